Source: an optimization exercise on an open RTL-to-GDS flow (aim: small area, a short achievable clock period and few clock cycles per item). Production flows keep margins and buffers that such runs may drop.
Where RTL was checked, it was by simulation tests only, not by an equivalence proof against the original.
Order is by start time. A run may have started before the one above it ended, and the first run may already hold edits.
Not every run is shown, and edits may drop behaviour that the tests do not exercise.
The RTL of runs 2 to 4 and 33 was laid out without a check of its function.
Power and IR drop assume default switching activity.

==> design/flow/design.v <==
`timescale 1ns / 1ps
module task3 (
    input  wire        clk,
    input  wire        rst,         
    input  wire [2:0]  opcode,      
    input  wire [7:0]  in2,         
    input  wire [7:0]  in1,         
    input  wire [7:0]  in0,         
    output reg signed [23:0] result,      
    output reg         done         
);
    reg signed [23:0] comb_result;
    always @(*) begin
        case (opcode)
            3'b000: comb_result = $signed({8'd0,in1}) + $signed({8'd0,in0});
            3'b001: comb_result = $signed({8'd0,in0}) - $signed({8'd0,in1});
            3'b010: comb_result = $signed($signed(in0)) * $signed($signed(in1));
            3'b011: comb_result = $signed($signed(in0)) >>> in1; 
            3'b100: comb_result = $signed($signed(in1)) * $signed($signed(in1));
            3'b101: comb_result = $signed($signed(in0)) * $signed($signed(in0)) * $signed($signed(in0));
            3'b110: comb_result = $signed($signed(in2)) + $signed($signed(in1)) + $signed($signed(in0));
            default: comb_result = 24'sd0;
        endcase
    end
    reg [2:0] opcode_reg;
    reg signed [7:0] a_reg, b_reg, c_reg;
    localparam signed [7:0] A_COEF =  8'sd5;
    localparam signed [7:0] B_COEF =  8'sd8;
    localparam signed [7:0] C_COEF = -8'sd4;
    localparam signed [7:0] D_COEF =  8'sd3;
    localparam signed [7:0] E_COEF =  8'sd6;
    localparam signed [7:0] F_COEF = -8'sd2; 
    localparam signed [15:0] G_COEF = 16'sd13;
    reg [2:0] state;
    reg signed [31:0] acc;
    localparam S_IDLE   = 3'd0;
    localparam S_AX2    = 3'd1;
    localparam S_BX     = 3'd2;
    localparam S_CY2    = 3'd3;
    localparam S_DY     = 3'd4;
    localparam S_EZ2    = 3'd5;
    localparam S_FZ     = 3'd6;
    localparam S_DONE   = 3'd7;
    always @(posedge clk) begin
        if (rst) begin
            state      <= S_IDLE;
            acc        <= 0;
            result     <= 0;
            done       <= 0;
            opcode_reg <= 0;
            a_reg      <= 0;
            b_reg      <= 0;
            c_reg      <= 0;
        end
        else begin
            case (state)
                S_IDLE: begin
                    done <= 0;
                    if (opcode == 3'b111) begin
                        opcode_reg <= opcode;
                        a_reg <= $signed(in2);
                        b_reg <= $signed(in1);
                        c_reg <= $signed(in0);
                        acc <= $signed(G_COEF);
                        state <= S_AX2;
                    end
                    else begin
                        result <= comb_result;
                        done   <= 1'b1;
                        state  <= S_IDLE;
                    end
                end
                S_AX2: begin
                    acc <= acc + $signed(A_COEF) * $signed(a_reg) * $signed(a_reg);
                    state <= S_BX;
                end
                S_BX: begin
                    acc <= acc + $signed(B_COEF) * $signed(a_reg);
                    state <= S_CY2;
                end
                S_CY2: begin
                    acc <= acc + $signed(C_COEF) * $signed(b_reg) * $signed(b_reg);
                    state <= S_DY;
                end
                S_DY: begin
                    acc <= acc + $signed(D_COEF) * $signed(b_reg);
                    state <= S_EZ2;
                end
                S_EZ2: begin
                    acc <= acc + $signed(E_COEF) * $signed(c_reg) * $signed(c_reg);
                    state <= S_FZ;
                end
                S_FZ: begin
                    acc <= acc + $signed(F_COEF) * $signed(c_reg);
                    state <= S_DONE; 
                end
                S_DONE: begin
                    result <= acc[23:0];
                    done <= 1'b1;
                    state <= S_IDLE;
                end
                default: state <= S_IDLE;
            endcase
        end
    end
endmodule
==> design/flow/run.sh <==
#!/bin/bash
# synth_recipe.tcl (not shown) runs the flow's synth.tcl, then flattens the netlist and writes it again
# the make line also repeats each setting of config.mk as NAME=value (left out here)
make -C /OpenROAD-flow-scripts/flow DESIGN_CONFIG=/design/flow/config.mk WORK_HOME=/design/flow/orfs CLKGATE_MAP_FILE= SYNTH_SCRIPT=/design/flow/synth_recipe.tcl finish
==> design/flow/config.mk <==
export PLATFORM = sky130hd
export DESIGN_NAME = task3
export DESIGN_NICKNAME = task3
export VERILOG_FILES = /design/flow/design.v
export SDC_FILE = /design/flow/constraint.sdc
export NUM_CORES = 4
export LEC_CHECK = 0
export CAP_MARGIN = 20
export CORE_MARGIN = 2
export CORE_UTILIZATION = 40
export SLEW_MARGIN = 20
==> design/flow/constraint.sdc <==
create_clock -name core_clock -period 11.0 [get_ports {clk}]
set_input_delay 2.2000 -clock core_clock [delete_from_list [all_inputs] [get_ports {clk}]]
set_output_delay 2.2000 -clock core_clock [all_outputs]
set_load 0.01 [all_outputs]
==> results of run 1 <==
-- timing repair --
item | in CTS | in global routing
endpoints found under the setup margin | 0 | 8
hold endpoints to repair | 0 | 0
resized for setup | 0 | 13
-- worst max-delay path by stage --
stage,endpoint,slack [ps],cells after the start
detailed placement,result[22],-70,34
floorplan,result[23],510,37
finish,result[23],620,34
CTS,result[22],300,36
global route,result[23],5,39
global placement,result[22],-40,34
-- layout by cell type (no fill, tap or decap), types with 9 or more instances in the layout --
master           count
a31oi_1             25
dfxtp_1             76
nand2b_1            75
a22oi_1             14
o211ai_1            10
or3_1                9
and3_1              18
o21bai_1            38
and2_1             202
nor3_1              50
nand3_1             37
a211oi_1            45
clkinv_1             9
buf_4               93
o21ai_0            116
a222oi_1             9
a21oi_1            226
or2_2                9
clkbuf_16            9
xor2_1              61
inv_1              777
nor2b_1             30
a221oi_1            13
a211o_1              9
o221ai_1            11
nand2_1            310
o22ai_1             15
o31ai_1             12
xnor2_1            172
a21o_1              67
ha_1               464
nor2_1             288
mux2i_1             12
o21a_1              24
fa_1               547
clkdlybuf4s50_1     48
-- per-stage QoR --
step                 util  std cells  setup TNS (ps)  hold slack (ps)
floorplan               -       4001               0              492
finish              0.432       5130               0              513
global route        0.432       5130               0              546
detailed placement  0.428       5114            -160              505
global placement    0.428       5114           -43.6              500
CTS                 0.431       5130               0              513
-- cell families after synthesis --
family	after synthesis
adders and majority gates	1011
muxes	17
buffers and inverters	900
and+or+nand+nor	1060
xor gates and xnor gates	236
other	1
DFF	76
AOI/OAI and AO/OA	700
-- per-layer routing --
layer  up-vias  share of wire  track usage
li1      12912              -            -
met1     13525           0.45        0.322
met2       787           0.46        0.378
met3       132          0.059       0.0276
met4         4          0.026       0.0566
met5         -        0.00028            0
-- Yosys cell counts, types with 61 or more instances --
library cell,n,area [µm²]
a21o_1,67,503
a21oi_1,227,1140
and2_1,202,1260
clkbuf_1,102,383
dfxtp_1,76,1520
fa_1,547,11000
ha_1,464,5810
inv_1,777,2920
nand2_1,311,1170
nand2b_1,75,469
nor2_1,291,1090
o21ai_0,116,581
xnor2_1,174,1520
xor2_1,61,534
-- tightest hold or removal path: stages (launching register included) --
cell and delay [ps]:
dfxtp_1 320, nor2_1 100, nor3_1 50
-- cell type report --
class,count,area share
Clock buffer,10,0.00636
Tap cell,1080,0.0375
Inverter,787,0.0821
Multi-Input combinational cell,3025,0.796
Clock inverter,6,0.00139
Timing Repair Buffer,146,0.0343
Sequential cell,76,0.0423
==> notes.md, run 1 <==
* Hold endpoint: result[4]
* Worst slew pin tran at 1050 ps
* Top Registers: acc: 24 flops, result: 24 flops
* Worst slew margin at 0.297
* Diode count at 0
* Fmax at 0.0963 GHz
* Worst R2R Path Depth at 37
* Synth async-reset ratio at 0
* Die Span X at 293 µm
* First-pass detailed-route iteration total at 8
* Critical R2R Capture: acc[23]
* DR DRC count at 0
* CTS sink cnt at 76
* Final period demand of the worst path at 10380 ps
* Fin area at 36000 µm²
* CP Data Arrival Time at 10660 ps
* Critical path's slowest cell: fa_1
* PnR worst setup slack at 615 ps
* Multi-input gate area in the final layout at 28700 µm²
* Clock Tree Buf Depth at 2
* Final antenna-violating net count at 0
* Top_reg_cell synth: dfxtp_1
* Largest stage delay, worst path at 570 ps
* Gpl congestion at 0.940
* Routed length per instance at 18.6 µm
* Final setup fails at 0
* Critical Path End Type: flop
* Final Hold Violating Endpoints at 0
* CP startpoint: in0[5]
* Via Count at 27360
* Mux share of post-synthesis cell area at 0.00527
* First-pass GRT wire length at 156 mm
* RSZ-0062 raised after global routing: false
* Xor/xnor cell area share of the yosys netlist at 0.0621
* CP most frequent cell: fa_1
* Post-CTS setup buffers at 0
* Sequential element share of the synthesized area at 0.0454
* Clk root buf: clkbuf_16
* Post-synthesis cell count at 4001
* Total CTS buffers at 9
* Fin crit share at 0.944
* CP max FO at 6
* Vias per cell at 5.33
* Cell Area, Synth at 33500 µm²
* Max Slew Vio Count at 0
* Outcome: complete, no violations
* Min-Delay Path Depth at 2
* Avg Inst Size Synth at 8.37 µm²
* Clock latency (worst-skew pair) at 380 ps
* Complex-gate fraction of the synthesized area at 0.135
* Core region area at 83300 µm²
* Hold buffers post-CTS at 0
* Overflow after GRT at 0
* CP top delay family: adder cells
* Setup Skew at 13.3 ps
* Area Overhead vs Synth at 7.48%
* Vias in the first global route at 28210
* Max cap viols at 0
* Simple-Gate Fraction of Synth Area at 0.151
* Worst Setup Path Type: in2reg
* Setup WS pre-CTS at -73.8 ps
* CTS tree: yes
* Worst r2r src: c_reg[1]
* Layout cells sized above 1 at 0.0365
* Initial antenna violation count at 3
* Fillers at 8452
* Mapped Nets at 5041
* DP Area at 35600 µm²
* FF+latch area at 1520 µm²
* EDFF count, synth at 0
* Adder-Cell Fraction of Synth Area at 0.500
* Initial core utilization at 0.402
* Gr usage total at 0.230
* HPWL Detailed at 79.1 mm
* Clk pin slew, worst setup/hold paths at 60 ps
* Largest family of logic cells by synthesized area: adder cells
* Final #Nets at 5085
* Synth unique cells at 78
* Worst endpoint required time at 11280 ps
* Rows at 106
* Hold/Removal Path Class: reg2reg
* Top Ports at 54
* DIE HEIGHT at 293 µm
* DRT iter0 DRCs at 1738
* Min-delay src: result[4]
* Worst path buffer plus inverter count at 8
* Pin count of the biggest net entering global routing at 77
* Post-Route WL at 95.7 mm
* Reg-to-reg slack, setup at 1380 ps
* Full die area at 86000 µm²
* I/O Buffers at 53
* Yosys reg bits at 76
* Ys Warns at 1
* H-Tree Level Count at 3
* Kind of start point of the critical path: primary input
Testbench counts, summed over its fixed seeds: cycles 299,258, ops 160,000.
Power of run 1 is left out: the tool's default activity adds up to more than one toggle a clock period on the data nets, which glitch-free logic cannot reach.
==> run 2: changes to the inputs <==
==> design/flow/design.v (replaced) <==
module task3 (
    input  wire        clk,
    input  wire        rst,
    input  wire [2:0]  opcode,
    input  wire [7:0]  in2,
    input  wire [7:0]  in1,
    input  wire [7:0]  in0,
    output wire [23:0] result,
    output wire        done
);
    wire [7:0] a = in2, b = in1, c = in0;
    reg  [23:0] S, C;
    reg  [7:0]  ar, cr;
    reg  [1:0]  ph;       
    wire acc = (ph == 2'd0);
    assign done   = acc;
    wire [23:0] P = S + C;
    assign result = P;
    wire is0 = opcode == 3'd0, is1 = opcode == 3'd1, is2 = opcode == 3'd2, is3 = opcode == 3'd3;
    wire is4 = opcode == 3'd4, is5 = opcode == 3'd5, is6 = opcode == 3'd6, is7 = opcode == 3'd7;
    wire [23:0] bz = {16'd0, b};
    wire [23:0] cz = {16'd0, c};
    wire [23:0] as = {{16{a[7]}}, a};
    wire [23:0] bs = {{16{b[7]}}, b};
    wire [23:0] cs = {{16{c[7]}}, c};
    wire [23:0] shr = $signed(cs) >>> b;
    wire [15:0] xm4b = ~{{6{b[7]}}, b, 2'b00};      
    wire [15:0] ar5  = {{8{ar[7]}}, ar} + {{6{ar[7]}}, ar, 2'b00} + 16'd8;
    wire [15:0] cr6  = {{7{cr[7]}}, cr, 1'b0} + {{6{cr[7]}}, cr, 2'b00} - 16'd2;
    reg [15:0] X;
    reg [7:0]  Y;
    reg [23:0] F1, F2, F3;
    always @(*) begin
        X = 16'd0; Y = 8'd0; F1 = 24'd0; F2 = 24'd0; F3 = 24'd0;
        case (ph)
            2'd0: begin
                if (is2)      begin X = cs[15:0]; Y = b; end
                else if (is4) begin X = bs[15:0]; Y = b; end
                else if (is5) begin X = cs[15:0]; Y = c; end
                else if (is7) begin X = xm4b;     Y = b; end
                if (is0)      begin F1 = bz;  F2 = cz; end
                if (is1)      begin F1 = ~bz; F2 = cz; F3 = 24'd1; end
                if (is3)      F1 = shr;
                if (is6)      begin F1 = as; F2 = bs; F3 = cs; end
                if (is7)      begin F1 = {bs[21:0], 2'b00}; F3 = 24'd13; end
            end
            2'd1: begin X = P[15:0]; Y = cr; end
            2'd2: begin X = ar5;     Y = ar; F1 = S; F2 = C; end
            default: begin X = cr6;  Y = cr; F1 = S; F2 = C; end
        endcase
    end
    wire [23:0] xs = {{8{X[15]}}, X};
    wire [23:0] R0 = Y[0] ? xs       : 24'd0;
    wire [23:0] R1 = Y[1] ? xs << 1  : 24'd0;
    wire [23:0] R2 = Y[2] ? xs << 2  : 24'd0;
    wire [23:0] R3 = Y[3] ? xs << 3  : 24'd0;
    wire [23:0] R4 = Y[4] ? xs << 4  : 24'd0;
    wire [23:0] R5 = Y[5] ? xs << 5  : 24'd0;
    wire [23:0] R6 = Y[6] ? xs << 6  : 24'd0;
    wire [23:0] R7 = {~(Y[7] ? xs[16:0] : 17'd0), 7'd0};
    wire [23:0] K  = 24'd128;
    function [47:0] csa(input [23:0] x, input [23:0] y, input [23:0] z);
        csa = {x ^ y ^ z, ((x & y) | (x & z) | (y & z)) << 1};
    endfunction
    wire [23:0] s1, c1, s2, c2, s3, c3, s4, c4;
    assign {s1, c1} = csa(R0, R1, R2);
    assign {s2, c2} = csa(R3, R4, R5);
    assign {s3, c3} = csa(R6, R7, F1);
    assign {s4, c4} = csa(F2, F3, K);
    wire [23:0] s5, c5, s6, c6;
    assign {s5, c5} = csa(s1, c1, s2);
    assign {s6, c6} = csa(c2, s3, c3);
    wire [23:0] s7, c7, s8, c8;
    assign {s7, c7} = csa(s5, c5, s6);
    assign {s8, c8} = csa(c6, s4, c4);
    wire [23:0] s9, c9;
    assign {s9, c9} = csa(s7, c7, s8);
    wire [23:0] s10, c10;
    assign {s10, c10} = csa(s9, c9, c8);
    always @(posedge clk) begin
        S <= s10;
        C <= c10;
        if (acc) begin ar <= a; cr <= c; end
        if (rst) ph <= 2'd0;
        else case (ph)
            2'd0: ph <= is5 ? 2'd1 : is7 ? 2'd2 : 2'd0;
            2'd2: ph <= 2'd3;
            default: ph <= 2'd0;
        endcase
    end
endmodule
==> run 2 against run 1 <==
Compared with the run above: via count shrank 66%; design area decreased by 66%; critical path depth decreased by 17; largest cell class unchanged; fmax increased by 23%; highest routed layer is now met4; clock-buffer cell count stayed put; global-route usage grew 1.3 points; non-clock buffer count is 80 lower; register-to-register slack better by 3000 ps; clock skew about the same; first-iteration DRC count is 43% lower.
==> notes.md, run 2 <==
* Outcome: complete, no violations
* Setup TNS at 0 ps
* DR DRC count at 0
* Commonest non-fill, non-tap cell in the layout: inv_1
* Most common cell in the netlist: inv_1
* Post-CTS setup buffers at 0
* Max Slew Vio Count at 0
* Inst Count DP at 1657
* DRT iter0 DRCs at 995
* Gr usage total at 0.243
* Pin count of the biggest net entering global routing at 53
* Sequential element share of the synthesized area at 0.129
* CP top delay family: simple AND/OR/NAND/NOR gates
* HPWL Detailed at 27.1 mm
* Die Span X at 171 µm
* Most common library cells after synthesis: inv_1 (230), fa_1 (164), ha_1 (90)
* Worst endpoint required time at 11240 ps
* Top Ports at 54
* Top Registers: S: 24 flops, C: 22 flops
* CP most frequent cell: xnor2_1
* Setup WS pre-CTS at 2400 ps
* Gpl congestion at 0.932
* Setup Skew at 13.3 ps
* Via Count at 9417
* Worst path buffer plus inverter count at 1
* Diode count at 0
* CP max FO at 25
* Clk root buf: clkbuf_16
* Clock Tree Buf Depth at 2
* First-pass detailed-route iteration total at 6
* Most frequent cells in the layout: inv_1 (230), fa_1 (164), ha_1 (90)
* Fin crit share at 0.766
* Max reg flops at 24
* Yosys reg bits at 64
* Initial antenna violation count at 0
* Share of the synthesized area in the top cell type at 0.294
* Routed length per instance at 20.1 µm
* Clock latency (worst-skew pair) at 360 ps
* Core region area at 27600 µm²
* CTS tree: yes
* EDFF count, synth at 16
* Worst slew margin at 0.334
* Max cap viols at 0
* Final setup fails at 0
* DIE HEIGHT at 171 µm
* Critical path's slowest cell: clkdlybuf4s50_1
* Synth area leader: fa_1
* Kind of start point of the critical path: primary input
* Vias per cell at 5.63
* PnR worst setup slack at 2580 ps
* Leak at 5.40 nW
* Mapped Nets at 1549
* Final Hold Violating Endpoints at 0
* RSZ-0062 raised after global routing: false
* First-pass GRT wire length at 53.8 mm
* Vias in the first global route at 9416
* Layout cells sized above 1 at 0.0486
* Ys Warns at 1
* PD cells at 243 nW/µm²
* Post-Route WL at 33.6 mm
* CTS resizes at 0
* Top_reg_cell synth: dfxtp_1
* Synth unique cells at 80
* Post-synthesis cell count at 1266
* Synth area leaders: fa_1 (29%), ha_1 (10%), dfxtp_1 (8.6%)
* Initial core utilization at 0.404
* Total chip power at 2.99 mW
* Full die area at 29200 µm²
* Final antenna-violating net count at 0
* I/O Buffers at 53
* Final #Nets at 1573
* Final period demand of the worst path at 8420 ps
* VDD IR max at 200 µV
* Worst Setup Path Type: in2reg
* CTS sink cnt at 64
* Total CTS buffers at 9
* Synth async-reset ratio at 0
* Fmax at 0.119 GHz
* Avg Inst Size Synth at 8.81 µm²
* Fin cells at 1673
* Cell Area, Synth at 11200 µm²
* Critical Path End Type: flop
* Rows at 61
* Largest reg by FF count: S
* CP Cell Sequence: clkdlybuf4s50_1 > nor2b_1 > a22o_1 > a221oi_1 > nor2_1 > nand2_1 > or2_1 > fa_1 > fa_1 > fa_1 > fa_1 > xor2_1 > xnor2_1 > xnor2_1 > xnor2_1 > xnor2_1 > xnor2_1
* Hold/Removal Path Class: reg2reg
* Clk pin slew, worst setup/hold paths at 60 ps
* Area Overhead vs Synth at 10.5%
* CP Data Arrival Time at 8660 ps
* Hold buffers post-CTS at 0
* H-Tree Level Count at 3
* Largest stage delay, worst path at 910 ps
* Worst slew pin tran at 996 ps
* Overflow after GRT at 0
[run 2: changes by cell type after synthesis, moves of 69 or more]
cell     change
ha_1       -374
nand2_1    -241
a21oi_1    -138
nor2_1     -204
and2_1     -195
o21ai_0     -69
fa_1       -383
inv_1      -547
xnor2_1    -144
[run 2: metal layers]
| metal | share of wire | wire [µm] | track usage |
|---|---|---|---|
| met5 | 0 | 0 | 0 |
| met4 | 0.022 | 740 | 0.0604 |
| met3 | 0.10 | 3500 | 0.0694 |
| met2 | 0.43 | 14300 | 0.353 |
| met1 | 0.45 | 15100 | 0.355 |
[run 2: worst min-delay path, cell delays in order (launching register included)]
cell and delay [ps]:
dfxtp_1 340, nor2_1 90, a221oi_1 90, xnor2_1 130
[run 2: area by class of cell]
| type | count | area (µm²) |
|---|---|---|
| multi-input combinational | 918 | 8620 |
| fill | 2792 | 15300 |
| clock inverter | 6 | 50.0 |
| inverter | 231 | 867 |
| tap | 378 | 473 |
| clock buffer | 10 | 239 |
| sequential | 64 | 1440 |
| timing repair buffer | 66 | 628 |
[run 2: metrics by stage]
stage / hold WS (ps) / utilization / area, µm²
final: 666 / 0.446 / 12300
after CTS: 678 / 0.446 / 12300
after detailed placement: 672 / 0.436 / 12000
after global placement: 660 / 0.436 / 12000
after global routing: 733 / 0.446 / 12300
after floorplan: 612 / - / 11200
[run 2: worst paths after layout]
| check | start | to | slack [ps] | cells after the start |
|---|---|---|---|---|
| worst max-delay path | opcode[1] | S[23] | 2580 | 17 |
| worst min-delay path | C[23] | S[23] | 670 | 3 |
| worst max register to register | ar[3] | S[23] | 4400 | 23 |
| worst min register to register | C[23] | S[23] | 670 | 3 |
[run 2: where the power goes]
part           switching (mW)  total [mW]  internal, mW
clock network           0.132       0.294         0.162
registers              0.0653       0.419         0.354
logic                    1.30        2.28         0.976
[run 2: kinds of logic after synthesis]
kind of cell	count (synthesis)	synth area share
AOI/OAI and AO/OA	305	0.190
xor gates and xnor gates	41	0.0322
adders and majority gates	254	0.395
buffers and inverters	284	0.0981
DFF	64	0.129
muxes	30	0.0313
and+or+nand+nor	288	0.124
==> run 3: changes to the inputs <==
==> design/flow/design.v (replaced) <==
module task3 (
    input  wire        clk,
    input  wire        rst,
    input  wire [2:0]  opcode,
    input  wire [7:0]  in2,
    input  wire [7:0]  in1,
    input  wire [7:0]  in0,
    output wire [23:0] result,
    output wire        done
);
    wire [7:0] a = in2, b = in1, c = in0;
    reg  [23:0] S, C;
    reg  [7:0]  ar, cr;
    reg  [1:0]  ph;       
    wire acc = (ph == 2'd0);
    assign done   = acc;
    wire [23:0] P = S + C;
    assign result = P;
    wire is0 = opcode == 3'd0, is1 = opcode == 3'd1, is2 = opcode == 3'd2, is3 = opcode == 3'd3;
    wire is4 = opcode == 3'd4, is5 = opcode == 3'd5, is6 = opcode == 3'd6, is7 = opcode == 3'd7;
    wire [23:0] bz = {16'd0, b};
    wire [23:0] cz = {16'd0, c};
    wire [23:0] bs = {{16{b[7]}}, b};
    wire [23:0] cs = {{16{c[7]}}, c};
    wire [23:0] shr = $signed(cs) >>> b;
    wire [7:0]  t  = (ph == 2'd2) ? ar : cr;
    wire [15:0] ts = {{8{t[7]}}, t};
    wire [15:0] x7 = (ts << 2) + ((ph == 2'd2) ? ts : (ts << 1)) + ((ph == 2'd2) ? 16'd8 : 16'hfffe);
    reg [15:0] X;
    reg [7:0]  Y;
    reg [23:0] F1, F2;
    reg [23:0] K;
    always @(*) begin
        X = 16'd0; Y = 8'd0; F1 = 24'd0; F2 = 24'd0; K = 24'h808080;
        case (ph)
            2'd0: begin
                if (is2)      begin X = cs[15:0]; Y = b; end
                if (is4)      begin X = bs[15:0]; Y = b; end
                if (is5)      begin X = cs[15:0]; Y = c; end
                if (is6)      begin X = {{8{a[7]}}, a}; Y = 8'd1; end
                if (is7)      begin X = ~{bs[13:0], 2'b00}; Y = b; end
                if (is0)      begin F1 = bz;  F2 = cz; end
                if (is1)      begin F1 = ~bz; F2 = cz; K = 24'h808081; end
                if (is3)      F1 = shr;
                if (is6)      begin F1 = bs; F2 = cs; end
                if (is7)      begin F1 = {bs[21:0], 2'b00}; K = 24'h80808d; end
            end
            2'd1: begin X = P[15:0]; Y = cr; end
            default: begin X = x7; Y = t; F1 = S; F2 = C; end
        endcase
    end
    wire [23:0] R0 = {8'd0, ~(X[15] & Y[0]), X[14:0] & {15{Y[0]}}};
    wire [23:0] R1 = {7'd0, ~(X[15] & Y[1]), X[14:0] & {15{Y[1]}}, 1'd0};
    wire [23:0] R2 = {6'd0, ~(X[15] & Y[2]), X[14:0] & {15{Y[2]}}, 2'd0};
    wire [23:0] R3 = {5'd0, ~(X[15] & Y[3]), X[14:0] & {15{Y[3]}}, 3'd0};
    wire [23:0] R4 = {4'd0, ~(X[15] & Y[4]), X[14:0] & {15{Y[4]}}, 4'd0};
    wire [23:0] R5 = {3'd0, ~(X[15] & Y[5]), X[14:0] & {15{Y[5]}}, 5'd0};
    wire [23:0] R6 = {2'd0, ~(X[15] & Y[6]), X[14:0] & {15{Y[6]}}, 6'd0};
    wire [23:0] R7 = {1'd0, (X[15] & Y[7]), ~(X[14:0] & {15{Y[7]}}), 7'd0};
    function [47:0] csa(input [23:0] x, input [23:0] y, input [23:0] z);
        csa = {x ^ y ^ z, ((x & y) | (x & z) | (y & z)) << 1};
    endfunction
    wire [23:0] s1, c1, s2, c2, s3, c3, s4, c4;
    assign {s1, c1} = csa(R0, R1, R2);
    assign {s2, c2} = csa(R3, R4, R5);
    assign {s3, c3} = csa(R6, R7, K);
    wire [23:0] s5, c5, s6, c6;
    assign {s5, c5} = csa(s1, c1, s2);
    assign {s6, c6} = csa(c2, s3, c3);
    assign {s4, c4} = csa(F1, F2, s6);
    wire [23:0] s7, c7, s8, c8;
    assign {s7, c7} = csa(s5, c5, c6);
    wire [23:0] s9, c9;
    assign {s9, c9} = csa(s7, c7, s4);
    wire [23:0] s10, c10;
    assign {s10, c10} = csa(s9, c9, c4);
    always @(posedge clk) begin
        S <= s10;
        C <= c10;
        if (acc) begin ar <= a; cr <= c; end
        if (rst) ph <= 2'd0;
        else case (ph)
            2'd0: ph <= is5 ? 2'd1 : is7 ? 2'd2 : 2'd0;
            2'd2: ph <= 2'd3;
            default: ph <= 2'd0;
        endcase
    end
endmodule
--- a/design/flow/config.mk
+++ b/design/flow/config.mk
@@ -10,2 +10,4 @@
 export CORE_UTILIZATION = 40
+export SETUP_SLACK_MARGIN = 5
 export SLEW_MARGIN = 20
+export TNS_END_PERCENT = 100
==> run 3 against run 2 <==
Compared with the run above: sequential share of layout area is 0.38 points lower; fmax is 30% higher; clock skew is 3.8 ps lower; register-to-register slack better by 130 ps; area after synthesis shrank 13%; clock power hardly changed; non-clock buffer count rose by 104; first-iteration DRC count down 6.4%; via count is 1.8% lower; worst hold slack better by 11 ps; sequential power about the same; clock-buffer cell count increased by 2; largest cell class unchanged.
==> notes.md, run 3 <==
* Final period demand of the worst path at 6470 ps
* Critical path's slowest cell: fa_1
* Layout cells sized above 1 at 0.273
* DR DRC count at 0
* Initial antenna violation count at 0
* Full die area at 25400 µm²
* Top Registers: S: 24 flops, C: 22 flops
* Gr usage total at 0.270
* CTS tree: yes
* Setup TNS at 0 ps
* Largest stage delay, worst path at 550 ps
* CP Cell Sequence: inv_4 > buf_12 > nor2_4 > inv_8 > and2_4 > a21o_1 > ha_4 > fa_2 > buf_4 > xor2_2 > a21oi_1 > o31ai_4 > a31oi_4 > buf_4 > buf_4 > xnor2_1 > mux2_2 > nand2_1 > fa_1 > fa_1 > fa_1 > fa_1 > inv_1 > fa_2
* Commonest non-fill, non-tap cell in the layout: inv_1
* First-pass detailed-route iteration total at 5
* Final setup fails at 0
* Synth async-reset ratio at 0
* DIE HEIGHT at 159 µm
* CP most frequent cell: fa_1
* Clk pin slew, worst setup/hold paths at 60 ps
* Max reg flops at 24
* DRT iter0 DRCs at 931
* Most common cell in the netlist: inv_1
* Kind of start point of the critical path: flop
* CP Data Arrival Time at 6770 ps
* Top Ports at 54
* Leak at 5.38 nW
* Routed length per instance at 21.8 µm
* Max Slew Vio Count at 0
* Synth area leader: fa_1
* Setup Skew at 9.44 ps
* Number of cells on the critical path at 24
* Outcome: complete, no violations
* Clk root buf: clkbuf_16
* Sequential element share of the synthesized area at 0.149
* Worst Setup Path Type: reg2reg
* H-Tree Level Count at 3
* Final antenna-violating net count at 0
* Core region area at 23600 µm²
* Largest reg by FF count: S
* Die Span X at 159 µm
* Min-Delay Path Depth at 3
* HPWL Detailed at 22.5 mm
* Worst R2R Path Depth at 24
* Vias in the first global route at 9373
* Initial core utilization at 0.409
* Overflow after GRT at 0
* Post-synthesis cell count at 1094
* Post-Route WL at 33.9 mm
* Most common library cells after synthesis: inv_1 (139), fa_1 (132), nand2_1 (96)
* Ys Warns at 1
* I/O Buffers at 53
* Share of the synthesized area in the top cell type at 0.274
* Mapped Nets at 1324
* Via Count at 9246
* Total chip power at 3.28 mW
* DP Area at 10700 µm²
* Worst slew pin tran at 939 ps
* Worst path buffer plus inverter count at 7
* Clock Tree Buf Depth at 2
* RSZ-0062 raised after global routing: true
* Final Hold Violating Endpoints at 0
* Worst slew margin at 0.370
* Clock latency (worst-skew pair) at 350 ps
* Final #Nets at 1458
* CP max FO at 6
* Rows at 56
* PD cells at 257 nW/µm²
* Fmax at 0.155 GHz
* Critical Path End Type: flop
* Avg Inst Size Synth at 8.83 µm²
* Max cap viols at 0
* First-pass GRT wire length at 53.4 mm
* Fin crit share at 0.588
* Gpl congestion at 0.933
* Hold/Removal Path Class: reg2reg
* Total CTS buffers at 9
* VDD IR max at 146 µV
* Synth area leaders: fa_1 (27%), dfxtp_1 (9.9%), ha_1 (8.9%)
* Cell Area, Synth at 9660 µm²
* EDFF count, synth at 16
* Yosys reg bits at 64
* Vias per cell at 5.95
* Synth unique cells at 81
* Most frequent cells in the layout: inv_1 (118), nand2_1 (94), fa_1 (94)
* Top_reg_cell synth: dfxtp_1
* Area Overhead vs Synth at 32.4%
* CTS sink cnt at 64
* CP top delay family: adder cells
* Pin count of the biggest net entering global routing at 29
* Fin area at 12800 µm²
* Worst endpoint required time at 11300 ps
## run 3: cell count changes after synthesis, moves of 11 or more
cell	delta
nand3_1	+12
fa_1	-32
a21oi_1	-34
a22oi_1	-14
nor2_1	-23
nand2_1	+26
ha_1	-21
xnor2_1	-11
inv_1	-91
## run 3: per-stage QoR
step	hold WS, ps	setup slack [ps]	std cells	utilization
floorplan	617	4830	1094	-
CTS	679	4610	1541	0.526
detailed placement	668	3270	1427	0.452
finish	677	4530	1553	0.542
global placement	647	2940	1427	0.452
global route	721	4370	1552	0.542
## run 3: logic make-up (layout without fill, tap and decap cells)
| group | Yosys count | count (layout) | share of synthesized area |
|---|---|---|---|
| multiplexers | 25 | 25 | 0.0298 |
| buffers and inverters | 194 | 331 | 0.0776 |
| adder cells (fa/ha/maj) | 201 | 201 | 0.363 |
| AO/OA/AOI/OAI | 265 | 266 | 0.192 |
| flip-flops | 64 | 64 | 0.149 |
| AND/OR/NAND/NOR | 314 | 315 | 0.158 |
| other | 0 | 1 | 0 |
| XOR/XNOR | 31 | 31 | 0.0295 |
## run 3: final cells by class
cell class	instances	area, µm²
inverters	143	551
clock inverters	4	45.0
repair inverters	2	12.5
diodes	1	2.50
repair buffers	170	1720
flip-flops and latches	64	1450
multi-input cells	838	8370
fillers	2092	10800
well taps	319	399
clock buffers	12	246
## run 3: metal layers
metal	wire length (µm)	vias up	global-route usage
li1	-	4072	-
met1	14100	4558	0.371
met2	15200	504	0.414
met3	3090	112	0.0518
met4	1550	0	0.122
met5	0	-	0
## run 3: what timing repair did
item	CTS	global route
setup buffers	88	11
hold buffers	0	0
resized for setup	169	73
pin swaps	61	32
gates cloned	10	0
endpoints found under the setup margin	47	42
## run 3: worst paths after layout
kind	endpoint	start	slack [ps]
max	S[14]	ph[1]	4530
min	S[23]	S[23]	680
max reg2reg	S[14]	ph[1]	4530
min reg2reg	S[23]	S[23]	680
## run 3: power breakdown
part	switching, mW	leakage (nW)	internal (mW)	total, mW
Combinational	1.40	4.67	1.17	2.57
Sequential	0.0608	0.568	0.360	0.421
Clock	0.113	0.146	0.181	0.294
## run 3: tightest hold or removal path: cells and delay by family (launching register included)
kind,cells,cell delay [ps]
AO/OA/AOI/OAI,1,110
XOR/XNOR,1,70
flip-flops,1,360
AND/OR/NAND/NOR,1,90
==> run 4: changes to the inputs <==
--- a/design/flow/config.mk
+++ b/design/flow/config.mk
@@ -7,2 +7,3 @@
 export LEC_CHECK = 0
+export ABC_CLOCK_PERIOD_IN_PS = 4000
 export CAP_MARGIN = 20
==> run 4 against run 3 <==
Compared with the run above: still clean; core utilization is the same; register-to-register slack is essentially flat; first-iteration DRC count unchanged; flip-flop and latch count stayed put; clock-buffer cell count unchanged; fmax stayed put; final cell count did not move; sequential share of layout area did not move.
==> notes.md, run 4 <==
* Synth unique cells at 81
* PD cells at 257 nW/µm²
* Worst Setup Path Type: reg2reg
* GRT busiest layer: met2
* HPWL Detailed at 22.5 mm
* RSZ-0062 raised after global routing: true
* CP Data Arrival Time at 6770 ps
* Outcome: complete, no violations
* Clk root buf: clkbuf_16
* Area Overhead vs Synth at 32.4%
* Worst slew margin at 0.370
* Kind of start point of the critical path: flop
* First-pass detailed-route iteration total at 5
* Hold/Removal Path Class: reg2reg
* Top Registers: S: 24 flops, C: 22 flops
* CTS sink cnt at 64
* Overflow after GRT at 0
* Leak at 5.38 nW
* Worst endpoint required time at 11300 ps
* Gpl congestion at 0.933
* Share of the synthesized area in the top cell type at 0.274
* Layout cells sized above 1 at 0.273
* Final #Nets at 1458
* Final period demand of the worst path at 6470 ps
* Setup TNS at 0 ps
* Max reg flops at 24
* Synth async-reset ratio at 0
* Most frequent cells in the layout: inv_1 (118), nand2_1 (94), fa_1 (94)
* Pin count of the biggest net entering global routing at 29
* Vias in the first global route at 9373
* Mapped Nets at 1324
* Clk pin slew, worst setup/hold paths at 60 ps
* Clock Tree Buf Depth at 2
* Most common cell in the netlist: inv_1
* Synth area leader: fa_1
* Adder-Cell Fraction of Synth Area at 0.363
* Top Ports at 54
* Clock latency (worst-skew pair) at 350 ps
* Total CTS buffers at 9
* Xor/xnor cell area share of the yosys netlist at 0.0295
* Routing usage on met1 at 0.371
* CTS tree: yes
* Worst slew pin tran at 939 ps
* EDFF count, synth at 16
* Largest reg by FF count: S
* I/O Buffers at 53
* GR met3 Demand/Resource at 0.0518
* Top_reg_cell synth: dfxtp_1
* Commonest non-fill, non-tap cell in the layout: inv_1
* Final antenna-violating net count at 0
* Met2 Usage GRT at 0.414
* Gr usage total at 0.270
* DRT iter0 DRCs at 931
* Final setup fails at 0
* Post-synthesis cell count at 1094
* Critical Path End Type: flop
* Largest family of logic cells by synthesized area: adder cells
* Max cap viols at 0
* Die Span X at 159 µm
* Full die area at 25400 µm²
* Ys Warns at 1
* Simple-Gate Fraction of Synth Area at 0.158
* Cell Area, Synth at 9660 µm²
* Via Count at 9246
* Setup Skew at 9.44 ps
* Final Hold Violating Endpoints at 0
* Initial core utilization at 0.409
* Routed length per instance at 21.8 µm
* Synth area leaders: fa_1 (27%), dfxtp_1 (9.9%), ha_1 (8.9%)
* Yosys reg bits at 64
* Most common library cells after synthesis: inv_1 (139), fa_1 (132), nand2_1 (96)
* Sequential element share of the synthesized area at 0.149
* First-pass GRT wire length at 53.4 mm
* Hold buffers post-CTS at 0
* CP max FO at 6
* Avg Inst Size Synth at 8.83 µm²
* FF+latch area at 1450 µm²
* VDD IR max at 146 µV
* Core region area at 23600 µm²
* Complex-gate fraction of the synthesized area at 0.192
* H-Tree Level Count at 3
* Fmax at 0.155 GHz
* Initial antenna violation count at 0
* Fin crit share at 0.588
* Max Slew Vio Count at 0
* Post-Route WL at 33.9 mm
* Multi-input gate area in the final layout at 8370 µm²
* Worst hold margin at 677 ps
* Fillers at 2092
* DIE HEIGHT at 159 µm
* DR DRC count at 0
* Rows at 56
* Vias per cell at 5.95
* Mux share of post-synthesis cell area at 0.0298
run 4: cell counts after synthesis:
No cell type changed its count.
run 4: final cells by class:
type,instances,share of cell area
clock buffer,12,0.0193
inverter,143,0.0430
antenna,1,0.000196
multi-input combinational,838,0.654
clock inverter,4,0.00352
sequential,64,0.113
tap,319,0.0312
timing repair inverter,2,0.000978
timing repair buffer,170,0.134
run 4: metal layers:
metal | wire (µm) | share of wire
met1 | 14100 | 0.42
met2 | 15200 | 0.45
met3 | 3090 | 0.091
met4 | 1550 | 0.046
met5 | 0 | 0
run 4: what timing repair did:
item                                    CTS  global route
endpoints found under the setup margin   47            42
hold endpoints to repair                  0             0
setup buffers                            88            11
gates cloned                             10             0
gates resized for setup                 169            73
pin swaps                                61            32
run 4: worst paths after layout:
kind | start | to | slack (ps) | depth (start not counted)
worst max-delay path | ph[1] | S[14] | 4530 | 24
worst min-delay path | S[23] | S[23] | 680 | 3
worst max register to register | ph[1] | S[14] | 4530 | 24
worst min register to register | S[23] | S[23] | 680 | 3
run 4: stage by stage:
step	instance area, µm²	std cells	utilization	setup slack [ps]	power, mW
3_5_place_dp	10700	1427	0.452	3270	2.64
3_3_place_gp	10700	1427	0.452	2940	2.60
2_1_floorplan	9950	1094	-	4830	1.90
6_report	12800	1553	0.542	4530	3.28
4_1_cts	12400	1541	0.526	4610	3.18
5_1_grt	12800	1552	0.542	4370	3.59
run 4: critical path, stage by stage (launching register included):
cell and delay, ps:
dfxtp_4 400, inv_4 50, buf_12 130, nor2_4 190, inv_8 40, and2_4 160
a21o_1 190, ha_4 170, fa_2 370, buf_4 150, xor2_2 310, a21oi_1 170
o31ai_4 310, a31oi_4 190, buf_4 170, buf_4 130, xnor2_1 330, mux2_2 310
nand2_1 90, fa_1 440, fa_1 500, fa_1 520, fa_1 550, inv_1 50
fa_2 500
run 4: cells by family (layout without fill, tap and decap cells):
family | Yosys count | after routing
mux | 25 | 25
flops | 64 | 64
buf+inv | 194 | 331
simple gates | 314 | 315
compound gates | 265 | 266
fa+ha+maj | 201 | 201
other cells | 0 | 1
xor+xnor | 31 | 31
run 4: power by group:
| part | total (mW) | switching (mW) | internal, mW |
|---|---|---|---|
| clock | 0.294 | 0.113 | 0.181 |
| sequential | 0.421 | 0.0608 | 0.360 |
| combinational | 2.57 | 1.40 | 1.17 |
| total | 3.28 | 1.58 | 1.71 |
==> run 5: changes to the inputs <==
==> design/flow/design.v (replaced) <==
module task3 (
    input  wire        clk,
    input  wire        rst,
    input  wire [2:0]  opcode,
    input  wire [7:0]  in2,
    input  wire [7:0]  in1,
    input  wire [7:0]  in0,
    output wire [23:0] result,
    output wire        done
);
    wire [7:0] a = in2, b = in1, c = in0;
    reg  [23:0] S, C;         
    reg  [7:0]  ar, yr;       
    reg  [10:0] xr;           
    reg  [1:0]  ph;           
    wire acc = (ph == 2'd0);
    assign done   = acc;
    wire [23:0] P = S + C;
    assign result = P;
    wire is0 = opcode == 3'd0, is1 = opcode == 3'd1, is2 = opcode == 3'd2, is3 = opcode == 3'd3;
    wire is4 = opcode == 3'd4, is5 = opcode == 3'd5, is6 = opcode == 3'd6, is7 = opcode == 3'd7;
    wire [23:0] bz = {16'd0, b};
    wire [23:0] cz = {16'd0, c};
    wire [23:0] bs = {{16{b[7]}}, b};
    wire [23:0] cs = {{16{c[7]}}, c};
    wire [23:0] shr = $signed(cs) >>> b;
    wire [1:0]  s7 = {1'b0, a[7]} + {1'b0, b[7]} + {1'b0, c[7]};
    reg [15:0] X;
    reg [7:0]  Y;
    reg [23:0] F1, F2;
    reg        k1, k13;
    always @(*) begin
        X = 16'd0; Y = 8'd0; F1 = 24'd0; F2 = 24'd0; k1 = 1'b0; k13 = 1'b0;
        case (ph)
            2'd0: begin
                if (is0) begin F1 = bz;  F2 = cz; end
                if (is1) begin F1 = ~bz; F2 = cz; k1 = 1'b1; end
                if (is2) begin X = cs[15:0]; Y = b; F2 = {17'd0, b[7], 6'd0}; end
                if (is3) F1 = shr;
                if (is4) begin X = bs[15:0]; Y = b; F2 = {17'd0, b[7], 6'd0}; end
                if (is5) begin X = cs[15:0]; Y = c; F2 = {17'd0, c[7], 6'd0}; end
                if (is6) begin X = {{8{a[7]}}, a}; Y = 8'd1; F1 = bs; F2 = cs; end
                if (is7) begin X = ~{bs[13:0], 2'b00}; Y = b; F1 = {bs[21:0], 2'b00};
                               F2 = {16'd0, s7, 6'd0}; k13 = 1'b1; end
            end
            2'd1: begin X = P[15:0]; Y = yr; F2 = {17'd0, yr[7], 6'd0}; end
            default: begin X = {{5{xr[10]}}, xr}; Y = yr; F1 = S; F2 = C; end
        endcase
    end
    wire [16:0] xe = {X[15], X};
    wire [8:0]  yb = {Y, 1'b0};
    wire [16:0] v0, v1, v2, v3;
    wire [3:0]  ng;
    genvar j;
    generate for (j = 0; j < 4; j = j + 1) begin : bth
        wire y2 = yb[2*j+2], y1 = yb[2*j+1], y0 = yb[2*j];
        wire one = y1 ^ y0;
        wire two = (y2 & ~y1 & ~y0) | (~y2 & y1 & y0);
        wire [16:0] sel = ({17{one}} & xe) | ({17{two}} & {xe[15:0], 1'b0});
        wire [16:0] v = sel ^ {17{y2}};
        assign ng[j] = y2;
        if (j == 0) assign v0 = v;
        if (j == 1) assign v1 = v;
        if (j == 2) assign v2 = v;
        if (j == 3) assign v3 = v;
    end endgenerate
    wire [23:0] B0 = {5'd0, ~v0[16], v0[16], v0[16], v0[15:0]};
    wire [23:0] B1 = {3'd0, 1'b1, ~v1[16], v1[15:0], 1'b0, ng[0]};
    wire [23:0] B2 = {1'd0, 1'b1, ~v2[16], v2[15:0], 1'b0, ng[1], 1'b0, k1};
    wire [23:0] B3 = {1'b1, ~v3[16], v3[15:0], 1'b0, ng[2], k13, k13, 1'b0, k13};
    function [47:0] csa(input [23:0] x, input [23:0] y, input [23:0] z);
        csa = {x ^ y ^ z, ((x & y) | (x & z) | (y & z)) << 1};
    endfunction
    wire [23:0] s1, c1, s2, c2, s3, c3, s4, c4;
    assign {s1, c1} = csa(B0, B1, B2);
    assign {s2, c2} = csa(B3, F1, F2);
    assign {s3, c3} = csa(s1, c1, s2);
    assign {s4, c4} = csa(s3, c3, c2);
    always @(posedge clk) begin
        S <= s4;
        C <= c4;
        if (acc) begin
            ar <= a;
            yr <= c;
            xr <= {c[7], c[7], c[7], c} * 11'sd6 - 11'sd2;
        end else if (ph == 2'd2) begin
            yr <= ar;
            xr <= {ar[7], ar[7], ar[7], ar} * 11'sd5 + 11'sd8;
        end
        if (rst) ph <= 2'd0;
        else case (ph)
            2'd0: ph <= is5 ? 2'd1 : is7 ? 2'd2 : 2'd0;
            2'd2: ph <= 2'd3;
            default: ph <= 2'd0;
        endcase
    end
endmodule
--- a/design/flow/config.mk
+++ b/design/flow/config.mk
@@ -7,3 +7,2 @@
 export LEC_CHECK = 0
-export ABC_CLOCK_PERIOD_IN_PS = 4000
 export CAP_MARGIN = 20
==> run 5 against run 4 <==
Compared with the run above: total power down 9.1%; area after synthesis up 1.8%; fmax up 9.8%; design area down 9.0%; clock-buffer cell count down 3.
==> notes.md, run 5 <==
* Final setup fails at 0
* PD cells at 257 nW/µm²
* Top_reg_cell synth: dfxtp_1
* Synth async-reset ratio at 0
* Post-Route WL at 34.5 mm
* Pin count of the biggest net entering global routing at 58
* Setup TNS at 0 ps
* Clk pin slew, worst setup/hold paths at 70 ps
* Via Count at 9827
* Sequential share of power at 0.161
* DRT iter0 DRCs at 1075
* Hold buffers post-CTS at 0
* CP most frequent cell: fa_1
* Fin crit share at 0.535
* First-pass detailed-route iteration total at 8
* Worst endpoint required time at 11240 ps
* H-Tree Level Count at 3
* Min-Delay Path Depth at 2
* Clock Tree Buf Depth at 2
* Total CTS buffers at 9
* Max cap viols at 0
* Inst Count DP at 1516
* Rows at 57
* Largest reg by FF count: S
* Layout cells sized above 1 at 0.144
* Int Pwr at 1.56 mW
* Overflow after GRT at 0
* Share of the synthesized area in the top cell type at 0.163
* Commonest non-fill, non-tap cell in the layout: o21ai_0
* Min-delay src: ar[5]
* Final #Nets at 1393
* Critical Path End Type: flop
* EDFF count, synth at 27
* Vias in the first global route at 9381
* CP max FO at 16
* Clk root buf: clkbuf_16
* Gpl congestion at 0.933
* VDD IR max at 148 µV
* Fin area at 11600 µm²
* Hold endpoint: yr[5]
* Avg Inst Size Synth at 8.07 µm²
* Max reg flops at 24
* Mapped Nets at 1376
* Logic pwr share at 0.718
* Initial core utilization at 0.405
* Vias per cell at 6.28
* Area Overhead vs Synth at 18.3%
* Fin cells at 1565
* Clock latency (worst-skew pair) at 360 ps
* Sw Ratio at 0.477
* CP Data Arrival Time at 6130 ps
* Most common cell in the netlist: o21ai_0
* Most common library cells after synthesis: o21ai_0 (131), nand2_1 (115), a21oi_1 (102)
* Sequential element share of the synthesized area at 0.180
* Psw at 1.42 mW
* Worst slew pin tran at 939 ps
* HPWL Detailed at 23.5 mm
* Setup Skew at 8.96 ps
* Most frequent cells in the layout: o21ai_0 (126), nand2_1 (106), a21oi_1 (94)
* Core region area at 24200 µm²
* Fillers at 2403
* Worst Setup Path Type: in2reg
* Full die area at 25800 µm²
* Worst slew margin at 0.374
* Final Hold Violating Endpoints at 0
* I/O Buffers at 53
* CP top delay family: compound AO/OA/AOI/OAI gates
* Total chip power at 2.99 mW
* DP Area at 10500 µm²
* Reg-to-reg slack, setup at 5830 ps
* PnR worst setup slack at 5110 ps
* Worst r2r src: ph[1]
* Initial antenna violation count at 0
* RSZ-0062 raised after global routing: true
* Worst path buffer plus inverter count at 5
* Hold/Removal Path Class: reg2reg
* Final antenna-violating net count at 0
* Synth unique cells at 82
* Worst hold margin at 608 ps
* FF+latch area at 1770 µm²
* Yosys reg bits at 75
* Die Span X at 161 µm
* Synth area leaders: fa_1 (16%), dfxtp_1 (9.8%), edfxtp_1 (8.2%)
* Clock network power share at 0.122
* Routed length per instance at 22.1 µm
* Multi-input gate area in the final layout at 7660 µm²
* Setup WS pre-CTS at 3330 ps
* Critical R2R Capture: S[20]
* CTS sink cnt at 75
* Leak at 4.85 nW
* First-pass GRT wire length at 54.0 mm
* Outcome: complete, no violations
* Largest stage delay, worst path at 680 ps
* Critical path's slowest cell: a21oi_2
* Cell Area, Synth at 9830 µm²
* Post-synthesis cell count at 1218
* DR DRC count at 0
* Gr usage total at 0.267
* DIE HEIGHT at 161 µm
* CTS tree: yes
* Final period demand of the worst path at 5890 ps
* Top Ports at 54
* Kind of start point of the critical path: primary input
* Fmax at 0.170 GHz
* Max Slew Vio Count at 0
* Worst R2R Path Depth at 14
* Ys Warns at 1
* Final core utilization at 0.480
* Synth area leader: fa_1
* Top Registers: S: 24 flops, C: 22 flops, xr: 11 flops
* CP Cell Sequence: dlygate4sd2_1 > buf_12 > xor2_2 > o22ai_4 > a22oi_2 > buf_12 > a21oi_2 > o221ai_1 > a22oi_1 > fa_1 > inv_1 > fa_1 > inv_1 > fa_1
## run 5: changes by cell type after synthesis, sizes merged, moves of 21 or more
cell | previous run | this run
o21ai | 62 | 140
a21oi | 55 | 107
fa | 132 | 80
inv | 141 | 101
o221ai | 3 | 38
o22ai | 9 | 42
buf | 15 | 45
a22oi | 6 | 27
nand2 | 96 | 117
## run 5: routing by layer
metal  GRT usage  wire [µm]
met1       0.360      14500
met2       0.424      15600
met3      0.0455       2820
met4       0.118       1630
met5           0          0
## run 5: worst reg2reg max path: stages (launching register included)
cell and delay (ps):
dfxtp_1 320, inv_2 620, nand2_1 110, buf_4 270, inv_2 320, buf_12 280, o21ai_0 140, a211oi_1 360
o21ai_0 160, nand2_1 590, o21ai_0 310, fa_1 550, fa_1 560, inv_1 50, fa_1 420
## run 5: cell type report
| class | count | share of cell area |
|---|---|---|
| antenna | 1 | 0.000215 |
| clock buffer | 9 | 0.0194 |
| clock inverter | 7 | 0.0106 |
| inverter | 101 | 0.0339 |
| multi-input combinational | 947 | 0.659 |
| sequential | 75 | 0.152 |
| tap | 324 | 0.0348 |
| timing repair buffer | 101 | 0.0900 |
## run 5: power groups by stage
stage	sequential (mW)	combinational, mW	clock, mW
2_1_floorplan	0.458	1.36	0
3_3_place_gp	0.484	1.99	0
3_5_place_dp	0.483	2.03	0
4_1_cts	0.479	2.12	0.367
5_1_grt	0.491	2.41	0.378
6_report	0.480	2.14	0.364
## run 5: what timing repair did
item	CTS	global route
setup buffers	19	5
pin swaps	10	15
endpoints found under the setup margin	48	38
resized for setup	93	55
gates cloned	5	2
## run 5: worst max-delay path by stage
stage	depth (start not counted)	from	slack [ps]	endpoint
2_1_floorplan	17	opcode[2]	5160	S[9]
3_3_place_gp	13	opcode[2]	3290	S[6]
3_5_place_dp	13	opcode[2]	3330	S[10]
4_1_cts	17	in0[7]	5000	S[10]
5_1_grt	15	in1[1]	4970	S[7]
6_report	14	opcode[1]	5110	S[11]
## run 5: cell families (layout without fill, tap and decap cells)
family	count (synthesis)	in the layout	share of synthesized area
other cells	0	1	0
flops	75	75	0.180
xor+xnor	52	52	0.0479
simple gates	258	258	0.117
mux	22	22	0.0227
fa+ha+maj	139	139	0.236
buf+inv	198	218	0.0815
compound gates	474	476	0.315
Testbench counts for the RTL of run 5, summed over its fixed seeds: cycles 219,878, ops 160,000.
==> run 6: changes to the inputs <==
--- a/design/flow/config.mk
+++ b/design/flow/config.mk
@@ -7,5 +7,6 @@
 export LEC_CHECK = 0
+export ABC_AREA = 1
 export CAP_MARGIN = 20
 export CORE_MARGIN = 2
-export CORE_UTILIZATION = 40
+export CORE_UTILIZATION = 60
 export SETUP_SLACK_MARGIN = 5
==> run 6 against run 5 <==
Compared with the run above: setup slack gained 4.9 ps; sequential power grew 3%; area after synthesis shrank 5.5%; critical path depth shrank 1; combinational power is essentially flat; non-clock buffer count shrank 38; core utilization grew 20 points; final cell count shrank 5.5%.
==> notes.md, run 6 <==
* Area Overhead vs Synth at 11.2%
* Final period demand of the worst path at 5890 ps
* CP Cell Sequence: clkdlybuf4s50_1 > clkinvlp_4 > a21oi_1 > nand2_1 > nand2_2 > nor2_2 > clkinvlp_4 > o221ai_1 > fa_1 > inv_1 > fa_1 > inv_1 > fa_1
* Commonest non-fill, non-tap cell in the layout: nand2_1
* Overflow after GRT at 0
* Critical Path End Type: flop
* CTS tree: yes
* Fin cells at 1479
* Sequential element share of the synthesized area at 0.191
* Outcome: complete, no violations
* Avg Inst Size Synth at 7.44 µm²
* Synth async-reset ratio at 0
* Clock Tree Buf Depth at 2
* DRT iter0 DRCs at 616
* Max Slew Vio Count at 0
* Synth area leaders: fa_1 (17%), nand2_1 (11%), dfxtp_1 (10%)
* Diode count at 0
* Total chip power at 2.91 mW
* Clk root buf: clkbuf_16
* Synth area leader: fa_1
* CP top delay family: adder cells
* I/O Buffers at 53
* FF+latch area at 1770 µm²
* Top_reg_cell synth: dfxtp_1
* Yosys reg bits at 75
* Setup Skew at 9.71 ps
* Fmax at 0.170 GHz
* CP Data Arrival Time at 6110 ps
* Initial core utilization at 0.613
* Max reg flops at 24
* Vias in the first global route at 7828
* Rows at 45
* HPWL Detailed at 21.5 mm
* Multi-input gate area in the final layout at 6590 µm²
* Clock latency (worst-skew pair) at 350 ps
* CP most frequent cell: fa_1
* Fin area at 10300 µm²
* Hold buffers post-CTS at 0
* DR DRC count at 0
* Routed length per instance at 18.2 µm
* Worst slew margin at 0.476
* Worst hold margin at 626 ps
* Core region area at 15100 µm²
* Worst endpoint required time at 11230 ps
* Final #Nets at 1444
* Post-Route WL at 26.9 mm
* Largest stage delay, worst path at 720 ps
* Most common cell in the netlist: nand2_1
* Layout cells sized above 1 at 0.0922
* Final Hold Violating Endpoints at 0
* Mapped Nets at 1406
* Total CTS buffers at 9
* Worst Setup Path Type: in2reg
* Most common library cells after synthesis: nand2_1 (280), inv_1 (189), o21ai_0 (102)
* Ys Warns at 1
* Initial antenna violation count at 0
* Gr usage total at 0.338
* Cell Area, Synth at 9290 µm²
* Final antenna-violating net count at 0
* First-pass GRT wire length at 42.4 mm
* RSZ-0062 raised after global routing: false
* Hold/Removal Path Class: reg2reg
* Setup TNS at 0 ps
* Inst Count DP at 1458
* Top Ports at 54
* Final setup fails at 0
* First-pass detailed-route iteration total at 6
* Die Span X at 128 µm
* Leak at 5.03 nW
* Kind of start point of the critical path: primary input
* Max cap viols at 0
* Share of the synthesized area in the top cell type at 0.172
* Fin crit share at 0.535
* CTS sink cnt at 75
* DIE HEIGHT at 128 µm
* PD cells at 282 nW/µm²
* CP max FO at 9
* Full die area at 16500 µm²
* Gpl congestion at 0.956
* Most frequent cells in the layout: nand2_1 (279), inv_1 (186), o21ai_0 (101)
* VDD IR max at 172 µV
* Worst slew pin tran at 785 ps
* Largest reg by FF count: S
* Top Registers: S: 24 flops, C: 22 flops, xr: 11 flops
* Worst path buffer plus inverter count at 5
* Post-synthesis cell count at 1248
* Via Count at 8547
* H-Tree Level Count at 3
* Clk pin slew, worst setup/hold paths at 60 ps
* Vias per cell at 5.78
* Synth unique cells at 54
* Pin count of the biggest net entering global routing at 38
* EDFF count, synth at 27
* Critical path's slowest cell: clkdlybuf4s50_1
* Fillers at 1333
* DP Area at 9890 µm²
run 6: cell count changes in the layout (fill, tap and decap cells not counted), moves of 22 or more:
| cell | before | now |
|---|---|---|
| nand2_1 | 106 | 279 |
| o22ai_1 | 40 | 18 |
| a21oi_1 | 94 | 51 |
| buf_4 | 35 | 10 |
| o21ai_0 | 126 | 101 |
| nand3_1 | 13 | 64 |
| inv_1 | 93 | 186 |
| xor2_1 | 20 | 58 |
run 6: repair_timing:
item	4_1_cts	5_1_grt
resized for setup	20	20
buffers inserted	3	2
pin swaps	1	0
endpoints found under the setup margin	39	38
run 6: power by group:
| part | internal, mW | switching [mW] |
|---|---|---|
| Clock | 0.180 | 0.132 |
| Sequential | 0.423 | 0.0696 |
| Combinational | 0.882 | 1.23 |
| Total | 1.49 | 1.43 |
run 6: through the flow:
stage	setup WS (ps)	util
floorplan	5550	-
global placement	3960	0.653
detailed placement	3810	0.653
CTS	5030	0.679
global route	5010	0.682
finish	5110	0.682
run 6: path summary, 6_finish.rpt:
check,startpoint,slack [ps],endpoint,cells after the start
worst max-delay path,in1[0],5110,S[8],13
worst min-delay path,ar[0],630,xr[0],2
worst max register to register,ph[0],6000,S[11],12
worst min register to register,ar[0],630,xr[0],2
run 6: worst register-to-register path: stages, from the launching register on:
cell,delay (ps)
dfxtp_1,830
inv_1,590
nor2_1,540
inv_1,250
o21ai_1,530
inv_1,170
nand2_1,100
o21ai_1,80
xor2_1,260
fa_1,510
fa_1,540
inv_1,50
fa_1,420
run 6: logic make-up (layout without fill, tap and decap cells):
kind of cell | Yosys count | in the layout | synth area share
adder cells (fa/ha/maj) | 129 | 129 | 0.239
AND/OR/NAND/NOR | 456 | 456 | 0.215
flip-flops | 75 | 75 | 0.191
multiplexers | 1 | 1 | 0.00108
AO/OA/AOI/OAI | 274 | 274 | 0.185
buffers and inverters | 246 | 289 | 0.106
XOR/XNOR | 67 | 67 | 0.0632
run 6: layer usage:
metal / up-vias / part of all wire / track usage
met5: - / 0 / 0
met4: 0 / 0.045 / 0.164
met3: 73 / 0.071 / 0.0640
met2: 342 / 0.46 / 0.539
met1: 3956 / 0.42 / 0.446
li1: 4176 / - / -
run 6: layout make-up:
type | instances | area share
inverter | 210 | 0.0802
clock buffer | 9 | 0.0218
sequential | 75 | 0.172
multi-input combinational | 927 | 0.638
tap | 188 | 0.0228
clock inverter | 7 | 0.00800
timing repair buffer | 63 | 0.0575
==> run 7: changes to the inputs <==
--- a/design/flow/config.mk
+++ b/design/flow/config.mk
@@ -10,3 +10,3 @@
 export CORE_MARGIN = 2
-export CORE_UTILIZATION = 60
+export CORE_UTILIZATION = 40
 export SETUP_SLACK_MARGIN = 5
==> run 7 against run 6 <==
Compared with the run above: sequential share of layout area shrank 0.30 points; worst hold slack better by 22 ps; final cell count grew 6.8%; clock-buffer cell count grew 3; non-clock buffer count rose by 3; combinational power about the same; clock skew is 3.8 ps lower; critical path depth up 1; die area increased by 48%; routed wire length grew 5.3%; global-route usage down 9.5 points; sequential power barely moved; largest cell class unchanged; highest routed layer unchanged.
==> notes.md, run 7 <==
* Outcome: complete, no violations
* Max reg flops at 24
* Largest stage delay, worst path at 610 ps
* I/O Buffers at 53
* CP max FO at 12
* Layout cells sized above 1 at 0.0989
* Post-Route WL at 28.3 mm
* DR DRC count at 0
* Rows at 55
* Initial core utilization at 0.409
* Fmax at 0.172 GHz
* First-pass GRT wire length at 45.7 mm
* Share of the synthesized area in the top cell type at 0.172
* Gr usage total at 0.243
* Vias in the first global route at 8372
* Final #Nets at 1447
* Fillers at 2344
* DRT iter0 DRCs at 802
* Clk pin slew, worst setup/hold paths at 60 ps
* Setup TNS at 0 ps
* Worst endpoint required time at 11230 ps
* Synth async-reset ratio at 0
* Fin crit share at 0.528
* Synth area leaders: fa_1 (17%), nand2_1 (11%), dfxtp_1 (10%)
* Final Hold Violating Endpoints at 0
* Final period demand of the worst path at 5810 ps
* Top Ports at 54
* Synth area leader: fa_1
* EDFF count, synth at 27
* PD cells at 276 nW/µm²
* Avg Inst Size Synth at 7.44 µm²
* Area Overhead vs Synth at 13.2%
* Sequential element share of the synthesized area at 0.191
* Full die area at 24400 µm²
* Clk root buf: clkbuf_16
* Max cap viols at 0
* Critical Path End Type: flop
* FF+latch area at 1770 µm²
* Fin area at 10500 µm²
* Max Slew Vio Count at 0
* Leak at 5.07 nW
* Clock Tree Buf Depth at 2
* H-Tree Level Count at 3
* Kind of start point of the critical path: primary input
* CP most frequent cell: fa_1
* Diode count at 0
* Total chip power at 2.91 mW
* Gpl congestion at 1.01
* RSZ-0062 raised after global routing: false
* Multi-input gate area in the final layout at 6630 µm²
* Worst slew pin tran at 831 ps
* PnR worst setup slack at 5190 ps
* Hold/Removal Path Class: reg2reg
* Overflow after GRT at 0
* Final antenna-violating net count at 0
* Clock latency (worst-skew pair) at 350 ps
* Cell Area, Synth at 9290 µm²
* CP Data Arrival Time at 6040 ps
* Mapped Nets at 1406
* Worst Setup Path Type: in2reg
* Largest reg by FF count: S
* CTS tree: yes
* First-pass detailed-route iteration total at 6
* Initial antenna violation count at 0
* Yosys reg bits at 75
* Setup Skew at 5.90 ps
* Post-synthesis cell count at 1248
* Die Span X at 156 µm
* Top_reg_cell synth: dfxtp_1
* Vias per cell at 5.43
* Worst slew margin at 0.445
* HPWL Detailed at 22.9 mm
* CTS sink cnt at 75
* Core region area at 22700 µm²
* Most common library cells after synthesis: nand2_1 (280), inv_1 (189), o21ai_0 (102)
* Synth unique cells at 54
* Via Count at 8569
* Hold buffers post-CTS at 0
* Routed length per instance at 17.9 µm
* Critical path's slowest cell: clkdlybuf4s50_1
* Final core utilization at 0.463
* VDD IR max at 144 µV
* DIE HEIGHT at 156 µm
* Final setup fails at 0
* DP Area at 10000 µm²
* Top Registers: S: 24 flops, C: 22 flops, xr: 11 flops
* Ys Warns at 1
* Pin count of the biggest net entering global routing at 38
* Most common cell in the netlist: nand2_1
* Setup WS pre-CTS at 3670 ps
* Total CTS buffers at 9
* Commonest non-fill, non-tap cell in the layout: nand2_1
* Most frequent cells in the layout: nand2_1 (277), inv_1 (185), o21ai_0 (100)
* CP Cell Sequence: clkdlybuf4s50_1 > clkinvlp_4 > a21oi_1 > nand2_1 > nand2_2 > nand2_1 > clkinv_1 > a22oi_1 > o21ai_0 > fa_1 > inv_1 > fa_1 > inv_1 > fa_1
-- run 7: worst paths after layout --
path                             start    end  slack (ps)  cells after the start
worst max-delay path            in1[0]   S[7]        5190                     14
worst min-delay path             S[23]  S[23]         650                      3
worst max register to register   ph[0]   S[4]        6290                     10
worst min register to register   S[23]  S[23]         650                      3
-- run 7: where the power goes --
group | leakage [nW] | internal, mW | switching (mW)
registers | 0.687 | 0.423 | 0.0700
logic | 4.24 | 0.877 | 1.23
clock network | 0.146 | 0.183 | 0.122
-- run 7: kinds of logic (layout without fill, tap and decap cells) --
logic type | Yosys count | in the layout | synth area share
adder cells (fa/ha/maj) | 129 | 129 | 0.239
flip-flops | 75 | 75 | 0.191
XOR/XNOR | 67 | 67 | 0.0632
AND/OR/NAND/NOR | 456 | 456 | 0.215
multiplexers | 1 | 1 | 0.00108
AO/OA/AOI/OAI | 274 | 274 | 0.185
buffers and inverters | 246 | 292 | 0.106
-- run 7: critical path: cells and delay by family --
kind / cells / cell delay [ps]
AND/OR/NAND/NOR: 3 / 410
AO/OA/AOI/OAI: 3 / 550
buffers and inverters: 5 / 1320
adder cells (fa/ha/maj): 3 / 1540
-- run 7: through the flow --
step           hold WS [ps]  cells
3_5_place_dp            641   1556
6_report                648   1579
4_1_cts                 657   1576
2_1_floorplan           559   1248
5_1_grt                 696   1579
3_3_place_gp            622   1556
-- run 7: final cells by class --
| class | count | share of cell area |
|---|---|---|
| Multi-Input combinational cell | 927 | 0.631 |
| Clock inverter | 4 | 0.00464 |
| Timing Repair Buffer | 66 | 0.0602 |
| Clock buffer | 12 | 0.0236 |
| Sequential cell | 75 | 0.169 |
| Tap cell | 285 | 0.0339 |
| Inverter | 210 | 0.0780 |
-- run 7: repair_timing --
item                       4_1_cts  5_1_grt
pin swaps                        1        0
setup buffers                    4        3
setup endpoints to repair       40       38
gates resized for setup         27       29
-- run 7: metal layers --
layer | vias up | wire (µm) | track usage
li1 | 4155 | - | -
met1 | 4082 | 13200 | 0.345
met2 | 286 | 12800 | 0.391
met3 | 46 | 1700 | 0.0346
met4 | 0 | 557 | 0.0603
met5 | - | 0 | 0
==> run 8: changes to the inputs <==
==> design/flow/flow/run.sh (new file) <==
#!/bin/bash
# Standard layout with port buffers of a faster cell and the timing repair
# aimed at a tighter setup margin. The make output goes to standard.log;
# each ORFS step's full log stays under orfs/logs.
set -o pipefail
bash standard.sh "BUFFER_PORTS_ARGS=-buffer_cell sky130_fd_sc_hd__buf_4" SETUP_SLACK_MARGIN=5.5 TNS_END_PERCENT=100 finish > standard.log 2>&1
==> design/flow/standard.sh (new file) <==
#!/bin/bash
# synth_recipe.tcl (not shown) runs the flow's synth.tcl, then flattens the netlist and writes it again
# the make line also repeats each setting of config.mk as NAME=value (left out here)
make -C /OpenROAD-flow-scripts/flow DESIGN_CONFIG=/design/flow/config.mk WORK_HOME=/design/flow/orfs CLKGATE_MAP_FILE= SYNTH_SCRIPT=/design/flow/synth_recipe.tcl "${@:-finish}"
removed: design/flow/run.sh
==> run 8 against run 7 <==
Compared with the run above: still clean on timing, DRC and antenna; register-to-register slack is essentially flat; sequential share of layout area shrank 0.71 points; design area rose by 4.4%; clock skew down 1.3 ps; first-iteration DRC count rose by 5.7%; worst hold slack improved by 6.4 ps; critical path type unchanged; synthesized cell count is the same; sequential power about the same; flip-flop and latch count is the same; via count grew 3.1%; clock power is 7.6% higher; critical endpoint is now S[12]; combinational power is essentially flat.
==> notes.md, run 8 <==
* Int Pwr at 1.48 mW
* Max Slew Vio Count at 0
* Critical path's slowest cell: fa_1
* Adder-Cell Fraction of Synth Area at 0.239
* Top Registers: S: 24 flops, C: 22 flops, xr: 11 flops
* Outcome: complete, no violations
* Largest reg by FF count: S
* VDD IR max at 143 µV
* CTS sink cnt at 75
* Worst Setup Path Type: in2reg
* Most common library cells after synthesis: nand2_1 (280), inv_1 (189), o21ai_0 (102)
* Setup Skew at 4.55 ps
* Gr usage total at 0.246
* First-pass GRT wire length at 46.2 mm
* Commonest non-fill, non-tap cell in the layout: nand2_1
* Final Hold Violating Endpoints at 0
* CP Cell Sequence: buf_4 > inv_1 > nand3_4 > buf_12 > nand2_2 > inv_1 > o221ai_1 > o21ai_0 > a21o_2 > or2_0 > nand2_1 > xor2_2 > fa_1 > fa_1 > inv_1 > fa_1
* RSZ-0062 raised after global routing: true
* Core region area at 22700 µm²
* Pin count of the biggest net entering global routing at 38
* Full die area at 24400 µm²
* Total CTS buffers at 9
* Worst endpoint required time at 11230 ps
* Fillers at 2301
* Avg Inst Size Synth at 7.44 µm²
* Cell Area, Synth at 9290 µm²
* Logic pwr share at 0.720
* Sequential share of power at 0.169
* Gpl congestion at 0.978
* Setup TNS at 0 ps
* Synth unique cells at 54
* Most frequent cells in the layout: nand2_1 (268), inv_1 (183), buf_4 (99)
* Fmax at 0.184 GHz
* CTS tree: yes
* Synth area leader: fa_1
* Complex-gate fraction of the synthesized area at 0.185
* Clock latency (worst-skew pair) at 350 ps
* Routed length per instance at 18.1 µm
* Xor/xnor cell area share of the yosys netlist at 0.0632
* Clk pin slew, worst setup/hold paths at 60 ps
* Worst slew margin at 0.350
* Top Ports at 54
* Final core utilization at 0.483
* CP Data Arrival Time at 5680 ps
* Via Count at 8835
* FF+latch area at 1770 µm²
* CP max FO at 8
* Clock Tree Buf Depth at 2
* Simple-Gate Fraction of Synth Area at 0.215
* DIE HEIGHT at 156 µm
* Sw Ratio at 0.497
* Area Overhead vs Synth at 18.2%
* Final period demand of the worst path at 5450 ps
* Ys Warns at 1
* Hold/Removal Path Class: reg2reg
* Vias in the first global route at 8412
* DR DRC count at 0
* Max reg flops at 24
* Diode count at 0
* Fin crit share at 0.495
* Reg-to-reg slack, setup at 6300 ps
* Final antenna-violating net count at 0
* Max cap viols at 0
* Post-Route WL at 29.4 mm
* Synth async-reset ratio at 0
* Final #Nets at 1487
* DRT iter0 DRCs at 848
* HPWL Detailed at 23.0 mm
* Mux share of post-synthesis cell area at 0.00108
* Hold buffers post-CTS at 0
* Largest family of logic cells by synthesized area: adder cells
* Largest stage delay, worst path at 550 ps
* Psw at 1.46 mW
* First-pass detailed-route iteration total at 6
* Overflow after GRT at 0
* EDFF count, synth at 27
* I/O Buffers at 53
* Die Span X at 156 µm
* Post-synthesis cell count at 1248
* Rows at 55
* Kind of start point of the critical path: primary input
* Initial antenna violation count at 0
* H-Tree Level Count at 3
* Top_reg_cell synth: dfxtp_1
* Clock network power share at 0.111
* Critical Path End Type: flop
* Worst slew pin tran at 971 ps
* Synth area leaders: fa_1 (17%), nand2_1 (11%), dfxtp_1 (10%)
* Final setup fails at 0
* Share of the synthesized area in the top cell type at 0.172
* Multi-input gate area in the final layout at 6870 µm²
* Layout cells sized above 1 at 0.187
* Leak at 5.35 nW
* PD cells at 268 nW/µm²
* Sequential element share of the synthesized area at 0.191
* Initial core utilization at 0.409
* Clk root buf: clkbuf_16
* Yosys reg bits at 75
* Most common cell in the netlist: nand2_1
* Mapped Nets at 1406
* Vias per cell at 5.46
==> run 8: worst max-delay path: cells and delay by family <==
family | cells | cell delay (ps)
adder cells (fa/ha/maj) | 3 | 1410
buffers and inverters | 5 | 570
AND/OR/NAND/NOR | 4 | 590
XOR/XNOR | 1 | 210
AO/OA/AOI/OAI | 3 | 690
==> run 8: final cells by class <==
cell class,count,area share
tap,285,0.0325
clock buffer,12,0.0253
clock inverter,4,0.00502
sequential,75,0.161
inverter,210,0.0762
timing repair buffer,103,0.0725
timing repair inverter,1,0.000798
multi-input combinational,929,0.626
==> run 8: logic make-up (layout without fill, tap and decap cells) <==
logic type               after synthesis  after routing
AO/OA/AOI/OAI                        274            275
XOR/XNOR                              67             67
AND/OR/NAND/NOR                      456            457
flip-flops                            75             75
multiplexers                           1              1
adder cells (fa/ha/maj)              129            129
buffers and inverters                246            330
==> run 8: stage by stage <==
step | hold WS [ps] | area (µm²) | std cells | total power [mW] | setup slack, ps
2_1_floorplan | 559 | 9290 | 1248 | 1.89 | 5550
3_3_place_gp | 620 | 9880 | 1555 | 2.49 | 4500
3_5_place_dp | 646 | 9880 | 1555 | 2.53 | 4390
4_1_cts | 663 | 10500 | 1593 | 2.91 | 5530
5_1_grt | 710 | 11000 | 1619 | 3.29 | 5420
6_report | 654 | 11000 | 1619 | 2.94 | 5550
==> run 8: layer usage <==
layer | part of all wire | vias to the layer above | wire length, µm | GRT usage
met5 | 0 | - | 0 | 0
met1 | 0.45 | 4231 | 13400 | 0.344
met3 | 0.070 | 49 | 2050 | 0.0526
met4 | 0.020 | 0 | 602 | 0.0542
met2 | 0.45 | 313 | 13400 | 0.390
li1 | - | 4242 | - | -
==> run 8: worst paths after layout <==
| check | from | cells after the start | to |
|---|---|---|---|
| worst min-delay path | S[23] | 3 | S[23] |
| worst max register to register | ph[0] | 13 | S[18] |
| worst max-delay path | opcode[1] | 16 | S[12] |
| worst min register to register | S[23] | 3 | S[23] |
==> run 8: power groups by stage <==
stage / logic (mW) / clock network [mW] / registers [mW]
2_1_floorplan: 1.43 / 0 / 0.466
3_3_place_gp: 1.99 / 0 / 0.496
3_5_place_dp: 2.03 / 0 / 0.499
4_1_cts: 2.08 / 0.332 / 0.496
5_1_grt: 2.44 / 0.345 / 0.507
6_report: 2.12 / 0.327 / 0.495
==> run 8: timing repair <==
action / 4_1_cts / 5_1_grt
cloned: 2 / 1
buffers inserted: 20 / 25
pin swaps: 11 / 15
endpoints found under the hold margin: 0 / 0
endpoints found under the setup margin: 38 / 39
gates resized for setup: 37 / 59
==> run 9: changes to the inputs <==
==> design/flow/flow/run.sh (replaced) <==
#!/bin/bash
# Standard layout with port buffers of a faster cell and the timing repair
# aimed at a tighter setup margin. The make output goes to standard.log;
# each ORFS step's full log stays under orfs/logs.
set -o pipefail
bash standard.sh "BUFFER_PORTS_ARGS=-buffer_cell sky130_fd_sc_hd__buf_4" SETUP_SLACK_MARGIN=5 TNS_END_PERCENT=100 finish > standard.log 2>&1
==> run 9 against run 8 <==
Compared with the run above: largest power group unchanged; flip-flop and latch count unchanged; largest cell class unchanged; setup slack got worse by 330 ps; first-iteration DRC count decreased by 8.7%; still clean on timing, DRC and antenna.
==> notes.md, run 9 <==
* Initial core utilization at 0.409
* I/O Buffers at 53
* Hold endpoint: S[23]
* Largest reg by FF count: S
* Core region area at 22700 µm²
* First-pass detailed-route iteration total at 5
* Area Overhead vs Synth at 10.5%
* Max Slew Vio Count at 0
* Fin crit share at 0.526
* Avg Inst Size Synth at 7.44 µm²
* Mapped Nets at 1406
* H-Tree Level Count at 3
* Vias per cell at 5.40
* PnR worst setup slack at 5220 ps
* Final core utilization at 0.452
* Final Hold Violating Endpoints at 0
* Int Pwr at 1.43 mW
* Fmax at 0.173 GHz
* DP Area at 9880 µm²
* Top_reg_cell synth: dfxtp_1
* Fin area at 10300 µm²
* Max reg flops at 24
* CTS resizes at 1
* Most common library cells after synthesis: nand2_1 (280), inv_1 (189), o21ai_0 (102)
* Synth area leader: fa_1
* Synth unique cells at 54
* Ys Warns at 1
* EDFF count, synth at 27
* Setup WS pre-CTS at 4390 ps
* Cell Area, Synth at 9290 µm²
* Post-CTS setup buffers at 0
* VDD IR max at 140 µV
* Min-delay src: S[23]
* Final period demand of the worst path at 5780 ps
* Full die area at 24400 µm²
* Critical Path End Type: flop
* Commonest non-fill, non-tap cell in the layout: nand2_1
* Fin cells at 1571
* Pin count of the biggest net entering global routing at 38
* Clock latency (worst-skew pair) at 350 ps
* Diode count at 0
* Sequential element share of the synthesized area at 0.191
* Clock network power share at 0.115
* CTS tree: yes
* Sw Ratio at 0.499
* HPWL Detailed at 23.0 mm
* Overflow after GRT at 0
* CP max FO at 14
* CP Data Arrival Time at 6080 ps
* Final setup fails at 0
* Final antenna-violating net count at 0
* DRT iter0 DRCs at 774
* Worst slew pin tran at 856 ps
* DR DRC count at 0
* Worst r2r src: ph[0]
* Worst hold margin at 654 ps
* Share of the synthesized area in the top cell type at 0.172
* Inst Count DP at 1555
* Critical R2R Capture: S[19]
* Min-Delay Path Depth at 3
* Die Span X at 156 µm
* Synth area leaders: fa_1 (17%), nand2_1 (11%), dfxtp_1 (10%)
* Outcome: complete, no violations
* Max cap viols at 0
* Total CTS buffers at 9
* Synth async-reset ratio at 0
* Vias in the first global route at 8244
* Hold/Removal Path Class: reg2reg
* Setup Skew at 4.99 ps
* Top Ports at 54
* First-pass GRT wire length at 45.4 mm
* Psw at 1.42 mW
* Most frequent cells in the layout: nand2_1 (279), inv_1 (189), o21ai_0 (102)
* Via Count at 8480
* Worst endpoint required time at 11290 ps
* Gpl congestion at 0.978
* Leak at 5.04 nW
* Gr usage total at 0.242
* Setup TNS at 0 ps
* Rows at 55
* RSZ-0062 raised after global routing: true
* Post-Route WL at 28.2 mm
* Final #Nets at 1439
* PD cells at 277 nW/µm²
* Worst R2R Path Depth at 15
* Total chip power at 2.85 mW
* Logic pwr share at 0.711
* Worst Setup Path Type: in2reg
* Top Registers: S: 24 flops, C: 22 flops, xr: 11 flops
* Layout cells sized above 1 at 0.122
* Clk root buf: clkbuf_16
* Most common cell in the netlist: nand2_1
* Sequential share of power at 0.174
* DIE HEIGHT at 156 µm
* CTS sink cnt at 75
* Clk pin slew, worst setup/hold paths at 60 ps
* Clock Tree Buf Depth at 2
* Post-synthesis cell count at 1248
* Yosys reg bits at 75
* Worst slew margin at 0.429
* Kind of start point of the critical path: primary input
* Initial antenna violation count at 0
* Routed length per instance at 18.0 µm
* Hold buffers post-CTS at 0
* Reg-to-reg slack, setup at 5970 ps
==> run 9: power groups by stage <==
stage / combinational, mW / clock [mW] / sequential [mW]
floorplan: 1.43 / 0 / 0.466
global placement: 1.99 / 0 / 0.496
detailed placement: 2.03 / 0 / 0.499
CTS: 2.04 / 0.332 / 0.495
global route: 2.35 / 0.345 / 0.506
finish: 2.03 / 0.327 / 0.495
==> run 9: per-layer routing <==
| metal | vias to the layer above | GRT usage | routed length (µm) |
|---|---|---|---|
| met5 | - | 0 | 0 |
| met4 | 0 | 0.0511 | 444 |
| met3 | 35 | 0.0476 | 1790 |
| li1 | 4149 | - | - |
| met2 | 254 | 0.381 | 12600 |
| met1 | 4042 | 0.344 | 13300 |
==> run 9: final cells by class <==
cell class,instances,area (µm²)
Sequential cell,75,1770
Clock inverter,4,55.1
Tap cell,285,357
Multi-Input combinational cell,927,6560
Clock buffer,12,278
Inverter,210,801
Fill cell,2379,12400
Timing Repair Buffer,58,435
==> run 9: logic make-up after synthesis <==
kind of cell	share of synthesized area
AOI/OAI and AO/OA	0.185
muxes	0.00108
and+or+nand+nor	0.215
adders and majority gates	0.239
buffers and inverters	0.106
xor gates and xnor gates	0.0632
DFF	0.191
==> run 9: worst max-delay path, stage by stage <==
cell      delay [ps]
buf_4            160
inv_1            140
nor2_8           250
inv_2            140
o21ai_1          310
nand2_1          110
nand2_2          210
clkinv_1         340
nand2_2          300
o21ai_0          200
fa_1             560
inv_1             50
fa_1             520
inv_1             50
fa_1             520
==> run 9: worst max-delay path by stage <==
stage | from | to | slack (ps) | depth (start not counted)
after floorplan | opcode[0] | S[9] | 5550 | 19
after global placement | opcode[0] | S[7] | 4500 | 18
after detailed placement | opcode[0] | S[19] | 4390 | 17
after CTS | opcode[0] | S[19] | 5010 | 17
after global routing | opcode[1] | S[19] | 4970 | 18
final | opcode[0] | S[7] | 5220 | 15
==> run 10: changes to the inputs <==
--- a/design/flow/design.v
+++ b/design/flow/design.v
@@ -81,9 +81,9 @@
         C <= c4;
-        if (acc) begin
-            ar <= a;
+        ar <= a;
+        if (ph == 2'd2) begin
+            yr <= ar;
+            xr <= {ar[7], ar[7], ar[7], ar} * 11'sd5 + 11'sd8;
+        end else begin
             yr <= c;
             xr <= {c[7], c[7], c[7], c} * 11'sd6 - 11'sd2;
-        end else if (ph == 2'd2) begin
-            yr <= ar;
-            xr <= {ar[7], ar[7], ar[7], ar} * 11'sd5 + 11'sd8;
         end
==> run 10 against run 9 <==
Compared with the run above: still clean; critical path depth grew 2; clock-buffer cell count is the same; global-route usage shrank 0.48 points; synthesized cell count shrank 1.2%; clock skew grew 4.8 ps; worst hold slack lost 180 ps; register-to-register slack lost 160 ps; routed wire length shrank 4.5%; design area shrank 3.7%; area after synthesis shrank 4.4%; critical path type unchanged; largest power group unchanged.
==> notes.md, run 10 <==
* Outcome: complete, no violations
* DP Area at 9450 µm²
* Via Count at 8373
* Inst Count DP at 1533
* Max reg flops at 24
* Share of the synthesized area in the top cell type at 0.180
* Most common library cells after synthesis: nand2_1 (257), inv_1 (188), o21ai_0 (112)
* Worst slew margin at 0.422
* Commonest non-fill, non-tap cell in the layout: nand2_1
* Core region area at 21800 µm²
* CP Cell Sequence: buf_4 > inv_2 > nand3_2 > nand2_1 > nand2_1 > nand3_1 > a21oi_2 > a21oi_1 > inv_1 > nor2_1 > o21ai_0 > o21ai_0 > fa_1 > inv_1 > fa_1 > inv_1 > fa_1
* RSZ-0062 raised after global routing: false
* Complex-gate fraction of the synthesized area at 0.191
* Total chip power at 2.79 mW
* Adder-Cell Fraction of Synth Area at 0.250
* Clock latency (worst-skew pair) at 350 ps
* DIE HEIGHT at 153 µm
* Clock Tree Buf Depth at 2
* Leak at 4.93 nW
* Largest reg by FF count: S
* Final period demand of the worst path at 5780 ps
* PD cells at 282 nW/µm²
* Int Pwr at 1.41 mW
* Final antenna-violating net count at 0
* Max cap viols at 0
* Worst endpoint required time at 11230 ps
* Most common cell in the netlist: nand2_1
* Largest family of logic cells by synthesized area: adder cells
* Psw at 1.37 mW
* CP max FO at 15
* PnR worst setup slack at 5220 ps
* Top Ports at 54
* Avg Inst Size Synth at 7.20 µm²
* Critical Path End Type: flop
* Initial antenna violation count at 0
* Setup WS pre-CTS at 4540 ps
* Gr usage total at 0.237
* Routed length per instance at 17.3 µm
* Pin count of the biggest net entering global routing at 53
* Clk pin slew, worst setup/hold paths at 60 ps
* Final #Nets at 1432
* DRT iter0 DRCs at 695
* Logic pwr share at 0.718
* Max Slew Vio Count at 0
* Xor/xnor cell area share of the yosys netlist at 0.0730
* Die Span X at 153 µm
* Area Overhead vs Synth at 11.3%
* Sw Ratio at 0.494
* Sequential element share of the synthesized area at 0.169
* Post-Route WL at 26.9 mm
* Clock network power share at 0.117
* Synth area leader: fa_1
* CTS sink cnt at 75
* Fillers at 2256
* Mapped Nets at 1391
* Ys Warns at 1
* Final setup fails at 0
* Yosys reg bits at 75
* Worst hold margin at 478 ps
* First-pass detailed-route iteration total at 5
* Top Registers: S: 24 flops, C: 22 flops, xr: 11 flops
* Vias in the first global route at 8200
* I/O Buffers at 53
* DR DRC count at 0
* Top_reg_cell synth: dfxtp_1
* Vias per cell at 5.37
* Setup TNS at 0 ps
* Post-synthesis cell count at 1233
* Fmax at 0.173 GHz
* Critical path's slowest cell: fa_1
* Most frequent cells in the layout: nand2_1 (255), inv_1 (187), o21ai_0 (112)
* Final core utilization at 0.453
* Synth async-reset ratio at 0
* Fin cells at 1559
* Hold buffers post-CTS at 0
* VDD IR max at 102 µV
* Initial core utilization at 0.407
* Final Hold Violating Endpoints at 0
* Cell Area, Synth at 8870 µm²
* Simple-Gate Fraction of Synth Area at 0.206
* HPWL Detailed at 21.5 mm
* Hold/Removal Path Class: reg2reg
* CP top delay family: adder cells
* Largest stage delay, worst path at 540 ps
* Worst Setup Path Type: in2reg
* CP Data Arrival Time at 6010 ps
* Fin crit share at 0.525
* Worst slew pin tran at 865 ps
* Gpl congestion at 0.999
* CTS tree: yes
* First-pass GRT wire length at 44.1 mm
* EDFF count, synth at 0
* Fin area at 9880 µm²
* Layout cells sized above 1 at 0.115
* Full die area at 23400 µm²
* Synth area leaders: fa_1 (18%), dfxtp_1 (17%), nand2_1 (11%)
* Worst path buffer plus inverter count at 5
* Setup Skew at 9.79 ps
* Diode count at 0
* Total CTS buffers at 9
* Sequential share of power at 0.166
* H-Tree Level Count at 3
* Rows at 54
* Kind of start point of the critical path: primary input
* Overflow after GRT at 0
* Mux share of post-synthesis cell area at 0
* Synth unique cells at 51
* Clk root buf: clkbuf_16
[run 10: cell types whose count changed in the layout (fill, tap and decap cells not counted), sizes merged, moves of 11 or more]
cell    delta
nand3     -11
edfxtp    -27
dfxtp     +27
nand2     -26
o22ai     +14
nor2      +16
[run 10: worst paths after layout]
| kind | slack (ps) | to | start | cells after the start |
|---|---|---|---|---|
| hold reg to reg | 480 | xr[0] | ar[0] | 2 |
| hold / removal | 480 | xr[0] | ar[0] | 2 |
| setup / recovery | 5220 | S[13] | opcode[1] | 17 |
| setup reg to reg | 5810 | S[18] | ph[1] | 17 |
[run 10: logic make-up after synthesis]
logic type,Yosys count
xor+xnor,74
buf+inv,243
flops,75
fa+ha+maj,129
compound gates,283
simple gates,429
[run 10: worst reg2reg max path, cell delays in order (launching register included)]
cell and delay, ps:
dfxtp_1 310, inv_2 620, nand2_2 380, inv_2 440, nand2_2 160, o21ai_0 210
nand2_1 140, o21ai_2 70, buf_4 290, inv_2 130, nand2_1 100, nand2_2 210
o21ai_0 320, xor2_1 210, fa_1 460, fa_1 550, inv_1 50, fa_1 420
[run 10: cell type report]
cell class / instances / area (µm²) / area share
multi-input cells: 915 / 6410 / 0.649
flip-flops and latches: 75 / 1500 / 0.152
inverters: 205 / 782 / 0.0792
repair buffers: 68 / 510 / 0.0517
well taps: 280 / 350 / 0.0355
clock buffers: 12 / 246 / 0.0250
clock inverters: 4 / 73.8 / 0.00747
[run 10: layer usage]
layer | wire (µm) | share of wire | GRT usage
met1 | 12400 | 0.46 | 0.336
met2 | 11900 | 0.44 | 0.371
met3 | 2030 | 0.075 | 0.0428
met4 | 533 | 0.020 | 0.0653
met5 | 0 | 0 | 0
[run 10: power by group through the flow]
| stage | Clock [mW] | Combinational, mW | Sequential, mW |
|---|---|---|---|
| after detailed placement | 0 | 1.99 | 0.466 |
| after global routing | 0.342 | 2.31 | 0.472 |
| after floorplan | 0 | 1.39 | 0.440 |
| final | 0.324 | 2.00 | 0.462 |
| after global placement | 0 | 1.95 | 0.465 |
| after CTS | 0.329 | 2.01 | 0.461 |
[run 10: timing repair]
| item | 4_1_cts | 5_1_grt |
|---|---|---|
| buffers inserted | 2 | 8 |
| pin swaps | 1 | 0 |
| endpoints found under the setup margin | 8 | 24 |
| gates resized for setup | 1 | 7 |
Testbench counts for the RTL of run 10, summed over its fixed seeds: cycles 219,878, ops 160,000.
==> run 11: changes to the inputs <==
--- a/design/flow/config.mk
+++ b/design/flow/config.mk
@@ -11,2 +11,3 @@
 export CORE_UTILIZATION = 40
+export GPL_TIMING_DRIVEN = 1
 export SETUP_SLACK_MARGIN = 5
==> run 11 against run 10 <==
Compared with the run above: still clean on timing, DRC and antenna; combinational power is essentially flat; die area is the same; worst hold slack is the same; clock skew is the same; total power is the same; global-route usage is the same; core utilization is the same; non-clock buffer count is the same; fmax is the same; via count is the same; flip-flop and latch count is the same; highest routed layer unchanged.
==> notes.md, run 11 <==
* Hold/Removal Path Class: reg2reg
* Ys Warns at 1
* Gpl congestion at 0.999
* Top_reg_cell synth: dfxtp_1
* Setup TNS at 0 ps
* Clock latency (worst-skew pair) at 350 ps
* DR DRC count at 0
* Critical Path End Type: flop
* Setup Skew at 9.79 ps
* Hold endpoint: xr[0]
* Sw Ratio at 0.494
* Routed length per instance at 17.3 µm
* Most frequent cells in the layout: nand2_1 (255), inv_1 (187), o21ai_0 (112)
* CP max FO at 15
* EDFF count, synth at 0
* First-pass detailed-route iteration total at 5
* Full die area at 23400 µm²
* Fillers at 2256
* Max reg flops at 24
* Synth area leaders: fa_1 (18%), dfxtp_1 (17%), nand2_1 (11%)
* CTS tree: yes
* Most common cell in the netlist: nand2_1
* Max Slew Vio Count at 0
* Clock Tree Buf Depth at 2
* Worst R2R Path Depth at 17
* Rows at 54
* Final Hold Violating Endpoints at 0
* Sequential element share of the synthesized area at 0.169
* Mapped Nets at 1391
* Psw at 1.37 mW
* Logic pwr share at 0.718
* Top Registers: S: 24 flops, C: 22 flops, xr: 11 flops
* Initial antenna violation count at 0
* Area Overhead vs Synth at 11.3%
* Commonest non-fill, non-tap cell in the layout: nand2_1
* Clk root buf: clkbuf_16
* Fin crit share at 0.525
* Multi-input gate area in the final layout at 6410 µm²
* Final core utilization at 0.453
* CTS sink cnt at 75
* Worst slew pin tran at 865 ps
* Diode count at 0
* HPWL Detailed at 21.5 mm
* Worst slew margin at 0.422
* Outcome: complete, no violations
* Largest reg by FF count: S
* Leak at 4.93 nW
* H-Tree Level Count at 3
* Final setup fails at 0
* DP Area at 9450 µm²
* Min-Delay Path Depth at 2
* DIE HEIGHT at 153 µm
* Die Span X at 153 µm
* Via Count at 8373
* Critical R2R Capture: S[18]
* Post-synthesis cell count at 1233
* Initial core utilization at 0.407
* Clock network power share at 0.117
* RSZ-0062 raised after global routing: false
* First-pass GRT wire length at 44.1 mm
* Post-Route WL at 26.9 mm
* Core region area at 21800 µm²
* Top Ports at 54
* Final period demand of the worst path at 5780 ps
* Fin area at 9880 µm²
* Share of the synthesized area in the top cell type at 0.180
* Avg Inst Size Synth at 7.20 µm²
* PD cells at 282 nW/µm²
* Layout cells sized above 1 at 0.115
* DRT iter0 DRCs at 695
* Final antenna-violating net count at 0
* Min-delay src: ar[0]
* Kind of start point of the critical path: primary input
* Reg-to-reg slack, setup at 5810 ps
* Yosys reg bits at 75
* Clk pin slew, worst setup/hold paths at 60 ps
* Most common library cells after synthesis: nand2_1 (257), inv_1 (188), o21ai_0 (112)
* CP Data Arrival Time at 6010 ps
* Synth async-reset ratio at 0
* Worst r2r src: ph[1]
* Fmax at 0.173 GHz
* Vias per cell at 5.37
* Final #Nets at 1432
* Synth unique cells at 51
* Gr usage total at 0.237
* Vias in the first global route at 8200
* Max cap viols at 0
* FF+latch area at 1500 µm²
* Overflow after GRT at 0
* Worst endpoint required time at 11230 ps
* VDD IR max at 102 µV
* Cell Area, Synth at 8870 µm²
* Total CTS buffers at 9
* I/O Buffers at 53
* Sequential share of power at 0.166
* Worst Setup Path Type: in2reg
* Int Pwr at 1.41 mW
* Synth area leader: fa_1
* Pin count of the biggest net entering global routing at 53
## run 11: cell counts after synthesis
No cell type changed its count.
## run 11: layout make-up
type                       count  share of cell area
sequential                    75               0.152
inverter                     205              0.0792
timing repair buffer          68              0.0517
clock buffer                  12              0.0250
tap                          280              0.0355
clock inverter                 4             0.00747
multi-input combinational    915               0.649
## run 11: metal layers
metal,share of wire,wire (µm),global-route usage
met5,0,0,0
met4,0.020,533,0.0653
met3,0.075,2030,0.0428
met1,0.46,12400,0.336
met2,0.44,11900,0.371
## run 11: through the flow
stage / total power, mW / setup slack (ps) / hold WS (ps) / std cells
6_report: 2.79 / 5220 / 478 / 1559
5_1_grt: 3.12 / 5010 / 515 / 1559
4_1_cts: 2.80 / 5000 / 477 / 1551
3_5_place_dp: 2.46 / 4540 / 468 / 1533
3_3_place_gp: 2.41 / 4510 / 467 / 1533
2_1_floorplan: 1.83 / 5500 / 421 / 1233
## run 11: critical path, cell delays in order
cell,delay [ps]
buf_4,160
inv_2,80
nand3_2,230
nand2_1,170
nand2_1,90
nand3_1,160
a21oi_2,460
a21oi_1,270
inv_1,250
nor2_1,60
o21ai_0,160
o21ai_0,180
fa_1,540
inv_1,50
fa_1,470
inv_1,50
fa_1,420
## run 11: worst max-delay path by stage
stage / end / cells past startpoint / slack (ps) / start
finish: S[13] / 17 / 5220 / opcode[1]
global route: S[13] / 17 / 5010 / opcode[1]
CTS: S[7] / 17 / 5000 / opcode[1]
detailed placement: S[7] / 19 / 4540 / opcode[0]
global placement: S[7] / 19 / 4510 / opcode[0]
floorplan: S[9] / 20 / 5500 / opcode[2]
## run 11: logic make-up after synthesis
family | count (synthesis) | synth area share
simple gates | 429 | 0.206
compound gates | 283 | 0.191
buf+inv | 243 | 0.111
fa+ha+maj | 129 | 0.250
flops | 75 | 0.169
xor+xnor | 74 | 0.0730
## run 11: power by group through the flow
stage                     clock, mW  combinational, mW  sequential, mW
final                         0.324               2.00           0.462
after global routing          0.342               2.31           0.472
after CTS                     0.329               2.01           0.461
after detailed placement          0               1.99           0.466
after global placement            0               1.95           0.465
after floorplan                   0               1.39           0.440
## run 11: timing repair
item / in CTS / in global routing
setup buffers: 2 / 8
endpoints found under the setup margin: 8 / 24
pin swaps: 1 / 0
resized for setup: 1 / 7
hold buffers: 0 / 0
==> run 12: changes to the inputs <==
==> design/flow/flow/run.sh (replaced) <==
#!/bin/bash
# Standard layout with port buffers of a faster cell and the timing repair
# aimed at a tighter setup margin. The make output goes to standard.log;
# each ORFS step's full log stays under orfs/logs.
set -o pipefail
bash standard.sh "BUFFER_PORTS_ARGS=-buffer_cell sky130_fd_sc_hd__buf_4" SETUP_SLACK_MARGIN=4.5 TNS_END_PERCENT=100 finish > standard.log 2>&1
--- a/design/flow/config.mk
+++ b/design/flow/config.mk
@@ -11,3 +11,2 @@
 export CORE_UTILIZATION = 40
-export GPL_TIMING_DRIVEN = 1
 export SETUP_SLACK_MARGIN = 5
==> run 12 against run 11 <==
Compared with the run above: still clean on timing, DRC and antenna; critical path depth grew 1; sequential power is essentially flat; total power shrank 0.46%; area after synthesis is the same; worst hold slack is essentially flat; sequential share of layout area grew 0.17 points; clock power is essentially flat; die area is the same; synthesized cell count is the same; final cell count shrank 0.64%; non-clock buffer count shrank 10.
==> notes.md, run 12 <==
* Clock latency (worst-skew pair) at 350 ps
* Clock Tree Buf Depth at 2
* Top_reg_cell synth: dfxtp_1
* Post-Route WL at 26.8 mm
* First-pass detailed-route iteration total at 5
* Outcome: complete, no violations
* Layout cells sized above 1 at 0.106
* Die Span X at 153 µm
* Mapped Nets at 1391
* Fin cells at 1549
* Post-CTS setup buffers at 0
* Vias per cell at 5.39
* I/O Buffers at 53
* Critical path's slowest cell: a21oi_4
* Clk pin slew, worst setup/hold paths at 60 ps
* Max reg flops at 24
* Largest stage delay, worst path at 630 ps
* Gpl congestion at 0.999
* Synth unique cells at 51
* Setup Skew at 9.55 ps
* CP most frequent cell: nand2_1
* Most frequent cells in the layout: nand2_1 (256), inv_1 (188), o21ai_0 (112)
* CTS sink cnt at 75
* Worst slew margin at 0.421
* Worst endpoint required time at 11230 ps
* Logic pwr share at 0.716
* Diode count at 0
* Share of the synthesized area in the top cell type at 0.180
* Largest reg by FF count: S
* CP top delay family: adder cells
* Worst Setup Path Type: in2reg
* Hold/Removal Path Class: reg2reg
* Most common library cells after synthesis: nand2_1 (257), inv_1 (188), o21ai_0 (112)
* Pin count of the biggest net entering global routing at 53
* Avg Inst Size Synth at 7.20 µm²
* Initial antenna violation count at 0
* Fmax at 0.165 GHz
* Synth area leader: fa_1
* Gr usage total at 0.237
* Worst path buffer plus inverter count at 4
* Critical Path End Type: flop
* Yosys reg bits at 75
* Rows at 54
* Most common cell in the netlist: nand2_1
* Commonest non-fill, non-tap cell in the layout: nand2_1
* DP Area at 9450 µm²
* Max Slew Vio Count at 0
* Routed length per instance at 17.3 µm
* Cell Area, Synth at 8870 µm²
* Final #Nets at 1422
* Synth async-reset ratio at 0
* CP Data Arrival Time at 6300 ps
* Final antenna-violating net count at 0
* H-Tree Level Count at 3
* Max cap viols at 0
* Setup TNS at 0 ps
* First-pass GRT wire length at 44.0 mm
* Sw Ratio at 0.494
* DIE HEIGHT at 153 µm
* VDD IR max at 104 µV
* Inst Count DP at 1533
* Area Overhead vs Synth at 10.1%
* Overflow after GRT at 0
* Psw at 1.37 mW
* CP Cell Sequence: buf_4 > nand3_2 > nor2_1 > nor2_1 > a21oi_4 > inv_4 > nand2_2 > nand2_1 > nand2_2 > inv_1 > nand2_1 > o21ai_0 > nand2_1 > nand2_1 > fa_1 > fa_1 > inv_1 > fa_1
* Synth area leaders: fa_1 (18%), dfxtp_1 (17%), nand2_1 (11%)
* Top Ports at 54
* Fin crit share at 0.552
* DR DRC count at 0
* Final setup fails at 0
* RSZ-0062 raised after global routing: false
* Sequential share of power at 0.167
* Fin area at 9770 µm²
* Kind of start point of the critical path: primary input
* Int Pwr at 1.40 mW
* HPWL Detailed at 21.5 mm
* Clock network power share at 0.117
* Top Registers: S: 24 flops, C: 22 flops, xr: 11 flops
* Initial core utilization at 0.407
* PD cells at 284 nW/µm²
* Full die area at 23400 µm²
* Total CTS buffers at 9
* Ys Warns at 1
* Via Count at 8353
* Sequential element share of the synthesized area at 0.169
* Post-synthesis cell count at 1233
* Vias in the first global route at 8192
* EDFF count, synth at 0
* Final period demand of the worst path at 6070 ps
* DRT iter0 DRCs at 714
* Final Hold Violating Endpoints at 0
* CTS tree: yes
* Leak at 4.88 nW
* Clk root buf: clkbuf_16
* Worst slew pin tran at 867 ps
* Final core utilization at 0.448
* Core region area at 21800 µm²
* CP max FO at 18
run 12: cell counts after synthesis:
No cell type changed its count.
run 12: worst register-to-register path: cells and delay by family, from the launching register on:
family          cells  cell delay [ps]
xor+xnor            1              180
flops               1              310
fa+ha+maj           3             1520
simple gates        5             1270
compound gates      1              140
buf+inv             6             1870
run 12: area by class of cell:
class                           count  area [µm²]
Clock inverter                      4        73.8
Sequential cell                    75        1500
Multi-Input combinational cell    915        6390
Fill cell                        2266       12100
Clock buffer                       12         246
Tap cell                          280         350
Timing Repair Buffer               58         435
Inverter                          205         774
run 12: repair_timing:
item | 4_1_cts | 5_1_grt
gates resized for setup | 0 | 1
setup endpoints to repair | 0 | 2
hold buffers | 0 | 0
run 12: worst paths after layout:
check                               start  endpoint  slack (ps)  depth (start not counted)
worst min-delay path                ar[0]     xr[0]         480                          2
worst min register to register      ar[0]     xr[0]         480                          2
worst max register to register      ph[1]      S[7]        5580                         16
worst max-delay path            opcode[2]     S[19]        4930                         18
run 12: cells by family after synthesis:
family                     Yosys count  synth area share
and+or+nand+nor                    429             0.206
AOI/OAI and AO/OA                  283             0.191
buffers and inverters              243             0.111
adders and majority gates          129             0.250
DFF                                 75             0.169
xor gates and xnor gates            74            0.0730
run 12: through the flow:
stage / setup WS (ps) / hold WS [ps] / total power, mW
6_report: 4930 / 479 / 2.77
3_3_place_gp: 4510 / 467 / 2.41
3_5_place_dp: 4540 / 468 / 2.46
4_1_cts: 4900 / 477 / 2.80
5_1_grt: 4640 / 515 / 3.11
2_1_floorplan: 5500 / 421 / 1.83
run 12: routing by layer:
metal / vias up / global-route usage / routed length [µm]
met4: 0 / 0.0653 / 546
met3: 42 / 0.0428 / 1920
met2: 284 / 0.371 / 11800
met5: - / 0 / 0
li1: 4059 / - / -
met1: 3968 / 0.336 / 12600
run 12: power by group through the flow:
stage	clock (mW)	combinational, mW	sequential, mW
final	0.324	1.99	0.462
after global placement	0	1.95	0.465
after detailed placement	0	1.99	0.466
after CTS	0.329	2.01	0.461
after floorplan	0	1.39	0.440
after global routing	0.342	2.30	0.472
==> run 13: changes to the inputs <==
==> design/flow/flow/run.sh (replaced) <==
#!/bin/bash
# Standard layout, except: synthesis leaves the adder trees to ABC instead
# of extracting full-adder cells (ADDER_MAP_FILE empty), port buffers use a
# faster cell, and the timing repair aims at a tighter setup margin. The make
# output goes to standard.log; each ORFS step's full log stays under orfs/logs.
set -o pipefail
bash standard.sh ADDER_MAP_FILE= "BUFFER_PORTS_ARGS=-buffer_cell sky130_fd_sc_hd__buf_4" SETUP_SLACK_MARGIN=6 TNS_END_PERCENT=100 finish > standard.log 2>&1
==> run 13 against run 12 <==
Compared with the run above: area after synthesis grew 20%; critical path depth shrank 14; sequential share of layout area decreased by 3.2 points; largest power group unchanged.
==> notes.md, run 13 <==
* Initial antenna violation count at 0
* Mapped Nets at 2121
* Clk pin slew, worst setup/hold paths at 70 ps
* Fin area at 12600 µm²
* Via Count at 13383
* Final #Nets at 2187
* Post-Route WL at 41.0 mm
* Core region area at 26100 µm²
* Fmax at 0.202 GHz
* Commonest non-fill, non-tap cell in the layout: nand2_1
* Synth async-reset ratio at 0
* Min-Delay Path Depth at 2
* CTS sink cnt at 75
* Setup TNS at 0 ps
* Vias per cell at 5.36
* Rows at 59
* Adder-Cell Fraction of Synth Area at 0
* Worst slew pin tran at 1050 ps
* Outcome: complete, no violations
* DRT iter0 DRCs at 1319
* Largest reg by FF count: S
* Area Overhead vs Synth at 18.4%
* EDFF count, synth at 0
* Hold buffers post-CTS at 0
* Initial core utilization at 0.408
* Sw Ratio at 0.555
* Kind of start point of the critical path: flop
* DR DRC count at 0
* Top Ports at 54
* Full die area at 28000 µm²
* Inst Count DP at 2442
* Critical R2R Capture: S[6]
* Top_reg_cell synth: dfxtp_1
* Fin crit share at 0.450
* Routed length per instance at 16.4 µm
* H-Tree Level Count at 3
* CTS tree: yes
* Clock network power share at 0.103
* Worst Setup Path Type: reg2out
* Overflow after GRT at 0
* Max reg flops at 24
* Max cap viols at 0
* DP Area at 11300 µm²
* Worst R2R Path Depth at 19
* Final antenna-violating net count at 0
* Layout cells sized above 1 at 0.154
* Pin count of the biggest net entering global routing at 40
* Max Slew Vio Count at 0
* Die Span X at 167 µm
* Logic pwr share at 0.750
* Total CTS buffers at 9
* Gr usage total at 0.285
* First-pass GRT wire length at 63.6 mm
* DIE HEIGHT at 167 µm
* Most common library cells after synthesis: nand2_1 (837), inv_1 (256), nand3_1 (231)
* HPWL Detailed at 31.5 mm
* Leak at 7.19 nW
* Simple-Gate Fraction of Synth Area at 0.531
* Gpl congestion at 0.945
* CP max FO at 21
* Yosys reg bits at 75
* Final core utilization at 0.483
* Final setup fails at 0
* Post-synthesis cell count at 2092
* Clock latency (worst-skew pair) at 360 ps
* VDD IR max at 102 µV
* Fillers at 2835
* Reg-to-reg slack, setup at 6430 ps
* Sequential share of power at 0.148
* Largest family of logic cells by synthesized area: simple AND/OR/NAND/NOR gates
* Synth unique cells at 58
* Min-delay src: ar[7]
* Sequential element share of the synthesized area at 0.141
* Worst r2r src: ph[0]
* Final Hold Violating Endpoints at 0
* Hold endpoint: xr[10]
* Critical Path End Type: output pin
* Clk root buf: clkbuf_16
* First-pass detailed-route iteration total at 17
* Most common cell in the netlist: nand2_1
* Int Pwr at 1.41 mW
* Diode count at 0
* Synth area leaders: nand2_1 (29%), dfxtp_1 (14%), nand3_1 (11%)
* PD cells at 251 nW/µm²
* Setup Skew at 9.39 ps
* Worst endpoint required time at 8800 ps
* Synth area leader: nand2_1
* CP Data Arrival Time at 2750 ps
* Worst slew margin at 0.297
* Top Registers: S: 24 flops, C: 22 flops, xr: 11 flops
* Avg Inst Size Synth at 5.09 µm²
* Psw at 1.76 mW
* Xor/xnor cell area share of the yosys netlist at 0.0432
* Fin cells at 2498
* Hold/Removal Path Class: reg2reg
* I/O Buffers at 53
* Vias in the first global route at 11872
* Most frequent cells in the layout: nand2_1 (789), inv_1 (247), nand3_1 (224)
* Ys Warns at 1
* Final period demand of the worst path at 4950 ps
* RSZ-0062 raised after global routing: true
* Mux share of post-synthesis cell area at 0.00188
* Complex-gate fraction of the synthesized area at 0.157
* Cell Area, Synth at 10700 µm²
* Clock Tree Buf Depth at 2
* Share of the synthesized area in the top cell type at 0.295
==> run 13: through the flow <==
stage / setup WS (ps) / total power [mW] / hold WS (ps)
final: 6050 / 3.17 / 511
after global routing: 5950 / 3.49 / 576
after CTS: 5970 / 2.96 / 514
after detailed placement: 4820 / 2.57 / 509
after global placement: 4900 / 2.53 / 511
after floorplan: 6460 / 1.97 / 451
==> run 13: power groups by stage <==
stage                     logic, mW  registers (mW)  clock network, mW
after floorplan                1.55           0.421                  0
after global placement         2.09           0.447                  0
after detailed placement       2.12           0.448                  0
after CTS                      2.18           0.450              0.328
after global routing           2.66           0.482              0.339
final                          2.38           0.468              0.325
==> run 13: worst max path at each step <==
stage | startpoint | endpoint | slack (ps) | cells past startpoint
after floorplan | opcode[2] | C[16] | 6460 | 23
after global placement | opcode[0] | S[10] | 4900 | 23
after detailed placement | opcode[0] | S[10] | 4820 | 23
after CTS | C[6] | result[23] | 5970 | 16
after global routing | opcode[0] | S[6] | 5950 | 21
final | ph[0] | done | 6050 | 4
==> run 13: cell type report <==
class	instances	area [µm²]	area share
repair buffers	98	815	0.0646
clock inverters	5	62.6	0.00496
clock buffers	11	233	0.0184
inverters	292	1180	0.0935
multi-input cells	1682	8370	0.663
flip-flops and latches	75	1540	0.122
well taps	335	419	0.0332
==> run 13: critical path, stage by stage (launching register included) <==
cell     delay, ps
dfxtp_1        680
inv_1          190
nand2_1        810
inv_2          420
buf_4          280
==> run 13: cells by family after synthesis <==
group,count (synthesis)
flops,75
mux,2
xor+xnor,51
buf+inv,337
compound gates,286
simple gates,1341
==> run 13: repair_timing <==
item | in CTS | in global routing
setup endpoints to repair | 47 | 44
endpoints found under the hold margin | 0 | 0
gates resized for setup | 52 | 157
cloned | 1 | 2
pin swaps | 6 | 38
setup buffers | 8 | 29
==> run 13: per-layer routing <==
metal  vias up  track usage  share of wire
li1       6772            -              -
met1      6025        0.406           0.47
met2       510        0.456           0.44
met3        76       0.0312          0.068
met4         0       0.0813          0.030
met5         -            0              0
==> run 14: changes to the inputs <==
==> design/flow/flow/run.sh (replaced) <==
#!/bin/bash
# Standard layout with port buffers of a faster cell and the timing repair
# aimed at a tighter setup margin. The make output goes to standard.log;
# each ORFS step's full log stays under orfs/logs.
set -o pipefail
bash standard.sh "BUFFER_PORTS_ARGS=-buffer_cell sky130_fd_sc_hd__buf_4" SETUP_SLACK_MARGIN=5 TNS_END_PERCENT=5 finish > standard.log 2>&1
--- a/design/flow/config.mk
+++ b/design/flow/config.mk
@@ -13,2 +13,2 @@
 export SLEW_MARGIN = 20
-export TNS_END_PERCENT = 100
+export TNS_END_PERCENT = 5
==> run 14 against run 13 <==
Compared with the run above: non-clock buffer count fell by 30; flip-flop and latch count did not move; register-to-register slack got worse by 630 ps; via count fell by 38%; worst hold slack got worse by 29 ps; largest cell class unchanged; design area fell by 22%; clock-buffer cell count rose by 1.
==> notes.md, run 14 <==
* CTS tree: yes
* Via Count at 8348
* Multi-input gate area in the final layout at 6400 µm²
* Inst Count DP at 1533
* Total chip power at 2.78 mW
* Cell Area, Synth at 8870 µm²
* Vias in the first global route at 8200
* Mapped Nets at 1391
* Final setup fails at 0
* CP Data Arrival Time at 6050 ps
* Most frequent cells in the layout: nand2_1 (255), inv_1 (187), o21ai_0 (112)
* Clk root buf: clkbuf_16
* Simple-Gate Fraction of Synth Area at 0.206
* Commonest non-fill, non-tap cell in the layout: nand2_1
* Max Slew Vio Count at 0
* VDD IR max at 102 µV
* Fin cells at 1559
* Area Overhead vs Synth at 11.2%
* Clock Tree Buf Depth at 2
* RSZ-0062 raised after global routing: true
* Share of the synthesized area in the top cell type at 0.180
* Final period demand of the worst path at 5820 ps
* FF+latch area at 1500 µm²
* Final #Nets at 1432
* Layout cells sized above 1 at 0.115
* Initial antenna violation count at 0
* Die Span X at 153 µm
* Synth async-reset ratio at 0
* Vias per cell at 5.35
* Avg Inst Size Synth at 7.20 µm²
* Kind of start point of the critical path: primary input
* Worst r2r src: ph[1]
* Outcome: complete, no violations
* Routed length per instance at 17.3 µm
* Synth area leaders: fa_1 (18%), dfxtp_1 (17%), nand2_1 (11%)
* DR DRC count at 0
* Full die area at 23400 µm²
* CTS sink cnt at 75
* Leak at 4.93 nW
* CP max FO at 20
* Yosys reg bits at 75
* Sequential element share of the synthesized area at 0.169
* Post-synthesis cell count at 1233
* Initial core utilization at 0.407
* H-Tree Level Count at 3
* Largest reg by FF count: S
* Final antenna-violating net count at 0
* DIE HEIGHT at 153 µm
* HPWL Detailed at 21.5 mm
* Pin count of the biggest net entering global routing at 53
* Worst Setup Path Type: in2reg
* Total CTS buffers at 9
* PD cells at 282 nW/µm²
* EDFF count, synth at 0
* Xor/xnor cell area share of the yosys netlist at 0.0730
* Hold/Removal Path Class: reg2reg
* Overflow after GRT at 0
* Worst slew margin at 0.416
* Adder-Cell Fraction of Synth Area at 0.250
* Ys Warns at 1
* Fillers at 2257
* Setup TNS at 0 ps
* Diode count at 0
* Worst slew pin tran at 876 ps
* Setup Skew at 9.71 ps
* Max cap viols at 0
* Max reg flops at 24
* First-pass detailed-route iteration total at 5
* Gr usage total at 0.237
* Rows at 54
* Fin area at 9870 µm²
* Gpl congestion at 0.999
* Mux share of post-synthesis cell area at 0
* Core region area at 21800 µm²
* Complex-gate fraction of the synthesized area at 0.191
* Synth area leader: fa_1
* DP Area at 9450 µm²
* Clock latency (worst-skew pair) at 350 ps
* Top_reg_cell synth: dfxtp_1
* Largest family of logic cells by synthesized area: adder cells
* Critical Path End Type: flop
* I/O Buffers at 53
* Most common library cells after synthesis: nand2_1 (257), inv_1 (188), o21ai_0 (112)
* Worst endpoint required time at 11230 ps
* First-pass GRT wire length at 44.1 mm
* DRT iter0 DRCs at 754
* Post-Route WL at 27.0 mm
* Min-delay src: ar[0]
* Fin crit share at 0.529
* Top Registers: S: 24 flops, C: 22 flops, xr: 11 flops
* Fmax at 0.172 GHz
* Top Ports at 54
* Synth unique cells at 51
* Clk pin slew, worst setup/hold paths at 60 ps
* Final Hold Violating Endpoints at 0
* Most common cell in the netlist: nand2_1
* CP startpoint: opcode[0]
[run 14: cell count changes in the layout (fill, tap and decap cells not counted), moves of 20 or more]
cell,change
buf_4,-22
ha_1,+49
xor2_1,+20
inv_1,-60
nand3_1,-171
nand2_1,-534
fa_1,+80
nor2_1,-84
nand2_2,-33
o22ai_1,+23
[run 14: final timing paths]
check | cells past startpoint | slack (ps) | endpoint
worst min-delay path | 2 | 480 | xr[0]
worst max-delay path | 19 | 5180 | S[7]
worst max register to register | 17 | 5800 | S[18]
worst min register to register | 2 | 480 | xr[0]
[run 14: cell families after synthesis]
group                    count (synthesis)
AO/OA/AOI/OAI                          283
XOR/XNOR                                74
adder cells (fa/ha/maj)                129
buffers and inverters                  243
flip-flops                              75
AND/OR/NAND/NOR                        429
[run 14: layer usage]
layer / wire (µm) / vias up / track usage
met3: 1850 / 35 / 0.0428
met5: 0 / - / 0
met2: 11900 / 262 / 0.371
li1: - / 4083 / -
met1: 12700 / 3968 / 0.336
met4: 529 / 0 / 0.0653
[run 14: what timing repair did]
| item | in CTS | in global routing |
|---|---|---|
| hold buffers | 0 | 0 |
| pin swaps | 1 | 0 |
| gates resized for setup | 1 | 5 |
| setup buffers | 2 | 8 |
| setup endpoints to repair | 8 | 24 |
[run 14: layout make-up]
type,instances,area share
tap,280,0.0355
clock inverter,4,0.00748
clock buffer,12,0.0250
sequential,75,0.152
timing repair buffer,68,0.0517
inverter,205,0.0792
multi-input combinational,915,0.649
[run 14: per-stage QoR]
stage | hold WS (ps) | setup WS (ps) | utilization
6_report | 482 | 5180 | 0.452
5_1_grt | 515 | 4950 | 0.452
4_1_cts | 477 | 5000 | 0.448
3_5_place_dp | 468 | 4540 | 0.433
3_3_place_gp | 467 | 4510 | 0.433
2_1_floorplan | 421 | 5500 | -
[run 14: worst max-delay path, cell delays in order]
cell        delay, ps
buf_4             150
inv_2             100
nand2_2           130
nor2_4            230
inv_2             190
nand2_1           130
inv_1              70
o211ai_1          110
nand2_1            90
nand2_2           280
clkinvlp_4        230
buf_4             200
o22ai_1           190
xor2_1            120
fa_1              540
inv_1              50
fa_1              520
inv_1              50
fa_1              450
[run 14: power breakdown]
group	internal (mW)	total [mW]	switching, mW
clock	0.205	0.324	0.119
combinational	0.805	2.00	1.19
sequential	0.399	0.462	0.0622
==> run 15: changes to the inputs <==
==> design/flow/flow/run.sh (replaced) <==
#!/bin/bash
# Standard layout with port buffers of a faster cell and the timing repair
# aimed at a tighter setup margin. The make output goes to standard.log;
# each ORFS step's full log stays under orfs/logs.
set -o pipefail
bash standard.sh "BUFFER_PORTS_ARGS=-buffer_cell sky130_fd_sc_hd__buf_4" SETUP_SLACK_MARGIN=5 TNS_END_PERCENT=30 finish > standard.log 2>&1
--- a/design/flow/config.mk
+++ b/design/flow/config.mk
@@ -13,2 +13,2 @@
 export SLEW_MARGIN = 20
-export TNS_END_PERCENT = 5
+export TNS_END_PERCENT = 30
==> run 15 against run 14 <==
Compared with the run above: clock skew barely moved; flip-flop and latch count is the same; final cell count did not move; sequential power barely moved; core utilization is essentially flat; global-route usage unchanged; clock power is essentially flat; fmax increased by 0.79%; synthesized cell count stayed put; die area stayed put; via count is 0.30% higher; critical path type unchanged; critical endpoint is now S[13]; largest cell class unchanged; largest power group unchanged.
==> notes.md, run 15 <==
* Most common library cells after synthesis: nand2_1 (257), inv_1 (188), o21ai_0 (112)
* CTS tree: yes
* DRT iter0 DRCs at 695
* Max cap viols at 0
* Simple-Gate Fraction of Synth Area at 0.206
* PD cells at 282 nW/µm²
* CP top delay family: adder cells
* Diode count at 0
* Final #Nets at 1432
* RSZ-0062 raised after global routing: false
* VDD IR max at 102 µV
* Worst r2r src: ph[1]
* Clk pin slew, worst setup/hold paths at 60 ps
* Synth area leaders: fa_1 (18%), dfxtp_1 (17%), nand2_1 (11%)
* Hold/Removal Path Class: reg2reg
* Synth async-reset ratio at 0
* First-pass detailed-route iteration total at 5
* Setup Skew at 9.79 ps
* Mapped Nets at 1391
* Top Registers: S: 24 flops, C: 22 flops, xr: 11 flops
* Min-Delay Path Depth at 2
* Post-synthesis cell count at 1233
* Ys Warns at 1
* Adder-Cell Fraction of Synth Area at 0.250
* EDFF count, synth at 0
* Area Overhead vs Synth at 11.3%
* Kind of start point of the critical path: primary input
* CTS sink cnt at 75
* Sequential element share of the synthesized area at 0.169
* Fmax at 0.173 GHz
* Outcome: complete, no violations
* Share of the synthesized area in the top cell type at 0.180
* Worst R2R Path Depth at 17
* Total CTS buffers at 9
* Worst slew pin tran at 865 ps
* PnR worst setup slack at 5220 ps
* Commonest non-fill, non-tap cell in the layout: nand2_1
* CP max FO at 15
* Number of cells on the critical path at 17
* Final setup fails at 0
* Setup TNS at 0 ps
* Complex-gate fraction of the synthesized area at 0.191
* Largest stage delay, worst path at 540 ps
* Vias per cell at 5.37
* CP Cell Sequence: buf_4 > inv_2 > nand3_2 > nand2_1 > nand2_1 > nand3_1 > a21oi_2 > a21oi_1 > inv_1 > nor2_1 > o21ai_0 > o21ai_0 > fa_1 > inv_1 > fa_1 > inv_1 > fa_1
* Top Ports at 54
* Final Hold Violating Endpoints at 0
* Full die area at 23400 µm²
* Layout cells sized above 1 at 0.115
* Synth unique cells at 51
* Crit path capture: S[13]
* Overflow after GRT at 0
* Gpl congestion at 0.999
* Yosys reg bits at 75
* Initial core utilization at 0.407
* DR DRC count at 0
* Worst slew margin at 0.422
* Rows at 54
* Largest family of logic cells by synthesized area: adder cells
* Largest reg by FF count: S
* Critical R2R Capture: S[18]
* Routed length per instance at 17.3 µm
* Post-Route WL at 26.9 mm
* Critical Path End Type: flop
* Mux share of post-synthesis cell area at 0
* Core region area at 21800 µm²
* Avg Inst Size Synth at 7.20 µm²
* Clock Tree Buf Depth at 2
* Top_reg_cell synth: dfxtp_1
* Most frequent cells in the layout: nand2_1 (255), inv_1 (187), o21ai_0 (112)
* Clock latency (worst-skew pair) at 350 ps
* Pin count of the biggest net entering global routing at 53
* Max Slew Vio Count at 0
* Reg-to-reg slack, setup at 5810 ps
* Initial antenna violation count at 0
* Xor/xnor cell area share of the yosys netlist at 0.0730
* Worst path buffer plus inverter count at 5
* Leak at 4.93 nW
* Cell Area, Synth at 8870 µm²
* CP Data Arrival Time at 6010 ps
* Via Count at 8373
* Worst Setup Path Type: in2reg
* Worst endpoint required time at 11230 ps
* Fin crit share at 0.525
* Critical path's slowest cell: fa_1
* CP startpoint: opcode[1]
* Final period demand of the worst path at 5780 ps
* First-pass GRT wire length at 44.1 mm
* Setup WS pre-CTS at 4540 ps
* Final antenna-violating net count at 0
* Synth area leader: fa_1
* H-Tree Level Count at 3
* HPWL Detailed at 21.5 mm
* Gr usage total at 0.237
* Clk root buf: clkbuf_16
* Most common cell in the netlist: nand2_1
* I/O Buffers at 53
* Max reg flops at 24
* Vias in the first global route at 8200
* Die Span X at 153 µm
* DIE HEIGHT at 153 µm
-- run 15: cell types whose count changed in the layout (fill, tap and decap cells not counted) --
cell and delta:
nand2_4 +2, nand2_2 -2
-- run 15: report_power, final --
group,switching (mW),internal (mW),total [mW]
Sequential,0.0622,0.399,0.462
Clock,0.119,0.205,0.324
Combinational,1.19,0.806,2.00
-- run 15: stage by stage --
stage	power (mW)	hold WS, ps	cell area [µm²]	utilization	std cells
after floorplan	1.83	421	8870	-	1233
after global placement	2.41	467	9450	0.433	1533
after detailed placement	2.46	468	9450	0.433	1533
after CTS	2.80	477	9790	0.448	1551
after global routing	3.12	515	9880	0.453	1559
final	2.79	478	9880	0.453	1559
-- run 15: final cells by class --
| cell class | instances | area (µm²) |
|---|---|---|
| Tap cell | 280 | 350 |
| Clock buffer | 12 | 246 |
| Timing Repair Buffer | 68 | 510 |
| Clock inverter | 4 | 73.8 |
| Sequential cell | 75 | 1500 |
| Inverter | 205 | 782 |
| Fill cell | 2256 | 11900 |
| Multi-Input combinational cell | 915 | 6410 |
-- run 15: worst min-delay path by stage --
stage	start	to	slack, ps
after global routing	ar[0]	xr[0]	510
after CTS	ar[0]	xr[0]	480
after global placement	ar[0]	xr[0]	470
final	ar[0]	xr[0]	480
after floorplan	ar[0]	xr[0]	420
after detailed placement	ar[0]	xr[0]	470
-- run 15: what timing repair did --
action	in CTS	in global routing
hold buffers	0	0
resized for setup	1	7
buffers inserted	2	8
pin swaps	1	0
setup endpoints to repair	8	24
-- run 15: cell families (layout without fill, tap and decap cells) --
| family | count (synthesis) | count (layout) |
|---|---|---|
| AO/OA/AOI/OAI | 283 | 283 |
| adder cells (fa/ha/maj) | 129 | 129 |
| XOR/XNOR | 74 | 74 |
| buffers and inverters | 243 | 289 |
| AND/OR/NAND/NOR | 429 | 429 |
| flip-flops | 75 | 75 |
-- run 15: metal layers --
layer	up-vias	global-route usage	wire length (µm)
met4	0	0.0653	533
met2	292	0.371	11900
met1	3962	0.336	12400
met3	39	0.0428	2030
met5	-	0	0
li1	4080	-	-
-- run 15: worst min-delay path, cell delays in order, from the launching register on --
cell     delay (ps)
dfxtp_1         320
inv_1            50
nor2_1           50
==> run 16: changes to the inputs <==
--- a/design/flow/design.v
+++ b/design/flow/design.v
@@ -27,2 +27,3 @@
     wire [1:0]  s7 = {1'b0, a[7]} + {1'b0, b[7]} + {1'b0, c[7]};
+    wire nomul = acc & (is0 | is1 | is3);
     reg [15:0] X;
@@ -35,10 +36,11 @@
             2'd0: begin
+                Y = is5 ? c : is6 ? 8'd1 : b;
                 if (is0) begin F1 = bz;  F2 = cz; end
                 if (is1) begin F1 = ~bz; F2 = cz; k1 = 1'b1; end
-                if (is2) begin X = cs[15:0]; Y = b; F2 = {17'd0, b[7], 6'd0}; end
+                if (is2) begin X = cs[15:0]; F2 = {17'd0, b[7], 6'd0}; end
                 if (is3) F1 = shr;
-                if (is4) begin X = bs[15:0]; Y = b; F2 = {17'd0, b[7], 6'd0}; end
-                if (is5) begin X = cs[15:0]; Y = c; F2 = {17'd0, c[7], 6'd0}; end
-                if (is6) begin X = {{8{a[7]}}, a}; Y = 8'd1; F1 = bs; F2 = cs; end
-                if (is7) begin X = ~{bs[13:0], 2'b00}; Y = b; F1 = {bs[21:0], 2'b00};
+                if (is4) begin X = bs[15:0]; F2 = {17'd0, b[7], 6'd0}; end
+                if (is5) begin X = cs[15:0]; F2 = {17'd0, c[7], 6'd0}; end
+                if (is6) begin X = {{8{a[7]}}, a}; F1 = bs; F2 = cs; end
+                if (is7) begin X = ~{bs[13:0], 2'b00}; F1 = {bs[21:0], 2'b00};
                                F2 = {16'd0, s7, 6'd0}; k13 = 1'b1; end
@@ -59,4 +61,5 @@
         wire [16:0] sel = ({17{one}} & xe) | ({17{two}} & {xe[15:0], 1'b0});
-        wire [16:0] v = sel ^ {17{y2}};
-        assign ng[j] = y2;
+        wire n = (j == 3) ? y2 & ~nomul : y2;
+        wire [16:0] v = sel ^ {17{n}};
+        assign ng[j] = n;
         if (j == 0) assign v0 = v;
==> design/flow/flow/run.sh (replaced) <==
#!/bin/bash
# Standard layout with port buffers of a faster cell and the timing repair
# aimed at a tighter setup margin. The make output goes to standard.log;
# each ORFS step's full log stays under orfs/logs.
set -o pipefail
bash standard.sh "BUFFER_PORTS_ARGS=-buffer_cell sky130_fd_sc_hd__buf_4" SETUP_SLACK_MARGIN=5 TNS_END_PERCENT=100 finish > standard.log 2>&1
--- a/design/flow/config.mk
+++ b/design/flow/config.mk
@@ -13,2 +13,2 @@
 export SLEW_MARGIN = 20
-export TNS_END_PERCENT = 30
+export TNS_END_PERCENT = 100
==> run 16 against run 15 <==
Compared with the run above: combinational power about the same; final cell count up 0.26%; register-to-register slack gained 130 ps; non-clock buffer count fell by 5; fmax shrank 1.0%; area after synthesis up 1.3%; sequential power grew 2%; largest power group unchanged.
==> notes.md, run 16 <==
* H-Tree Level Count at 3
* Clk pin slew, worst setup/hold paths at 60 ps
* Core region area at 22000 µm²
* Complex-gate fraction of the synthesized area at 0.184
* Most common cell in the netlist: nand2_1
* Avg Inst Size Synth at 7.24 µm²
* Post-Route WL at 28.5 mm
* Critical Path End Type: flop
* Cell Area, Synth at 8990 µm²
* Overflow after GRT at 0
* Final setup fails at 0
* Final period demand of the worst path at 5840 ps
* Top Registers: S: 24 flops, C: 22 flops, xr: 11 flops
* Synth area leaders: fa_1 (18%), dfxtp_1 (17%), nand2_1 (11%)
* Initial core utilization at 0.409
* DRT iter0 DRCs at 791
* Min-Delay Path Depth at 2
* Initial antenna violation count at 0
* CP max FO at 22
* Clk root buf: clkbuf_16
* Post-synthesis cell count at 1242
* Clock network power share at 0.120
* Worst slew margin at 0.388
* Max reg flops at 24
* Setup WS pre-CTS at 4710 ps
* Hold/Removal Path Class: reg2reg
* Max cap viols at 0
* Layout cells sized above 1 at 0.111
* Clock Tree Buf Depth at 2
* Synth unique cells at 61
* Simple-Gate Fraction of Synth Area at 0.218
* Outcome: complete, no violations
* VDD IR max at 124 µV
* Mapped Nets at 1400
* Multi-input gate area in the final layout at 6520 µm²
* Final Hold Violating Endpoints at 0
* Full die area at 23700 µm²
* Worst slew pin tran at 919 ps
* Reg-to-reg slack, setup at 5940 ps
* Share of the synthesized area in the top cell type at 0.178
* Worst endpoint required time at 11300 ps
* DIE HEIGHT at 154 µm
* Vias in the first global route at 8173
* Fmax at 0.171 GHz
* DR DRC count at 0
* CTS sink cnt at 75
* Worst R2R Path Depth at 16
* Final antenna-violating net count at 0
* Total CTS buffers at 9
* Synth area leader: fa_1
* Largest family of logic cells by synthesized area: adder cells
* Sequential share of power at 0.167
* Xor/xnor cell area share of the yosys netlist at 0.0741
* Commonest non-fill, non-tap cell in the layout: nand2_1
* Ys Warns at 1
* Most frequent cells in the layout: nand2_1 (262), inv_1 (182), o21ai_0 (124)
* First-pass detailed-route iteration total at 6
* Rows at 54
* Die Span X at 154 µm
* Fin crit share at 0.531
* PD cells at 283 nW/µm²
* I/O Buffers at 53
* Via Count at 8352
* PnR worst setup slack at 5160 ps
* Routed length per instance at 18.2 µm
* Final #Nets at 1438
* HPWL Detailed at 23.0 mm
* Most common library cells after synthesis: nand2_1 (262), inv_1 (182), o21ai_0 (124)
* Sequential element share of the synthesized area at 0.167
* Adder-Cell Fraction of Synth Area at 0.246
* Diode count at 0
* Worst Setup Path Type: in2reg
* CTS tree: yes
* Fillers at 2284
* Setup Skew at 3.24 ps
* Logic pwr share at 0.713
* Int Pwr at 1.42 mW
* Largest reg by FF count: S
* Clock latency (worst-skew pair) at 350 ps
* FF+latch area at 1500 µm²
* Vias per cell at 5.34
* Sw Ratio at 0.496
* Gpl congestion at 1.00
* Setup TNS at 0 ps
* Gr usage total at 0.249
* Synth async-reset ratio at 0
* Mux share of post-synthesis cell area at 0.00111
* Pin count of the biggest net entering global routing at 26
* Area Overhead vs Synth at 10.7%
* Max Slew Vio Count at 0
* Top_reg_cell synth: dfxtp_1
* First-pass GRT wire length at 45.6 mm
* Leak at 4.95 nW
* Kind of start point of the critical path: primary input
* Yosys reg bits at 75
* RSZ-0062 raised after global routing: true
* CP Data Arrival Time at 6130 ps
* EDFF count, synth at 0
* Top Ports at 54
* Psw at 1.39 mW
run 16: changes by cell type after synthesis, sizes merged, moves of 3 or more:
cell,change
nand3,+17
o21ai,+12
o22ai,-8
a31oi,-7
or2,-7
a21oi,-5
nand2,+5
nor3,-3
o21bai,-3
run 16: repair_timing:
item	CTS	global route
endpoints found under the setup margin	0	20
hold endpoints to repair	0	0
gates resized for setup	0	4
hold buffers	0	0
setup buffers	0	5
run 16: area by class of cell:
type                            count  area share
Inverter                          204      0.0777
Tap cell                          280      0.0352
Clock buffer                        9      0.0226
Sequential cell                    75       0.151
Timing Repair Buffer               63      0.0475
Multi-Input combinational cell    927       0.656
Clock inverter                      5      0.0104
run 16: path summary, 6_finish.rpt:
kind | start | endpoint
min reg2reg | ar[0] | xr[0]
min | ar[0] | xr[0]
max reg2reg | ph[1] | S[11]
max | opcode[2] | S[8]
run 16: routing by layer:
metal / track usage / part of all wire / vias up
met3: 0.0496 / 0.076 / 35
met5: 0 / 0 / -
met4: 0.0530 / 0.014 / 0
met2: 0.388 / 0.44 / 251
met1: 0.357 / 0.47 / 3964
li1: - / - / 4102
run 16: per-stage QoR:
stage	utilization	hold slack, ps	power, mW	std cells	instance area (µm²)
final	0.453	471	2.81	1563	9950
after global routing	0.453	504	3.17	1563	9950
after CTS	0.451	468	2.84	1558	9900
after detailed placement	0.436	459	2.49	1544	9570
after global placement	0.436	455	2.45	1544	9570
after floorplan	-	429	1.84	1242	8990
run 16: cell families (layout without fill, tap and decap cells):
logic type,Yosys count,count (layout)
buffers and inverters,240,281
AOI/OAI and AO/OA,273,273
and+or+nand+nor,448,448
muxes,1,1
adders and majority gates,129,129
DFF,75,75
xor gates and xnor gates,76,76
run 16: power groups by stage:
stage          clock, mW  sequential [mW]  combinational (mW)
3_3_place_gp           0            0.474                1.97
2_1_floorplan          0            0.443                1.39
5_1_grt            0.354            0.482                2.33
3_5_place_dp           0            0.475                2.01
6_report           0.337            0.470                2.00
4_1_cts            0.342            0.470                2.03
run 16: critical path, cell delays in order:
cell	delay, ps
buf_4	140
nand2_4	110
nor2_4	260
inv_4	160
nand3_1	130
a21oi_2	60
buf_4	230
inv_2	220
nand2_2	120
o21ai_4	290
inv_2	180
o21ai_0	250
xor2_1	120
fa_1	490
inv_1	50
fa_1	520
inv_1	50
fa_1	520
Testbench counts for the RTL of run 16, summed over its fixed seeds: cycles 219,878, ops 160,000.
==> run 17: changes to the inputs <==
==> design/flow/flow/run.sh (replaced) <==
#!/bin/bash
# Standard layout with port buffers of a faster cell and the timing repair
# aimed at a tighter setup margin. The make output goes to standard.log;
# each ORFS step's full log stays under orfs/logs.
set -o pipefail
bash standard.sh "BUFFER_PORTS_ARGS=-buffer_cell sky130_fd_sc_hd__buf_4" SETUP_SLACK_MARGIN=5.75 TNS_END_PERCENT=100 finish > standard.log 2>&1
==> run 17 against run 16 <==
Compared with the run above: still clean on timing, DRC and antenna; clock-buffer cell count unchanged; sequential share of layout area down 1.5 points; register-to-register slack better by 120 ps; critical path depth up 1; routed wire length up 5.1%.
==> notes.md, run 17 <==
* Outcome: complete, no violations
* Core region area at 22000 µm²
* Synth unique cells at 61
* Cell Area, Synth at 8990 µm²
* Setup TNS at 0 ps
* Rows at 54
* PD cells at 268 nW/µm²
* Via Count at 8842
* Worst Setup Path Type: in2reg
* EDFF count, synth at 0
* First-pass GRT wire length at 47.2 mm
* Simple-Gate Fraction of Synth Area at 0.218
* Sequential element share of the synthesized area at 0.167
* Synth area leader: fa_1
* VDD IR max at 141 µV
* Top Ports at 54
* Kind of start point of the critical path: primary input
* Die Span X at 154 µm
* Gr usage total at 0.256
* Post-Route WL at 29.9 mm
* Most common cell in the netlist: nand2_1
* First-pass detailed-route iteration total at 9
* CTS sink cnt at 75
* Share of the synthesized area in the top cell type at 0.178
* Fin cells at 1613
* Largest family of logic cells by synthesized area: adder cells
* Pin count of the biggest net entering global routing at 28
* CP max FO at 7
* Ys Warns at 1
* CTS tree: yes
* Synth area leaders: fa_1 (18%), dfxtp_1 (17%), nand2_1 (11%)
* Complex-gate fraction of the synthesized area at 0.184
* Fmax at 0.192 GHz
* Avg Inst Size Synth at 7.24 µm²
* DRT iter0 DRCs at 969
* Final period demand of the worst path at 5210 ps
* Largest stage delay, worst path at 530 ps
* Max cap viols at 0
* Synth async-reset ratio at 0
* H-Tree Level Count at 3
* Final setup fails at 0
* Hold/Removal Path Class: reg2reg
* HPWL Detailed at 23.2 mm
* Worst slew pin tran at 849 ps
* RSZ-0062 raised after global routing: true
* Area Overhead vs Synth at 22.5%
* Final antenna-violating net count at 0
* Total CTS buffers at 9
* Full die area at 23700 µm²
* Critical Path End Type: flop
* Final Hold Violating Endpoints at 0
* CP Cell Sequence: buf_12 > nand2_8 > nor2_4 > buf_6 > nor2_2 > nand2_2 > nand2_4 > a21oi_4 > buf_12 > buf_8 > nand2_8 > nand2_8 > o22ai_4 > xor2_2 > fa_1 > inv_1 > fa_1 > inv_1 > fa_1
* Inst Count DP at 1544
* Worst path buffer plus inverter count at 6
* Most frequent cells in the layout: nand2_1 (240), inv_1 (174), o21ai_0 (106)
* Critical path's slowest cell: fa_1
* Fin crit share at 0.474
* Top Registers: S: 24 flops, C: 22 flops, xr: 11 flops
* Largest reg by FF count: S
* DIE HEIGHT at 154 µm
* Overflow after GRT at 0
* Initial core utilization at 0.409
* Post-synthesis cell count at 1242
* Commonest non-fill, non-tap cell in the layout: nand2_1
* Adder-Cell Fraction of Synth Area at 0.246
* Top_reg_cell synth: dfxtp_1
* I/O Buffers at 53
* Hold buffers post-CTS at 0
* Vias in the first global route at 8417
* Max Slew Vio Count at 0
* Leak at 5.29 nW
* Yosys reg bits at 75
* Clock Tree Buf Depth at 2
* Clock latency (worst-skew pair) at 350 ps
* Worst endpoint required time at 11230 ps
* CP top delay family: adder cells
* Routed length per instance at 18.6 µm
* Clk pin slew, worst setup/hold paths at 60 ps
* DR DRC count at 0
* Most common library cells after synthesis: nand2_1 (262), inv_1 (182), o21ai_0 (124)
* Worst slew margin at 0.433
* Vias per cell at 5.48
* Xor/xnor cell area share of the yosys netlist at 0.0741
* Clk root buf: clkbuf_16
* Diode count at 0
* Mapped Nets at 1400
* Setup Skew at 5.40 ps
* Layout cells sized above 1 at 0.206
* Max reg flops at 24
* Initial antenna violation count at 0
* Final #Nets at 1486
* Gpl congestion at 0.988
* CP Data Arrival Time at 5450 ps
* Final core utilization at 0.502
* Mux share of post-synthesis cell area at 0.00111
## run 17: cell counts after synthesis
Identical to the previous run, type by type.
## run 17: power by group
part,internal [mW],switching [mW]
sequential,0.400,0.0737
combinational,0.876,1.28
clock,0.180,0.134
total,1.46,1.49
## run 17: final timing paths
| path | start | end | slack, ps | depth (start not counted) |
|---|---|---|---|---|
| max | opcode[2] | S[14] | 5790 | 19 |
| min | ar[0] | xr[0] | 460 | 2 |
| max reg2reg | ph[1] | S[18] | 6060 | 16 |
| min reg2reg | ar[0] | xr[0] | 460 | 2 |
## run 17: cell type report
type                       instances  area [µm²]
tap                              280         350
timing repair inverter             1        3.75
sequential                        75        1500
multi-input combinational        928        7080
fill                            2172       10900
timing repair buffer             109         937
clock buffer                       9         225
clock inverter                     7        82.6
inverter                         204         835
## run 17: timing repair
action,in CTS,in global routing
endpoints found under the setup margin,37,37
buffers inserted,23,27
pin swaps,15,27
cloned,2,1
gates resized for setup,74,100
## run 17: cells by family after synthesis
logic type               count (synthesis)
multiplexers                             1
buffers and inverters                  240
adder cells (fa/ha/maj)                129
AO/OA/AOI/OAI                          273
AND/OR/NAND/NOR                        448
XOR/XNOR                                76
flip-flops                              75
## run 17: metal layers
layer,GRT usage,vias to the layer above,wire [µm]
li1,-,4208,-
met5,0,-,0
met2,0.401,339,13600
met3,0.0409,55,2160
met1,0.367,4240,13500
met4,0.0717,0,633
## run 17: worst min-delay path, cell delays in order (launching register included)
cell and delay (ps):
dfxtp_1 310, inv_1 60, nor2_1 40
## run 17: through the flow
step / power (mW) / hold WS, ps / area (µm²) / worst slack [ps]
finish: 2.95 / 461 / 11000 / 5790
global route: 3.29 / 480 / 11000 / 5660
CTS: 2.87 / 457 / 10300 / 5720
detailed placement: 2.49 / 447 / 9580 / 4700
global placement: 2.45 / 451 / 9580 / 4740
floorplan: 1.84 / 429 / 9000 / 5740
==> run 18: changes to the inputs <==
==> design/flow/flow/run.sh (replaced) <==
#!/bin/bash
# Standard layout with port buffers of a faster cell and the timing repair
# aimed at a tighter setup margin. The make output goes to standard.log;
# each ORFS step's full log stays under orfs/logs.
set -o pipefail
bash standard.sh "BUFFER_PORTS_ARGS=-buffer_cell sky130_fd_sc_hd__buf_4" SETUP_SLACK_MARGIN=6 TNS_END_PERCENT=100 finish > standard.log 2>&1
==> run 18 against run 17 <==
Compared with the run above: still clean; combinational power rose by 4%; via count is 0.59% lower; setup slack improved by 37 ps; clock-buffer cell count is the same; highest routed layer is now met5.
==> notes.md, run 18 <==
* Outcome: complete, no violations
* Setup TNS at 0 ps
* Worst slew pin tran at 979 ps
* Initial core utilization at 0.409
* Area Overhead vs Synth at 28.1%
* Final period demand of the worst path at 5180 ps
* Setup WS pre-CTS at 4770 ps
* Synth unique cells at 61
* Max Slew Vio Count at 0
* Mapped Nets at 1400
* Most common cell in the netlist: nand2_1
* Share of the synthesized area in the top cell type at 0.178
* Largest stage delay, worst path at 570 ps
* H-Tree Level Count at 3
* PD cells at 264 nW/µm²
* Max cap viols at 0
* Vias in the first global route at 8774
* Post-Route WL at 30.0 mm
* Max reg flops at 24
* Reg-to-reg slack, setup at 5980 ps
* Core region area at 22000 µm²
* Synth area leaders: fa_1 (18%), dfxtp_1 (17%), nand2_1 (11%)
* Diode count at 0
* Kind of start point of the critical path: primary input
* Critical path's slowest cell: fa_1
* CP Data Arrival Time at 5420 ps
* Sequential share of power at 0.155
* Ys Warns at 1
* Avg Inst Size Synth at 7.24 µm²
* Crit path capture: S[14]
* Overflow after GRT at 0
* DR DRC count at 0
* Worst hold margin at 469 ps
* Final setup fails at 0
* HPWL Detailed at 22.7 mm
* CTS sink cnt at 75
* Synth area leader: fa_1
* Clk pin slew, worst setup/hold paths at 70 ps
* Most frequent cells in the layout: nand2_1 (228), inv_1 (162), o21ai_0 (104), buf_4 (104), dfxtp_1 (75)
* Gpl congestion at 0.964
* PnR worst setup slack at 5820 ps
* Worst Setup Path Type: in2reg
* Post-synthesis cell count at 1242
* Commonest non-fill, non-tap cell in the layout: nand2_1
* Final antenna-violating net count at 0
* Clock latency (worst-skew pair) at 370 ps
* First-pass GRT wire length at 47.5 mm
* Psw at 1.53 mW
* Worst endpoint required time at 11240 ps
* Fmax at 0.193 GHz
* Yosys reg bits at 75
* Fin crit share at 0.471
* Cell Area, Synth at 8990 µm²
* CP max FO at 8
* VDD IR max at 137 µV
* DRT iter0 DRCs at 673
* Final Hold Violating Endpoints at 0
* Leak at 5.47 nW
* Worst r2r src: ph[1]
* DIE HEIGHT at 154 µm
* RSZ-0062 raised after global routing: true
* Gr usage total at 0.258
* Layout cells sized above 1 at 0.262
* Pin count of the biggest net entering global routing at 49
* Top Registers: S: 24 flops, C: 22 flops, xr: 11 flops
* CP Cell Sequence: buf_12 > inv_16 > nand3_4 > o21ai_1 > inv_1 > a21oi_4 > buf_12 > buf_12 > nand3_4 > o21ai_4 > buf_4 > nand2_1 > nand2_1 > xor2_1 > fa_1 > inv_2 > fa_1 > inv_1 > fa_1
* Die Span X at 154 µm
* Most common library cells after synthesis: nand2_1 (262), inv_1 (182), o21ai_0 (124)
* First-pass detailed-route iteration total at 5
* Hold/Removal Path Class: reg2reg
* Top_reg_cell synth: dfxtp_1
* Initial antenna violation count at 1
* Critical R2R Capture: S[7]
* Fin area at 11500 µm²
* Fillers at 2088
* Worst slew margin at 0.346
* I/O Buffers at 53
* Largest reg by FF count: S
* Vias per cell at 5.38
* Clock Tree Buf Depth at 2
* Total CTS buffers at 9
* Full die area at 23700 µm²
* Worst R2R Path Depth at 12
* CTS tree: yes
* Synth async-reset ratio at 0
* Rows at 54
* Critical Path End Type: flop
* Clock network power share at 0.107
* EDFF count, synth at 0
* Setup Skew at 13.3 ps
* DP Area at 9770 µm²
* Sw Ratio at 0.503
* Routed length per instance at 18.4 µm
* Top Ports at 54
* Int Pwr at 1.51 mW
* Final #Nets at 1506
* Via Count at 8790
* Sequential element share of the synthesized area at 0.167
* Clk root buf: clkbuf_16
* CP startpoint: opcode[1]
* Logic pwr share at 0.738
run 18: cell counts after synthesis:
No cell type changed its count.
run 18: power by group through the flow:
stage                     logic [mW]  registers, mW  clock network, mW
after global placement          2.00          0.474                  0
final                           2.24          0.472              0.325
after detailed placement        2.04          0.475                  0
after global routing            2.56          0.482              0.337
after floorplan                 1.41          0.444                  0
after CTS                       2.19          0.471              0.329
run 18: logic make-up after synthesis:
logic type | after synthesis | share of synthesized area
compound gates | 273 | 0.184
xor+xnor | 76 | 0.0741
fa+ha+maj | 129 | 0.246
buf+inv | 240 | 0.109
flops | 75 | 0.167
mux | 1 | 0.00111
simple gates | 448 | 0.218
run 18: worst max-delay path: cells and delay by family:
family                   cells  cell delay (ps)
AO/OA/AOI/OAI                3              450
AND/OR/NAND/NOR              4              350
XOR/XNOR                     1               80
buffers and inverters        8              800
adder cells (fa/ha/maj)      3             1510
run 18: per-layer routing:
metal,vias up,routed length (µm),GRT usage,share of wire
li1,4249,-,-,-
met3,60,2510,0.0617,0.084
met1,4178,13400,0.349,0.44
met5,-,13,0,0.00043
met2,301,13400,0.408,0.45
met4,2,740,0.0854,0.025
run 18: final cells by class:
| cell class | instances | area [µm²] | area share |
|---|---|---|---|
| tap | 280 | 350 | 0.0304 |
| inverter | 204 | 877 | 0.0762 |
| timing repair inverter | 2 | 17.5 | 0.00152 |
| clock inverter | 7 | 90.1 | 0.00782 |
| multi-input combinational | 929 | 7320 | 0.636 |
| sequential | 75 | 1500 | 0.130 |
| clock buffer | 9 | 225 | 0.0196 |
| timing repair buffer | 127 | 1130 | 0.0986 |
run 18: what timing repair did:
item / in CTS / in global routing
cloned: 5 / 0
buffers inserted: 55 / 14
hold buffers: 0 / 0
endpoints found under the setup margin: 44 / 44
gates resized for setup: 141 / 67
pin swaps: 58 / 26
run 18: worst min path at each step:
stage	startpoint	to	slack, ps	cells past startpoint
after global routing	ar[0]	xr[0]	490	2
after detailed placement	ar[0]	xr[0]	460	2
after CTS	ar[0]	xr[0]	470	2
after global placement	ar[0]	xr[0]	450	2
after floorplan	ar[0]	xr[0]	430	2
final	ar[0]	xr[0]	470	2
run 18: metrics by stage:
step                std cells  utilization  total power, mW
floorplan                1242            -             1.86
global placement         1543        0.445             2.48
detailed placement       1543        0.445             2.52
CTS                      1619        0.508             2.99
global route             1633        0.524             3.38
finish                   1633        0.524             3.04
==> run 19: changes to the inputs <==
==> design/flow/flow/run.sh (replaced) <==
#!/bin/bash
# Standard layout with port buffers of a faster cell and the timing repair
# aimed at a tighter setup margin. The make output goes to standard.log;
# each ORFS step's full log stays under orfs/logs.
set -o pipefail
bash standard.sh "BUFFER_PORTS_ARGS=-buffer_cell sky130_fd_sc_hd__buf_4" SETUP_SLACK_MARGIN=5.5 TNS_END_PERCENT=100 finish > standard.log 2>&1
==> run 19 against run 18 <==
Compared with the run above: worst hold slack better by 3.1 ps; core utilization down 5.4 points; design area down 10%; routed wire length down 3.0%; highest routed layer is now met4; global-route usage down 0.76 points; synthesized cell count unchanged; critical path depth down 3; area after synthesis unchanged; clock skew down 9.9 ps; non-clock buffer count down 44; largest cell class unchanged; first-iteration DRC count up 0.89%.
==> notes.md, run 19 <==
* Vias per cell at 5.38
* Final #Nets at 1460
* Synth async-reset ratio at 0
* VDD IR max at 124 µV
* CTS sink cnt at 75
* Kind of start point of the critical path: primary input
* CTS tree: yes
* Worst Setup Path Type: in2reg
* Top_reg_cell synth: dfxtp_1
* Hold buffers post-CTS at 0
* Leak at 5.07 nW
* Fin crit share at 0.487
* Vias in the first global route at 8252
* Share of the synthesized area in the top cell type at 0.178
* Commonest non-fill, non-tap cell in the layout: nand2_1
* Yosys reg bits at 75
* Overflow after GRT at 0
* Sequential element share of the synthesized area at 0.167
* Total chip power at 2.85 mW
* Ys Warns at 1
* Crit path capture: S[8]
* Final period demand of the worst path at 5360 ps
* Worst slew pin tran at 756 ps
* Most frequent cells in the layout: nand2_1 (249), inv_1 (179), o21ai_0 (114)
* Worst R2R Path Depth at 17
* Area Overhead vs Synth at 14.9%
* CP Data Arrival Time at 5590 ps
* Worst r2r src: ph[1]
* RSZ-0062 raised after global routing: true
* Worst endpoint required time at 11230 ps
* Max Slew Vio Count at 0
* Rows at 54
* Mapped Nets at 1400
* Min-delay src: ar[0]
* Top Ports at 54
* Synth area leader: fa_1
* Gpl congestion at 1.00
* Final antenna-violating net count at 0
* Post-Route WL at 29.1 mm
* Routed length per instance at 18.4 µm
* I/O Buffers at 53
* Fmax at 0.187 GHz
* Pin count of the biggest net entering global routing at 26
* EDFF count, synth at 0
* HPWL Detailed at 23.0 mm
* Hold/Removal Path Class: reg2reg
* Min-Delay Path Depth at 2
* Reg-to-reg slack, setup at 6160 ps
* First-pass detailed-route iteration total at 7
* Core region area at 22000 µm²
* Synth area leaders: fa_1 (18%), dfxtp_1 (17%), nand2_1 (11%)
* DRT iter0 DRCs at 679
* DIE HEIGHT at 154 µm
* Full die area at 23700 µm²
* PD cells at 276 nW/µm²
* Outcome: complete, no violations
* Clock latency (worst-skew pair) at 350 ps
* DR DRC count at 0
* Setup TNS at 0 ps
* Initial antenna violation count at 0
* Clk pin slew, worst setup/hold paths at 60 ps
* CP startpoint: opcode[1]
* First-pass GRT wire length at 46.0 mm
* Most common library cells after synthesis: nand2_1 (262), inv_1 (182), o21ai_0 (124)
* Via Count at 8531
* Final Hold Violating Endpoints at 0
* Total CTS buffers at 9
* Initial core utilization at 0.409
* Largest reg by FF count: S
* Final setup fails at 0
* Worst slew margin at 0.495
* Critical R2R Capture: S[11]
* Max reg flops at 24
* Cell Area, Synth at 8990 µm²
* Avg Inst Size Synth at 7.24 µm²
* Synth unique cells at 61
* Max cap viols at 0
* Most common cell in the netlist: nand2_1
* Post-synthesis cell count at 1242
* Setup Skew at 3.37 ps
* CP max FO at 8
* Top Registers: S: 24 flops, C: 22 flops, xr: 11 flops
* Clock Tree Buf Depth at 2
* Layout cells sized above 1 at 0.146
* Clk root buf: clkbuf_16
* Die Span X at 154 µm
* Fillers at 2259
* Critical Path End Type: flop
* H-Tree Level Count at 3
* Gr usage total at 0.251
[run 19: cell types whose count changed in the layout (fill, tap and decap cells not counted), sizes merged]
cell	before	now
buf	126	82
bufbuf	1	0
bufinv	1	3
clkbuf	9	10
clkinv	5	8
clkinvlp	4	1
diode	0	1
inv	203	198
nand2	277	276
[run 19: cell families (layout without fill, tap and decap cells)]
family | Yosys count | in the layout | share of synthesized area
simple gates | 448 | 449 | 0.218
compound gates | 273 | 273 | 0.184
buf+inv | 240 | 302 | 0.109
fa+ha+maj | 129 | 129 | 0.246
xor+xnor | 76 | 76 | 0.0741
flops | 75 | 75 | 0.167
mux | 1 | 1 | 0.00111
other cells | 0 | 1 | 0
[run 19: power breakdown]
group | internal, mW | total [mW] | leakage (nW) | switching, mW
Combinational | 0.823 | 2.05 | 4.28 | 1.23
Sequential | 0.400 | 0.470 | 0.630 | 0.0699
Clock | 0.219 | 0.336 | 0.161 | 0.117
Total | 1.44 | 2.85 | 5.07 | 1.41
[run 19: worst min-delay path by stage]
| stage | to | slack, ps |
|---|---|---|
| 2_1_floorplan | xr[0] | 430 |
| 6_report | xr[0] | 470 |
| 3_3_place_gp | xr[0] | 460 |
| 3_5_place_dp | xr[0] | 460 |
| 4_1_cts | xr[0] | 470 |
| 5_1_grt | xr[0] | 500 |
[run 19: timing repair]
action | in CTS | in global routing
cloned | 0 | 2
resized for setup | 18 | 57
setup buffers | 10 | 15
endpoints found under the setup margin | 36 | 35
pin swaps | 4 | 12
endpoints found under the hold margin | 0 | 0
[run 19: final cells by class]
class | count | area (µm²) | area share
timing repair inverter | 1 | 5.00 | 0.000484
inverter | 204 | 810 | 0.0783
clock buffer | 9 | 225 | 0.0218
timing repair buffer | 83 | 672 | 0.0650
antenna | 1 | 2.50 | 0.000242
tap | 280 | 350 | 0.0339
clock inverter | 5 | 104 | 0.0101
sequential | 75 | 1500 | 0.145
multi-input combinational | 928 | 6660 | 0.645
[run 19: metal layers]
layer / up-vias / wire length (µm) / track usage
met5: - / 0 / 0
met4: 0 / 462 / 0.0525
met3: 42 / 2220 / 0.0575
met2: 252 / 13000 / 0.395
met1: 4065 / 13400 / 0.353
li1: 4172 / - / -
[run 19: per-stage QoR]
stage / cell area, µm² / hold WS, ps / util / worst slack (ps) / std cells
6_report: 10300 / 472 / 0.471 / 5640 / 1586
5_1_grt: 10300 / 504 / 0.470 / 5500 / 1585
4_1_cts: 10100 / 468 / 0.458 / 5500 / 1568
3_5_place_dp: 9570 / 459 / 0.436 / 4710 / 1544
3_3_place_gp: 9570 / 455 / 0.436 / 4740 / 1544
2_1_floorplan: 8990 / 429 / - / 5710 / 1242
[run 19: worst max-delay path, cell delays in order]
cell	delay, ps
buf_6	130
nand2_8	80
nor2_4	230
clkinv_4	120
clkbuf_2	160
buf_4	160
nand3_1	80
o2111ai_1	170
o221ai_2	260
o21ai_0	220
xor2_1	190
fa_1	490
inv_1	50
fa_1	520
inv_1	50
fa_1	450
==> run 20: changes to the inputs <==
--- a/design/flow/config.mk
+++ b/design/flow/config.mk
@@ -10,3 +10,3 @@
 export CORE_MARGIN = 2
-export CORE_UTILIZATION = 40
+export CORE_UTILIZATION = 60
 export SETUP_SLACK_MARGIN = 5
==> run 20 against run 19 <==
Compared with the run above: worst hold slack better by 4.9 ps; total power decreased by 0.66%; synthesized cell count is the same; routed wire length decreased by 4.6%; area after synthesis stayed put; final cell count is 5.5% lower; non-clock buffer count is 9 higher; first-iteration DRC count up 35%; critical path type unchanged; register-to-register slack got worse by 80 ps; design area down 0.97%.
==> notes.md, run 20 <==
* Final antenna-violating net count at 0
* Top_reg_cell synth: dfxtp_1
* Vias in the first global route at 8071
* Gr usage total at 0.344
* Final period demand of the worst path at 5460 ps
* Synth area leader: fa_1
* CP max FO at 13
* Max cap viols at 0
* DR DRC count at 0
* CTS sink cnt at 75
* Die Span X at 126 µm
* GR met3 Demand/Resource at 0.0789
* Max reg flops at 24
* Sequential element share of the synthesized area at 0.167
* Multi-input gate area in the final layout at 6680 µm²
* Overflow after GRT at 0
* Simple-Gate Fraction of Synth Area at 0.218
* Hold buffers post-CTS at 0
* Leak at 5.10 nW
* Top Ports at 54
* Adder-Cell Fraction of Synth Area at 0.246
* First-pass GRT wire length at 43.0 mm
* Complex-gate fraction of the synthesized area at 0.184
* Initial antenna violation count at 1
* Synth async-reset ratio at 0
* Mapped Nets at 1400
* Outcome: complete, no violations
* Most frequent cells in the layout: nand2_1 (252), inv_1 (179), o21ai_0 (115)
* Routing usage on met1 at 0.493
* Total chip power at 2.84 mW
* HPWL Detailed at 21.4 mm
* Xor/xnor cell area share of the yosys netlist at 0.0741
* Via Count at 8811
* VDD IR max at 376 µV
* Kind of start point of the critical path: primary input
* Cell Area, Synth at 8990 µm²
* First-pass detailed-route iteration total at 8
* Worst endpoint required time at 11290 ps
* Area Overhead vs Synth at 13.8%
* Top Registers: S: 24 flops, C: 22 flops, xr: 11 flops
* Setup Skew at 6.34 ps
* I/O Buffers at 53
* Full die area at 16000 µm²
* Total CTS buffers at 9
* EDFF count, synth at 0
* Post-Route WL at 27.8 mm
* DIE HEIGHT at 126 µm
* Hold endpoint: xr[0]
* Layout cells sized above 1 at 0.153
* Most common library cells after synthesis: nand2_1 (262), inv_1 (182), o21ai_0 (124)
* Worst r2r src: ph[1]
* Clock latency (worst-skew pair) at 340 ps
* Setup TNS at 0 ps
* Met2 Usage GRT at 0.523
* Fin crit share at 0.496
* Final Hold Violating Endpoints at 0
* Synth unique cells at 61
* Reg-to-reg slack, setup at 6080 ps
* Core region area at 14600 µm²
* H-Tree Level Count at 3
* Post-synthesis cell count at 1242
* Gpl congestion at 1.06
* Worst R2R Path Depth at 15
* Critical Path End Type: flop
* PD cells at 277 nW/µm²
* Min-Delay Path Depth at 2
* Max Slew Vio Count at 0
* Rows at 44
* Largest reg by FF count: S
* Pin count of the biggest net entering global routing at 26
* Clock Tree Buf Depth at 2
* Commonest non-fill, non-tap cell in the layout: nand2_1
* CP Data Arrival Time at 5740 ps
* Fillers at 1277
* Ys Warns at 1
* Clk pin slew, worst setup/hold paths at 60 ps
* FF+latch area at 1500 µm²
* Initial core utilization at 0.616
* Worst Setup Path Type: in2reg
* Worst slew pin tran at 791 ps
* Worst slew margin at 0.472
* Diode count at 0
* GRT busiest layer: met2
* Yosys reg bits at 75
* Avg Inst Size Synth at 7.24 µm²
* Final #Nets at 1468
* DRT iter0 DRCs at 915
* Final setup fails at 0
* Fmax at 0.183 GHz
* Share of the synthesized area in the top cell type at 0.178
* Critical R2R Capture: S[10]
* Vias per cell at 5.88
* Routed length per instance at 18.5 µm
* Hold/Removal Path Class: reg2reg
* Min-delay src: ar[0]
* Largest family of logic cells by synthesized area: adder cells
* Most common cell in the netlist: nand2_1
* Clk root buf: clkbuf_16
* Mux share of post-synthesis cell area at 0.00111
* CTS tree: yes
* RSZ-0062 raised after global routing: true
* Synth area leaders: fa_1 (18%), dfxtp_1 (17%), nand2_1 (11%)
run 20: worst max-delay path, stage by stage:
cell	delay, ps
buf_4	230
nor2_4	110
buf_4	150
o21ai_1	140
nand2_2	110
nand2_8	100
inv_6	60
or2_4	270
nand2_2	80
nand2_4	140
o21ai_0	310
xor2_1	270
fa_1	460
fa_1	520
inv_1	50
fa_1	520
run 20: how the worst max path moves through the flow:
stage,start,to,slack [ps]
after floorplan,opcode[0],S[8],5710
after detailed placement,opcode[2],S[8],4750
after global placement,opcode[2],S[8],4820
after global routing,opcode[1],S[10],5400
after CTS,opcode[2],S[8],5470
final,opcode[0],S[10],5540
run 20: cells by family after synthesis:
group,count (synthesis)
AND/OR/NAND/NOR,448
AO/OA/AOI/OAI,273
XOR/XNOR,76
flip-flops,75
multiplexers,1
buffers and inverters,240
adder cells (fa/ha/maj),129
run 20: power by group:
part / internal, mW / switching, mW
registers: 0.400 / 0.0708
logic: 0.852 / 1.24
clock network: 0.154 / 0.122
run 20: layer usage:
metal  wire (µm)  vias up
met5           0        -
met4         664        0
met3        3040       64
met2       12300      437
met1       11700     4138
li1            -     4172
run 20: layout make-up:
class,instances,area share
multi-input combinational,928,0.653
sequential,75,0.147
inverter,204,0.0783
timing repair buffer,92,0.0732
clock buffer,11,0.0227
tap,184,0.0225
clock inverter,5,0.00391
run 20: stage by stage:
step	util	hold slack, ps	std cells	cell area [µm²]	worst slack (ps)
2_1_floorplan	-	429	1242	8990	5710
3_5_place_dp	0.648	456	1448	9450	4750
3_3_place_gp	0.648	460	1448	9450	4820
5_1_grt	0.701	492	1499	10200	5400
6_report	0.701	477	1499	10200	5540
4_1_cts	0.675	466	1472	9840	5470
run 20: repair_timing:
item | 4_1_cts | 5_1_grt
resized for setup | 13 | 55
endpoints found under the hold margin | 0 | 0
buffers inserted | 8 | 25
pin swaps | 3 | 13
cloned | 0 | 2
setup endpoints to repair | 34 | 35
==> run 21: changes to the inputs <==
==> design/flow/flow/run.sh (replaced) <==
#!/bin/bash
# Standard layout with port buffers of a faster cell and the timing repair
# aimed at a tighter setup margin. The make output goes to standard.log;
# each ORFS step's full log stays under orfs/logs.
set -o pipefail
bash standard.sh "BUFFER_PORTS_ARGS=-buffer_cell sky130_fd_sc_hd__buf_2" SETUP_SLACK_MARGIN=5.5 TNS_END_PERCENT=100 finish > standard.log 2>&1
--- a/design/flow/config.mk
+++ b/design/flow/config.mk
@@ -10,3 +10,3 @@
 export CORE_MARGIN = 2
-export CORE_UTILIZATION = 60
+export CORE_UTILIZATION = 40
 export SETUP_SLACK_MARGIN = 5
==> run 21 against run 20 <==
Compared with the run above: flip-flop and latch count unchanged; first-iteration DRC count down 14%; sequential power about the same; register-to-register slack better by 100 ps; non-clock buffer count up 3; design area up 0.43%; critical path depth up 2; via count down 1.4%; clock-buffer cell count down 1; still clean on timing, DRC and antenna; total power down 2.9%; routed wire length up 4.3%; critical path type unchanged; global-route usage down 9.7 points.
==> notes.md, run 21 <==
* Outcome: complete, no violations
* CTS tree: yes
* Mapped Nets at 1400
* Kind of start point of the critical path: primary input
* Commonest non-fill, non-tap cell in the layout: nand2_1
* PnR worst setup slack at 5620 ps
* Most common library cells after synthesis: nand2_1 (262), inv_1 (182), o21ai_0 (124)
* Worst slew pin tran at 800 ps
* Clock latency (worst-skew pair) at 360 ps
* Clk pin slew, worst setup/hold paths at 70 ps
* Diode count at 0
* Cell Area, Synth at 8990 µm²
* Initial antenna violation count at 0
* Fmax at 0.186 GHz
* Largest reg by FF count: S
* Rows at 54
* Worst Setup Path Type: in2reg
* Post-synthesis cell count at 1242
* Share of the synthesized area in the top cell type at 0.178
* Worst path buffer plus inverter count at 6
* PD cells at 268 nW/µm²
* Synth area leader: fa_1
* Max cap viols at 0
* Leak at 5.07 nW
* Final setup fails at 0
* Fin area at 10300 µm²
* Initial core utilization at 0.409
* Most frequent cells in the layout: nand2_1 (253), inv_1 (178), o21ai_0 (112)
* Worst slew margin at 0.466
* Setup Skew at 8.59 ps
* Pin count of the biggest net entering global routing at 26
* Avg Inst Size Synth at 7.24 µm²
* Fin crit share at 0.489
* CP Data Arrival Time at 5680 ps
* Setup TNS at 0 ps
* Total CTS buffers at 9
* Post-Route WL at 29.0 mm
* Most common cell in the netlist: nand2_1
* DP Area at 9440 µm²
* Top Ports at 54
* Final period demand of the worst path at 5380 ps
* Critical path's slowest cell: fa_1
* Hold buffers post-CTS at 0
* Core region area at 22000 µm²
* EDFF count, synth at 0
* DRT iter0 DRCs at 783
* Worst endpoint required time at 11300 ps
* Max Slew Vio Count at 0
* Vias in the first global route at 8337
* Critical Path End Type: flop
* CP most frequent cell: buf_4
* Synth async-reset ratio at 0
* Synth area leaders: fa_1 (18%), dfxtp_1 (17%), nand2_1 (11%)
* Area Overhead vs Synth at 14.3%
* Sequential element share of the synthesized area at 0.167
* Setup WS pre-CTS at 4640 ps
* Total chip power at 2.75 mW
* CP top delay family: adder cells
* RSZ-0062 raised after global routing: false
* Hold/Removal Path Class: reg2reg
* Full die area at 23700 µm²
* Final antenna-violating net count at 0
* Die Span X at 154 µm
* Clk root buf: clkbuf_16
* CTS sink cnt at 75
* DIE HEIGHT at 154 µm
* H-Tree Level Count at 3
* Final core utilization at 0.468
* Largest stage delay, worst path at 560 ps
* Routed length per instance at 18.1 µm
* Top_reg_cell synth: dfxtp_1
* Yosys reg bits at 75
* First-pass GRT wire length at 45.5 mm
* Final Hold Violating Endpoints at 0
* Final #Nets at 1471
* Gpl congestion at 1.01
* First-pass detailed-route iteration total at 5
* Ys Warns at 1
* Vias per cell at 5.44
* DR DRC count at 0
* HPWL Detailed at 22.7 mm
* Synth unique cells at 61
* Top Registers: S: 24 flops, C: 22 flops, xr: 11 flops
* CP Cell Sequence: buf_4 > nand2_8 > nor2_4 > buf_4 > buf_4 > o21ai_1 > a22oi_1 > or2_4 > nand2_2 > nand2_4 > buf_4 > o22ai_2 > xor2_1 > fa_1 > inv_1 > fa_1 > inv_1 > fa_1
* Gr usage total at 0.247
* CP max FO at 10
* VDD IR max at 114 µV
* I/O Buffers at 53
* Via Count at 8689
* Clock Tree Buf Depth at 2
* Layout cells sized above 1 at 0.159
* Max reg flops at 24
* Overflow after GRT at 0
## run 21: changes by cell type in the layout (fill, tap and decap cells not counted), moves of 4 or more
cell / change
buf_2: +50
buf_4: -45
nor2_1: -4
nor2_2: +4
o21ai_1: +4
## run 21: logic make-up after synthesis
logic type | after synthesis | synth area share
buf+inv | 240 | 0.109
mux | 1 | 0.00111
xor+xnor | 76 | 0.0741
compound gates | 273 | 0.184
simple gates | 448 | 0.218
flops | 75 | 0.167
fa+ha+maj | 129 | 0.246
## run 21: repair_timing
action	4_1_cts	5_1_grt
pin swaps	5	15
cloned	0	2
buffers inserted	13	23
setup endpoints to repair	37	36
gates resized for setup	22	57
## run 21: routing by layer
layer  up-vias  routed length, µm  global-route usage
met2       328              12800               0.385
li1       4169                  -                   -
met1      4137              13600               0.357
met5         -                  0                   0
met4         0                725              0.0717
met3        55               1890              0.0344
## run 21: cell type report
cell class                      count  area [µm²]
Sequential cell                    75        1500
Inverter                          204         811
Clock buffer                       10         239
Multi-Input combinational cell    928        6690
Timing Repair Buffer               95         631
Fill cell                        2255       11700
Tap cell                          280         350
Clock inverter                      6        56.3
## run 21: worst min-delay path, cell delays in order, from the launching register on
cell and delay [ps]:
dfxtp_1 320, inv_1 60, nor2_1 40
## run 21: where the power goes
part	leakage (nW)	total [mW]	internal, mW	switching [mW]
clock network	0.143	0.298	0.164	0.135
registers	0.630	0.470	0.400	0.0702
logic	4.30	1.99	0.758	1.23
## run 21: worst paths after layout
kind                  start  endpoint  slack [ps]  depth (start not counted)
setup / recovery  opcode[2]      S[7]        5620                         18
hold / removal        ar[0]     xr[0]         460                          2
setup reg to reg      ph[1]      S[9]        6180                         16
hold reg to reg       ar[0]     xr[0]         460                          2
## run 21: stage by stage
| step | cells | hold WS [ps] |
|---|---|---|
| floorplan | 1242 | 429 |
| global placement | 1544 | 451 |
| detailed placement | 1544 | 447 |
| CTS | 1573 | 457 |
| global route | 1598 | 526 |
| finish | 1598 | 458 |
==> run 22: changes to the inputs <==
==> design/flow/flow/run.sh (replaced) <==
#!/bin/bash
# Standard layout with port buffers of a faster cell and the timing repair
# aimed at a tighter setup margin. The make output goes to standard.log;
# each ORFS step's full log stays under orfs/logs.
set -o pipefail
bash standard.sh "BUFFER_PORTS_ARGS=-buffer_cell sky130_fd_sc_hd__buf_1" SETUP_SLACK_MARGIN=5.5 TNS_END_PERCENT=100 finish > standard.log 2>&1
==> run 22 against run 21 <==
Compared with the run above: design area shrank 0.54%; non-clock buffer count shrank 8; final cell count shrank 0.50%; area after synthesis is the same; clock skew grew 7.7 ps; sequential power is essentially flat; largest cell class unchanged; total power is essentially flat; highest routed layer unchanged; combinational power is essentially flat; worst hold slack gained 15 ps.
==> notes.md, run 22 <==
* Fmax at 0.185 GHz
* Synth area leaders: fa_1 (18%), dfxtp_1 (17%), nand2_1 (11%)
* Inst Count DP at 1545
* Die Span X at 154 µm
* Pin count of the biggest net entering global routing at 26
* Synth area leader: fa_1
* Most frequent cells in the layout: nand2_1 (252), inv_1 (177), o21ai_0 (117)
* Final setup fails at 0
* H-Tree Level Count at 3
* Area Overhead vs Synth at 13.7%
* Clk pin slew, worst setup/hold paths at 60 ps
* VDD IR max at 109 µV
* Final antenna-violating net count at 0
* Worst Setup Path Type: in2reg
* CTS tree: yes
* Yosys reg bits at 75
* Diode count at 0
* Sw Ratio at 0.526
* Vias per cell at 5.43
* Most common cell in the netlist: nand2_1
* Ys Warns at 1
* Gr usage total at 0.247
* Avg Inst Size Synth at 7.24 µm²
* Synth async-reset ratio at 0
* Post-synthesis cell count at 1242
* Share of the synthesized area in the top cell type at 0.178
* Top Ports at 54
* Vias in the first global route at 8291
* Core region area at 22000 µm²
* Synth unique cells at 61
* I/O Buffers at 53
* Clock latency (worst-skew pair) at 370 ps
* HPWL Detailed at 22.5 mm
* Sequential element share of the synthesized area at 0.167
* Int Pwr at 1.31 mW
* Fin crit share at 0.492
* First-pass GRT wire length at 45.4 mm
* Final #Nets at 1463
* Clock Tree Buf Depth at 2
* Mapped Nets at 1400
* Commonest non-fill, non-tap cell in the layout: nand2_1
* Worst slew margin at 0.464
* Logic pwr share at 0.713
* Critical Path End Type: flop
* Hold buffers post-CTS at 0
* DR DRC count at 0
* Gpl congestion at 1.00
* First-pass detailed-route iteration total at 5
* Psw at 1.45 mW
* FF+latch area at 1500 µm²
* Layout cells sized above 1 at 0.127
* Initial antenna violation count at 0
* CP Data Arrival Time at 5640 ps
* Overflow after GRT at 0
* Cell Area, Synth at 8990 µm²
* Clk root buf: clkbuf_16
* Clock network power share at 0.116
* Setup Skew at 16.3 ps
* Post-Route WL at 28.9 mm
* Routed length per instance at 18.2 µm
* DRT iter0 DRCs at 831
* Max reg flops at 24
* Top Registers: S: 24 flops, C: 22 flops, xr: 11 flops
* Outcome: complete, no violations
* Hold/Removal Path Class: reg2reg
* Largest reg by FF count: S
* EDFF count, synth at 0
* Rows at 54
* Kind of start point of the critical path: primary input
* Final Hold Violating Endpoints at 0
* Leak at 4.95 nW
* Most common library cells after synthesis: nand2_1 (262), inv_1 (182), o21ai_0 (124)
* Setup TNS at 0 ps
* Total CTS buffers at 9
* Fin cells at 1590
* DIE HEIGHT at 154 µm
* Final core utilization at 0.465
* RSZ-0062 raised after global routing: true
* Multi-input gate area in the final layout at 6730 µm²
* Final period demand of the worst path at 5410 ps
* PD cells at 269 nW/µm²
* Via Count at 8632
* Worst endpoint required time at 11230 ps
* DP Area at 9380 µm²
* Initial core utilization at 0.409
* Full die area at 23700 µm²
* Max Slew Vio Count at 0
* Top_reg_cell synth: dfxtp_1
* Max cap viols at 0
* Fin area at 10200 µm²
* CTS sink cnt at 75
* Fillers at 2238
* Sequential share of power at 0.171
* Worst slew pin tran at 802 ps
* CP max FO at 12
run 22: worst max-delay path, cell delays in order:
cell      delay (ps)
clkbuf_4         180
nand2_8          130
nor2_4            60
buf_6            150
o21ai_2          140
nand2_2          110
nand2_8           90
inv_4             70
or2_4            290
nand2_2           90
nand2_4          110
inv_2            110
nand2_1           80
o21ai_2           90
xor2_1           250
fa_1             470
fa_1             540
inv_1             50
fa_1             420
run 22: per-stage QoR:
step	hold slack, ps	power (mW)	worst slack (ps)
3_5_place_dp	460	2.38	4370
5_1_grt	512	3.10	5470
3_3_place_gp	446	2.32	4420
4_1_cts	470	2.73	5490
2_1_floorplan	429	1.84	5710
6_report	473	2.75	5590
run 22: what timing repair did:
item                                   CTS  global route
pin swaps                                5             9
gates resized for setup                 28            63
setup endpoints to repair               39            39
endpoints found under the hold margin    0             0
buffers inserted                        11            16
gates cloned                             0             2
run 22: final timing paths:
check | start | to | slack, ps | depth (start not counted)
worst max register to register | ph[1] | S[8] | 6160 | 14
worst min-delay path | ar[0] | xr[0] | 470 | 2
worst min register to register | ar[0] | xr[0] | 470 | 2
worst max-delay path | opcode[1] | S[11] | 5590 | 19
run 22: power by group through the flow:
stage                     Combinational, mW  Clock, mW  Sequential (mW)
final                                  1.96      0.319            0.470
after global routing                   2.29      0.332            0.481
after CTS                              1.94      0.323            0.470
after detailed placement               1.90          0            0.474
after global placement                 1.85          0            0.473
after floorplan                        1.39          0            0.443
run 22: per-layer routing:
| layer | up-vias | GRT usage | part of all wire |
|---|---|---|---|
| met3 | 48 | 0.0485 | 0.083 |
| li1 | 4160 | - | - |
| met5 | - | 0 | 0 |
| met4 | 0 | 0.0712 | 0.023 |
| met2 | 342 | 0.386 | 0.44 |
| met1 | 4082 | 0.347 | 0.45 |
run 22: cell type report:
cell class                 instances  area share
multi-input combinational        928       0.658
inverter                         204      0.0782
sequential                        75       0.147
timing repair buffer              87      0.0520
tap                              280      0.0343
clock inverter                     7     0.00820
clock buffer                       9      0.0220
run 22: cell families after synthesis:
kind of cell               after synthesis  share of synthesized area
buffers and inverters                  240                      0.109
xor gates and xnor gates                76                     0.0741
DFF                                     75                      0.167
AOI/OAI and AO/OA                      273                      0.184
muxes                                    1                    0.00111
and+or+nand+nor                        448                      0.218
adders and majority gates              129                      0.246
==> run 23: changes to the inputs <==
--- a/design/flow/design.v
+++ b/design/flow/design.v
@@ -27,3 +27,2 @@
     wire [1:0]  s7 = {1'b0, a[7]} + {1'b0, b[7]} + {1'b0, c[7]};
-    wire nomul = acc & (is0 | is1 | is3);
     reg [15:0] X;
@@ -36,11 +35,10 @@
             2'd0: begin
-                Y = is5 ? c : is6 ? 8'd1 : b;
                 if (is0) begin F1 = bz;  F2 = cz; end
                 if (is1) begin F1 = ~bz; F2 = cz; k1 = 1'b1; end
-                if (is2) begin X = cs[15:0]; F2 = {17'd0, b[7], 6'd0}; end
+                if (is2) begin X = cs[15:0]; Y = b; F2 = {17'd0, b[7], 6'd0}; end
                 if (is3) F1 = shr;
-                if (is4) begin X = bs[15:0]; F2 = {17'd0, b[7], 6'd0}; end
-                if (is5) begin X = cs[15:0]; F2 = {17'd0, c[7], 6'd0}; end
-                if (is6) begin X = {{8{a[7]}}, a}; F1 = bs; F2 = cs; end
-                if (is7) begin X = ~{bs[13:0], 2'b00}; F1 = {bs[21:0], 2'b00};
+                if (is4) begin X = bs[15:0]; Y = b; F2 = {17'd0, b[7], 6'd0}; end
+                if (is5) begin X = cs[15:0]; Y = c; F2 = {17'd0, c[7], 6'd0}; end
+                if (is6) begin X = {{8{a[7]}}, a}; Y = 8'd1; F1 = bs; F2 = cs; end
+                if (is7) begin X = ~{bs[13:0], 2'b00}; Y = b; F1 = {bs[21:0], 2'b00};
                                F2 = {16'd0, s7, 6'd0}; k13 = 1'b1; end
@@ -61,5 +59,4 @@
         wire [16:0] sel = ({17{one}} & xe) | ({17{two}} & {xe[15:0], 1'b0});
-        wire n = (j == 3) ? y2 & ~nomul : y2;
-        wire [16:0] v = sel ^ {17{n}};
-        assign ng[j] = n;
+        wire [16:0] v = sel ^ {17{y2}};
+        assign ng[j] = y2;
         if (j == 0) assign v0 = v;
==> run 23 against run 22 <==
Compared with the run above: still clean; design area is 1.4% higher; fmax is 0.67% lower; flip-flop and latch count stayed put; synthesized cell count is 0.72% lower; core utilization is 0.95 points higher; sequential share of layout area is 0.21 points lower; clock skew is 10 ps lower; clock-buffer cell count is 3 higher; final cell count is 1.1% higher; non-clock buffer count is 26 higher; critical path type unchanged; highest routed layer unchanged.
==> notes.md, run 23 <==
* First-pass GRT wire length at 45.3 mm
* CP max FO at 13
* Post-Route WL at 28.8 mm
* Synth unique cells at 51
* Worst slew margin at 0.591
* DR DRC count at 0
* Final period demand of the worst path at 5440 ps
* First-pass detailed-route iteration total at 6
* Vias per cell at 5.41
* Top_reg_cell synth: dfxtp_1
* Clk root buf: clkbuf_16
* DIE HEIGHT at 153 µm
* DP Area at 9260 µm²
* CP top delay family: adder cells
* Post-synthesis cell count at 1233
* Clock latency (worst-skew pair) at 350 ps
* Via Count at 8701
* Worst slew pin tran at 612 ps
* Share of the synthesized area in the top cell type at 0.180
* I/O Buffers at 53
* Final setup fails at 0
* Hold buffers post-CTS at 0
* Synth async-reset ratio at 0
* Area Overhead vs Synth at 16.8%
* CP Data Arrival Time at 5670 ps
* Initial antenna violation count at 0
* Avg Inst Size Synth at 7.20 µm²
* Fin area at 10400 µm²
* Pin count of the biggest net entering global routing at 52
* Commonest non-fill, non-tap cell in the layout: nand2_1
* Setup TNS at 0 ps
* Outcome: complete, no violations
* Ys Warns at 1
* H-Tree Level Count at 3
* Worst R2R Path Depth at 18
* Vias in the first global route at 8302
* Kind of start point of the critical path: primary input
* Synth area leaders: fa_1 (18%), dfxtp_1 (17%), nand2_1 (11%)
* CP Cell Sequence: buf_1 > inv_1 > o21ai_2 > nand2_1 > nand2_4 > clkinvlp_4 > nand2_2 > o22ai_1 > xor2_1 > fa_1 > inv_1 > fa_1 > inv_1 > fa_1
* Leak at 5.06 nW
* Core region area at 21800 µm²
* Layout cells sized above 1 at 0.151
* Number of cells on the critical path at 14
* VDD IR max at 144 µV
* Initial core utilization at 0.407
* Yosys reg bits at 75
* HPWL Detailed at 22.0 mm
* Final Hold Violating Endpoints at 0
* Diode count at 0
* Most frequent cells in the layout: nand2_1 (249), inv_1 (179), o21ai_0 (103)
* Final core utilization at 0.475
* Full die area at 23400 µm²
* Total chip power at 2.71 mW
* Most common cell in the netlist: nand2_1
* RSZ-0062 raised after global routing: true
* Setup Skew at 5.92 ps
* Synth area leader: fa_1
* Final antenna-violating net count at 0
* Largest reg by FF count: S
* CTS tree: yes
* Largest stage delay, worst path at 530 ps
* Die Span X at 153 µm
* DRT iter0 DRCs at 720
* Top Ports at 54
* Fin crit share at 0.495
* Overflow after GRT at 0
* Worst path buffer plus inverter count at 5
* Fmax at 0.184 GHz
* Fillers at 2212
* Mapped Nets at 1391
* Worst Setup Path Type: in2reg
* Most common library cells after synthesis: nand2_1 (257), inv_1 (188), o21ai_0 (112)
* Top Registers: S: 24 flops, C: 22 flops, xr: 11 flops
* Cell Area, Synth at 8870 µm²
* Min-Delay Path Depth at 2
* Sequential element share of the synthesized area at 0.169
* Rows at 54
* Gr usage total at 0.245
* Max reg flops at 24
* CTS sink cnt at 75
* Gpl congestion at 0.966
* Clock Tree Buf Depth at 2
* Final #Nets at 1482
* Total CTS buffers at 9
* Critical path's slowest cell: fa_1
* EDFF count, synth at 0
* PD cells at 261 nW/µm²
* Max cap viols at 0
* Reg-to-reg slack, setup at 6170 ps
* Hold/Removal Path Class: reg2reg
* Clk pin slew, worst setup/hold paths at 60 ps
* Max Slew Vio Count at 0
* Critical Path End Type: flop
* Routed length per instance at 17.9 µm
* Worst endpoint required time at 11220 ps
run 23: changes by cell type in the layout (fill, tap and decap cells not counted), moves of 6 or more:
| cell | change |
|---|---|
| nand3_1 | -19 |
| o21ai_0 | -14 |
| inv_6 | -6 |
| buf_4 | +29 |
| a31oi_1 | +6 |
| inv_2 | -6 |
| or2_2 | +8 |
| nor2_2 | -10 |
| nor2_1 | +10 |
| o22ai_2 | +6 |
run 23: final timing paths:
check,to,start
max reg2reg,S[7],ph[0]
min,xr[0],ar[0]
min reg2reg,xr[0],ar[0]
max,S[7],in1[0]
run 23: per-stage QoR:
step,setup WS (ps),hold WS [ps],instances
after floorplan,5500,421,1233
after global placement,4140,461,1534
after detailed placement,4150,453,1534
after CTS,5470,462,1562
after global routing,5420,477,1608
final,5560,460,1608
run 23: area by class of cell:
class	count	area, µm²	share of cell area
repair buffers	113	696	0.0671
multi-input cells	918	6700	0.646
inverters	205	831	0.0801
flip-flops and latches	75	1500	0.145
clock buffers	12	236	0.0228
well taps	280	350	0.0338
clock inverters	3	40.0	0.00386
repair inverters	2	12.5	0.00121
run 23: layer usage:
| metal | wire length (µm) | vias to the layer above | track usage |
|---|---|---|---|
| met1 | 13500 | 4126 | 0.356 |
| met3 | 2100 | 50 | 0.0420 |
| met2 | 12700 | 343 | 0.378 |
| met5 | 0 | - | 0 |
| met4 | 598 | 0 | 0.0617 |
| li1 | - | 4182 | - |
run 23: kinds of logic after synthesis:
| family | share of synthesized area |
|---|---|
| and+or+nand+nor | 0.206 |
| AOI/OAI and AO/OA | 0.191 |
| buffers and inverters | 0.111 |
| adders and majority gates | 0.250 |
| DFF | 0.169 |
| xor gates and xnor gates | 0.0730 |
run 23: repair_timing:
| item | in CTS | in global routing |
|---|---|---|
| gates cloned | 1 | 4 |
| hold endpoints to repair | 0 | 0 |
| setup buffers | 12 | 42 |
| pin swaps | 6 | 30 |
| endpoints found under the setup margin | 44 | 43 |
| gates resized for setup | 41 | 76 |
run 23: worst min-delay path, cell delays in order, from the launching register on:
cell,delay (ps)
dfxtp_1,320
inv_1,50
nor2_1,40
run 23: power breakdown:
| part | total, mW | internal (mW) | switching, mW |
|---|---|---|---|
| logic | 1.96 | 0.737 | 1.22 |
| clock network | 0.288 | 0.174 | 0.115 |
| registers | 0.461 | 0.400 | 0.0611 |
Testbench counts for the RTL of run 23, summed over its fixed seeds: cycles 219,878, ops 160,000.
==> run 24: changes to the inputs <==
--- a/design/flow/design.v
+++ b/design/flow/design.v
@@ -27,2 +27,3 @@
     wire [1:0]  s7 = {1'b0, a[7]} + {1'b0, b[7]} + {1'b0, c[7]};
+    wire nomul = acc & (is0 | is1 | is3);
     reg [15:0] X;
@@ -35,10 +36,11 @@
             2'd0: begin
+                Y = is5 ? c : is6 ? 8'd1 : b;
                 if (is0) begin F1 = bz;  F2 = cz; end
                 if (is1) begin F1 = ~bz; F2 = cz; k1 = 1'b1; end
-                if (is2) begin X = cs[15:0]; Y = b; F2 = {17'd0, b[7], 6'd0}; end
+                if (is2) begin X = cs[15:0]; F2 = {17'd0, b[7], 6'd0}; end
                 if (is3) F1 = shr;
-                if (is4) begin X = bs[15:0]; Y = b; F2 = {17'd0, b[7], 6'd0}; end
-                if (is5) begin X = cs[15:0]; Y = c; F2 = {17'd0, c[7], 6'd0}; end
-                if (is6) begin X = {{8{a[7]}}, a}; Y = 8'd1; F1 = bs; F2 = cs; end
-                if (is7) begin X = ~{bs[13:0], 2'b00}; Y = b; F1 = {bs[21:0], 2'b00};
+                if (is4) begin X = bs[15:0]; F2 = {17'd0, b[7], 6'd0}; end
+                if (is5) begin X = cs[15:0]; F2 = {17'd0, c[7], 6'd0}; end
+                if (is6) begin X = cs[15:0]; F1 = bs; F2 = {{16{a[7]}}, a}; end
+                if (is7) begin X = ~{bs[13:0], 2'b00}; F1 = {bs[21:0], 2'b00};
                                F2 = {16'd0, s7, 6'd0}; k13 = 1'b1; end
@@ -59,4 +61,5 @@
         wire [16:0] sel = ({17{one}} & xe) | ({17{two}} & {xe[15:0], 1'b0});
-        wire [16:0] v = sel ^ {17{y2}};
-        assign ng[j] = y2;
+        wire n = (j == 3) ? y2 & ~nomul : y2;
+        wire [16:0] v = sel ^ {17{n}};
+        assign ng[j] = n;
         if (j == 0) assign v0 = v;
==> run 24 against run 23 <==
Compared with the run above: still clean on timing, DRC and antenna; sequential share of layout area is 0.47 points higher; synthesized cell count is 2.2% lower; clock power is 8.0% higher.
==> notes.md, run 24 <==
* Outcome: complete, no violations
* Min-delay src: ar[0]
* Core region area at 21800 µm²
* Die Span X at 153 µm
* Max reg flops at 24
* Clk root buf: clkbuf_16
* Post-Route WL at 28.3 mm
* Post-synthesis cell count at 1206
* Synth async-reset ratio at 0
* Layout cells sized above 1 at 0.114
* I/O Buffers at 53
* Pin count of the biggest net entering global routing at 48
* Hold endpoint: xr[0]
* CP startpoint: opcode[2]
* Diode count at 0
* Top Ports at 54
* Setup WS pre-CTS at 4360 ps
* CP Cell Sequence: clkbuf_4 > inv_2 > nand2_1 > inv_1 > nor2_1 > inv_1 > a21oi_2 > inv_2 > o211ai_1 > nand2_1 > fa_1 > fa_1 > inv_1 > fa_1
* Mapped Nets at 1364
* CP Data Arrival Time at 5590 ps
* First-pass GRT wire length at 45.7 mm
* Vias in the first global route at 8262
* Via Count at 8413
* Largest reg by FF count: S
* Critical Path End Type: flop
* Min-Delay Path Depth at 2
* DIE HEIGHT at 153 µm
* Worst R2R Path Depth at 16
* Share of the synthesized area in the top cell type at 0.181
* Worst slew margin at 0.456
* H-Tree Level Count at 3
* Clk pin slew, worst setup/hold paths at 60 ps
* Top Registers: S: 24 flops, C: 22 flops, xr: 11 flops
* DRT iter0 DRCs at 654
* Full die area at 23400 µm²
* First-pass detailed-route iteration total at 5
* Total CTS buffers at 9
* Worst slew pin tran at 814 ps
* Worst path buffer plus inverter count at 6
* Final setup fails at 0
* Fin cells at 1556
* Yosys reg bits at 75
* Worst r2r src: ph[0]
* Area Overhead vs Synth at 13.3%
* Inst Count DP at 1507
* Final period demand of the worst path at 5360 ps
* Largest stage delay, worst path at 570 ps
* Setup Skew at 5.74 ps
* Setup TNS at 0 ps
* CP top delay family: adder cells
* DP Area at 9250 µm²
* Overflow after GRT at 0
* Clock latency (worst-skew pair) at 350 ps
* Final antenna-violating net count at 0
* Final Hold Violating Endpoints at 0
* CP max FO at 15
* Max Slew Vio Count at 0
* CTS sink cnt at 75
* DR DRC count at 0
* Fmax at 0.186 GHz
* Worst Setup Path Type: in2reg
* Sequential element share of the synthesized area at 0.169
* Synth unique cells at 57
* Initial antenna violation count at 0
* Max cap viols at 0
* VDD IR max at 107 µV
* HPWL Detailed at 22.4 mm
* CTS tree: yes
* Top_reg_cell synth: dfxtp_1
* Avg Inst Size Synth at 7.35 µm²
* Synth area leaders: fa_1 (18%), dfxtp_1 (17%), nand2_1 (10%)
* Synth area leader: fa_1
* Kind of start point of the critical path: primary input
* Hold buffers post-CTS at 0
* Ys Warns at 1
* Hold/Removal Path Class: reg2reg
* Fin area at 10000 µm²
* Final core utilization at 0.460
* PnR worst setup slack at 5640 ps
* RSZ-0062 raised after global routing: true
* Cell Area, Synth at 8870 µm²
* Total chip power at 2.70 mW
* Rows at 54
* PD cells at 268 nW/µm²
* EDFF count, synth at 0
* Gr usage total at 0.248
* Most frequent cells in the layout: nand2_1 (228), inv_1 (174), o21ai_0 (103)
* Worst endpoint required time at 11230 ps
* Critical R2R Capture: S[8]
* Final #Nets at 1429
* Leak at 4.85 nW
* Routed length per instance at 18.2 µm
* Worst hold margin at 473 ps
* Gpl congestion at 0.961
* Most common library cells after synthesis: nand2_1 (236), inv_1 (174), o21ai_0 (106)
* Vias per cell at 5.41
* Most common cell in the netlist: nand2_1
* Clock Tree Buf Depth at 2
* Fin crit share at 0.488
* Commonest non-fill, non-tap cell in the layout: nand2_1
* Reg-to-reg slack, setup at 6280 ps
* Initial core utilization at 0.406
* Critical path's slowest cell: fa_1
## run 24: cell type report
cell class	instances	area [µm²]
Timing Repair Buffer	91	536
Fill cell	2244	11800
Multi-Input combinational cell	900	6600
Sequential cell	75	1500
Clock inverter	5	60.1
Tap cell	280	350
Inverter	194	752
Clock buffer	11	243
## run 24: power by group
| group | switching, mW | internal (mW) |
|---|---|---|
| clock | 0.128 | 0.183 |
| sequential | 0.0726 | 0.400 |
| combinational | 1.21 | 0.702 |
## run 24: worst register-to-register path, stage by stage, from the launching register on
cell and delay [ps]:
dfxtp_1 520, nor2_4 740, inv_1 390, nand2_1 170
nand2_1 110, nor2_4 220, buf_4 160, nand3_1 120
nand2_4 120, inv_2 100, o22ai_1 210, xor2_1 110
fa_1 520, inv_1 60, fa_1 520, inv_1 50
fa_1 470
## run 24: per-layer routing
| layer | share of wire | wire length (µm) | track usage |
|---|---|---|---|
| met1 | 0.48 | 13400 | 0.368 |
| met2 | 0.44 | 12400 | 0.383 |
| met3 | 0.070 | 1980 | 0.0332 |
| met4 | 0.018 | 501 | 0.0573 |
| met5 | 0 | 0 | 0 |
## run 24: worst max-delay path by stage
stage                       end  slack, ps  depth (start not counted)
after global routing      S[10]       5490                         15
after floorplan            S[6]       5550                         18
after detailed placement  S[16]       4360                         18
after global placement    S[10]       4470                         18
final                     S[17]       5640                         14
after CTS                 S[16]       5460                         18
## run 24: cell families (layout without fill, tap and decap cells)
family | count (synthesis) | count (layout) | synth area share
AND/OR/NAND/NOR | 418 | 419 | 0.212
AO/OA/AOI/OAI | 273 | 273 | 0.185
buffers and inverters | 232 | 301 | 0.106
adder cells (fa/ha/maj) | 129 | 129 | 0.250
XOR/XNOR | 78 | 78 | 0.0771
flip-flops | 75 | 75 | 0.169
multiplexers | 1 | 1 | 0.00113
## run 24: repair_timing
action                     4_1_cts  5_1_grt
cloned                           1        0
resized for setup               21       41
setup endpoints to repair       40       41
buffers inserted                11       21
pin swaps                        7       11
Testbench counts for the RTL of run 24, summed over its fixed seeds: cycles 219,878, ops 160,000.
==> run 25: changes to the inputs <==
==> design/flow/flow/run.sh (replaced) <==
#!/bin/bash
# Standard layout with port buffers of a faster cell and the timing repair
# aimed at a tighter setup margin. The make output goes to standard.log;
# each ORFS step's full log stays under orfs/logs.
set -o pipefail
bash standard.sh "BUFFER_PORTS_ARGS=-buffer_cell sky130_fd_sc_hd__buf_1" SETUP_SLACK_MARGIN=5.8 TNS_END_PERCENT=100 finish > standard.log 2>&1
==> run 25 against run 24 <==
Compared with the run above: synthesized cell count did not move; first-iteration DRC count rose by 29%; global-route usage fell by 0.36 points; critical path type unchanged.
==> notes.md, run 25 <==
* Most common cell in the netlist: nand2_1
* Max reg flops at 24
* Share of the synthesized area in the top cell type at 0.181
* Fillers at 2161
* Clk pin slew, worst setup/hold paths at 60 ps
* Sequential element share of the synthesized area at 0.169
* Worst R2R Path Depth at 14
* Worst Setup Path Type: in2reg
* Via Count at 8699
* Routed length per instance at 18.0 µm
* Worst slew margin at 0.346
* Most frequent cells in the layout: nand2_1 (216), inv_1 (165), o21ai_0 (94)
* Full die area at 23400 µm²
* Overflow after GRT at 0
* Gpl congestion at 0.998
* Post-Route WL at 28.5 mm
* Top Ports at 54
* Fin area at 10700 µm²
* Worst slew pin tran at 980 ps
* Vias in the first global route at 8281
* Largest reg by FF count: S
* HPWL Detailed at 22.0 mm
* Setup Skew at 9.20 ps
* Total chip power at 2.77 mW
* DP Area at 9390 µm²
* Final Hold Violating Endpoints at 0
* Min-delay src: ar[4]
* Initial antenna violation count at 0
* Worst r2r src: ph[1]
* GRT busiest layer: met2
* GR met3 Demand/Resource at 0.0349
* Final setup fails at 0
* Yosys reg bits at 75
* Final period demand of the worst path at 5220 ps
* CTS sink cnt at 75
* First-pass detailed-route iteration total at 5
* Top Registers: S: 24 flops, C: 22 flops, xr: 11 flops
* Top_reg_cell synth: dfxtp_1
* Max cap viols at 0
* Mapped Nets at 1364
* Max Slew Vio Count at 0
* Avg Inst Size Synth at 7.35 µm²
* Hold buffers post-CTS at 0
* Fmax at 0.191 GHz
* RSZ-0062 raised after global routing: true
* I/O Buffers at 53
* Setup WS pre-CTS at 4420 ps
* Critical Path End Type: flop
* Area Overhead vs Synth at 21.1%
* Clock Tree Buf Depth at 2
* Synth area leader: fa_1
* Most common library cells after synthesis: nand2_1 (236), inv_1 (174), o21ai_0 (106)
* CTS tree: yes
* Synth async-reset ratio at 0
* Gr usage total at 0.244
* Layout cells sized above 1 at 0.192
* Setup TNS at 0 ps
* Worst endpoint required time at 11300 ps
* Clk root buf: clkbuf_16
* Fin crit share at 0.475
* Critical R2R Capture: S[15]
* Ys Warns at 1
* Die Span X at 153 µm
* Initial core utilization at 0.406
* H-Tree Level Count at 3
* DR DRC count at 0
* Synth unique cells at 57
* Total CTS buffers at 9
* CP max FO at 15
* DIE HEIGHT at 153 µm
* DRT iter0 DRCs at 846
* Outcome: complete, no violations
* Commonest non-fill, non-tap cell in the layout: nand2_1
* Hold/Removal Path Class: reg2reg
* Routing usage on met1 at 0.352
* VDD IR max at 105 µV
* First-pass GRT wire length at 45.2 mm
* Multi-input gate area in the final layout at 7010 µm²
* Final antenna-violating net count at 0
* Cell Area, Synth at 8870 µm²
* Pin count of the biggest net entering global routing at 27
* Met2 Usage GRT at 0.382
* PD cells at 258 nW/µm²
* Clock latency (worst-skew pair) at 360 ps
* Final #Nets at 1454
* Min-Delay Path Depth at 2
* Hold endpoint: yr[4]
* Post-synthesis cell count at 1206
* CP Data Arrival Time at 5520 ps
* EDFF count, synth at 0
* Rows at 54
* Core region area at 21800 µm²
* FF+latch area at 1500 µm²
* Synth area leaders: fa_1 (18%), dfxtp_1 (17%), nand2_1 (10%)
* Vias per cell at 5.50
* Final core utilization at 0.492
* Kind of start point of the critical path: primary input
* PnR worst setup slack at 5780 ps
* Diode count at 0
* Reg-to-reg slack, setup at 6070 ps
* Leak at 5.07 nW
-- run 25: final cells by class --
class	count	share of cell area
Timing Repair Buffer	116	0.0721
Tap cell	280	0.0326
Clock buffer	10	0.0223
Inverter	194	0.0732
Sequential cell	75	0.140
Multi-Input combinational cell	900	0.653
Clock inverter	6	0.00676
-- run 25: worst max path at each step --
stage | endpoint | depth (start not counted) | startpoint
2_1_floorplan | S[8] | 20 | opcode[0]
4_1_cts | S[15] | 16 | opcode[1]
5_1_grt | S[10] | 14 | opcode[0]
3_3_place_gp | S[10] | 16 | opcode[0]
3_5_place_dp | S[7] | 18 | opcode[0]
6_report | S[13] | 14 | opcode[0]
-- run 25: kinds of logic (layout without fill, tap and decap cells) --
group | after synthesis | after routing | synth area share
AO/OA/AOI/OAI | 273 | 273 | 0.185
XOR/XNOR | 78 | 78 | 0.0771
adder cells (fa/ha/maj) | 129 | 129 | 0.250
buffers and inverters | 232 | 326 | 0.106
flip-flops | 75 | 75 | 0.169
multiplexers | 1 | 1 | 0.00113
AND/OR/NAND/NOR | 418 | 419 | 0.212
-- run 25: timing repair --
action | in CTS | in global routing
pin swaps | 17 | 34
setup endpoints to repair | 44 | 40
hold endpoints to repair | 0 | 0
gates cloned | 1 | 0
setup buffers | 25 | 34
gates resized for setup | 66 | 86
-- run 25: report_power, final --
group / leakage, nW / internal (mW) / total (mW) / switching (mW)
logic: 4.29 / 0.744 / 1.98 / 1.23
clock network: 0.149 / 0.184 / 0.316 / 0.132
registers: 0.630 / 0.399 / 0.470 / 0.0704
total: 5.07 / 1.33 / 2.77 / 1.44
-- run 25: worst max-delay path: stages --
cell and delay, ps:
buf_12 100, clkinv_8 50, buf_4 150, nand2_8 110, nand2_8 80, o211ai_1 240
o21ai_2 170, a21oi_4 350, inv_4 210, xor2_1 210, fa_1 520, fa_1 540
inv_1 50, fa_2 510
-- run 25: metal layers --
layer	vias to the layer above	share of wire
met1	4155	0.45
met5	-	0
met4	0	0.022
met2	365	0.45
met3	50	0.076
li1	4129	-
-- run 25: stage by stage --
step | cells | hold slack, ps
floorplan | 1206 | 429
global placement | 1505 | 496
detailed placement | 1505 | 505
CTS | 1547 | 516
global route | 1581 | 546
finish | 1581 | 523
==> run 26: changes to the inputs <==
==> design/flow/flow/run.sh (replaced) <==
#!/bin/bash
# Standard layout with port buffers of a faster cell and the timing repair
# aimed at a tighter setup margin. The make output goes to standard.log;
# each ORFS step's full log stays under orfs/logs.
set -o pipefail
bash standard.sh "BUFFER_PORTS_ARGS=-buffer_cell sky130_fd_sc_hd__buf_1" SETUP_SLACK_MARGIN=5.65 TNS_END_PERCENT=100 finish > standard.log 2>&1
==> run 26 against run 25 <==
Compared with the run above: design area is 4.5% lower; still clean on timing, DRC and antenna; final cell count is 1.0% lower; die area is the same; critical path depth unchanged; routed wire length grew 0.82%; via count down 2.9%; clock skew is 1.0 ps lower; synthesized cell count stayed put; setup slack worse by 37 ps.
==> notes.md, run 26 <==
* Outcome: complete, no violations
* Critical Path End Type: flop
* Clk root buf: clkbuf_16
* RSZ-0062 raised after global routing: true
* Max cap viols at 0
* Synth unique cells at 57
* Critical R2R Capture: S[13]
* Hold/Removal Path Class: reg2reg
* Diode count at 0
* Worst R2R Path Depth at 17
* Avg Inst Size Synth at 7.35 µm²
* Vias in the first global route at 8254
* Psw at 1.43 mW
* Pin count of the biggest net entering global routing at 48
* H-Tree Level Count at 3
* Final Hold Violating Endpoints at 0
* Final period demand of the worst path at 5260 ps
* Final #Nets at 1438
* First-pass GRT wire length at 45.9 mm
* Worst r2r src: C[2]
* Post-synthesis cell count at 1206
* Worst slew pin tran at 889 ps
* DP Area at 9300 µm²
* Synth area leader: fa_1
* Area Overhead vs Synth at 15.7%
* Clk pin slew, worst setup/hold paths at 70 ps
* Vias per cell at 5.40
* Cell Area, Synth at 8870 µm²
* Leak at 4.91 nW
* Rows at 54
* Yosys reg bits at 75
* Fmax at 0.190 GHz
* Worst path buffer plus inverter count at 6
* Number of cells on the critical path at 14
* Fin crit share at 0.478
* Clock Tree Buf Depth at 2
* Clock network power share at 0.116
* I/O Buffers at 53
* CP max FO at 8
* Max Slew Vio Count at 0
* Commonest non-fill, non-tap cell in the layout: nand2_1
* Total CTS buffers at 9
* Top Registers: S: 24 flops, C: 22 flops, xr: 11 flops
* EDFF count, synth at 0
* Worst endpoint required time at 11240 ps
* First-pass detailed-route iteration total at 5
* Full die area at 23400 µm²
* Fin area at 10300 µm²
* Crit path capture: S[4]
* Layout cells sized above 1 at 0.142
* Inst Count DP at 1507
* CP Data Arrival Time at 5500 ps
* CTS tree: yes
* VDD IR max at 111 µV
* CP Cell Sequence: buf_4 > inv_2 > nor3_4 > buf_4 > inv_1 > o221ai_1 > nand2_2 > o22ai_1 > xor2_1 > inv_1 > fa_1 > inv_1 > fa_1 > fa_1
* Initial core utilization at 0.406
* CP startpoint: opcode[2]
* Ys Warns at 1
* Sw Ratio at 0.524
* Setup Skew at 8.17 ps
* Initial antenna violation count at 0
* Hold buffers post-CTS at 0
* DR DRC count at 0
* Post-Route WL at 28.7 mm
* Most common cell in the netlist: nand2_1
* Die Span X at 153 µm
* Fin cells at 1565
* Final antenna-violating net count at 0
* Mapped Nets at 1364
* Synth async-reset ratio at 0
* Logic pwr share at 0.711
* Largest stage delay, worst path at 530 ps
* Synth area leaders: fa_1 (18%), dfxtp_1 (17%), nand2_1 (10%)
* Worst hold margin at 488 ps
* Kind of start point of the critical path: primary input
* Critical path's slowest cell: fa_1
* HPWL Detailed at 22.6 mm
* Worst slew margin at 0.406
* DIE HEIGHT at 153 µm
* Most frequent cells in the layout: nand2_1 (223), inv_1 (172), o21ai_0 (100)
* CTS sink cnt at 75
* PD cells at 265 nW/µm²
* Top_reg_cell synth: dfxtp_1
* Int Pwr at 1.30 mW
* Gr usage total at 0.250
* Final core utilization at 0.470
* Clock latency (worst-skew pair) at 360 ps
* Core region area at 21800 µm²
* Worst Setup Path Type: in2reg
* Share of the synthesized area in the top cell type at 0.181
* Final setup fails at 0
* Setup TNS at 0 ps
* DRT iter0 DRCs at 630
* Fillers at 2218
* Via Count at 8446
* Routed length per instance at 18.4 µm
* Largest reg by FF count: S
* Overflow after GRT at 0
* Sequential element share of the synthesized area at 0.169
* Most common library cells after synthesis: nand2_1 (236), inv_1 (174), o21ai_0 (106)
* Max reg flops at 24
* Top Ports at 54
* CP top delay family: adder cells
* Gpl congestion at 0.981
* Reg-to-reg slack, setup at 6740 ps
* Sequential share of power at 0.173
[run 26: how the worst min path moves through the flow]
stage	startpoint	endpoint	slack, ps	depth (start not counted)
4_1_cts	ar[0]	xr[0]	490	2
3_5_place_dp	ar[0]	xr[0]	480	2
5_1_grt	ar[0]	xr[0]	520	2
3_3_place_gp	ar[0]	xr[0]	480	2
6_report	ar[0]	xr[0]	490	2
2_1_floorplan	ar[0]	xr[0]	430	2
[run 26: worst min-delay path, stage by stage, from the launching register on]
cell and delay [ps]:
dfxtp_1 330, inv_1 70, nor2_1 40
[run 26: metrics by stage]
step	power (mW)	setup slack (ps)
final	2.72	5740
after global routing	3.04	5610
after CTS	2.68	5610
after detailed placement	2.34	4220
after global placement	2.28	4360
after floorplan	1.81	5660
[run 26: cell families after synthesis]
family / share of synthesized area
xor gates and xnor gates: 0.0771
AOI/OAI and AO/OA: 0.185
and+or+nand+nor: 0.212
adders and majority gates: 0.250
muxes: 0.00113
DFF: 0.169
buffers and inverters: 0.106
[run 26: layer usage]
metal	global-route usage	vias to the layer above	share of wire
met5	0	-	0
met4	0.0675	0	0.020
met3	0.0352	42	0.063
met2	0.392	269	0.45
li1	-	4092	-
met1	0.361	4043	0.47
[run 26: cell type report]
class / count / area, µm² / area share
clock buffers: 9 / 225 / 0.0220
clock inverters: 7 / 85.1 / 0.00829
inverters: 194 / 764 / 0.0745
multi-input cells: 900 / 6750 / 0.658
flip-flops and latches: 75 / 1500 / 0.146
well taps: 280 / 350 / 0.0341
repair buffers: 100 / 587 / 0.0572
[run 26: power by group through the flow]
stage / clock, mW / combinational [mW] / sequential [mW]
after floorplan: 0 / 1.37 / 0.442
after global placement: 0 / 1.81 / 0.471
after detailed placement: 0 / 1.86 / 0.474
after CTS: 0.323 / 1.89 / 0.470
after global routing: 0.333 / 2.23 / 0.481
final: 0.315 / 1.94 / 0.471
[run 26: repair_timing]
action,in CTS,in global routing
buffers inserted,17,24
gates resized for setup,26,71
endpoints found under the setup margin,45,39
gates cloned,1,0
pin swaps,8,22
==> run 27: changes to the inputs <==
==> design/flow/flow/run.sh (replaced) <==
#!/bin/bash
# Standard layout with port buffers of a faster cell and the timing repair
# aimed at a tighter setup margin. The make output goes to standard.log;
# each ORFS step's full log stays under orfs/logs.
set -o pipefail
bash standard.sh "BUFFER_PORTS_ARGS=-buffer_cell sky130_fd_sc_hd__buf_1" SETUP_SLACK_MARGIN=5.3 TNS_END_PERCENT=100 finish > standard.log 2>&1
==> run 27 against run 26 <==
Compared with the run above: global-route usage decreased by 0.41 points; sequential share of layout area is 0.67 points higher; combinational power shrank 3%; clock power about the same; clock skew shrank 0.97 ps; largest power group unchanged; highest routed layer unchanged.
==> notes.md, run 27 <==
* Post-synthesis cell count at 1206
* Critical path's slowest cell: fa_1
* Kind of start point of the critical path: primary input
* Leak at 4.74 nW
* Outcome: complete, no violations
* Worst endpoint required time at 11230 ps
* Hold buffers post-CTS at 0
* Sequential element share of the synthesized area at 0.169
* Gpl congestion at 0.961
* Setup TNS at 0 ps
* Top Registers: S: 24 flops, C: 22 flops, xr: 11 flops
* Clock Tree Buf Depth at 2
* Layout cells sized above 1 at 0.0957
* Total CTS buffers at 9
* H-Tree Level Count at 3
* Diode count at 0
* First-pass detailed-route iteration total at 7
* Rows at 54
* Initial antenna violation count at 0
* Most common library cells after synthesis: nand2_1 (236), inv_1 (174), o21ai_0 (106)
* Most common cell in the netlist: nand2_1
* Share of the synthesized area in the top cell type at 0.181
* Post-Route WL at 28.1 mm
* Final setup fails at 0
* Commonest non-fill, non-tap cell in the layout: nand2_1
* DIE HEIGHT at 153 µm
* Setup Skew at 7.20 ps
* Inst Count DP at 1507
* Worst path buffer plus inverter count at 6
* Synth unique cells at 57
* Routed length per instance at 18.2 µm
* CP Data Arrival Time at 5760 ps
* CP Cell Sequence: buf_1 > clkinvlp_4 > a21oi_1 > a22oi_1 > buf_4 > nand2_2 > inv_1 > nand2_1 > o21ai_1 > xor2_1 > fa_1 > inv_1 > fa_1 > inv_1 > fa_1
* Fin cells at 1544
* Fillers at 2275
* Largest stage delay, worst path at 550 ps
* Overflow after GRT at 0
* Multi-input gate area in the final layout at 6510 µm²
* Vias per cell at 5.44
* VDD IR max at 107 µV
* Top_reg_cell synth: dfxtp_1
* EDFF count, synth at 0
* Initial core utilization at 0.406
* Largest reg by FF count: S
* Synth async-reset ratio at 0
* Full die area at 23400 µm²
* Final #Nets at 1417
* CTS sink cnt at 75
* Synth area leaders: fa_1 (18%), dfxtp_1 (17%), nand2_1 (10%)
* Clock latency (worst-skew pair) at 350 ps
* CTS tree: yes
* CP top delay family: adder cells
* Die Span X at 153 µm
* Worst slew margin at 0.481
* PD cells at 272 nW/µm²
* Core region area at 21800 µm²
* Ys Warns at 1
* Top Ports at 54
* Cell Area, Synth at 8870 µm²
* Most frequent cells in the layout: nand2_1 (231), inv_1 (174), o21ai_0 (104)
* Final Hold Violating Endpoints at 0
* Synth area leader: fa_1
* Max cap viols at 0
* Critical Path End Type: flop
* Gr usage total at 0.246
* Avg Inst Size Synth at 7.35 µm²
* Via Count at 8405
* RSZ-0062 raised after global routing: false
* Max Slew Vio Count at 0
* CP max FO at 14
* Worst slew pin tran at 777 ps
* Hold/Removal Path Class: reg2reg
* Final antenna-violating net count at 0
* Final period demand of the worst path at 5530 ps
* Fmax at 0.181 GHz
* Vias in the first global route at 8266
* Final core utilization at 0.450
* Pin count of the biggest net entering global routing at 48
* Clk root buf: clkbuf_16
* DRT iter0 DRCs at 648
* HPWL Detailed at 22.4 mm
* Fin crit share at 0.503
* FF+latch area at 1500 µm²
* Mapped Nets at 1364
* DR DRC count at 0
* Yosys reg bits at 75
* I/O Buffers at 53
* First-pass GRT wire length at 45.3 mm
* Worst Setup Path Type: in2reg
* Max reg flops at 24
* Area Overhead vs Synth at 10.7%
* Clk pin slew, worst setup/hold paths at 60 ps
run 27: changes by cell type in the layout (fill, tap and decap cells not counted), moves of 5 or more:
cell     previous run  this run
o22ai_2            10         2
nor2_1             53        58
nand2_1           223       231
o22ai_1            36        44
buf_4              47        26
inv_2              10        15
run 27: worst paths after layout:
| path | cells after the start | endpoint | from | slack (ps) |
|---|---|---|---|---|
| setup reg to reg | 14 | S[10] | ph[0] | 6210 |
| setup / recovery | 15 | S[9] | in0[0] | 5470 |
| hold reg to reg | 2 | xr[0] | ar[0] | 480 |
| hold / removal | 2 | xr[0] | ar[0] | 480 |
run 27: worst reg2reg max path, delay by kind of cell, from the launching register on:
kind            cells  cell delay (ps)
simple gates        4             1360
flops               1              520
fa+ha+maj           3             1450
buf+inv             4              740
xor+xnor            1              230
compound gates      2              370
run 27: cell type report:
type | count | area share
well taps | 280 | 0.0357
clock buffers | 11 | 0.0247
clock inverters | 5 | 0.00612
multi-input cells | 900 | 0.664
repair buffers | 79 | 0.0412
inverters | 194 | 0.0754
flip-flops and latches | 75 | 0.153
run 27: report_power, final:
part	switching [mW]	internal [mW]
Combinational	1.20	0.686
Sequential	0.0723	0.400
Clock	0.128	0.183
Total	1.40	1.27
run 27: timing repair:
item / CTS / global route
resized for setup: 9 / 19
endpoints found under the setup margin: 39 / 33
pin swaps: 2 / 6
hold endpoints to repair: 0 / 0
gates cloned: 0 / 1
buffers inserted: 4 / 16
run 27: kinds of logic after synthesis:
kind of cell               after synthesis  share of synthesized area
adders and majority gates              129                      0.250
AOI/OAI and AO/OA                      273                      0.185
xor gates and xnor gates                78                     0.0771
and+or+nand+nor                        418                      0.212
muxes                                    1                    0.00113
DFF                                     75                      0.169
buffers and inverters                  232                      0.106
run 27: per-layer routing:
layer  track usage  vias up  routed length, µm  part of all wire
met5             0        -                  0                 0
met4        0.0613        0                404             0.014
met3        0.0352       29               1940             0.069
met2         0.378      296              12300              0.44
met1         0.363     4028              13400              0.48
li1              -     4052                  -                 -
run 27: metrics by stage:
step           worst slack, ps  area, µm²  total power, mW  hold slack, ps
3_3_place_gp              4470       9250             2.28             476
6_report                  5470       9810             2.67             475
4_1_cts                   5310       9610             2.67             481
3_5_place_dp              4360       9250             2.34             469
2_1_floorplan             5550       8870             1.81             429
5_1_grt                   5280       9810             3.01             530
==> run 28: changes to the inputs <==
==> design/flow/flow/run.sh (replaced) <==
#!/bin/bash
# Standard layout with port buffers of a faster cell and the timing repair
# aimed at a tighter setup margin. The make output goes to standard.log;
# each ORFS step's full log stays under orfs/logs.
set -o pipefail
bash standard.sh "BUFFER_PORTS_ARGS=-buffer_cell sky130_fd_sc_hd__buf_1" SETUP_SLACK_MARGIN=5.5 TNS_END_PERCENT=100 finish > standard.log 2>&1
--- a/design/flow/config.mk
+++ b/design/flow/config.mk
@@ -11,2 +11,3 @@
 export CORE_UTILIZATION = 40
+export CTS_BUF_LIST = sky130_fd_sc_hd__clkbuf_4 sky130_fd_sc_hd__clkbuf_8
 export SETUP_SLACK_MARGIN = 5
==> run 28 against run 27 <==
Compared with the run above: global-route usage up 0.19 points; first-iteration DRC count increased by 9.7%; clock power decreased by 25%; final cell count grew 0.52%; routed wire length up 0.83%; still clean; clock-buffer cell count unchanged.
==> notes.md, run 28 <==
* Clk root buf: clkbuf_8
* Overflow after GRT at 0
* Most frequent cells in the layout: nand2_1 (228), inv_1 (174), o21ai_0 (103)
* Die Span X at 153 µm
* Commonest non-fill, non-tap cell in the layout: nand2_1
* Mapped Nets at 1364
* Share of the synthesized area in the top cell type at 0.181
* DIE HEIGHT at 153 µm
* Routed length per instance at 18.2 µm
* Synth async-reset ratio at 0
* Total CTS buffers at 9
* Final period demand of the worst path at 5360 ps
* Clock latency (worst-skew pair) at 380 ps
* Synth area leaders: fa_1 (18%), dfxtp_1 (17%), nand2_1 (10%)
* Gpl congestion at 0.961
* DR DRC count at 0
* Leak at 4.78 nW
* Worst slew margin at 0.476
* Core region area at 21800 µm²
* Final antenna-violating net count at 0
* Setup Skew at 8.07 ps
* VDD IR max at 109 µV
* Worst endpoint required time at 11260 ps
* Max cap viols at 0
* Outcome: complete, no violations
* Post-synthesis cell count at 1206
* Cell Area, Synth at 8870 µm²
* Initial core utilization at 0.406
* Worst Setup Path Type: in2reg
* Fin area at 9880 µm²
* Top Ports at 54
* Hold/Removal Path Class: reg2reg
* I/O Buffers at 53
* Vias per cell at 5.44
* Top_reg_cell synth: dfxtp_1
* First-pass GRT wire length at 45.8 mm
* DRT iter0 DRCs at 711
* Largest reg by FF count: S
* Critical Path End Type: flop
* PD cells at 265 nW/µm²
* Most common library cells after synthesis: nand2_1 (236), inv_1 (174), o21ai_0 (106)
* Post-Route WL at 28.3 mm
* Rows at 54
* Area Overhead vs Synth at 11.4%
* DP Area at 9250 µm²
* Clock Tree Buf Depth at 2
* Diode count at 0
* Gr usage total at 0.247
* Via Count at 8439
* CP Data Arrival Time at 5620 ps
* H-Tree Level Count at 3
* Most common cell in the netlist: nand2_1
* Sequential element share of the synthesized area at 0.169
* Fin crit share at 0.487
* CP max FO at 11
* Final Hold Violating Endpoints at 0
* Kind of start point of the critical path: primary input
* Max Slew Vio Count at 0
* Full die area at 23400 µm²
* Pin count of the biggest net entering global routing at 48
* Clk pin slew, worst setup/hold paths at 90 ps
* Fmax at 0.186 GHz
* Vias in the first global route at 8303
* Hold buffers post-CTS at 0
* Ys Warns at 1
* Top Registers: S: 24 flops, C: 22 flops, xr: 11 flops
* Max reg flops at 24
* HPWL Detailed at 22.4 mm
* CTS sink cnt at 75
* Worst slew pin tran at 784 ps
* Yosys reg bits at 75
* RSZ-0062 raised after global routing: true
* Synth area leader: fa_1
* Avg Inst Size Synth at 7.35 µm²
* Layout cells sized above 1 at 0.112
* First-pass detailed-route iteration total at 5
* Initial antenna violation count at 0
* Final #Nets at 1425
* EDFF count, synth at 0
* Synth unique cells at 57
* Final setup fails at 0
* Setup TNS at 0 ps
* CTS tree: yes
-- run 28: cell counts after synthesis --
No cell type changed its count.
-- run 28: worst paths after layout --
check,startpoint,to,slack (ps),cells past startpoint
max reg2reg,ph[0],S[17],6270,16
min,ar[0],xr[0],480,2
min reg2reg,ar[0],xr[0],480,2
max,opcode[2],S[10],5640,19
-- run 28: critical path, cell delays in order --
cell and delay (ps):
buf_2 160, nand2_4 130, inv_2 70, nand2_4 160
nand2_4 110, nor2_2 160, o21bai_4 120, buf_12 150
nand2_2 70, inv_2 50, nor2_4 170, inv_4 100
o22ai_1 200, xor2_1 120, fa_1 540, inv_1 70
fa_1 500, inv_1 60, fa_1 470
-- run 28: cell type report --
| cell class | instances | area [µm²] |
|---|---|---|
| fill | 2266 | 11900 |
| multi-input combinational | 900 | 6570 |
| sequential | 75 | 1500 |
| inverter | 194 | 749 |
| timing repair buffer | 87 | 499 |
| tap | 280 | 350 |
| clock buffer | 11 | 145 |
| clock inverter | 5 | 60.1 |
-- run 28: kinds of logic after synthesis --
kind of cell,synth area share
buffers and inverters,0.106
multiplexers,0.00113
AND/OR/NAND/NOR,0.212
flip-flops,0.169
XOR/XNOR,0.0771
adder cells (fa/ha/maj),0.250
AO/OA/AOI/OAI,0.185
-- run 28: where the power goes --
part	total [mW]	leakage, nW	internal (mW)	switching, mW
Sequential	0.471	0.630	0.399	0.0722
Clock	0.234	0.104	0.115	0.119
Combinational	1.91	4.05	0.699	1.21
Total	2.61	4.78	1.21	1.40
-- run 28: repair_timing --
item | CTS | global route
buffers inserted | 11 | 17
pin swaps | 6 | 11
setup endpoints to repair | 40 | 41
cloned | 1 | 0
resized for setup | 20 | 35
-- run 28: metrics by stage --
stage               hold slack, ps  instances  utilization  power [mW]  worst slack [ps]
finish                         479       1552        0.453        2.61              5640
floorplan                      429       1206            -        1.81              5550
detailed placement             469       1507        0.424        2.34              4360
CTS                            485       1535        0.442        2.60              5500
global placement               476       1507        0.424        2.28              4470
global route                   534       1552        0.453        2.95              5470
-- run 28: layer usage --
layer,vias up,global-route usage,routed length (µm)
met3,31,0.0329,1900
met2,264,0.383,12400
met1,4069,0.368,13600
met5,-,0,0
li1,4075,-,-
met4,0,0.0556,447
==> run 29: changes to the inputs <==
--- a/design/flow/design.v
+++ b/design/flow/design.v
@@ -40,3 +40,3 @@
                 if (is2) begin X = cs[15:0]; F2 = {17'd0, b[7], 6'd0}; end
-                if (is3) F1 = shr;
+                if (is3) F2 = shr;
                 if (is4) begin X = bs[15:0]; F2 = {17'd0, b[7], 6'd0}; end
==> run 29 against run 28 <==
Compared with the run above: register-to-register slack improved by 180 ps; non-clock buffer count decreased by 5; total power decreased by 0.56%; clock skew increased by 13 ps; design area decreased by 1.4%; routed wire length decreased by 4.2%.
==> notes.md, run 29 <==
* Fmax at 0.187 GHz
* CTS sink cnt at 75
* Synth area leader: fa_1
* DRT iter0 DRCs at 626
* Outcome: complete, no violations
* Most frequent cells in the layout: nand2_1 (233), inv_1 (172), o21ai_0 (81)
* Total chip power at 2.60 mW
* PnR worst setup slack at 5650 ps
* H-Tree Level Count at 3
* HPWL Detailed at 21.1 mm
* Layout cells sized above 1 at 0.108
* Area Overhead vs Synth at 11.1%
* Final core utilization at 0.449
* RSZ-0062 raised after global routing: false
* Pin count of the biggest net entering global routing at 50
* Vias per cell at 5.35
* Top Registers: S: 24 flops, C: 22 flops, xr: 11 flops
* CP max FO at 9
* Largest family of logic cells by synthesized area: adder cells
* Routed length per instance at 17.7 µm
* Ys Warns at 1
* CP startpoint: in1[7]
* Gr usage total at 0.234
* Initial antenna violation count at 0
* Synth unique cells at 55
* Max reg flops at 24
* VDD IR max at 85.9 µV
* Max Slew Vio Count at 0
* Clock latency (worst-skew pair) at 400 ps
* Yosys reg bits at 75
* Sequential element share of the synthesized area at 0.171
* Complex-gate fraction of the synthesized area at 0.181
* Worst slew pin tran at 736 ps
* DIE HEIGHT at 152 µm
* I/O Buffers at 53
* Min-delay src: ar[0]
* Clock Tree Buf Depth at 2
* Post-synthesis cell count at 1195
* Worst hold margin at 471 ps
* Max cap viols at 0
* Final #Nets at 1405
* Worst r2r src: ph[0]
* Share of the synthesized area in the top cell type at 0.183
* CTS tree: yes
* Full die area at 23100 µm²
* Initial core utilization at 0.404
* Rows at 54
* Mapped Nets at 1353
* Diode count at 0
* Vias in the first global route at 7958
* CP Cell Sequence: buf_2 > nor2_1 > nor2_1 > a21oi_1 > nand2_1 > o21ai_0 > o21ai_0 > o21ai_0 > a22oi_1 > nor2_1 > a21oi_1 > fa_1 > inv_1 > fa_1 > fa_1
* Setup Skew at 21.4 ps
* Leak at 4.77 nW
* Cell Area, Synth at 8770 µm²
* Adder-Cell Fraction of Synth Area at 0.253
* Most common cell in the netlist: nand2_1
* Worst slew margin at 0.508
* Xor/xnor cell area share of the yosys netlist at 0.0819
* First-pass GRT wire length at 43.0 mm
* Core region area at 21700 µm²
* Mux share of post-synthesis cell area at 0
* Final Hold Violating Endpoints at 0
* Die Span X at 152 µm
* Worst endpoint required time at 11350 ps
* Setup TNS at 0 ps
* Critical path's slowest cell: fa_1
* Final period demand of the worst path at 5350 ps
* PD cells at 267 nW/µm²
* Final antenna-violating net count at 0
* Hold buffers post-CTS at 0
* Post-Route WL at 27.1 mm
* Top Ports at 54
* First-pass detailed-route iteration total at 5
* Simple-Gate Fraction of Synth Area at 0.201
* Fin crit share at 0.486
* Synth async-reset ratio at 0
* Top_reg_cell synth: dfxtp_1
* Most common library cells after synthesis: nand2_1 (240), inv_1 (174), o21ai_0 (83)
* Via Count at 8203
* Critical Path End Type: flop
* Kind of start point of the critical path: primary input
* EDFF count, synth at 0
* Commonest non-fill, non-tap cell in the layout: nand2_1
* Gpl congestion at 0.948
* DR DRC count at 0
* Worst Setup Path Type: in2reg
* Largest reg by FF count: S
* Final setup fails at 0
* Setup WS pre-CTS at 4210 ps
* Clk root buf: clkbuf_8
* Largest stage delay, worst path at 540 ps
* Overflow after GRT at 0
* Synth area leaders: fa_1 (18%), dfxtp_1 (17%), nand2_1 (10%)
* Clk pin slew, worst setup/hold paths at 100 ps
* Total CTS buffers at 9
* CP Data Arrival Time at 5700 ps
* Avg Inst Size Synth at 7.34 µm²
* Hold/Removal Path Class: reg2reg
run 29: cell types whose count changed after synthesis, moves of 5 or more:
cell	before	now
o21ai_0	106	83
o22ai_1	44	57
xor2_1	69	75
nor2_1	60	54
a31oi_1	1	8
nor2_4	7	1
o211ai_1	22	17
nand3_1	64	71
run 29: worst paths after layout:
check,to,cells after the start,slack [ps]
max,S[4],15,5650
min,xr[0],2,470
max reg2reg,S[8],14,6450
min reg2reg,xr[0],2,470
run 29: critical path: cells and delay by family:
family	cells	cell delay (ps)
fa+ha+maj	3	1420
buf+inv	2	300
compound gates	6	1210
simple gates	4	560
run 29: through the flow:
step	std cells	cell area [µm²]
3_5_place_dp	1490	9120
4_1_cts	1516	9400
5_1_grt	1532	9740
6_report	1532	9740
2_1_floorplan	1195	8770
3_3_place_gp	1490	9110
run 29: repair_timing:
action	CTS	global route
setup endpoints to repair	42	36
pin swaps	3	7
resized for setup	11	52
setup buffers	9	15
cloned	1	1
run 29: cell families after synthesis:
kind of cell             Yosys count
AO/OA/AOI/OAI                    263
XOR/XNOR                          82
adder cells (fa/ha/maj)          129
buffers and inverters            238
flip-flops                        75
AND/OR/NAND/NOR                  408
run 29: final cells by class:
type                            instances  area (µm²)
Fill cell                            2250       12000
Timing Repair inverter                  1        5.00
Sequential cell                        75        1500
Timing Repair Buffer                   82         454
Clock inverter                          7        51.3
Inverter                              195         768
Clock buffer                            9         124
Multi-Input combinational cell        883        6480
Tap cell                              280         350
run 29: report_power, final:
group | leakage, nW | total, mW | switching, mW | internal (mW)
registers | 0.631 | 0.471 | 0.0701 | 0.401
clock network | 0.0860 | 0.206 | 0.123 | 0.0830
logic | 4.06 | 1.92 | 1.22 | 0.706
run 29: metal layers:
metal  track usage  wire (µm)  vias to the layer above  share of wire
met5             0          0                        -              0
met2         0.367      12200                      268           0.45
li1              -          -                     4012              -
met4        0.0552        454                        0          0.017
met1         0.340      12800                     3891           0.47
met3        0.0345       1680                       32          0.062
Testbench counts for the RTL of run 29, summed over its fixed seeds: cycles 219,878, ops 160,000.
==> run 30: changes to the inputs <==
==> design/flow/flow/run.sh (replaced) <==
#!/bin/bash
# Standard layout with port buffers of a faster cell and the timing repair
# aimed at a tighter setup margin. The make output goes to standard.log;
# each ORFS step's full log stays under orfs/logs.
set -o pipefail
bash standard.sh "BUFFER_PORTS_ARGS=-buffer_cell sky130_fd_sc_hd__buf_1" SETUP_SLACK_MARGIN=5.65 TNS_END_PERCENT=100 finish > standard.log 2>&1
==> run 30 against run 29 <==
Compared with the run above: highest routed layer unchanged; synthesized cell count unchanged; sequential power hardly changed; setup slack improved by 72 ps; core utilization is 1.4 points higher; total power up 4.3%; die area is the same; still clean on timing, DRC and antenna; design area is 3.0% higher; final cell count up 0.26%.
==> notes.md, run 30 <==
* Outcome: complete, no violations
* Clock latency (worst-skew pair) at 390 ps
* Hold buffers post-CTS at 0
* Initial antenna violation count at 0
* Setup TNS at 0 ps
* CP most frequent cell: fa_1
* PD cells at 270 nW/µm²
* Max reg flops at 24
* Gr usage total at 0.244
* Commonest non-fill, non-tap cell in the layout: nand2_1
* Simple-Gate Fraction of Synth Area at 0.201
* HPWL Detailed at 21.4 mm
* I/O Buffers at 53
* Clk root buf: clkbuf_8
* Mux share of post-synthesis cell area at 0
* Fin crit share at 0.480
* DP Area at 9120 µm²
* Reg-to-reg slack, setup at 6370 ps
* Critical path's slowest cell: fa_1
* Mapped Nets at 1353
* Top Registers: S: 24 flops, C: 22 flops, xr: 11 flops
* Core region area at 21700 µm²
* DR DRC count at 0
* Clk pin slew, worst setup/hold paths at 100 ps
* Total CTS buffers at 9
* Critical R2R Capture: S[7]
* Sequential element share of the synthesized area at 0.171
* Most common cell in the netlist: nand2_1
* Hold/Removal Path Class: reg2reg
* Post-synthesis cell count at 1195
* CTS tree: yes
* Overflow after GRT at 0
* Xor/xnor cell area share of the yosys netlist at 0.0819
* Final setup fails at 0
* Initial core utilization at 0.404
* Final antenna-violating net count at 0
* Min-Delay Path Depth at 2
* Adder-Cell Fraction of Synth Area at 0.253
* Final Hold Violating Endpoints at 0
* Synth area leaders: fa_1 (18%), dfxtp_1 (17%), nand2_1 (10%)
* Max cap viols at 0
* Post-Route WL at 27.9 mm
* DIE HEIGHT at 152 µm
* Worst slew margin at 0.476
* Most frequent cells in the layout: nand2_1 (227), inv_1 (172), fa_1 (80)
* Rows at 54
* Pin count of the biggest net entering global routing at 50
* Top_reg_cell synth: dfxtp_1
* CTS sink cnt at 75
* Final period demand of the worst path at 5280 ps
* Synth unique cells at 55
* Worst Setup Path Type: in2reg
* First-pass GRT wire length at 45.0 mm
* First-pass detailed-route iteration total at 9
* Final #Nets at 1409
* Clock Tree Buf Depth at 2
* Gpl congestion at 0.989
* CP max FO at 11
* Die Span X at 152 µm
* Clock network power share at 0.099
* Fmax at 0.190 GHz
* Largest reg by FF count: S
* Int Pwr at 1.28 mW
* Full die area at 23100 µm²
* Vias in the first global route at 8300
* Setup Skew at 19.0 ps
* Cell Area, Synth at 8770 µm²
* Avg Inst Size Synth at 7.34 µm²
* Worst R2R Path Depth at 14
* EDFF count, synth at 0
* Sequential share of power at 0.173
* Top Ports at 54
* Layout cells sized above 1 at 0.139
* H-Tree Level Count at 3
* Worst endpoint required time at 11260 ps
* Leak at 4.87 nW
* Complex-gate fraction of the synthesized area at 0.181
* DRT iter0 DRCs at 731
* Vias per cell at 5.44
* Area Overhead vs Synth at 14.5%
* Routed length per instance at 18.2 µm
* CP Cell Sequence: buf_6 > inv_2 > nand3_4 > buf_4 > nand2_1 > nor2_1 > o22ai_2 > nand2_1 > nand2_4 > o22ai_2 > xor2_1 > fa_1 > inv_1 > fa_1 > inv_1 > fa_1
* Worst slew pin tran at 785 ps
* Largest family of logic cells by synthesized area: adder cells
* Share of the synthesized area in the top cell type at 0.183
* Critical Path End Type: flop
* Synth async-reset ratio at 0
* Max Slew Vio Count at 0
* Ys Warns at 1
* Logic pwr share at 0.728
* Fin area at 10000 µm²
* Worst r2r src: ph[0]
* Synth area leader: fa_1
* CP Data Arrival Time at 5530 ps
* RSZ-0062 raised after global routing: true
* Kind of start point of the critical path: primary input
* VDD IR max at 98.6 µV
* Psw at 1.43 mW
* Min-delay src: ar[0]
* CP startpoint: opcode[0]
* Yosys reg bits at 75
* Hold endpoint: xr[0]
* Sw Ratio at 0.528
* Most common library cells after synthesis: nand2_1 (240), inv_1 (174), o21ai_0 (83)
* Diode count at 0
* Via Count at 8351
* Largest stage delay, worst path at 540 ps
[run 30: cell counts after synthesis]
Identical to the previous run, type by type.
[run 30: how the worst max path moves through the flow]
stage	to	cells past startpoint	slack, ps
CTS	S[10]	18	5660
finish	S[10]	16	5720
global route	S[6]	16	5620
detailed placement	S[9]	14	4430
global placement	S[8]	15	4480
floorplan	S[10]	19	5650
[run 30: final cells by class]
type                    count  area, µm²
flip-flops and latches     75       1500
fillers                  2182      11700
repair inverters            2       10.0
clock inverters             6        114
multi-input cells         886       6700
inverters                 195        779
clock buffers              10        131
well taps                 280        350
repair buffers             82        453
[run 30: cell families after synthesis]
family | after synthesis
and+or+nand+nor | 408
AOI/OAI and AO/OA | 263
buffers and inverters | 238
adders and majority gates | 129
xor gates and xnor gates | 82
DFF | 75
[run 30: stage by stage]
step	instances	setup slack [ps]	hold WS, ps	util	power (mW)
floorplan	1195	5650	429	-	1.84
global route	1536	5620	510	0.463	3.06
global placement	1490	4480	456	0.420	2.33
finish	1536	5720	476	0.463	2.71
detailed placement	1490	4430	470	0.420	2.37
CTS	1525	5660	475	0.447	2.69
[run 30: timing repair]
action | in CTS | in global routing
gates resized for setup | 45 | 64
setup buffers | 16 | 8
pin swaps | 9 | 7
setup endpoints to repair | 43 | 36
cloned | 3 | 3
[run 30: layer usage]
metal	track usage	share of wire	up-vias
li1	-	-	4021
met1	0.349	0.47	3964
met2	0.392	0.45	316
met3	0.0322	0.064	50
met4	0.0614	0.018	0
met5	0	0	-
[run 30: power groups by stage]
stage / registers, mW / clock network [mW] / logic [mW]
global route: 0.478 / 0.283 / 2.30
finish: 0.468 / 0.268 / 1.98
CTS: 0.468 / 0.274 / 1.95
detailed placement: 0.472 / 0 / 1.90
global placement: 0.471 / 0 / 1.86
floorplan: 0.444 / 0 / 1.40
[run 30: worst max-delay path, delay by kind of cell]
family	cells	cell delay, ps
AOI/OAI and AO/OA	2	310
xor gates and xnor gates	1	180
adders and majority gates	3	1530
buffers and inverters	5	540
and+or+nand+nor	5	750
==> run 31: changes to the inputs <==
==> design/flow/flow/run.sh (replaced) <==
#!/bin/bash
# Standard layout with port buffers of a faster cell and the timing repair
# aimed at a tighter setup margin. The make output goes to standard.log;
# each ORFS step's full log stays under orfs/logs.
set -o pipefail
bash standard.sh "BUFFER_PORTS_ARGS=-buffer_cell sky130_fd_sc_hd__buf_1" SETUP_SLACK_MARGIN=5.5 TNS_END_PERCENT=100 finish > standard.log 2>&1
--- a/design/flow/config.mk
+++ b/design/flow/config.mk
@@ -10,3 +10,3 @@
 export CORE_MARGIN = 2
-export CORE_UTILIZATION = 40
+export CORE_UTILIZATION = 55
 export CTS_BUF_LIST = sky130_fd_sc_hd__clkbuf_4 sky130_fd_sc_hd__clkbuf_8
==> run 31 against run 30 <==
Compared with the run above: still clean; non-clock buffer count is 2 lower; clock power down 6%; design area decreased by 3.7%; critical path depth grew 1.
==> notes.md, run 31 <==
* Outcome: complete, no violations
* Diode count at 0
* Worst slew margin at 0.413
* Max reg flops at 24
* Gr usage total at 0.323
* Fmax at 0.185 GHz
* H-Tree Level Count at 3
* Top_reg_cell synth: dfxtp_1
* Mapped Nets at 1353
* Worst Setup Path Type: in2reg
* Clk pin slew, worst setup/hold paths at 90 ps
* Worst slew pin tran at 880 ps
* Setup TNS at 0 ps
* Routed length per instance at 18.2 µm
* DRT iter0 DRCs at 660
* Fin crit share at 0.492
* Most common library cells after synthesis: nand2_1 (240), inv_1 (174), o21ai_0 (83)
* DIE HEIGHT at 130 µm
* Max cap viols at 0
* First-pass GRT wire length at 41.5 mm
* Top Registers: S: 24 flops, C: 22 flops, xr: 11 flops
* Vias in the first global route at 7783
* RSZ-0062 raised after global routing: true
* Core region area at 15700 µm²
* HPWL Detailed at 20.6 mm
* CTS tree: yes
* EDFF count, synth at 0
* Avg Inst Size Synth at 7.34 µm²
* Total CTS buffers at 9
* Critical Path End Type: flop
* PnR worst setup slack at 5580 ps
* FF+latch area at 1500 µm²
* Setup WS pre-CTS at 4450 ps
* Initial core utilization at 0.558
* Final setup fails at 0
* Die Span X at 130 µm
* VDD IR max at 225 µV
* Synth unique cells at 55
* Clock Tree Buf Depth at 2
* DR DRC count at 0
* Min-Delay Path Depth at 2
* Largest stage delay, worst path at 540 ps
* Sequential element share of the synthesized area at 0.171
* Worst endpoint required time at 11260 ps
* Setup Skew at 11.6 ps
* I/O Buffers at 53
* Hold endpoint: xr[0]
* CP Data Arrival Time at 5680 ps
* Critical path's slowest cell: fa_1
* Clk root buf: clkbuf_8
* Reg-to-reg slack, setup at 6100 ps
* Ys Warns at 1
* Vias per cell at 5.71
* Gpl congestion at 0.992
* Hold/Removal Path Class: reg2reg
* Clock latency (worst-skew pair) at 390 ps
* CP max FO at 10
* CP most frequent cell: fa_1
* Area Overhead vs Synth at 10.2%
* PD cells at 274 nW/µm²
* Final #Nets at 1403
* Worst R2R Path Depth at 14
* Yosys reg bits at 75
* Total chip power at 2.65 mW
* Multi-input gate area in the final layout at 6470 µm²
* Most common cell in the netlist: nand2_1
* Max Slew Vio Count at 0
* Worst hold margin at 454 ps
* Initial antenna violation count at 0
* Fillers at 1552
* Full die area at 17000 µm²
* Top Ports at 54
* Min-delay src: ar[0]
* Share of the synthesized area in the top cell type at 0.183
* Final antenna-violating net count at 0
* Rows at 46
* Final period demand of the worst path at 5420 ps
* Post-synthesis cell count at 1195
* Post-Route WL at 26.7 mm
* CP Cell Sequence: clkbuf_4 > inv_6 > nand3_4 > inv_4 > nand2_1 > nand3_1 > o21ai_1 > buf_6 > or2_1 > nand2_2 > nand2_4 > o22ai_1 > xor2_1 > fa_1 > fa_1 > inv_1 > fa_1
* Synth area leaders: fa_1 (18%), dfxtp_1 (17%), nand2_1 (10%)
* Kind of start point of the critical path: primary input
* Pin count of the biggest net entering global routing at 50
* Layout cells sized above 1 at 0.106
* Commonest non-fill, non-tap cell in the layout: nand2_1
* Cell Area, Synth at 8770 µm²
* Largest reg by FF count: S
* Via Count at 8369
* Critical R2R Capture: S[7]
* Synth async-reset ratio at 0
* Worst r2r src: ph[0]
* First-pass detailed-route iteration total at 6
* Final Hold Violating Endpoints at 0
* Most frequent cells in the layout: nand2_1 (232), inv_1 (173), o21ai_0 (81)
* Overflow after GRT at 0
* Leak at 4.78 nW
* CTS sink cnt at 75
* Synth area leader: fa_1
==> run 31: cell counts after synthesis <==
No cell type changed its count.
==> run 31: power by group <==
part	internal [mW]	total, mW	switching [mW]
combinational	0.708	1.93	1.22
clock	0.130	0.253	0.123
sequential	0.400	0.468	0.0677
==> run 31: area by class of cell <==
cell class,count,share of cell area
Clock buffer,9,0.0128
Clock inverter,7,0.0104
Inverter,195,0.0794
Multi-Input combinational cell,883,0.670
Sequential cell,75,0.155
Tap cell,216,0.0280
Timing Repair Buffer,80,0.0438
Timing Repair inverter,1,0.000518
==> run 31: what timing repair did <==
item | in CTS | in global routing
resized for setup | 12 | 48
endpoints found under the setup margin | 42 | 37
pin swaps | 3 | 5
cloned | 1 | 1
buffers inserted | 7 | 15
hold buffers | 0 | 0
==> run 31: cell families after synthesis <==
kind of cell / share of synthesized area
fa+ha+maj: 0.253
buf+inv: 0.113
simple gates: 0.201
flops: 0.171
xor+xnor: 0.0819
compound gates: 0.181
==> run 31: worst max path at each step <==
stage | end | depth (start not counted) | from | slack (ps)
finish | S[15] | 17 | opcode[1] | 5580
global route | S[11] | 17 | opcode[1] | 5460
CTS | S[7] | 14 | opcode[1] | 5510
detailed placement | S[8] | 15 | opcode[0] | 4450
global placement | S[6] | 14 | opcode[1] | 4510
floorplan | S[8] | 15 | opcode[2] | 5600
==> run 31: critical path: cells and delay by family <==
family	cells	cell delay, ps
buffers and inverters	5	660
adders and majority gates	3	1460
and+or+nand+nor	6	870
xor gates and xnor gates	1	200
AOI/OAI and AO/OA	2	280
==> run 31: per-layer routing <==
metal  GRT usage  wire [µm]
met5           0          0
met4       0.115        782
met1       0.473      12100
met2       0.485      11700
met3      0.0504       2040
==> run 31: metrics by stage <==
stage / std cells / cell area, µm² / utilization
after global routing: 1466 / 9670 / 0.615
after detailed placement: 1426 / 9030 / 0.575
after global placement: 1426 / 9030 / 0.575
after CTS: 1450 / 9340 / 0.595
final: 1466 / 9670 / 0.615
after floorplan: 1195 / 8770 / -
==> run 32: changes to the inputs <==
--- a/design/flow/config.mk
+++ b/design/flow/config.mk
@@ -10,4 +10,4 @@
 export CORE_MARGIN = 2
-export CORE_UTILIZATION = 55
-export CTS_BUF_LIST = sky130_fd_sc_hd__clkbuf_4 sky130_fd_sc_hd__clkbuf_8
+export CORE_UTILIZATION = 40
+export CTS_BUF_LIST = sky130_fd_sc_hd__clkbuf_8
 export SETUP_SLACK_MARGIN = 5
==> run 32 against run 31 <==
Compared with the run above: still clean on timing, DRC and antenna; design area up 0.75%; clock-buffer cell count unchanged; via count fell by 2.0%; worst hold slack improved by 17 ps; area after synthesis stayed put; first-iteration DRC count down 5.2%; die area grew 36%; synthesized cell count did not move; global-route usage fell by 8.9 points; clock power fell by 19%; largest cell class unchanged; largest power group unchanged.
==> notes.md, run 32 <==
* Vias per cell at 5.35
* Setup Skew at 21.4 ps
* Critical Path End Type: flop
* CTS sink cnt at 75
* Worst endpoint required time at 11350 ps
* Adder-Cell Fraction of Synth Area at 0.253
* Final antenna-violating net count at 0
* CP top delay family: adder cells
* Diode count at 0
* Rows at 54
* Top_reg_cell synth: dfxtp_1
* DR DRC count at 0
* Clk pin slew, worst setup/hold paths at 100 ps
* Initial antenna violation count at 0
* Worst path buffer plus inverter count at 2
* FF+latch area at 1500 µm²
* Setup WS pre-CTS at 4210 ps
* EDFF count, synth at 0
* Synth async-reset ratio at 0
* Post-synthesis cell count at 1195
* Most common cell in the netlist: nand2_1
* Via Count at 8203
* H-Tree Level Count at 3
* Worst Setup Path Type: in2reg
* Top Registers: S: 24 flops, C: 22 flops, xr: 11 flops
* Share of the synthesized area in the top cell type at 0.183
* Avg Inst Size Synth at 7.34 µm²
* Routed length per instance at 17.7 µm
* Pin count of the biggest net entering global routing at 50
* CTS tree: yes
* Layout cells sized above 1 at 0.108
* First-pass detailed-route iteration total at 5
* Multi-input gate area in the final layout at 6480 µm²
* Initial core utilization at 0.404
* Max cap viols at 0
* Final #Nets at 1405
* Gpl congestion at 0.948
* Synth area leaders: fa_1 (18%), dfxtp_1 (17%), nand2_1 (10%)
* Largest stage delay, worst path at 540 ps
* Final setup fails at 0
* Xor/xnor cell area share of the yosys netlist at 0.0819
* Largest family of logic cells by synthesized area: adder cells
* Yosys reg bits at 75
* CP max FO at 9
* Simple-Gate Fraction of Synth Area at 0.201
* Post-Route WL at 27.1 mm
* Outcome: complete, no violations
* I/O Buffers at 53
* Complex-gate fraction of the synthesized area at 0.181
* Fin area at 9740 µm²
* Clock Tree Buf Depth at 2
* Met2 Usage GRT at 0.367
* Kind of start point of the critical path: primary input
* Area Overhead vs Synth at 11.1%
* HPWL Detailed at 21.1 mm
* Synth area leader: fa_1
* Cell Area, Synth at 8770 µm²
* Die Span X at 152 µm
* GRT busiest layer: met2
* Mux share of post-synthesis cell area at 0
* Hold/Removal Path Class: reg2reg
* Ys Warns at 1
* Overflow after GRT at 0
* DRT iter0 DRCs at 626
* Clock latency (worst-skew pair) at 400 ps
* Sequential element share of the synthesized area at 0.171
* Routing usage on met1 at 0.340
* DIE HEIGHT at 152 µm
* CP Data Arrival Time at 5700 ps
* CP Cell Sequence: buf_2 > nor2_1 > nor2_1 > a21oi_1 > nand2_1 > o21ai_0 > o21ai_0 > o21ai_0 > a22oi_1 > nor2_1 > a21oi_1 > fa_1 > inv_1 > fa_1 > fa_1
* Most common library cells after synthesis: nand2_1 (240), inv_1 (174), o21ai_0 (83)
* Most frequent cells in the layout: nand2_1 (233), inv_1 (172), o21ai_0 (81)
* Max Slew Vio Count at 0
* Clk root buf: clkbuf_8
* Vias in the first global route at 7958
* VDD IR max at 85.9 µV
* Total CTS buffers at 9
* Leak at 4.77 nW
* GR met3 Demand/Resource at 0.0345
* Mapped Nets at 1353
* Commonest non-fill, non-tap cell in the layout: nand2_1
* Full die area at 23100 µm²
* Setup TNS at 0 ps
* Critical path's slowest cell: fa_1
* Top Ports at 54
* Fin crit share at 0.486
* Worst slew margin at 0.508
* PnR worst setup slack at 5650 ps
* Fillers at 2250
* RSZ-0062 raised after global routing: false
* Worst slew pin tran at 736 ps
* Fmax at 0.187 GHz
* Core region area at 21700 µm²
* Largest reg by FF count: S
* DP Area at 9120 µm²
* Final period demand of the worst path at 5350 ps
* First-pass GRT wire length at 43.0 mm
* Final Hold Violating Endpoints at 0
* PD cells at 267 nW/µm²
* Max reg flops at 24
* Synth unique cells at 55
* Gr usage total at 0.234
[run 32: final cells by class]
type                    count  share of cell area
multi-input cells         883               0.666
flip-flops and latches     75               0.154
inverters                 195              0.0789
repair buffers             82              0.0466
well taps                 280              0.0360
clock buffers               9              0.0127
clock inverters             7             0.00527
repair inverters            1            0.000514
[run 32: path summary, 6_finish.rpt]
path | from | to | slack, ps | depth (start not counted)
worst min register to register | ar[0] | xr[0] | 470 | 2
worst max register to register | ph[0] | S[8] | 6450 | 14
worst max-delay path | in1[7] | S[4] | 5650 | 15
worst min-delay path | ar[0] | xr[0] | 470 | 2
[run 32: metal layers]
metal | up-vias | wire (µm)
li1 | 4012 | -
met1 | 3891 | 12800
met2 | 268 | 12200
met3 | 32 | 1680
met4 | 0 | 454
met5 | - | 0
[run 32: worst min-delay path, stage by stage, from the launching register on]
cell and delay (ps):
dfxtp_1 330, inv_1 70, nor2_1 40
[run 32: timing repair]
item,in CTS,in global routing
pin swaps,3,7
endpoints found under the setup margin,42,36
gates cloned,1,1
resized for setup,11,52
buffers inserted,9,15
hold buffers,0,0
[run 32: metrics by stage]
stage / std cells / hold WS (ps) / power (mW) / util
2_1_floorplan: 1195 / 429 / 1.84 / -
6_report: 1532 / 471 / 2.60 / 0.449
5_1_grt: 1532 / 526 / 2.93 / 0.449
3_3_place_gp: 1490 / 462 / 2.30 / 0.420
3_5_place_dp: 1490 / 458 / 2.36 / 0.420
4_1_cts: 1516 / 466 / 2.58 / 0.433
[run 32: logic make-up (layout without fill, tap and decap cells)]
family,count (synthesis),after routing
compound gates,263,263
flops,75,75
fa+ha+maj,129,129
buf+inv,238,294
simple gates,408,409
xor+xnor,82,82
[run 32: report_power, final]
part | internal [mW] | switching (mW) | total (mW)
Combinational | 0.706 | 1.22 | 1.92
Clock | 0.0830 | 0.123 | 0.206
Sequential | 0.401 | 0.0701 | 0.471
Total | 1.19 | 1.41 | 2.60
==> run 33: changes to the inputs <==
--- a/design/flow/design.v
+++ b/design/flow/design.v
@@ -25,3 +25,7 @@
     wire [23:0] cs = {{16{c[7]}}, c};
-    wire [23:0] shr = $signed(cs) >>> b;
+    wire [7:0]  sh1 = b[0] ? {c[7], c[7:1]} : c;
+    wire [7:0]  sh2 = b[1] ? {{2{sh1[7]}}, sh1[7:2]} : sh1;
+    wire [7:0]  sh3 = b[2] ? {{4{sh2[7]}}, sh2[7:4]} : sh2;
+    wire [7:0]  sh8 = (|b[7:3]) ? {8{c[7]}} : sh3;
+    wire [23:0] shr = {{16{sh8[7]}}, sh8};
     wire [1:0]  s7 = {1'b0, a[7]} + {1'b0, b[7]} + {1'b0, c[7]};
--- a/design/flow/config.mk
+++ b/design/flow/config.mk
@@ -11,3 +11,3 @@
 export CORE_UTILIZATION = 40
-export CTS_BUF_LIST = sky130_fd_sc_hd__clkbuf_8
+export CTS_BUF_LIST = sky130_fd_sc_hd__clkbuf_4 sky130_fd_sc_hd__clkbuf_8
 export SETUP_SLACK_MARGIN = 5
==> run 33 against run 32 <==
Compared with the run above: largest cell class unchanged; fmax down 0.46%; final cell count up 1.8%; core utilization up 0.13 points; sequential share of layout area about the same; routed wire length up 0.96%; combinational power about the same; design area about the same; largest power group unchanged; area after synthesis down 0.24%; still clean; critical endpoint is now S[5]; first-iteration DRC count up 21%; register-to-register slack worse by 120 ps; worst hold slack better by 3.0 ps.
==> notes.md, run 33 <==
* Top Ports at 54
* Post-synthesis cell count at 1222
* GR met3 Demand/Resource at 0.0396
* VDD IR max at 99.8 µV
* Yosys reg bits at 75
* Final Hold Violating Endpoints at 0
* Largest reg by FF count: S
* Worst hold margin at 474 ps
* I/O Buffers at 53
* Share of the synthesized area in the top cell type at 0.183
* RSZ-0062 raised after global routing: true
* Worst r2r src: ph[0]
* First-pass GRT wire length at 43.1 mm
* Most frequent cells in the layout: nand2_1 (272), inv_1 (185), o21ai_0 (102)
* Final setup fails at 0
* Vias in the first global route at 7841
* Area Overhead vs Synth at 11.3%
* Routed length per instance at 17.6 µm
* Total chip power at 2.65 mW
* DRT iter0 DRCs at 757
* EDFF count, synth at 0
* Max Slew Vio Count at 0
* Die Span X at 152 µm
* CP Data Arrival Time at 5700 ps
* Final period demand of the worst path at 5370 ps
* CP max FO at 9
* Setup Skew at 12.7 ps
* Fmax at 0.186 GHz
* Top_reg_cell synth: dfxtp_1
* Worst slew margin at 0.504
* Most common cell in the netlist: nand2_1
* Clock Tree Buf Depth at 2
* Avg Inst Size Synth at 7.16 µm²
* Diode count at 0
* CP most frequent cell: fa_1
* Worst endpoint required time at 11320 ps
* GRT busiest layer: met2
* Gpl congestion at 0.930
* Gr usage total at 0.235
* Setup TNS at 0 ps
* Synth async-reset ratio at 0
* Total CTS buffers at 9
* DR DRC count at 0
* DIE HEIGHT at 152 µm
* Full die area at 23100 µm²
* Most common library cells after synthesis: nand2_1 (280), inv_1 (188), o21ai_0 (107)
* Via Count at 8377
* Critical Path End Type: flop
* Sequential element share of the synthesized area at 0.172
* Rows at 54
* Reg-to-reg slack, setup at 6330 ps
* Overflow after GRT at 0
* Layout cells sized above 1 at 0.0923
* Routing usage on met1 at 0.349
* Initial antenna violation count at 0
* Worst path buffer plus inverter count at 6
* Clk pin slew, worst setup/hold paths at 90 ps
* Clk root buf: clkbuf_8
* Hold buffers post-CTS at 0
* Vias per cell at 5.37
* Cell Area, Synth at 8750 µm²
* CTS sink cnt at 75
* Worst Setup Path Type: in2reg
* Met2 Usage GRT at 0.355
* HPWL Detailed at 22.0 mm
* Max cap viols at 0
* Initial core utilization at 0.405
* CTS tree: yes
* Clock latency (worst-skew pair) at 390 ps
* Top Registers: S: 24 flops, C: 22 flops, xr: 11 flops
* Synth area leaders: fa_1 (18%), dfxtp_1 (17%), nand2_1 (12%)
* Critical R2R Capture: S[8]
* H-Tree Level Count at 3
* Core region area at 21600 µm²
* CP Cell Sequence: clkbuf_4 > inv_4 > nand3_4 > nand2_4 > inv_4 > nand2_1 > nand2_1 > o21ai_4 > nand2_2 > inv_1 > nor2_4 > buf_12 > clkinv_2 > o22ai_1 > xor2_1 > fa_1 > fa_1 > fa_1
* Leak at 4.80 nW
* PD cells at 272 nW/µm²
* Final antenna-violating net count at 0
* First-pass detailed-route iteration total at 7
* Largest stage delay, worst path at 530 ps
* Kind of start point of the critical path: primary input
* Worst slew pin tran at 744 ps
* Ys Warns at 1
* Post-Route WL at 27.4 mm
* Worst R2R Path Depth at 16
* Synth area leader: fa_1
* Pin count of the biggest net entering global routing at 33
* CP top delay family: adder cells
* Fin crit share at 0.488
* Critical path's slowest cell: fa_1
* Outcome: complete, no violations
* Max reg flops at 24
* Hold/Removal Path Class: reg2reg
* Commonest non-fill, non-tap cell in the layout: nand2_1
* Final #Nets at 1433
* Min-Delay Path Depth at 2
* Synth unique cells at 56
* Min-delay src: ar[0]
* Hold endpoint: xr[0]
* Mapped Nets at 1380
[run 33: cell count changes after synthesis, moves of 6 or more]
cell and delta:
nand2_1 +40, nand2_2 -7, o211ai_1 -6, xor2_1 -16
nand3_1 -6, o21ai_0 +24, o22ai_1 -13, buf_2 -8
inv_2 -8, inv_1 +14, o21ai_1 -7
[run 33: power breakdown]
group          total (mW)  internal [mW]  switching, mW
Combinational        1.94          0.707           1.23
Clock               0.246          0.132          0.114
Sequential          0.471          0.399         0.0713
Total                2.65           1.24           1.41
[run 33: cell families after synthesis]
family / share of synthesized area
compound gates: 0.175
mux: 0.00229
xor+xnor: 0.0691
flops: 0.172
buf+inv: 0.108
simple gates: 0.220
fa+ha+maj: 0.253
[run 33: what timing repair did]
item | CTS | global route
setup endpoints to repair | 42 | 36
buffers inserted | 6 | 13
pin swaps | 2 | 4
gates cloned | 0 | 1
gates resized for setup | 22 | 42
[run 33: routing by layer]
| metal | vias up | wire length (µm) |
|---|---|---|
| met5 | - | 0 |
| met3 | 42 | 2190 |
| met4 | 0 | 552 |
| met2 | 338 | 11700 |
| met1 | 3927 | 12900 |
| li1 | 4070 | - |
[run 33: worst reg2reg max path: stages, from the launching register on]
cell      delay, ps
dfxtp_1         510
nor2_4          620
inv_1           490
nor2_4          300
inv_1           180
nor2_1          170
nor2_1           60
nand3b_1         80
buf_4           180
nor2_1           50
a21oi_1         150
xor2_1          130
fa_1            540
inv_1            50
fa_1            530
inv_1            50
fa_1            520
[run 33: area by class of cell]
class / count / area (µm²)
Timing Repair inverter: 1 / 5.00
Clock buffer: 10 / 138
Inverter: 202 / 782
Multi-Input combinational cell: 910 / 6490
Fill cell: 2262 / 11900
Timing Repair Buffer: 76 / 395
Tap cell: 280 / 350
Clock inverter: 5 / 77.6
Sequential cell: 75 / 1500
[run 33: how the worst max path moves through the flow]
| stage | from | cells after the start | endpoint | slack, ps |
|---|---|---|---|---|
| 2_1_floorplan | opcode[2] | 14 | S[7] | 5530 |
| 3_3_place_gp | opcode[2] | 16 | S[7] | 4520 |
| 3_5_place_dp | opcode[2] | 16 | S[7] | 4410 |
| 4_1_cts | in0[7] | 15 | S[8] | 5460 |
| 5_1_grt | opcode[1] | 16 | S[6] | 5460 |
| 6_report | opcode[1] | 18 | S[5] | 5630 |
[run 33: stage by stage]
step / util / setup slack, ps / area, µm² / instances
2_1_floorplan: - / 5530 / 8750 / 1222
3_3_place_gp: 0.423 / 4520 / 9140 / 1524
3_5_place_dp: 0.423 / 4410 / 9140 / 1524
4_1_cts: 0.439 / 5460 / 9480 / 1545
5_1_grt: 0.450 / 5460 / 9740 / 1559
6_report: 0.450 / 5630 / 9740 / 1559

## afterwards: timing with drivers on the ports
Ports are ideal in the flow. The routed layouts listed here were re-timed in OpenROAD.
Step 1 (the two cells are an assumption about what drives the block):
set clk [get_ports {clk}]
set_driving_cell -lib_cell sky130_fd_sc_hd__clkbuf_16 $clk
set_driving_cell -lib_cell sky130_fd_sc_hd__buf_2 [delete_from_list [all_inputs] $clk]
Step 2 times the ports against the registers' clock, not the clock port: input delays grow and output delays shrink by t, the midpoint of the rising clock arrivals with the driver on.
Slacks: no drivers / after step 1 / after step 2; pairs: no drivers / after step 1.
run	t, ns	setup slack, ns	worst register clock-pin slew, ns
run 1	0.427	0.615 / 0.650 / 0.222	0.07 / 0.07
run 2	0.398	2.579 / 2.601 / 2.203	0.07 / 0.07
run 3	0.392	4.530 / 4.530 / 4.229	0.06 / 0.06
run 4	0.392	4.530 / 4.530 / 4.229	0.06 / 0.06
run 5	0.402	5.110 / 5.137 / 4.735	0.07 / 0.07
run 6	0.396	5.115 / 5.140 / 4.745	0.07 / 0.07
run 7	0.397	5.193 / 5.219 / 4.822	0.06 / 0.06
run 8	0.395	5.551 / 5.542 / 5.148	0.06 / 0.06
run 9	0.394	5.217 / 5.239 / 4.845	0.06 / 0.06
run 10	0.395	5.223 / 5.247 / 4.852	0.06 / 0.06
run 11	0.395	5.223 / 5.247 / 4.852	0.06 / 0.06
run 12	0.395	4.926 / 4.943 / 4.549	0.06 / 0.06
run 13	0.408	6.049 / 6.000 / 5.685	0.07 / 0.07
run 14	0.394	5.177 / 5.201 / 4.807	0.06 / 0.06
run 15	0.395	5.223 / 5.247 / 4.852	0.06 / 0.06
run 16	0.389	5.162 / 5.180 / 4.792	0.06 / 0.06
run 17	0.397	5.787 / 5.767 / 5.371	0.07 / 0.07
run 18	0.406	5.824 / 5.824 / 5.418	0.08 / 0.08
run 19	0.392	5.640 / 5.641 / 5.250	0.06 / 0.06
run 20	0.385	5.543 / 5.563 / 5.179	0.06 / 0.06
run 21	0.398	5.622 / 5.641 / 5.243	0.07 / 0.07
run 22	0.403	5.593 / 5.617 / 5.214	0.08 / 0.08
run 23	0.390	5.556 / 5.581 / 5.191	0.06 / 0.06
run 24	0.395	5.637 / 5.662 / 5.267	0.06 / 0.06
run 25	0.400	5.778 / 5.761 / 5.362	0.07 / 0.07
run 26	0.396	5.741 / 5.759 / 5.363	0.07 / 0.07
run 27	0.396	5.470 / 5.495 / 5.099	0.07 / 0.07
run 28	0.416	5.638 / 5.659 / 5.243	0.09 / 0.09
run 29	0.430	5.652 / 5.668 / 5.238	0.10 / 0.10
run 30	0.425	5.724 / 5.729 / 5.303	0.10 / 0.10
run 31	0.425	5.584 / 5.605 / 5.180	0.09 / 0.09
run 32	0.430	5.652 / 5.668 / 5.238	0.10 / 0.10
run 33	0.418	5.628 / 5.642 / 5.224	0.09 / 0.09
After both steps every run listed still meets setup and hold. The setup slack of run 30, which loses most, moves by +0.005 ns with the drivers and by -0.421 ns with both steps.
